Source: an optimization exercise on an open RTL-to-GDS flow (aim: small area). Production flows keep margins and buffers that such runs may drop.
Where RTL was checked, it was by simulation tests only, not by an equivalence proof against the original.
Runs are listed by start time; runs that overlapped did not see each other's results, and the first one shown may already differ from the original design.
Some runs may be left out. An edit can pass the tests and still lose a function that they never use.
Function not checked in runs 1 to 7, 9 to 11 and 22: the RTL went through the layout flow alone.
Power and IR drop assume default switching activity.

==> design.v <==
`timescale 1 ns / 1 ps
module Shift_filter
				(
				i_clk,
				i_arst_n,
				i_filter,
				i_fop_fin,
				o_filter
				);
input	i_clk;
input	i_arst_n;
input 	[6:0]	i_fop_fin;		
input	signed	[17:0]	i_filter;	
output	reg signed	[17:0]	o_filter;	
reg signed	[17:0]	mem_reg [0:10];
reg signed	[21:0]	mux_select_reg;
reg signed	[21:0]	inv_mux_select_reg;
reg signed	[21:0]	accum_add;
reg signed	[21:0]	select_add;
reg signed	[24:0]	r_accum;
reg signed	[19:0]	round_accum;
reg 	mux_select_mode;	
reg 	sync_rst_n;
reg [6:0]	counter;
integer i;
always @(posedge i_clk, negedge i_arst_n)begin:	COUNTER
	if(!i_arst_n) begin
		counter <= 0;
		sync_rst_n <= 1;
	end	else begin
		if(counter == 5'b1111)
			sync_rst_n <= 0;
		if(counter == i_fop_fin) begin
			counter <= 0;
			sync_rst_n <= 1;
		end	else begin
			counter <= counter + 1'b1;
		end
	end
end 	 
always @(posedge i_clk, negedge i_arst_n)begin:	INPUT_REGISTER
	if(!i_arst_n) 
		for(i = 0; i < 11; i = i + 1)
			mem_reg[i] <= 0;
	else 
		if(counter == i_fop_fin) begin
			mem_reg[0] <= i_filter;
			for(i = 1; i < 11; i = i + 1)
				mem_reg[i] <= mem_reg[i - 1];
		end
end 	 
always @*begin:	MUX1_17X15	 
	case(counter[3:0])
	1:	begin	
			mux_select_reg = mem_reg[0];
			mux_select_mode = 1;
		end
	2:	begin
			mux_select_reg = mem_reg[0]<<1;
			mux_select_mode = 1;
		end	
	3:	begin
			mux_select_reg = mem_reg[1]<<3;
			mux_select_mode = 1;
		end
	4:	begin	
			mux_select_reg = mem_reg[2]<<3;
			mux_select_mode = 1;
		end		
	5:	begin
			mux_select_reg = mem_reg[4]<<3;
			mux_select_mode = 0;
		end
	6:	begin
			mux_select_reg = mem_reg[4]<<1;	
			mux_select_mode = 0;
		end
	7:	begin	
			mux_select_reg = mem_reg[4];
			mux_select_mode = 0;
		end	
	8:	begin
			mux_select_reg = mem_reg[5]<<4;
			mux_select_mode = 0;
		end
	9:	begin
			mux_select_reg = mem_reg[6]<<3;
			mux_select_mode = 0;
		end
	10:	begin
			mux_select_reg = mem_reg[6]<<1;
			mux_select_mode = 0;
		end
	11:	begin
			mux_select_reg = mem_reg[6];
			mux_select_mode = 0;
		end
	12:	begin
			mux_select_reg = mem_reg[8]<<3;
			mux_select_mode = 1;
		end
	13:	begin
			mux_select_reg = mem_reg[9]<<3;
			mux_select_mode = 1;
		end
	14:	begin	
			mux_select_reg = mem_reg[10]<<1;
			mux_select_mode = 1;
		end
	15:	begin
			mux_select_reg = mem_reg[10];
			mux_select_mode = 1;
		end
	default:	begin
					mux_select_reg = 0;
					mux_select_mode = 0;
				end
	endcase
end 	 
always @*	begin:	INV
	if(mux_select_reg[21]&&~(|mux_select_reg[20:0]))
		inv_mux_select_reg = 22'h1FFFF;
	else
		inv_mux_select_reg = ~mux_select_reg + 1'b1;
end 	 
always @*
begin:	MUX2_2X22
	case(mux_select_mode)
	0:	select_add = mux_select_reg;
	1:	select_add = inv_mux_select_reg;
	endcase
end 	 
always @(posedge i_clk)	begin:	ACCUM 	 
	accum_add = select_add & {25{sync_rst_n}};
	if(~(|counter)) 
		r_accum <= 0;
	else
		r_accum <= r_accum + accum_add;	
end 	 
always @*	begin:	ROUND	 
	round_accum = r_accum[24:5] + {r_accum[4]&&(|r_accum[3:0]||r_accum[5])};
end 	 
always @(posedge i_clk, negedge i_arst_n)begin: 	O_FILTER 	 
	if(!i_arst_n)
		o_filter <= 0;
	else if(!sync_rst_n)begin
			if((round_accum[19:17] == 3'b000) || (round_accum[19:17] == 3'b111))
				o_filter <= round_accum[17:0];
			else
				case(round_accum[19])
				0:	o_filter <= 18'h1_FFFF;	
				1:	o_filter <= 18'h2_0000;
				endcase
		end
end 	 
endmodule
==> run.sh <==
#!/bin/bash
# synth_recipe.tcl (not shown) runs the flow's synth.tcl, then flattens the netlist and writes it again
# the make line also repeats each setting of config.mk as NAME=value (left out here)
make -C /OpenROAD-flow-scripts/flow DESIGN_CONFIG=/design/flow/config.mk WORK_HOME=/design/flow/orfs CLKGATE_MAP_FILE= SYNTH_SCRIPT=/design/flow/synth_recipe.tcl finish
==> config.mk <==
export PLATFORM = sky130hd
export DESIGN_NAME = Shift_filter
export DESIGN_NICKNAME = Shift_filter
export VERILOG_FILES = /design/flow/design.v
export SDC_FILE = /design/flow/constraint.sdc
export NUM_CORES = 4
export LEC_CHECK = 0
export CAP_MARGIN = 20
export CORE_MARGIN = 2
export CORE_UTILIZATION = 40
export SLEW_MARGIN = 20
==> constraint.sdc <==
create_clock -name core_clock -period 7.0 [get_ports {i_clk}]
set_input_delay 1.4000 -clock core_clock [delete_from_list [all_inputs] [get_ports {i_clk}]]
set_output_delay 1.4000 -clock core_clock [all_outputs]
set_load 0.01 [all_outputs]
==> key figures, run 1 <==
Outcome
  – Status: no timing/DRC/antenna violations

CTS
  – CTS tree: done
  – Clk buf depth: 3
  – H-tree depth: 1
  – Total CTS buffers: 28
  – Cts repair resizes: 0
  – Clock latency at the later pin of the worst-skew pair: 550 ps
  – # Post-CTS Setup Buffers: 0
  – Clock transition at path regs: 60 ps
  – Clock Sinks: 249
  – CTS root buffer: clkbuf_16
  – Hold-fix buffers at CTS: 0

STA
  – RSZ-0062 raised after global routing: false
  – Fin Setup TNS: 0 ps
  – Final-report setup violation count: 0
  – Tcrit/Tclk final: 0.830
  – Setup WS post-layout: 1190 ps
  – Setup Skew: 23.7 ps
  – Hold_ws: 474 ps
  – Slew margin rel.: 0.233
  – Worst-Margin Slew: 1150 ps
  – Final slew viol count: 0
  – Final Critical Period: 5810 ps
  – Final hold violation count: 0
  – F_max: 0.172 GHz

Drt
  – Initial DRC Count: 968
  – DR vias/cell: 5.78
  – Post-route ant nets: 0
  – Via count: 9659
  – Drt total wl: 31600 um
  – Routed wire per std cell: 18.9 um
  – DRC viols: 0
  – First-pass iteration count of the detailed router: 8

Placement
  – Routability cong.: 0.865
  – Final HPWL from detailed placement: 21900 um
  – Dpl ws: 1260 ps
  – Placed cell areas: 0.0142 mm^2
  – Inst Count DP: 1619
  – Port Buffers: 44

Critical path
  – Worst endpoint data arrival time: 6290 ps
  – Setup Crit Path Kind: flip-flop to flip-flop
  – Startpoint class of the critical path: flip-flop
  – Data required, critical path: 7470 ps
  – CP top delay family: compound AO/OA/AOI/OAI gates
  – Slowest CP cell: dfrtp_2
  – Max incr delay on CP: 910 ps
  – CP cell instances: nor2b_1, a22o_1, a222oi_1, nand3_1, nor3_4, and2_1, a21oi_1, xnor2_1, and2_1, ha_1, a21oi_1, nand2_1, or2_2, o221a_2, o41a_1, a21o_1, a311o_1, a21o_1, a21oi_2
  – Endpoint type of the worst setup path: flip-flop
  – CP Buf/Inv Count: 0
  – Crit Path Max Fanout: 51

Logic synthesis
  – Seq/Total Area, Yosys: 0.457
  – Cell taking the most area after synthesis: dfrtp_1
  – Ys Warns: 2
  – Top post-synthesis cells by area: dfrtp_1 42%, mux2_2 18%, dfxtp_1 3.7%, ha_1 2.9%, a22oi_1 2.6%
  – Post-Syn Area: 0.0134 mm^2
  – Synth Register Bits: 249
  – Avg Synthesized Cell Area: 11.2 um^2
  – Number of synthesized flops with an enable pin: 0
  – Unique cell type count in the Yosys netlist: 79
  – Synth top area share: 0.418
  – Syn nets: 1252
  – Post-Syn Instances: 1193
  – Post-synth ARST share: 0.900
  – Post-synth top flop: dfrtp_1

Floorplanning
  – DIE AREA: 0.0349 mm^2
  – Die X: 187 um
  – Initial Util: 0.409
  – Io pins: 45
  – Die Ht: 187 um
  – Rows: 66
  – Core Region: 0.0327 mm^2

Global routing
  – Gr usage total: 0.179
  – Vias in the first global route: 9406
  – First-pass GRT wire length: 51500 um
  – Largest net degree at the start of global routing: 195
  – Initial antenna violation count: 0
  – Grt ovf: 0

Power and ir drop
  – P_leak: 6.68 nW
  – Power Total: 6.30 mW
  – Max VDD drop: 185 uV
  – Cell Pwr Density: 417 mW/mm^2

Final layout
  – Register area: 0.00611 mm^2
  – Area of the multi-input gates: 0.00684 mm^2
  – Final instance area: 0.0151 mm^2
  – Area added between synthesis and finish: 13.2%
  – Final Util: 0.463
  – Fin cells: 1670
  – Filler cells: 3092
  – Max reg flops: 198
  – Count of nets after finishing: 1267
  – Number of diodes: 0
  – Share of layout cells above drive strength 1: 0.239

Min path
  – Hold Path Class: flip-flop to flip-flop

Job
  – MaxCap Viol Count: 0
==> Yosys cell counts, drive strengths merged (8+ instances only) <==
cell and number:
inv 17, nor3 16, xnor2 30, and3 15, o211ai 19, a21oi 39, a222oi 13, ha 31
a31oi 8, nand3 46, mux2i 18, a21o 13, clkbuf 25, a22o 10, dfxtp 25, a211oi 10
o22ai 9, o21a 19, mux2 210, o21ai 28, nor2 65, dfrtp 223, a22oi 46, nor2b 9
nand2 57, a221oi 8, buf 52, xor2 33
==> layout by cell type (no fill, tap or decap), types with 25 or more instances in the layout <==
cell             instances
a21oi_1                 38
xnor2_1                 30
clkbuf_16               29
clkdlybuf4s50_1         43
nor2_1                  65
dfxtp_1                 25
ha_1                    28
xor2_1                  33
a22oi_1                 46
nand3_1                 46
dfrtp_1                221
o21ai_0                 26
nand2_1                 57
mux2_2                 209
==> per-layer routing <==
layer  vias to the layer above  GRT usage  share of wire
li1                       4505          -              -
met3                        57     0.0263          0.055
met4                         0     0.0479          0.022
met2                       275      0.277           0.44
met1                      4822      0.263           0.48
met5                         -          0              0
==> path summary, 6_finish.rpt <==
path	startpoint	to	slack, ps	cells past startpoint
setup / recovery	counter[2]	r_accum[24]	1190	19
hold / removal	o_filter[2]	o_filter[2]	470	1
setup reg to reg	counter[2]	r_accum[24]	1190	19
hold reg to reg	o_filter[2]	o_filter[2]	470	1
max in group asynchronous	i_arst_n	mem_reg[6][4]	4660	3
min in group asynchronous	i_arst_n	mem_reg[5][17]	710	1
==> where the power goes <==
part	switching [mW]	total, mW	internal (mW)
sequential	0.348	2.05	1.70
combinational	1.60	2.81	1.21
clock	0.578	1.45	0.875
total	2.52	6.30	3.78
==> cell type report <==
type                            count  share of cell area
Multi-Input combinational cell    849               0.453
Sequential cell                   249               0.404
Clock buffer                       43              0.0568
Timing Repair Buffer               62              0.0414
Tap cell                          442              0.0366
Inverter                           18             0.00447
Clock inverter                      7             0.00438
==> logic make-up (layout without fill, tap and decap cells) <==
group                      count (synthesis)  after routing  synth area share
AOI/OAI and AO/OA                        268            268             0.146
xor gates and xnor gates                  63             63            0.0413
adders and majority gates                 32             32            0.0305
buffers and inverters                     95            130            0.0323
DFF                                      249            249             0.457
muxes                                    233            233             0.199
and+or+nand+nor                          253            253            0.0937
==> run 2, diff against run 1 <==
==> design.v (replaced) <==
`timescale 1 ns / 1 ps
module Shift_filter
				(
				i_clk,
				i_arst_n,
				i_filter,
				i_fop_fin,
				o_filter
				);
input	i_clk;
input	i_arst_n;
input 	[6:0]	i_fop_fin;
input	signed	[17:0]	i_filter;
output	reg signed	[17:0]	o_filter;
reg	[6:0]	phase;
reg		started;		 
reg	[3:0]	tap_k;
reg signed	[17:0]	hold_reg;
reg signed	[17:0]	ring [0:9];
reg signed	[24:0]	acc;
integer i;
wire	take = (phase == i_fop_fin);
always @(posedge i_clk, negedge i_arst_n) begin
	if (!i_arst_n) begin
		phase <= 0;
		started <= 0;
	end else begin
		phase <= take ? 7'd0 : phase + 1'b1;
		if (take)
			started <= 1;
	end
end
always @(posedge i_clk)
	if (!take)
		tap_k <= (tap_k == 0) ? 4'd9 : tap_k - 1'b1;
always @(posedge i_clk)
	if (take)
		hold_reg <= i_filter;
wire	early = ~|phase[6:4];
wire	w_tap = early & (phase[3:0] <= 4'd9);
wire	w_w0 = early & (phase[3:0] >= 4'd1) & (phase[3:0] <= 4'd10);
wire	w_h = early & (phase[3:0] == 4'd11);
wire	first = early & (phase[3:0] == 4'd0);
wire	k0 = (tap_k == 4'd0);
wire	k8 = (tap_k == 4'd9) | (tap_k == 4'd8) | (tap_k == 4'd2) | (tap_k == 4'd1);
wire	k11 = (tap_k == 4'd6) | (tap_k == 4'd4);
wire	k16 = (tap_k == 4'd5);
wire	kw0 = (tap_k == 4'd5) | (tap_k == 4'd3);
wire	ins = w_tap & k0;
always @(posedge i_clk) begin
	ring[0] <= started ? (ins ? hold_reg : ring[9]) : 18'd0;
	for (i = 1; i < 10; i = i + 1)
		ring[i] <= ring[i - 1];
end
wire signed	[17:0]	tap = ring[9];
wire signed	[17:0]	w0 = ring[0];
wire	p2 = w_tap & k0;
wire	p3 = w_tap & (k8 | k11);
wire	p4 = w_tap & k16;
wire	neg = (w_tap & (k0 | k8)) | w_h;
wire	q_t = w_tap & k0;
wire	q_t1 = w_tap & k11;
wire	q_w0 = w_w0 & kw0;
wire signed	[21:0]	p_mag = ({22{p2}} & {{2{tap[17]}}, tap, 2'b0})
			| ({22{p3}} & {tap[17], tap, 3'b0})
			| ({22{p4}} & {tap, 4'b0})
			| ({22{w_h}} & {{2{hold_reg[17]}}, hold_reg, 2'b0});
wire signed	[18:0]	q = ({19{q_t}} & {tap[17], tap})
			| ({19{q_t1}} & {tap, 1'b0})
			| ({19{q_w0}} & {w0[17], w0})
			| ({19{w_h}} & {hold_reg[17], hold_reg});
wire signed	[24:0]	a = first ? 25'sd16 : acc;
wire signed	[24:0]	b = {{3{p_mag[21] ^ neg}}, p_mag ^ {22{neg}}};
wire signed	[24:0]	c = {{6{q[18]}}, q};
wire	[24:0]	s = a ^ b ^ c;
wire	[24:0]	cy = {(a[23:0] & b[23:0]) | (a[23:0] & c[23:0]) | (b[23:0] & c[23:0]), neg};
always @(posedge i_clk)
	acc <= s + cy;
wire	[17:0]	y = {acc[22:6], acc[5] & (|acc[4:0])};
wire	ovf = (acc[24:22] != 3'b000) && (acc[24:22] != 3'b111);
always @(posedge i_clk, negedge i_arst_n)
	if (!i_arst_n)
		o_filter <= 0;
	else if (started & ~early)
		o_filter <= ovf ? {acc[24], {17{~acc[24]}}} : y;
endmodule
--- a/config.mk
+++ b/config.mk
@@ -5,6 +5,7 @@
 export SDC_FILE = /design/flow/constraint.sdc
 export NUM_CORES = 4
 export LEC_CHECK = 0
+export ABC_AREA = 1
 export CAP_MARGIN = 20
 export CORE_MARGIN = 2
 export CORE_UTILIZATION = 40
==> run 2 against run 1 <==
  * Worst hold slack got worse by 150 ps
  * Wire length fell by 41%
  * Global-route usage fell by 2.4 points
==> key figures, run 2 <==
Placement
  – Placed cell areas: 0.0102 mm^2 (-28%)
  – Final HPWL from detailed placement: 13100 um (-40%)
  – Routability cong.: 0.878 (+1.5%)
  – Port Buffers: 44 (unchanged)

Logic synthesis
  – Avg Synthesized Cell Area: 10.3 um^2 (-8.5%)
  – Synth Register Bits: 253 (+1.6%)
  – Syn nets: 1003 (-20%)
  – Post-synth ARST share: 0.103 (-0.797)
  – Seq/Total Area, Yosys: 0.575 (+0.118)
  – Number of synthesized flops with an enable pin: 22 (+22)
  – Top cells by count, synth: 205 x dfxtp_1, 146 x nand2_1, 102 x inv_1
  – Cell taking the most area after synthesis: dfxtp_1
  – Synth top area share: 0.436 (+0.0184)
  – Post-Syn Instances: 918 (-23%)
  – Post-synth top flop: dfxtp_1
  – Top-count cell post-synth: dfxtp_1
  – Ys Warns: 2 (unchanged)
  – Post-Syn Area: 0.00941 mm^2 (-30%)
  – Top post-synthesis cells by area: dfxtp_1 44%, edfxtp_1 7.0%, dfrtp_1 6.9%, nand2_1 5.8%, fa_1 5.3%
  – Unique cell type count in the Yosys netlist: 45 (-43%)

Drt
  – Drt total wl: 18700 um (-41%)
  – Post-route ant nets: 0 (unchanged)
  – Via count: 6219 (-36%)
  – DRC viols: 0 (unchanged)
  – Routed wire per std cell: 14.3 um (-24%)
  – First-pass iteration count of the detailed router: 5 (-3)
  – DR vias/cell: 4.75 (-18%)
  – Initial DRC Count: 386 (-60%)

CTS
  – CTS tree: done
  – H-tree depth: 1 (unchanged)
  – Hold-fix buffers at CTS: 0 (unchanged)
  – # Post-CTS Setup Buffers: 0 (unchanged)
  – Clock latency at the later pin of the worst-skew pair: 520 ps (-30 ps)
  – Clock transition at path regs: 60 ps (about the same)
  – Clock Sinks: 253 (+1.6%)
  – Total CTS buffers: 25 (-11%)
  – Clk buf depth: 3 (unchanged)
  – Cts repair resizes: 0 (unchanged)
  – CTS root buffer: clkbuf_16

Critical path
  – Worst reg2reg path depth: 21 (+2)
  – Setup Crit Path Kind: flip-flop to flip-flop
  – Data required, critical path: 7420 ps (-50 ps)
  – Crit Path Max Fanout: 54 (+5.9%)
  – Startpoint class of the critical path: flip-flop
  – CP Depth: 21 (+2)
  – Most frequent CP cell: nand2_1
  – Slowest CP cell: nand3_4
  – CP Buf/Inv Count: 5 (+5)
  – CP cell instances: inv_1, ha_1, inv_1, nor3_4, nand3_4, nand3_4, inv_4, xor2_1, fa_1, inv_1, ha_1, a21oi_1, o21ai_0, nand2_1, nand2_1, nand2_1, nand3_1, a21oi_1, inv_1, nand2_1, nand2_1
  – Worst endpoint data arrival time: 4910 ps (-1380 ps)
  – CP top delay family: simple AND/OR/NAND/NOR gates
  – Endpoint type of the worst setup path: flip-flop
  – Max incr delay on CP: 540 ps (-370 ps)

STA
  – Final-report setup violation count: 0 (unchanged)
  – F_max: 0.223 GHz (+29%)
  – Final slew viol count: 0 (unchanged)
  – RSZ-0062 raised after global routing: false
  – Final Critical Period: 4490 ps (-1320 ps)
  – Tcrit/Tclk final: 0.642 (-0.189)
  – Final hold violation count: 0 (unchanged)
  – Setup Skew: 15.0 ps (-8.63 ps)
  – Fin Setup TNS: 0 ps (unchanged)
  – Slew margin rel.: 0.391 (+0.158)
  – Worst-Margin Slew: 911 ps (-240 ps)

Final layout
  – Final instance area: 0.0110 mm^2 (-27%)
  – Most common cell after layout, fill and taps aside: dfxtp_1
  – Most frequent cells in the layout: 205 x dfxtp_1, 146 x nand2_1, 102 x inv_1
  – Max reg flops: 180 (-9.1%)
  – Number of diodes: 0 (unchanged)
  – Share of layout cells above drive strength 1: 0.0797 (-0.159)
  – Count of nets after finishing: 1058 (-16%)
  – Area added between synthesis and finish: 16.7%
  – Filler cells: 2217 (-28%)

Power and ir drop
  – Max VDD drop: 216 uV (+17%)
  – P_leak: 4.96 nW (-26%)
  – Power Total: 4.60 mW (-27%)
  – Cell Pwr Density: 419 mW/mm^2 (+0.50%)

Job
  – MaxCap Viol Count: 0 (unchanged)

Global routing
  – Grt ovf: 0 (unchanged)
  – Largest net degree at the start of global routing: 55 (-72%)
  – Gr usage total: 0.156 (-0.0237)
  – Initial antenna violation count: 0 (unchanged)
  – Vias in the first global route: 6206 (-34%)
  – First-pass GRT wire length: 30800 um (-40%)

Floorplanning
  – DIE AREA: 0.0248 mm^2 (-29%)
  – Initial Util: 0.405 (-0.00398)
  – Die Ht: 157 um (-16%)
  – Io pins: 45 (unchanged)
  – Core Region: 0.0233 mm^2 (-29%)
  – Die X: 157 um (-16%)
  – Rows: 56 (-15%)

Min path
  – Hold Path Class: flip-flop to flip-flop
  – Worst Hold Path Cells: 0 (-1)

Outcome
  – Status: no timing/DRC/antenna violations
==> run 2: changes by cell type after synthesis, moves of 18 or more <==
| cell | previous run | this run |
|---|---|---|
| mux2_2 | 209 | 0 |
| dfrtp_1 | 223 | 26 |
| dfxtp_1 | 25 | 205 |
| nand2_1 | 57 | 146 |
| inv_1 | 17 | 102 |
| a22oi_1 | 46 | 0 |
| o21ai_0 | 26 | 57 |
| buf_2 | 39 | 9 |
| nand3_1 | 46 | 21 |
| fa_1 | 1 | 25 |
| edfxtp_1 | 0 | 22 |
| clkbuf_1 | 25 | 6 |
| mux2i_1 | 18 | 0 |
| o211ai_1 | 19 | 1 |
==> run 2: routing by layer <==
layer  track usage  vias to the layer above  share of wire
li1              -                     3116              -
met3        0.0229                       36          0.042
met2         0.255                      132           0.45
met1         0.209                     2935           0.48
met4        0.0580                        0          0.033
met5             0                        -              0
==> run 2: path summary, 6_finish.rpt <==
kind | slack, ps | endpoint | from
max in group asynchronous | 5490 | o_filter[0] | i_arst_n
max | 2510 | acc[24] | tap_k[0]
min | 320 | ring[9][2] | ring[8][2]
min in group asynchronous | 1250 | o_filter[9] | i_arst_n
min reg2reg | 320 | ring[9][2] | ring[8][2]
max reg2reg | 2510 | acc[24] | tap_k[0]
==> run 2: layout make-up <==
class / count / area [um^2] / area share
Tap cell: 319 / 399 / 0.0363
Inverter: 115 / 434 / 0.0395
Clock buffer: 38 / 746 / 0.0679
Multi-Input combinational cell: 532 / 3480 / 0.317
Sequential cell: 253 / 5420 / 0.493
Timing Repair Buffer: 46 / 455 / 0.0415
Clock inverter: 7 / 58.8 / 0.00535
==> run 2: kinds of logic (layout without fill, tap and decap cells) <==
family,Yosys count,after routing,synth area share
buf+inv,133,206,0.0557
xor+xnor,47,47,0.0437
fa+ha+maj,58,58,0.0970
compound gates,175,175,0.109
simple gates,252,252,0.119
flops,253,253,0.575
==> run 2: power by group <==
group / total, mW / internal, mW / leakage (nW) / switching (mW)
clock network: 1.29 / 0.740 / 0.386 / 0.545
registers: 1.89 / 1.72 / 2.18 / 0.166
logic: 1.43 / 0.568 / 2.40 / 0.859
total: 4.60 / 3.03 / 4.96 / 1.57
==> run 2: per-stage QoR <==
stage               hold WS [ps]  utilization  cells  setup slack [ps]
floorplan                    310            -    918              3370
detailed placement           312        0.438   1265              2480
finish                       320        0.472   1310              2510
CTS                          321        0.472   1310              2460
global route                 327        0.472   1310              2030
global placement             310        0.438   1265              2590
==> run 2: worst register-to-register path: stages (launching register included) <==
cell and delay, ps:
edfxtp_1 430, inv_1 140, ha_1 200, inv_1 90, nor3_4 250, nand3_4 450
nand3_4 550, inv_4 130, xor2_1 200, fa_1 400, inv_1 70, ha_1 300
a21oi_1 260, o21ai_0 160, nand2_1 80, nand2_1 70, nand2_1 60, nand3_1 140
a21oi_1 220, inv_1 60, nand2_1 60, nand2_1 40
==> run 3, diff against run 2 <==
--- a/design.v
+++ b/design.v
@@ -54,28 +54,33 @@
 end
 wire signed	[17:0]	tap = ring[9];
 wire signed	[17:0]	w0 = ring[0];
-wire	p2 = w_tap & k0;
-wire	p3 = w_tap & (k8 | k11);
-wire	p4 = w_tap & k16;
-wire	neg = (w_tap & (k0 | k8)) | w_h;
+wire	p2 = w_tap & (k0 | k11);
+wire	p3 = w_tap & k8;
+wire	p_w0 = w_w0 & kw0;
 wire	q_t = w_tap & k0;
-wire	q_t1 = w_tap & k11;
-wire	q_w0 = w_w0 & kw0;
-wire signed	[21:0]	p_mag = ({22{p2}} & {{2{tap[17]}}, tap, 2'b0})
+wire	q4 = w_tap & (k11 | k16);
+wire	[21:0]	p = ({22{p2}} & {{2{tap[17]}}, tap, 2'b0})
 			| ({22{p3}} & {tap[17], tap, 3'b0})
-			| ({22{p4}} & {tap, 4'b0})
+			| ({22{p_w0}} & {{4{w0[17]}}, w0})
 			| ({22{w_h}} & {{2{hold_reg[17]}}, hold_reg, 2'b0});
-wire signed	[18:0]	q = ({19{q_t}} & {tap[17], tap})
-			| ({19{q_t1}} & {tap, 1'b0})
-			| ({19{q_w0}} & {w0[17], w0})
-			| ({19{w_h}} & {hold_reg[17], hold_reg});
-wire signed	[24:0]	a = first ? 25'sd16 : acc;
-wire signed	[24:0]	b = {{3{p_mag[21] ^ neg}}, p_mag ^ {22{neg}}};
-wire signed	[24:0]	c = {{6{q[18]}}, q};
+wire	[21:0]	q = ({22{q_t}} & {{4{tap[17]}}, tap})
+			| ({22{q4}} & {tap, 4'b0})
+			| ({22{w_h}} & {{4{hold_reg[17]}}, hold_reg});
+wire	active = early & (phase[3:0] <= 4'd11);
+wire	[24:0]	a = first ? 25'd16 : acc;
+wire	[24:0]	b = {25{active}} & ~{{3{p[21]}}, p};
+wire	[24:0]	c = {{3{q[21]}}, q};
 wire	[24:0]	s = a ^ b ^ c;
-wire	[24:0]	cy = {(a[23:0] & b[23:0]) | (a[23:0] & c[23:0]) | (b[23:0] & c[23:0]), neg};
-always @(posedge i_clk)
-	acc <= s + cy;
+wire	[24:0]	cy = {(a[23:0] & b[23:0]) | (a[23:0] & c[23:0]) | (b[23:0] & c[23:0]), active};
+reg	[1:0]	cpend;
+wire	[25:0]	ci;
+wire	[24:0]	sum = s ^ cy ^ ci[24:0];
+wire	[24:0]	co = (s & cy) | (s & ci[24:0]) | (cy & ci[24:0]);
+assign	ci = {co[24:17], cpend[1], co[15:9], cpend[0], co[7:0], 1'b0};
+always @(posedge i_clk) begin
+	acc <= sum;
+	cpend <= {co[16], co[8]};
+end
 wire	[17:0]	y = {acc[22:6], acc[5] & (|acc[4:0])};
 wire	ovf = (acc[24:22] != 3'b000) && (acc[24:22] != 3'b111);
 always @(posedge i_clk, negedge i_arst_n)
==> run 3 against run 2 <==
  * Still clean on timing, DRC and antenna
  * Clock skew down 1.1 ps
  * First-iteration DRC count down 5.2%
  * Combinational power down 32%
  * Sequential power down 4%
  * Utilization up 1.1 points
  * Flip-flop and latch count up 2
  * Synthesized cell count down 17%
  * Wire length down 15%
  * Critical endpoint unchanged
  * Largest power group unchanged
  * Highest routed layer unchanged
==> key figures, run 3 <==
Logic synthesis
  – Post-synth top flop: dfxtp_1
  – Avg Synthesized Cell Area: 11.4 um^2 (+12%)
  – Unique cell type count in the Yosys netlist: 40 (-11%)
  – Syn nets: 844 (-16%)
  – Post-Syn Area: 0.00869 mm^2 (-7.7%)
  – Number of synthesized flops with an enable pin: 22 (unchanged)
  – Ys Warns: 2 (unchanged)
  – Synth Register Bits: 255 (+0.79%)
  – Top-count cell post-synth: dfxtp_1
  – Cell taking the most area after synthesis: dfxtp_1
  – Seq/Total Area, Yosys: 0.628 (+0.0526)
  – Top cells by count, synth: 207 x dfxtp_1, 103 x inv_1, 95 x nand2_1
  – Top post-synthesis cells by area: dfxtp_1 48%, fa_1 11%, edfxtp_1 7.6%, dfrtp_1 7.5%, a21oi_1 4.5%
  – Synth top area share: 0.477 (+0.0410)
  – Post-Syn Instances: 759 (-17%)
  – Post-synth ARST share: 0.102 (-0.000806)

STA
  – Fin Setup TNS: 0 ps (unchanged)
  – Setup Skew: 14.0 ps (-1.06 ps)
  – RSZ-0062 raised after global routing: false
  – Final-report setup violation count: 0 (unchanged)
  – F_max: 0.163 GHz (-27%)
  – Final Critical Period: 6150 ps (+1660 ps)
  – Final hold violation count: 0 (unchanged)
  – Slew margin rel.: 0.608 (+0.217)
  – Final slew viol count: 0 (unchanged)
  – Tcrit/Tclk final: 0.879 (+0.237)
  – Worst-Margin Slew: 587 ps (-324 ps)

Floorplanning
  – DIE AREA: 0.0229 mm^2 (-7.5%)
  – Core Region: 0.0212 mm^2 (-9.1%)
  – Die X: 151 um (-3.8%)
  – Rows: 53 (-5.4%)
  – Io pins: 45 (unchanged)
  – Initial Util: 0.411 (+0.00609)
  – Die Ht: 151 um (-3.8%)

CTS
  – Clock latency at the later pin of the worst-skew pair: 510 ps (about the same)
  – Hold-fix buffers at CTS: 0 (unchanged)
  – Clock transition at path regs: 60 ps (about the same)
  – CTS tree: done
  – Clk buf depth: 3 (unchanged)
  – Cts repair resizes: 0 (unchanged)
  – H-tree depth: 1 (unchanged)
  – Clock Sinks: 255 (+0.79%)
  – Total CTS buffers: 25 (unchanged)
  – CTS root buffer: clkbuf_16
  – # Post-CTS Setup Buffers: 0 (unchanged)

Drt
  – DRC viols: 0 (unchanged)
  – Initial DRC Count: 366 (-5.2%)
  – Via count: 5180 (-17%)
  – DR vias/cell: 4.67 (-1.6%)
  – First-pass iteration count of the detailed router: 5 (unchanged)
  – Routed wire per std cell: 14.4 um (+0.62%)
  – Drt total wl: 16000 um (-15%)
  – Post-route ant nets: 0 (unchanged)

Power and ir drop
  – Max VDD drop: 168 uV (-22%)
  – Cell internal pwr: 2.84 mW (-6.3%)
  – Sw frac: 0.302 (-0.0388)
  – Cell Pwr Density: 399 mW/mm^2 (-4.9%)
  – Comb pwr share: 0.240 (-0.070)
  – Clock Power Share: 0.315 (+0.036)
  – P_leak: 4.25 nW (-14%)
  – Reg power frac: 0.444 (+0.033)
  – Switch Pwr: 1.23 mW (-22%)

Job
  – MaxCap Viol Count: 0 (unchanged)

Final layout
  – Share of layout cells above drive strength 1: 0.0767 (-0.00298)
  – Count of nets after finishing: 902 (-15%)
  – Final instance area: 0.0102 mm^2 (-7.0%)
  – Max reg flops: 180 (unchanged)
  – Number of diodes: 0 (unchanged)
  – Most frequent cells in the layout: 207 x dfxtp_1, 103 x inv_1, 95 x nand2_1
  – Most common cell after layout, fill and taps aside: dfxtp_1
  – Area added between synthesis and finish: 17.6%

Min path
  – Hold Path Class: flip-flop to flip-flop

Placement
  – Port Buffers: 44 (unchanged)
  – Routability cong.: 0.925 (+5.4%)
  – Placed cell areas: 0.00941 mm^2 (-7.5%)
  – Final HPWL from detailed placement: 11500 um (-12%)

Critical path
  – Endpoint type of the worst setup path: flip-flop
  – Startpoint class of the critical path: flip-flop
  – Crit Path Max Fanout: 21 (-61%)
  – Data required, critical path: 7410 ps (about the same)
  – Worst endpoint data arrival time: 6560 ps (+1650 ps)
  – Setup Crit Path Kind: flip-flop to flip-flop

Global routing
  – Grt ovf: 0 (unchanged)
  – First-pass GRT wire length: 25900 um (-16%)
  – Gr usage total: 0.145 (-0.0108)
  – Initial antenna violation count: 0 (unchanged)
  – Largest net degree at the start of global routing: 37 (-33%)
  – Vias in the first global route: 5119 (-18%)

Outcome
  – Status: no timing/DRC/antenna violations
run 3: cell count changes after synthesis, moves of 9 or more:
cell | before | now
a221oi_1 | 14 | 0
a21oi_1 | 54 | 78
inv_2 | 12 | 3
ha_1 | 33 | 11
nand2_1 | 146 | 95
o21ai_1 | 16 | 0
fa_1 | 25 | 47
xnor2_1 | 16 | 6
nor2_1 | 49 | 23
o21ai_0 | 57 | 34
xor2_1 | 31 | 3
run 3: metal layers:
layer / up-vias / GRT usage / wire [um]
li1: 2556 / - / -
met1: 2402 / 0.213 / 7840
met2: 193 / 0.213 / 6580
met3: 29 / 0.0322 / 1190
met4: 0 / 0.0453 / 343
met5: - / 0 / 0
run 3: critical path, stage by stage, from the launching register on:
cell and delay, ps:
dfrtp_1 430, nor2_4 140, nand2_2 300, nor2_2 430, buf_4 240, inv_1 110
o21ai_0 180, a211oi_1 90, fa_1 430, inv_1 100, fa_1 180, inv_1 60
fa_1 450, fa_1 470, fa_1 460, fa_1 460, fa_1 460, fa_1 440
xor2_1 180, inv_1 60, nand4_1 90, nand2_1 100, nand3_1 80, nand2_1 70
inv_1 30
run 3: cell type report:
class                   instances  area (um^2)
well taps                     275          344
fillers                      1917        10900
flip-flops and latches        255         5460
inverters                     107          402
multi-input cells             377         2720
repair buffers                 51          493
clock buffers                  33          717
clock inverters                11         86.3
run 3: power groups by stage:
| stage | Sequential, mW | Combinational [mW] | Clock, mW |
|---|---|---|---|
| 3_3_place_gp | 1.84 | 0.954 | 0 |
| 2_1_floorplan | 1.83 | 0.675 | 0 |
| 5_1_grt | 1.84 | 1.15 | 1.38 |
| 3_5_place_dp | 1.84 | 0.988 | 0 |
| 4_1_cts | 1.81 | 0.991 | 1.31 |
| 6_report | 1.81 | 0.979 | 1.28 |
run 3: worst paths after layout:
| kind | startpoint | endpoint | slack [ps] | cells past startpoint |
|---|---|---|---|---|
| setup / recovery | phase[4] | acc[24] | 850 | 24 |
| hold / removal | ring[5][10] | ring[6][10] | 320 | 0 |
| setup reg to reg | phase[4] | acc[24] | 850 | 24 |
| hold reg to reg | ring[5][10] | ring[6][10] | 320 | 0 |
| max in group asynchronous | i_arst_n | phase[2] | 5430 | 2 |
| min in group asynchronous | i_arst_n | o_filter[13] | 1270 | 2 |
run 3: kinds of logic after synthesis:
kind of cell,count (synthesis),share of synthesized area
flip-flops,255,0.628
AND/OR/NAND/NOR,164,0.0860
AO/OA/AOI/OAI,146,0.0937
buffers and inverters,127,0.0593
adder cells (fa/ha/maj),58,0.124
XOR/XNOR,9,0.00907
run 3: per-stage QoR:
step | util | hold slack, ps | total power, mW | std cells | worst slack (ps)
4_1_cts | 0.483 | 324 | 4.11 | 1109 | 848
3_5_place_dp | 0.445 | 312 | 2.83 | 1065 | 882
5_1_grt | 0.483 | 326 | 4.36 | 1109 | 450
3_3_place_gp | 0.445 | 310 | 2.79 | 1065 | 983
2_1_floorplan | - | 310 | 2.51 | 759 | 1370
6_report | 0.483 | 322 | 4.07 | 1109 | 849
==> run 4, diff against run 3 <==
--- a/config.mk
+++ b/config.mk
@@ -9,4 +9,5 @@
 export CAP_MARGIN = 20
 export CORE_MARGIN = 2
 export CORE_UTILIZATION = 40
+export CTS_BUF_LIST = sky130_fd_sc_hd__clkbuf_4
 export SLEW_MARGIN = 20
==> run 4 against run 3 <==
  * Critical endpoint unchanged
  * Global-route usage rose by 0.41 points
  * Clock skew rose by 21 ps
  * Flip-flop and latch count did not move
  * Final area did not move
  * Still clean on timing, DRC and antenna
  * Synthesized cell count did not move
  * Critical path depth did not move
  * Combinational power fell by 0.4%
==> key figures, run 4 <==
Global routing
  – First-pass GRT wire length: 26300 um (+1.6%)
  – Largest net degree at the start of global routing: 37 (unchanged)
  – Initial antenna violation count: 1 (+1)
  – Vias in the first global route: 5417 (+5.8%)
  – Grt ovf: 0 (unchanged)
  – Gr usage total: 0.149 (+0.00411)

Outcome
  – Status: no timing/DRC/antenna violations

CTS
  – Clk buf depth: 3 (unchanged)
  – Clock latency at the later pin of the worst-skew pair: 680 ps (+170 ps)
  – CTS tree: done
  – Clock Sinks: 255 (unchanged)
  – Total CTS buffers: 60 (+140%)
  – Clock transition at path regs: 70 ps (about the same)
  – H-tree depth: 2 (+1)
  – # Post-CTS Setup Buffers: 0 (unchanged)
  – CTS root buffer: clkbuf_4
  – Hold-fix buffers at CTS: 0 (unchanged)
  – Cts repair resizes: 0 (unchanged)

STA
  – Worst-Margin Slew: 584 ps (-2.87 ps)
  – Final slew viol count: 0 (unchanged)
  – Final-report setup violation count: 0 (unchanged)
  – Tcrit/Tclk final: 0.873 (-0.00568)
  – F_max: 0.164 GHz (+0.65%)
  – RSZ-0062 raised after global routing: false
  – Final hold violation count: 0 (unchanged)
  – Setup Skew: 34.8 ps (+20.8 ps)
  – Setup WS post-layout: 889 ps (+39.7 ps)
  – Final Critical Period: 6110 ps (-39.7 ps)
  – Slew margin rel.: 0.610 (+0.00192)
  – Fin Setup TNS: 0 ps (unchanged)

Logic synthesis
  – Top cells by count, synth: 207 x dfxtp_1, 103 x inv_1, 95 x nand2_1
  – Ys Warns: 2 (unchanged)
  – Synth top area share: 0.477 (unchanged)
  – Post-synth top flop: dfxtp_1
  – Syn nets: 844 (unchanged)
  – Synth Register Bits: 255 (unchanged)
  – Post-Syn Instances: 759 (unchanged)
  – Post-synth ARST share: 0.102 (unchanged)
  – Top post-synthesis cells by area: dfxtp_1 48%, fa_1 11%, edfxtp_1 7.6%, dfrtp_1 7.5%, a21oi_1 4.5%
  – Top-count cell post-synth: dfxtp_1
  – Post-Syn Area: 0.00869 mm^2 (unchanged)
  – Avg Synthesized Cell Area: 11.4 um^2 (unchanged)
  – Unique cell type count in the Yosys netlist: 40 (unchanged)
  – Number of synthesized flops with an enable pin: 22 (unchanged)
  – Seq/Total Area, Yosys: 0.628 (unchanged)
  – Cell taking the most area after synthesis: dfxtp_1

Placement
  – Inst Count DP: 1065 (unchanged)
  – Routability cong.: 0.925 (unchanged)
  – Final HPWL from detailed placement: 11500 um (unchanged)
  – Port Buffers: 44 (unchanged)
  – Placed cell areas: 0.00941 mm^2 (unchanged)
  – Dpl ws: 882 ps (unchanged)

Final layout
  – Fin cells: 1177 (+6.1%)
  – Most common cell after layout, fill and taps aside: dfxtp_1
  – Max reg flops: 180 (unchanged)
  – Area added between synthesis and finish: 17.6% (unchanged)
  – Filler cells: 1954 (+1.9%)
  – Area of the multi-input gates: 0.00272 mm^2 (unchanged)
  – Register area: 0.00546 mm^2 (unchanged)
  – Share of layout cells above drive strength 1: 0.130 (+0.0531)
  – Count of nets after finishing: 937 (+3.9%)
  – Most frequent cells in the layout: 207 x dfxtp_1, 103 x inv_1, 95 x nand2_1
  – Final instance area: 0.0102 mm^2 (unchanged)

Power and ir drop
  – Cell Pwr Density: 389 mW/mm^2 (-2.5%)
  – Max VDD drop: 139 uV (-17%)
  – P_leak: 4.32 nW (+1.8%)

Floorplanning
  – Die X: 151 um (unchanged)
  – Die Ht: 151 um (unchanged)
  – Initial Util: 0.411 (unchanged)
  – DIE AREA: 0.0229 mm^2 (unchanged)
  – Io pins: 45 (unchanged)
  – Rows: 53 (unchanged)
  – Core Region: 0.0212 mm^2 (unchanged)

Drt
  – DRC viols: 0 (unchanged)
  – Drt total wl: 16200 um (+1.2%)
  – First-pass iteration count of the detailed router: 7 (+2)
  – Initial DRC Count: 312 (-15%)
  – DR vias/cell: 4.59 (-1.7%)
  – Post-route ant nets: 0 (unchanged)
  – Via count: 5406 (+4.4%)
  – Routed wire per std cell: 13.7 um (-4.6%)

Min path
  – Hold Path Class: flip-flop to flip-flop

Critical path
  – Worst endpoint data arrival time: 6690 ps (+130 ps)
  – Endpoint type of the worst setup path: flip-flop
  – Reg-to-reg slack, setup: 890 ps (+40 ps)
  – Startpoint class of the critical path: flip-flop
  – Crit Path Max Fanout: 21 (unchanged)
  – Data required, critical path: 7580 ps (+170 ps)
  – Setup Crit Path Kind: flip-flop to flip-flop

Job
  – MaxCap Viol Count: 0 (unchanged)
==> run 4: cell counts after synthesis <==
Identical to the previous run, type by type.
==> run 4: cells by family (layout without fill, tap and decap cells) <==
group / count (synthesis) / count (layout) / share of synthesized area
other cells: 0 / 1 / 0
buf+inv: 127 / 269 / 0.0593
fa+ha+maj: 58 / 58 / 0.124
simple gates: 164 / 164 / 0.0860
flops: 255 / 255 / 0.628
compound gates: 146 / 146 / 0.0937
xor+xnor: 9 / 9 / 0.00907
==> run 4: final cells by class <==
type | count | area share
well taps | 275 | 0.0337
repair buffers | 51 | 0.0483
clock buffers | 86 | 0.0632
inverters | 107 | 0.0393
multi-input cells | 377 | 0.266
clock inverters | 25 | 0.0152
flip-flops and latches | 255 | 0.534
diodes | 1 | 0.000245
==> run 4: worst max-delay path, cell delays in order (launching register included) <==
cell and delay (ps):
dfrtp_1 440, nor2_4 140, nand2_2 290, nor2_2 420, buf_4 240, inv_1 110
o21ai_0 180, a211oi_1 90, fa_1 430, inv_1 100, fa_1 180, inv_1 60
fa_1 450, fa_1 470, fa_1 460, fa_1 460, fa_1 460, fa_1 440
xor2_1 180, inv_1 60, nand4_1 90, nand2_1 110, nand3_1 80, nand2_1 80
inv_1 30
==> run 4: final timing paths <==
kind / start / endpoint / cells after the start
max: phase[4] / acc[24] / 24
min: ring[1][14] / ring[2][14] / 0
max reg2reg: phase[4] / acc[24] / 24
min reg2reg: ring[1][14] / ring[2][14] / 0
max in group asynchronous: i_arst_n / phase[1] / 2
min in group asynchronous: i_arst_n / o_filter[12] / 2
==> run 4: power by group <==
part	switching, mW	internal (mW)	leakage [nW]
clock network	0.544	0.643	0.470
registers	0.130	1.68	2.18
logic	0.570	0.406	1.68
==> run 4: metal layers <==
metal | share of wire | track usage | vias to the layer above
li1 | - | - | 2670
met1 | 0.49 | 0.208 | 2505
met2 | 0.42 | 0.215 | 196
met3 | 0.069 | 0.0401 | 35
met4 | 0.023 | 0.0710 | 0
met5 | 0 | 0 | -
==> run 4: per-stage QoR <==
stage / power, mW / hold slack (ps) / utilization
2_1_floorplan: 2.51 / 310 / -
3_3_place_gp: 2.79 / 310 / 0.445
5_1_grt: 4.29 / 325 / 0.483
4_1_cts: 4.03 / 309 / 0.483
3_5_place_dp: 2.83 / 312 / 0.445
6_report: 3.97 / 307 / 0.483
==> run 5, diff against run 4 <==
--- a/config.mk
+++ b/config.mk
@@ -9,5 +9,7 @@
 export CAP_MARGIN = 20
 export CORE_MARGIN = 2
 export CORE_UTILIZATION = 40
-export CTS_BUF_LIST = sky130_fd_sc_hd__clkbuf_4
+export CTS_BUF_LIST = sky130_fd_sc_hd__clkbuf_16
+export CTS_CLUSTER_DIAMETER = 80
+export CTS_CLUSTER_SIZE = 30
 export SLEW_MARGIN = 20
==> run 5 against run 4 <==
  * Flip-flop and latch count did not move
  * Area after synthesis did not move
  * First-iteration DRC count increased by 4.8%
  * Die area stayed put
  * Largest power group unchanged
  * Wire length down 4.0%
  * Synthesized cell count is the same
  * Final area down 4.0%
==> key figures, run 5 <==
Outcome
  – Status: no timing/DRC/antenna violations

CTS
  – Total CTS buffers: 13 (-78%)
  – Hold-fix buffers at CTS: 0 (unchanged)
  – # Post-CTS Setup Buffers: 0 (unchanged)
  – H-tree depth: 1 (-1)
  – Clk buf depth: 3 (unchanged)
  – Clock Sinks: 255 (unchanged)
  – CTS root buffer: clkbuf_16
  – Clock latency at the later pin of the worst-skew pair: 500 ps (-180 ps)
  – Cts repair resizes: 0 (unchanged)
  – Clock transition at path regs: 110 ps (+40 ps)
  – CTS tree: done

Power and ir drop
  – Max VDD drop: 176 uV (+26%)
  – Cell internal pwr: 2.44 mW (-10%)
  – Clock Power Share: 0.228 (-0.071)
  – Switch Pwr: 1.16 mW (-6.8%)
  – P_leak: 4.06 nW (-6.1%)
  – Cell Pwr Density: 367 mW/mm^2 (-5.5%)
  – Comb pwr share: 0.271 (+0.025)
  – Reg power frac: 0.502 (+0.046)
  – Sw frac: 0.322 (+0.00882)

Global routing
  – Grt ovf: 0 (unchanged)
  – Gr usage total: 0.141 (-0.00829)
  – First-pass GRT wire length: 25200 um (-4.2%)
  – Largest net degree at the start of global routing: 37 (unchanged)
  – Vias in the first global route: 4968 (-8.3%)
  – Initial antenna violation count: 0 (-1)

Logic synthesis
  – Ys Warns: 2 (unchanged)
  – Post-synth ARST share: 0.102 (unchanged)
  – Top post-synthesis cells by area: dfxtp_1 48%, fa_1 11%, edfxtp_1 7.6%, dfrtp_1 7.5%, a21oi_1 4.5%
  – Syn nets: 844 (unchanged)
  – Unique cell type count in the Yosys netlist: 40 (unchanged)
  – Seq/Total Area, Yosys: 0.628 (unchanged)
  – Cell taking the most area after synthesis: dfxtp_1
  – Avg Synthesized Cell Area: 11.4 um^2 (unchanged)
  – Top cells by count, synth: 207 x dfxtp_1, 103 x inv_1, 95 x nand2_1
  – Post-synth top flop: dfxtp_1
  – Number of synthesized flops with an enable pin: 22 (unchanged)
  – Post-Syn Area: 0.00869 mm^2 (unchanged)
  – Top-count cell post-synth: dfxtp_1
  – Synth top area share: 0.477 (unchanged)
  – Post-Syn Instances: 759 (unchanged)
  – Synth Register Bits: 255 (unchanged)

Critical path
  – Endpoint type of the worst setup path: flip-flop
  – Reg-to-reg slack, setup: 860 ps (-30 ps)
  – Setup Crit Path Kind: flip-flop to flip-flop
  – Critical path endpoint: acc[24]
  – Crit path from: phase[4]
  – Most frequent CP cell: fa_1
  – Max incr delay on CP: 470 ps (about the same)
  – Worst reg2reg path depth: 24 (unchanged)
  – Crit Path Max Fanout: 21 (unchanged)
  – Startpoint class of the critical path: flip-flop
  – Data required, critical path: 7390 ps (-190 ps)
  – Slowest CP cell: fa_1
  – Worst endpoint data arrival time: 6530 ps (-160 ps)
  – CP cell instances: nor2_4, nand2_2, nor2_2, buf_4, inv_1, o21ai_0, a211oi_1, fa_1, inv_1, fa_1, inv_1, fa_1, fa_1, fa_1, fa_1, fa_1, fa_1, xor2_1, inv_1, nand4_1, nand2_1, nand3_1, nand2_1, inv_1
  – Worst r2r src: phase[4]
  – FF-to-FF End: acc[24]

Floorplanning
  – Die Ht: 151 um (unchanged)
  – Rows: 53 (unchanged)
  – Die X: 151 um (unchanged)
  – Initial Util: 0.411 (unchanged)
  – Io pins: 45 (unchanged)
  – Core Region: 0.0212 mm^2 (unchanged)
  – DIE AREA: 0.0229 mm^2 (unchanged)

Drt
  – Via count: 5060 (-6.4%)
  – Initial DRC Count: 327 (+4.8%)
  – Routed wire per std cell: 14.3 um (+3.9%)
  – DRC viols: 0 (unchanged)
  – Post-route ant nets: 0 (unchanged)
  – First-pass iteration count of the detailed router: 5 (-2)
  – Drt total wl: 15500 um (-4.0%)
  – DR vias/cell: 4.66 (+1.3%)

Min path
  – Hold Path Class: flip-flop to flip-flop

STA
  – Final slew viol count: 0 (unchanged)
  – Hold_ws: 297 ps (-10.8 ps)
  – Worst-Margin Slew: 564 ps (-19.7 ps)
  – Tcrit/Tclk final: 0.877 (+0.00367)
  – Setup Skew: 32.8 ps (-2.01 ps)
  – Final-report setup violation count: 0 (unchanged)
  – Final hold violation count: 0 (unchanged)
  – F_max: 0.163 GHz (-0.42%)
  – Fin Setup TNS: 0 ps (unchanged)
  – Final Critical Period: 6140 ps (+25.7 ps)
  – RSZ-0062 raised after global routing: false
  – Slew margin rel.: 0.622 (+0.0121)

Placement
  – Routability cong.: 0.925 (unchanged)
  – Port Buffers: 44 (unchanged)
  – Final HPWL from detailed placement: 11500 um (unchanged)

Final layout
  – Register area: 0.00546 mm^2 (unchanged)
  – Most common cell after layout, fill and taps aside: dfxtp_1
  – Area added between synthesis and finish: 12.9%
  – Most frequent cells in the layout: 207 x dfxtp_1, 106 x inv_1, 95 x nand2_1
  – Count of nets after finishing: 890 (-5.0%)
  – Number of diodes: 0 (-1)
  – Area of the multi-input gates: 0.00272 mm^2 (unchanged)
  – Share of layout cells above drive strength 1: 0.0530 (-0.0769)
  – Filler cells: 1941 (-0.67%)
  – Max reg flops: 180 (unchanged)

Job
  – MaxCap Viol Count: 0 (unchanged)
-- run 5: cell count changes in the layout (fill, tap and decap cells not counted) --
| cell | before | now |
|---|---|---|
| clkinv_1 | 20 | 2 |
| clkbuf_4 | 86 | 0 |
| clkbuf_16 | 0 | 13 |
| diode_2 | 1 | 0 |
| inv_12 | 0 | 2 |
| inv_1 | 103 | 106 |
| clkinv_2 | 3 | 1 |
| inv_6 | 0 | 2 |
| clkinv_4 | 1 | 0 |
| bufinv_16 | 2 | 0 |
-- run 5: per-stage QoR --
step | power (mW) | std cells | setup WS [ps] | utilization | instance area (um^2)
final | 3.60 | 1087 | 863 | 0.464 | 9810
after global routing | 3.88 | 1087 | 465 | 0.464 | 9810
after CTS | 3.64 | 1087 | 855 | 0.464 | 9810
after detailed placement | 2.83 | 1065 | 882 | 0.445 | 9410
after global placement | 2.79 | 1065 | 983 | 0.445 | 9410
after floorplan | 2.51 | 759 | 1370 | - | 8690
-- run 5: kinds of logic (layout without fill, tap and decap cells) --
logic type,Yosys count,after routing,share of synthesized area
AOI/OAI and AO/OA,146,146,0.0937
xor gates and xnor gates,9,9,0.00907
adders and majority gates,58,58,0.124
buffers and inverters,127,180,0.0593
DFF,255,255,0.628
and+or+nand+nor,164,164,0.0860
-- run 5: final cells by class --
type                    count  area share
clock inverters             9     0.00714
flip-flops and latches    255       0.556
clock buffers              13      0.0332
inverters                 107      0.0409
multi-input cells         377       0.277
well taps                 275      0.0351
repair buffers             51      0.0503
-- run 5: critical path, delay by kind of cell (launching register included) --
kind            cells  cell delay (ps)
simple gates        7             1220
flops               1              440
compound gates      2              260
buf+inv             6              590
xor+xnor            1              180
fa+ha+maj           8             3350
-- run 5: layer usage --
metal / vias up / part of all wire / GRT usage / routed length [um]
li1: 2521 / - / - / -
met1: 2370 / 0.50 / 0.212 / 7820
met2: 147 / 0.41 / 0.208 / 6430
met3: 22 / 0.063 / 0.0262 / 984
met4: 0 / 0.017 / 0.0360 / 269
met5: - / 0 / 0 / 0
-- run 5: power groups by stage --
| stage | clock (mW) | sequential [mW] | combinational [mW] |
|---|---|---|---|
| global route | 0.903 | 1.83 | 1.14 |
| floorplan | 0 | 1.83 | 0.675 |
| CTS | 0.848 | 1.81 | 0.987 |
| finish | 0.820 | 1.81 | 0.975 |
| global placement | 0 | 1.84 | 0.954 |
| detailed placement | 0 | 1.84 | 0.988 |
-- run 5: worst min-delay path by stage --
stage               cells after the start     endpoint   startpoint
detailed placement                      0   ring[5][1]   ring[4][1]
CTS                                     0   ring[6][6]   ring[5][6]
finish                                  0   ring[6][6]   ring[5][6]
global placement                        0  ring[2][14]  ring[1][14]
global route                            0   ring[6][6]   ring[5][6]
floorplan                               0   ring[2][0]   ring[1][0]
==> run 6, diff against run 5 <==
--- a/config.mk
+++ b/config.mk
@@ -10,6 +10,6 @@
 export CORE_MARGIN = 2
 export CORE_UTILIZATION = 40
 export CTS_BUF_LIST = sky130_fd_sc_hd__clkbuf_16
-export CTS_CLUSTER_DIAMETER = 80
-export CTS_CLUSTER_SIZE = 30
+export CTS_CLUSTER_DIAMETER = 60
+export CTS_CLUSTER_SIZE = 24
 export SLEW_MARGIN = 20
==> run 6 against run 5 <==
  * Final area is 2.1% higher
  * Area after synthesis is the same
  * Combinational power grew 0.4%
  * Largest cell class unchanged
  * First-iteration DRC count fell by 3.4%
  * Largest power group unchanged
==> key figures, run 6 <==
Outcome
  – Status: no timing/DRC/antenna violations

Logic synthesis
  – Post-Syn Instances: 759 (unchanged)
  – Cell taking the most area after synthesis: dfxtp_1
  – Number of synthesized flops with an enable pin: 22 (unchanged)
  – Unique cell type count in the Yosys netlist: 40 (unchanged)
  – Avg Synthesized Cell Area: 11.4 um^2 (unchanged)
  – Top-count cell post-synth: dfxtp_1
  – Top cells by count, synth: 207 x dfxtp_1, 103 x inv_1, 95 x nand2_1
  – Post-synth top flop: dfxtp_1
  – Post-Syn Area: 0.00869 mm^2 (unchanged)
  – Ys Warns: 2 (unchanged)
  – Synth Register Bits: 255 (unchanged)
  – Top post-synthesis cells by area: dfxtp_1 48%, fa_1 11%, edfxtp_1 7.6%, dfrtp_1 7.5%, a21oi_1 4.5%
  – Synth top area share: 0.477 (unchanged)
  – Post-synth ARST share: 0.102 (unchanged)
  – Seq/Total Area, Yosys: 0.628 (unchanged)
  – Syn nets: 844 (unchanged)

STA
  – Final Critical Period: 6170 ps (+29.1 ps)
  – Final hold violation count: 0 (unchanged)
  – Setup Skew: 14.3 ps (-18.4 ps)
  – Slew margin rel.: 0.618 (-0.00361)
  – Final-report setup violation count: 0 (unchanged)
  – RSZ-0062 raised after global routing: false
  – F_max: 0.162 GHz (-0.47%)
  – Tcrit/Tclk final: 0.881 (+0.00416)
  – Worst-Margin Slew: 570 ps (+5.39 ps)
  – Final slew viol count: 0 (unchanged)
  – Fin Setup TNS: 0 ps (unchanged)

Drt
  – DRC viols: 0 (unchanged)
  – Post-route ant nets: 0 (unchanged)
  – Initial DRC Count: 316 (-3.4%)
  – Routed wire per std cell: 14.3 um (+0.36%)
  – First-pass iteration count of the detailed router: 5 (unchanged)
  – Via count: 5142 (+1.6%)
  – Drt total wl: 15700 um (+1.2%)
  – DR vias/cell: 4.69 (+0.79%)

CTS
  – CTS root buffer: clkbuf_16
  – Clock Sinks: 255 (unchanged)
  – CTS tree: done
  – Clock latency at the later pin of the worst-skew pair: 500 ps (about the same)
  – Clock transition at path regs: 80 ps (-30 ps)
  – # Post-CTS Setup Buffers: 0 (unchanged)
  – Clk buf depth: 3 (unchanged)
  – H-tree depth: 1 (unchanged)
  – Cts repair resizes: 0 (unchanged)
  – Hold-fix buffers at CTS: 0 (unchanged)
  – Total CTS buffers: 18 (+5)

Critical path
  – Crit Path Max Fanout: 21 (unchanged)
  – Worst r2r src: phase[4]
  – Startpoint class of the critical path: flip-flop
  – Worst reg2reg path depth: 24 (unchanged)
  – Worst endpoint data arrival time: 6570 ps (+40 ps)
  – Crit path from: phase[4]
  – CP Buf/Inv Count: 6 (unchanged)
  – CP cell instances: nor2_4, nand2_2, nor2_2, buf_4, inv_1, o21ai_0, a211oi_1, fa_1, inv_1, fa_1, inv_1, fa_1, fa_1, fa_1, fa_1, fa_1, fa_1, xor2_1, inv_1, nand4_1, nand2_1, nand3_1, nand2_1, inv_1
  – CP top delay family: adder cells
  – Endpoint type of the worst setup path: flip-flop
  – CP Depth: 24 (unchanged)
  – Setup Crit Path Kind: flip-flop to flip-flop
  – Reg-to-reg slack, setup: 830 ps (-30 ps)
  – Max incr delay on CP: 470 ps (about the same)
  – Slowest CP cell: fa_1
  – FF-to-FF End: acc[24]
  – Most frequent CP cell: fa_1
  – Data required, critical path: 7400 ps (about the same)
  – Critical path endpoint: acc[24]

Floorplanning
  – Core Region: 0.0212 mm^2 (unchanged)
  – Io pins: 45 (unchanged)
  – Rows: 53 (unchanged)
  – Initial Util: 0.411 (unchanged)
  – Die X: 151 um (unchanged)
  – Die Ht: 151 um (unchanged)
  – DIE AREA: 0.0229 mm^2 (unchanged)

Final layout
  – Final instance area: 0.0100 mm^2 (+2.1%)
  – Most common cell after layout, fill and taps aside: dfxtp_1
  – Register area: 0.00546 mm^2 (unchanged)
  – Most frequent cells in the layout: 207 x dfxtp_1, 105 x inv_1, 95 x nand2_1
  – Area of the multi-input gates: 0.00272 mm^2 (unchanged)
  – Filler cells: 1934 (-0.36%)
  – Number of diodes: 0 (unchanged)
  – Share of layout cells above drive strength 1: 0.0646 (+0.0116)
  – Area added between synthesis and finish: 15.3%
  – Max reg flops: 180 (unchanged)
  – Count of nets after finishing: 895 (+0.56%)

Global routing
  – Largest net degree at the start of global routing: 37 (unchanged)
  – GRT busiest layer: met2
  – Met1 GRT Util: 0.208 (-0.00413)
  – First-pass GRT wire length: 25300 um (+0.16%)
  – Initial antenna violation count: 0 (unchanged)
  – Vias in the first global route: 5002 (+0.68%)
  – Grt ovf: 0 (unchanged)
  – Met2 Use GR: 0.208 (-0.000452)
  – GR Util met3: 0.0295 (+0.00331)
  – Gr usage total: 0.142 (+0.00116)

Min path
  – Hold Path Class: flip-flop to flip-flop

Power and ir drop
  – Cell Pwr Density: 384 mW/mm^2 (+4.7%)
  – Max VDD drop: 249 uV (+42%)
  – P_leak: 4.16 nW (+2.4%)
  – Power Total: 3.85 mW (+6.9%)

Placement
  – Final HPWL from detailed placement: 11500 um (unchanged)
  – Routability cong.: 0.925 (unchanged)
  – Port Buffers: 44 (unchanged)
  – Placed cell areas: 0.00941 mm^2 (unchanged)

Job
  – MaxCap Viol Count: 0 (unchanged)
## run 6: cell counts after synthesis
No cell type changed its count.
## run 6: cells by family after synthesis
logic type      share of synthesized area
flops                               0.628
fa+ha+maj                           0.124
simple gates                       0.0860
xor+xnor                          0.00907
buf+inv                            0.0593
compound gates                     0.0937
## run 6: how the worst min path moves through the flow
stage           startpoint          end  cells past startpoint
2_1_floorplan   ring[1][0]   ring[2][0]                      0
4_1_cts         ring[1][3]   ring[2][3]                      0
6_report        ring[1][3]   ring[2][3]                      0
3_3_place_gp   ring[1][14]  ring[2][14]                      0
3_5_place_dp    ring[4][1]   ring[5][1]                      0
5_1_grt         ring[5][9]   ring[6][9]                      0
## run 6: stage by stage
step	std cells	setup slack, ps	hold slack (ps)	util
2_1_floorplan	759	1370	310	-
3_3_place_gp	1065	983	310	0.445
3_5_place_dp	1065	882	312	0.445
4_1_cts	1096	841	317	0.474
5_1_grt	1096	478	321	0.474
6_report	1096	834	317	0.474
## run 6: worst register-to-register path: stages, from the launching register on
cell	delay, ps
dfrtp_1	440
nor2_4	140
nand2_2	300
nor2_2	430
buf_4	240
inv_1	110
o21ai_0	170
a211oi_1	90
fa_1	430
inv_1	100
fa_1	180
inv_1	60
fa_1	450
fa_1	470
fa_1	460
fa_1	460
fa_1	460
fa_1	440
xor2_1	180
inv_1	60
nand4_1	90
nand2_1	110
nand3_1	80
nand2_1	80
inv_1	30
## run 6: power by group
| group | leakage [nW] | switching (mW) | internal [mW] | total (mW) |
|---|---|---|---|---|
| Clock | 0.304 | 0.537 | 0.529 | 1.07 |
| Sequential | 2.18 | 0.130 | 1.68 | 1.81 |
| Combinational | 1.68 | 0.573 | 0.405 | 0.979 |
## run 6: layer usage
metal	wire length, um	vias to the layer above
met5	0	-
met4	431	0
met3	966	31
met2	6410	165
met1	7880	2409
li1	-	2537
## run 6: cell type report
class,count,share of cell area
multi-input cells,377,0.271
flip-flops and latches,255,0.545
repair buffers,51,0.0492
well taps,275,0.0343
clock buffers,19,0.0475
inverters,107,0.0401
clock inverters,12,0.0130
==> run 7, diff against run 6 <==
==> flow/run.sh (new file) <==
#!/bin/bash
# The standard layout (standard.sh), with two changes to how it is made:
#  - Yosys's ABC step maps with an area-oriented script (flow/abc_area.script)
#    in place of ORFS's abc_area.script, in a copy of ORFS's scripts folder;
#  - the port buffers are plain buf_1 cells.
set -euo pipefail
rm -rf scripts_local
cp -r "$FLOW_HOME/scripts" scripts_local
cp flow/abc_area.script scripts_local/abc_area.script
bash standard.sh "SCRIPTS_DIR=$PWD/scripts_local" \
	"BUFFER_PORTS_ARGS=-buffer_cell sky130_fd_sc_hd__buf_1" finish > standard_flow.log 2>&1
==> flow/abc_area.script (new file) <==
&get -n
&st
&dch
&nf -R 1000
&put
==> standard.sh (new file) <==
#!/bin/bash
# synth_recipe.tcl (not shown) runs the flow's synth.tcl, then flattens the netlist and writes it again
# the make line also repeats each setting of config.mk as NAME=value (left out here)
make -C /OpenROAD-flow-scripts/flow DESIGN_CONFIG=/design/flow/config.mk WORK_HOME=/design/flow/orfs CLKGATE_MAP_FILE= SYNTH_SCRIPT=/design/flow/synth_recipe.tcl "${@:-finish}"
--- a/config.mk
+++ b/config.mk
@@ -10,6 +10,6 @@
 export CORE_MARGIN = 2
 export CORE_UTILIZATION = 40
 export CTS_BUF_LIST = sky130_fd_sc_hd__clkbuf_16
-export CTS_CLUSTER_DIAMETER = 60
-export CTS_CLUSTER_SIZE = 24
+export CTS_CLUSTER_DIAMETER = 80
+export CTS_CLUSTER_SIZE = 30
 export SLEW_MARGIN = 20
removed: run.sh
==> run 7 against run 6 <==
  * Sequential power about the same
  * Still clean
  * Flip-flop and latch count unchanged
  * Wire length grew 5.0%
  * Critical endpoint is now acc[16]
  * Die area is 4.5% lower
  * Worst setup slack got worse by 240 ps
==> key figures, run 7 <==
Power and ir drop
  – Reg power frac: 0.514 (+0.045)
  – P_leak: 3.60 nW (-13%)
  – Switch Pwr: 1.16 mW (-6.7%)
  – Cell internal pwr: 2.42 mW (-7.2%)
  – Comb pwr share: 0.256 (+0.002)
  – Sw frac: 0.323 (+0.00124)
  – Cell Pwr Density: 383 mW/mm^2 (-0.28%)
  – Max VDD drop: 247 uV (-0.89%)
  – Clock Power Share: 0.231 (-0.046)

Logic synthesis
  – Top-count cell post-synth: dfxtp_1
  – Post-Syn Area: 0.00828 mm^2 (-4.7%)
  – Largest family of logic cells by synthesized area: adder cells
  – Post-synth top flop: dfxtp_1
  – Number of synthesized flops with an enable pin: 22 (unchanged)
  – Post-synth ARST share: 0.102 (unchanged)
  – Post-Syn Instances: 653 (-14%)
  – Synth Area in Simple Gates: 0.0908 (+0.00481)
  – Compound-Gate Fraction of Synth Area: 0.0808 (-0.0129)
  – Top post-synthesis cells by area: dfxtp_1 50%, fa_1 11%, edfxtp_1 8.0%, dfrtp_1 7.9%, nand2_1 3.0%
  – Ys Warns: 2 (unchanged)
  – Seq/Total Area, Yosys: 0.659 (+0.0307)
  – Cell taking the most area after synthesis: dfxtp_1
  – Post-synthesis xor/xnor area fraction: 0.0148 (+0.00573)
  – Mux share of post-synthesis cell area: 0.00136 (+0.00136)
  – Synth Register Bits: 255 (unchanged)
  – Synth top area share: 0.500 (+0.0233)
  – Top cells by count, synth: 207 x dfxtp_1, 67 x nand2_1, 54 x nor2_1
  – Syn nets: 738 (-13%)
  – Avg Synthesized Cell Area: 12.7 um^2 (+11%)
  – Unique cell type count in the Yosys netlist: 38 (-5.0%)
  – Post-Synth Adder-Cell Area: 0.130 (+0.00607)

Drt
  – Post-route ant nets: 0 (unchanged)
  – Initial DRC Count: 539 (+71%)
  – Via count: 4850 (-5.7%)
  – DR vias/cell: 4.83 (+3.0%)
  – Drt total wl: 16500 um (+5.0%)
  – Routed wire per std cell: 16.4 um (+15%)
  – DRC viols: 0 (unchanged)
  – First-pass iteration count of the detailed router: 8 (+3)

Critical path
  – Worst endpoint data arrival time: 6760 ps (+190 ps)
  – CP Buf/Inv Count: 3 (-3)
  – CP cell instances: nor3_1, nand2_1, clkinv_1, o21ai_0, a21oi_1, a222oi_1, and3_1, fa_1, clkinv_1, fa_1, clkinv_1, fa_1, fa_1, fa_1, fa_1, fa_1, fa_1, fa_1
  – Endpoint type of the worst setup path: flip-flop
  – Startpoint class of the critical path: flip-flop
  – Data required, critical path: 7350 ps (-50 ps)
  – CP top delay family: adder cells
  – Crit Path Max Fanout: 7 (-67%)
  – Max incr delay on CP: 490 ps (+20 ps)
  – Slowest CP cell: a21oi_1
  – Setup Crit Path Kind: flip-flop to flip-flop
  – Most frequent CP cell: fa_1

CTS
  – Clock latency at the later pin of the worst-skew pair: 480 ps (-20 ps)
  – # Post-CTS Setup Buffers: 0 (unchanged)
  – H-tree depth: 1 (unchanged)
  – CTS tree: done
  – Cts repair resizes: 0 (unchanged)
  – Clk buf depth: 3 (unchanged)
  – Clock transition at path regs: 100 ps (+20 ps)
  – Total CTS buffers: 13 (-5)
  – CTS root buffer: clkbuf_16
  – Hold-fix buffers at CTS: 0 (unchanged)
  – Clock Sinks: 255 (unchanged)

STA
  – Setup Skew: 32.6 ps (+18.2 ps)
  – Hold_ws: 312 ps (-5.38 ps)
  – F_max: 0.156 GHz (-3.7%)
  – Fin Setup TNS: 0 ps (unchanged)
  – Worst-Margin Slew: 786 ps (+217 ps)
  – Slew margin rel.: 0.475 (-0.143)
  – Final hold violation count: 0 (unchanged)
  – Final slew viol count: 0 (unchanged)
  – Final Critical Period: 6410 ps (+239 ps)
  – RSZ-0062 raised after global routing: false
  – Tcrit/Tclk final: 0.915 (+0.0342)
  – Setup WS post-layout: 595 ps (-239 ps)
  – Final-report setup violation count: 0 (unchanged)

Floorplanning
  – Initial Util: 0.408 (-0.00268)
  – DIE AREA: 0.0219 mm^2 (-4.5%)
  – Die Ht: 148 um (-2.3%)
  – Die X: 148 um (-2.3%)
  – Rows: 52 (-1.9%)
  – Io pins: 45 (unchanged)
  – Core Region: 0.0203 mm^2 (-4.0%)

Job
  – MaxCap Viol Count: 0 (unchanged)

Final layout
  – Most frequent cells in the layout: 207 x dfxtp_1, 67 x nand2_1, 54 x nor2_1
  – Number of diodes: 0 (unchanged)
  – Count of nets after finishing: 813 (-9.2%)
  – Most common cell after layout, fill and taps aside: dfxtp_1
  – Filler cells: 1867 (-3.5%)
  – Area added between synthesis and finish: 12.8%
  – Share of layout cells above drive strength 1: 0.0490 (-0.0155)
  – Max reg flops: 180 (unchanged)

Global routing
  – Largest net degree at the start of global routing: 32 (-14%)
  – Vias in the first global route: 5003 (+0.020%)
  – Initial antenna violation count: 0 (unchanged)
  – Gr usage total: 0.156 (+0.0143)
  – First-pass GRT wire length: 27000 um (+6.8%)
  – Grt ovf: 0 (unchanged)

Placement
  – Final HPWL from detailed placement: 11900 um (+2.9%)
  – Dpl ws: 614 ps (-267 ps)
  – Port Buffers: 44 (unchanged)
  – Routability cong.: 0.844 (-8.8%)

Min path
  – Hold Path Class: flip-flop to flip-flop

Outcome
  – Status: no timing/DRC/antenna violations
==> run 7: worst paths after layout <==
kind	cells after the start	to	slack, ps	start
worst max-delay path	18	acc[16]	590	phase[4]
worst min-delay path	0	ring[8][5]	310	ring[7][5]
worst max register to register	18	acc[16]	590	phase[4]
worst min register to register	0	ring[8][5]	310	ring[7][5]
max in group asynchronous	2	phase[1]	5760	i_arst_n
min in group asynchronous	2	o_filter[15]	920	i_arst_n
==> run 7: final cells by class <==
type,count,area [um^2],area share
tap,270,338,0.0362
inverter,52,195,0.0209
sequential,255,5460,0.584
clock inverter,7,58.8,0.00630
timing repair buffer,60,285,0.0305
multi-input combinational,346,2660,0.285
clock buffer,14,350,0.0375
==> run 7: stage by stage <==
step           std cells  utilization  power [mW]  instance area, um^2
5_1_grt             1004        0.460        3.85                 9340
2_1_floorplan        653            -        2.48                 8290
6_report            1004        0.460        3.58                 9340
4_1_cts             1004        0.460        3.64                 9340
3_5_place_dp         983        0.440        2.81                 8930
3_3_place_gp         983        0.440        2.75                 8930
==> run 7: cell families (layout without fill, tap and decap cells) <==
family,after synthesis,count (layout)
flip-flops,255,255
adder cells (fa/ha/maj),58,58
buffers and inverters,52,133
AO/OA/AOI/OAI,102,102
XOR/XNOR,14,14
multiplexers,1,1
AND/OR/NAND/NOR,171,171
==> run 7: power groups by stage <==
stage,sequential (mW),clock [mW],combinational [mW]
floorplan,1.85,0,0.634
global placement,1.86,0,0.886
detailed placement,1.87,0,0.937
CTS,1.84,0.862,0.939
global route,1.87,0.914,1.07
finish,1.84,0.826,0.915
==> run 7: metal layers <==
metal  vias to the layer above  GRT usage  wire, um
li1                       2336          -         -
met1                      2356      0.214      7480
met2                       138      0.259      7740
met3                        20     0.0318       964
met4                         0     0.0319       291
met5                         -          0         0
==> run 8, diff against run 7 <==
--- a/design.v
+++ b/design.v
@@ -66,26 +66,32 @@
 wire	[21:0]	q = ({22{q_t}} & {{4{tap[17]}}, tap})
 			| ({22{q4}} & {tap, 4'b0})
 			| ({22{w_h}} & {{4{hold_reg[17]}}, hold_reg});
-wire	active = early & (phase[3:0] <= 4'd11);
 wire	[24:0]	a = first ? 25'd16 : acc;
-wire	[24:0]	b = {25{active}} & ~{{3{p[21]}}, p};
+wire	[24:0]	b = ~{{3{p[21]}}, p};
 wire	[24:0]	c = {{3{q[21]}}, q};
 wire	[24:0]	s = a ^ b ^ c;
-wire	[24:0]	cy = {(a[23:0] & b[23:0]) | (a[23:0] & c[23:0]) | (b[23:0] & c[23:0]), active};
-reg	[1:0]	cpend;
-wire	[25:0]	ci;
-wire	[24:0]	sum = s ^ cy ^ ci[24:0];
-wire	[24:0]	co = (s & cy) | (s & ci[24:0]) | (cy & ci[24:0]);
-assign	ci = {co[24:17], cpend[1], co[15:9], cpend[0], co[7:0], 1'b0};
+wire	[24:0]	m = (a & b) | (a & c) | (b & c);
+reg	[1:0]	cs_pend;		 
+reg	[1:0]	rc_pend;		 
+wire	[24:0]	cy = {m[23:17], cs_pend[1], m[15:9], cs_pend[0], m[7:0], 1'b1};
+wire	[24:0]	ci;
+wire	[24:0]	sum = s ^ cy ^ ci;
+wire	[24:0]	co = (s & cy) | (s & ci) | (cy & ci);
+assign	ci = {co[23:17], rc_pend[1], co[15:9], rc_pend[0], co[7:0], 1'b0};
 always @(posedge i_clk) begin
 	acc <= sum;
-	cpend <= {co[16], co[8]};
+	cs_pend <= {m[16], m[8]};
+	rc_pend <= {co[16], co[8]};
 end
+wire	ovf = (acc[24:22] != 3'b000) && (acc[24:22] != 3'b111);
+wire	load = started & ~early;
+wire	keep_y = load & ~ovf;
+wire	set_lo = load & ovf & ~acc[24];		 
+wire	set_hi = load & ovf & acc[24];		 
 wire	[17:0]	y = {acc[22:6], acc[5] & (|acc[4:0])};
-wire	ovf = (acc[24:22] != 3'b000) && (acc[24:22] != 3'b111);
 always @(posedge i_clk, negedge i_arst_n)
 	if (!i_arst_n)
 		o_filter <= 0;
-	else if (started & ~early)
-		o_filter <= ovf ? {acc[24], {17{~acc[24]}}} : y;
+	else
+		o_filter <= ({18{keep_y}} & y) | ({18{~load}} & o_filter) | {set_hi, {17{set_lo}}};
 endmodule
==> run 8 against run 7 <==
  * Worst hold slack gained 16 ps
  * Largest cell class unchanged
  * Worst setup slack lost 140 ps
  * Still clean on timing, DRC and antenna
  * Die area shrank 1.1%
  * First-iteration DRC count shrank 18%
  * Register-to-register slack lost 140 ps
  * Utilization shrank 0.41 points
  * Combinational power grew about 10%
  * Power grew 2.6%
  * Critical path type unchanged
  * Final cell count shrank 4.9%
  * Sequential share of layout area grew 1.3 points
  * Wire length shrank 5.2%
==> key figures, run 8 <==
Logic synthesis
  – Number of synthesized flops with an enable pin: 22 (unchanged)
  – Post-Syn Area: 0.00819 mm^2 (-1.2%)
  – Synth Register Bits: 257 (+0.78%)
  – Avg Synthesized Cell Area: 13.5 um^2 (+6.5%)
  – Top-count cell post-synth: dfxtp_1
  – Post-Syn Instances: 606 (-7.2%)
  – Unique cell type count in the Yosys netlist: 38 (unchanged)
  – Top cells by count, synth: 209 x dfxtp_1, 58 x nand2_1, 49 x clkinv_1
  – Post-synth ARST share: 0.101 (-0.000793)
  – Cell taking the most area after synthesis: dfxtp_1
  – Ys Warns: 2 (unchanged)
  – Synth top area share: 0.511 (+0.0108)
  – Seq/Total Area, Yosys: 0.671 (+0.0126)
  – Syn nets: 689 (-6.6%)
  – Top post-synthesis cells by area: dfxtp_1 51%, fa_1 11%, edfxtp_1 8.1%, dfrtp_1 7.9%, a222oi_1 2.9%
  – Post-synth top flop: dfxtp_1

Global routing
  – Gr usage total: 0.146 (-0.00968)
  – Largest net degree at the start of global routing: 32 (unchanged)
  – First-pass GRT wire length: 25200 um (-6.5%)
  – Initial antenna violation count: 0 (unchanged)
  – Grt ovf: 0 (unchanged)
  – Vias in the first global route: 4917 (-1.7%)

Floorplanning
  – Core Region: 0.0202 mm^2 (-0.64%)
  – DIE AREA: 0.0216 mm^2 (-1.1%)
  – Rows: 52 (unchanged)
  – Io pins: 45 (unchanged)
  – Initial Util: 0.406 (-0.00214)
  – Die Ht: 147 um (-0.57%)
  – Die X: 147 um (-0.57%)

Critical path
  – Endpoint type of the worst setup path: flip-flop
  – Reg-to-reg slack, setup: 460 ps (-140 ps)
  – Setup Crit Path Kind: flip-flop to flip-flop
  – Most frequent CP cell: fa_1
  – Data required, critical path: 7430 ps (+80 ps)
  – Worst reg2reg path depth: 15 (-3)
  – CP Buf/Inv Count: 1 (-2)
  – Worst r2r src: phase[0]
  – CP top delay family: adder cells
  – Max incr delay on CP: 540 ps (+50 ps)
  – Worst endpoint data arrival time: 6980 ps (+220 ps)
  – Slowest CP cell: fa_1
  – FF-to-FF End: acc[16]
  – CP cell instances: clkinv_1, ha_1, o311ai_1, a21oi_1, a222oi_1, a21boi_0, fa_1, fa_1, fa_1, fa_1, fa_1, fa_1, fa_1, fa_1, fa_1
  – Startpoint class of the critical path: flip-flop
  – Crit Path Max Fanout: 7 (unchanged)

STA
  – Fin Setup TNS: 0 ps (unchanged)
  – Setup Skew: 27.6 ps (-4.99 ps)
  – Tcrit/Tclk final: 0.935 (+0.0195)
  – Final hold violation count: 0 (unchanged)
  – F_max: 0.153 GHz (-2.1%)
  – Final slew viol count: 0 (unchanged)
  – Worst-Margin Slew: 828 ps (+41.7 ps)
  – Slew margin rel.: 0.447 (-0.0280)
  – Final Critical Period: 6540 ps (+137 ps)
  – Setup WS post-layout: 458 ps (-137 ps)
  – Final-report setup violation count: 0 (unchanged)
  – RSZ-0062 raised after global routing: false

Outcome
  – Status: no timing/DRC/antenna violations

Placement
  – Port Buffers: 44 (unchanged)
  – Final HPWL from detailed placement: 11100 um (-6.5%)
  – Dpl ws: 256 ps (-358 ps)
  – Routability cong.: 0.813 (-3.7%)

Min path
  – Hold endpoint: ring[5][10]
  – Hold Path Class: flip-flop to flip-flop
  – HP Start: ring[4][10]
  – Worst Hold Path Cells: 0 (unchanged)

Power and ir drop
  – P_leak: 3.61 nW (+0.25%)
  – Switch Pwr: 1.16 mW (-0.11%)
  – Max VDD drop: 210 uV (-15%)
  – Comb pwr share: 0.274 (+0.018)
  – Cell Pwr Density: 399 mW/mm^2 (+4.1%)
  – Reg power frac: 0.514 (about the same)
  – Cell internal pwr: 2.52 mW (+3.8%)
  – Clock Power Share: 0.212 (-0.019)
  – Sw frac: 0.315 (-0.00838)

Drt
  – First-pass iteration count of the detailed router: 7 (-1)
  – DRC viols: 0 (unchanged)
  – DR vias/cell: 4.97 (+2.8%)
  – Drt total wl: 15600 um (-5.2%)
  – Post-route ant nets: 0 (unchanged)
  – Routed wire per std cell: 16.3 um (-0.33%)
  – Via count: 4743 (-2.2%)
  – Initial DRC Count: 443 (-18%)

CTS
  – Clock Sinks: 257 (+0.78%)
  – Hold-fix buffers at CTS: 0 (unchanged)
  – Clock latency at the later pin of the worst-skew pair: 490 ps (about the same)
  – Clock transition at path regs: 110 ps (about the same)
  – # Post-CTS Setup Buffers: 0 (unchanged)
  – Total CTS buffers: 12 (-1)
  – H-tree depth: 1 (unchanged)
  – CTS tree: done
  – CTS root buffer: clkbuf_16
  – Clk buf depth: 3 (unchanged)
  – Cts repair resizes: 0 (unchanged)

Job
  – MaxCap Viol Count: 0 (unchanged)

Final layout
  – Max reg flops: 180 (unchanged)
  – Count of nets after finishing: 762 (-6.3%)
  – Number of diodes: 0 (unchanged)
  – Most common cell after layout, fill and taps aside: dfxtp_1
  – Final Util: 0.456 (-0.00410)
  – Area added between synthesis and finish: 12.3%
  – Share of layout cells above drive strength 1: 0.0496 (+0.000589)
  – Most frequent cells in the layout: 209 x dfxtp_1, 58 x nand2_1, 49 x clkinv_1
[run 8: cell count changes in the layout (fill, tap and decap cells not counted), moves of 3 or more]
cell and delta:
nand2_1 -9, inv_1 +3, clkinv_1 -3, a21boi_0 +4, a221o_1 +15, nand3_1 -5
and3_1 -8, nor2_1 -15, a21oi_1 -21, a222oi_1 +4, and2_0 -4
[run 8: power by group through the flow]
| stage | combinational, mW | clock [mW] | sequential (mW) |
|---|---|---|---|
| finish | 1.01 | 0.778 | 1.89 |
| global route | 1.18 | 0.856 | 1.92 |
| CTS | 1.03 | 0.804 | 1.89 |
| detailed placement | 1.03 | 0 | 1.92 |
| global placement | 0.947 | 0 | 1.91 |
| floorplan | 0.718 | 0 | 1.89 |
[run 8: routing by layer]
layer	GRT usage	share of wire	up-vias
met5	0	0	-
met4	0.0510	0.021	0
met3	0.0283	0.063	24
met2	0.245	0.48	152
met1	0.192	0.44	2352
li1	-	-	2215
[run 8: kinds of logic (layout without fill, tap and decap cells)]
| family | Yosys count | after routing | synth area share |
|---|---|---|---|
| DFF | 257 | 257 | 0.671 |
| and+or+nand+nor | 128 | 128 | 0.0672 |
| AOI/OAI and AO/OA | 101 | 101 | 0.0938 |
| adders and majority gates | 56 | 56 | 0.129 |
| buffers and inverters | 49 | 128 | 0.0225 |
| xor gates and xnor gates | 13 | 13 | 0.0139 |
| muxes | 2 | 2 | 0.00275 |
[run 8: final cells by class]
cell class | instances | area (um^2)
clock buffers | 13 | 325
clock inverters | 7 | 38.8
fillers | 1843 | 11000
inverters | 49 | 184
multi-input cells | 300 | 2540
flip-flops and latches | 257 | 5500
well taps | 270 | 338
repair buffers | 59 | 279
[run 8: how the worst max path moves through the flow]
stage | from | to | slack [ps] | cells after the start
2_1_floorplan | phase[5] | acc[24] | 370 | 18
3_3_place_gp | phase[1] | acc[16] | 460 | 15
3_5_place_dp | phase[0] | acc[16] | 260 | 15
4_1_cts | phase[0] | acc[16] | 190 | 15
5_1_grt | phase[1] | acc[24] | 200 | 19
6_report | phase[0] | acc[16] | 460 | 15
[run 8: through the flow]
| step | instance area (um^2) | hold slack, ps | instances | power (mW) |
|---|---|---|---|---|
| 2_1_floorplan | 8190 | 310 | 606 | 2.61 |
| 3_3_place_gp | 8820 | 310 | 935 | 2.86 |
| 3_5_place_dp | 8830 | 312 | 935 | 2.95 |
| 4_1_cts | 9190 | 327 | 955 | 3.72 |
| 5_1_grt | 9200 | 335 | 955 | 3.95 |
| 6_report | 9200 | 328 | 955 | 3.67 |
==> run 9, diff against run 8 <==
--- a/design.v
+++ b/design.v
@@ -47,8 +47,10 @@
 wire	k16 = (tap_k == 4'd5);
 wire	kw0 = (tap_k == 4'd5) | (tap_k == 4'd3);
 wire	ins = w_tap & k0;
+wire	sel_h = started & ins;
+wire	sel_r = started & ~ins;
 always @(posedge i_clk) begin
-	ring[0] <= started ? (ins ? hold_reg : ring[9]) : 18'd0;
+	ring[0] <= ({18{sel_h}} & hold_reg) | ({18{sel_r}} & ring[9]);
 	for (i = 1; i < 10; i = i + 1)
 		ring[i] <= ring[i - 1];
 end
--- a/config.mk
+++ b/config.mk
@@ -6,10 +6,11 @@
 export NUM_CORES = 4
 export LEC_CHECK = 0
 export ABC_AREA = 1
-export CAP_MARGIN = 20
+export CAP_MARGIN = 0
 export CORE_MARGIN = 2
-export CORE_UTILIZATION = 40
+export CORE_UTILIZATION = 65
 export CTS_BUF_LIST = sky130_fd_sc_hd__clkbuf_16
 export CTS_CLUSTER_DIAMETER = 80
 export CTS_CLUSTER_SIZE = 30
-export SLEW_MARGIN = 20
+export PLACE_DENSITY = 0.8
+export SLEW_MARGIN = 0
==> run 9 against run 8 <==
  * Still clean
  * Area after synthesis fell by 0.73%
  * Sequential power is essentially flat
  * Clock skew grew 7.1 ps
  * Power down 0.26%
  * Critical path type unchanged
  * Highest routed layer unchanged
==> key figures, run 9 <==
Outcome
  – Status: no timing/DRC/antenna violations

Critical path
  – Crit Path Max Fanout: 6 (-1)
  – Worst r2r src: phase[1]
  – Startpoint class of the critical path: flip-flop
  – Endpoint type of the worst setup path: flip-flop
  – FF-to-FF End: acc[16]
  – CP Buf/Inv Count: 1 (unchanged)
  – Most frequent CP cell: fa_1
  – Reg-to-reg slack, setup: 660 ps (+200 ps)
  – CP cell instances: clkinv_1, ha_1, o41ai_1, a211oi_2, a222oi_1, a21boi_0, fa_1, fa_1, fa_1, fa_1, fa_1, fa_1, fa_1, fa_1, fa_1
  – CP top delay family: adder cells
  – Worst endpoint data arrival time: 6770 ps (-210 ps)
  – Slowest CP cell: fa_1
  – Data required, critical path: 7420 ps (about the same)
  – Max incr delay on CP: 540 ps (about the same)
  – CP Depth: 15 (unchanged)
  – Setup Crit Path Kind: flip-flop to flip-flop
  – Worst reg2reg path depth: 15 (unchanged)

Final layout
  – Final Util: 0.741 (+0.285)
  – Share of layout cells above drive strength 1: 0.0448 (-0.00488)
  – Count of nets after finishing: 725 (-4.9%)
  – Area added between synthesis and finish: 10.4%
  – Most frequent cells in the layout: 209 x dfxtp_1, 61 x nand2_1, 47 x clkinv_1, 47 x fa_1, 44 x buf_1
  – Most common cell after layout, fill and taps aside: dfxtp_1
  – Number of diodes: 0 (unchanged)
  – Max reg flops: 180 (unchanged)

CTS
  – Total CTS buffers: 12 (unchanged)
  – Clock latency at the later pin of the worst-skew pair: 480 ps (about the same)
  – CTS root buffer: clkbuf_16
  – Clock Sinks: 257 (unchanged)
  – H-tree depth: 1 (unchanged)
  – # Post-CTS Setup Buffers: 0 (unchanged)
  – Clk buf depth: 3 (unchanged)
  – CTS tree: done
  – Cts repair resizes: 0 (unchanged)
  – Hold-fix buffers at CTS: 0 (unchanged)
  – Clock transition at path regs: 120 ps (about the same)

Drt
  – DRC viols: 0 (unchanged)
  – Drt total wl: 14900 um (-4.8%)
  – DR vias/cell: 5.67 (+14%)
  – Initial DRC Count: 421 (-5.0%)
  – Routed wire per std cell: 18.2 um (+11%)
  – First-pass iteration count of the detailed router: 10 (+3)
  – Post-route ant nets: 0 (unchanged)
  – Via count: 4629 (-2.4%)

Logic synthesis
  – Top cells by count, synth: 209 x dfxtp_1, 61 x nand2_1, 47 x clkinv_1, 47 x fa_1, 26 x dfrtp_1
  – Ys Warns: 2 (unchanged)
  – Top-count cell post-synth: dfxtp_1
  – Compound-Gate Fraction of Synth Area: 0.0988 (+0.00500)
  – Post-Syn Instances: 572 (-5.6%)
  – Synth Area in Simple Gates: 0.0559 (-0.0114)
  – Mux share of post-synthesis cell area: 0.00277 (+0.0000203)
  – Synth Register Bits: 257 (unchanged)
  – Unique cell type count in the Yosys netlist: 38 (unchanged)
  – Post-synth ARST share: 0.101 (unchanged)
  – Number of synthesized flops with an enable pin: 22 (unchanged)
  – Largest family of logic cells by synthesized area: adder cells
  – Syn nets: 655 (-4.9%)
  – Synth top area share: 0.515 (+0.00378)
  – Cell taking the most area after synthesis: dfxtp_1
  – Post-Synth Adder-Cell Area: 0.130 (+0.000951)
  – Avg Synthesized Cell Area: 14.2 um^2 (+5.2%)
  – Post-synth top flop: dfxtp_1
  – Top post-synthesis cells by area: dfxtp_1 51%, fa_1 12%, edfxtp_1 8.1%, dfrtp_1 8.0%, a222oi_1 3.0%
  – Seq/Total Area, Yosys: 0.676 (+0.00496)
  – Post-synthesis xor/xnor area fraction: 0.0151 (+0.00118)
  – Post-Syn Area: 0.00813 mm^2 (-0.73%)

STA
  – Final slew viol count: 0 (unchanged)
  – Final-report setup violation count: 0 (unchanged)
  – Worst-Margin Slew: 1280 ps (+447 ps)
  – Setup Skew: 34.7 ps (+7.08 ps)
  – Fin Setup TNS: 0 ps (unchanged)
  – RSZ-0062 raised after global routing: false
  – Slew margin rel.: 0.146 (-0.301)
  – Final hold violation count: 0 (unchanged)
  – F_max: 0.158 GHz (+3.1%)
  – Final Critical Period: 6340 ps (-199 ps)
  – Tcrit/Tclk final: 0.906 (-0.0284)

Global routing
  – Vias in the first global route: 4757 (-3.3%)
  – Initial antenna violation count: 0 (unchanged)
  – Largest net degree at the start of global routing: 32 (unchanged)
  – First-pass GRT wire length: 23700 um (-5.9%)
  – Grt ovf: 0 (unchanged)
  – Gr usage total: 0.230 (+0.0833)

Placement
  – Port Buffers: 44 (unchanged)
  – Routability cong.: 0.867 (+6.7%)
  – Final HPWL from detailed placement: 10300 um (-7.4%)

Floorplanning
  – Die Ht: 116 um (-21%)
  – DIE AREA: 0.0134 mm^2 (-38%)
  – Die X: 116 um (-21%)
  – Io pins: 45 (unchanged)
  – Rows: 40 (-23%)
  – Initial Util: 0.671 (+0.265)
  – Core Region: 0.0121 mm^2 (-40%)

Min path
  – HP Start: ring[2][6]
  – Hold endpoint: ring[3][6]
  – Worst Hold Path Cells: 0 (unchanged)
  – Hold Path Class: flip-flop to flip-flop

Power and ir drop
  – P_leak: 3.54 nW (-1.9%)
  – Cell Pwr Density: 408 mW/mm^2 (+2.2%)
  – Max VDD drop: 269 uV (+28%)

Job
  – MaxCap Viol Count: 0 (unchanged)
-- run 9: cell types whose count changed after synthesis, moves of 2 or more --
cell	change
a22o_1	+18
nor2_1	-33
nand2_1	+3
a21oi_1	-3
o21ai_0	-18
clkinv_1	-2
-- run 9: kinds of logic after synthesis --
group,after synthesis
compound gates,96
xor+xnor,14
fa+ha+maj,56
buf+inv,47
flops,257
mux,2
simple gates,100
-- run 9: final cells by class --
class | count | area [um^2]
flip-flops and latches | 257 | 5500
multi-input cells | 268 | 2470
inverters | 47 | 176
clock buffers | 13 | 325
clock inverters | 7 | 38.8
well taps | 168 | 210
fillers | 826 | 3140
repair buffers | 56 | 255
-- run 9: through the flow --
step | worst slack [ps] | hold WS, ps | cells | power (mW) | cell area [um^2]
2_1_floorplan | 492 | 310 | 572 | 2.60 | 8130
3_3_place_gp | 864 | 310 | 796 | 2.84 | 8610
3_5_place_dp | 766 | 312 | 796 | 2.93 | 8610
4_1_cts | 600 | 318 | 816 | 3.69 | 8970
5_1_grt | 335 | 328 | 816 | 3.90 | 8970
6_report | 657 | 316 | 816 | 3.66 | 8970
-- run 9: power breakdown --
group          internal (mW)  total [mW]  leakage [nW]  switching, mW
Sequential              1.71        1.86          2.21          0.147
Combinational          0.459        1.03          1.13          0.576
Clock                  0.343       0.772         0.199          0.429
Total                   2.51        3.66          3.54           1.15
-- run 9: worst max-delay path by stage --
stage	startpoint	end	slack, ps
floorplan	phase[4]	acc[16]	490
global placement	phase[1]	acc[16]	860
detailed placement	phase[4]	acc[24]	770
CTS	phase[1]	acc[16]	600
global route	phase[4]	acc[24]	330
finish	phase[1]	acc[16]	660
-- run 9: per-layer routing --
| layer | up-vias | GRT usage | wire, um |
|---|---|---|---|
| met1 | 2277 | 0.304 | 6090 |
| li1 | 2121 | - | - |
| met4 | 0 | 0.0730 | 421 |
| met3 | 35 | 0.0345 | 964 |
| met5 | - | 0 | 0 |
| met2 | 196 | 0.396 | 7390 |
==> run 10, diff against run 9 <==
--- a/config.mk
+++ b/config.mk
@@ -10,7 +10,7 @@
 export CORE_MARGIN = 2
 export CORE_UTILIZATION = 65
 export CTS_BUF_LIST = sky130_fd_sc_hd__clkbuf_16
-export CTS_CLUSTER_DIAMETER = 80
-export CTS_CLUSTER_SIZE = 30
+export CTS_CLUSTER_DIAMETER = 60
+export CTS_CLUSTER_SIZE = 36
 export PLACE_DENSITY = 0.8
 export SLEW_MARGIN = 0
==> run 10 against run 9 <==
  * Still clean
  * Flip-flop and latch count did not move
  * First-iteration DRC count rose by 8.8%
  * Non-clock buffer count did not move
  * Power rose by 5.7%
  * Highest routed layer unchanged
==> key figures, run 10 <==
STA
  – Fin Setup TNS: 0 ps (unchanged)
  – Final-report setup violation count: 0 (unchanged)
  – Tcrit/Tclk final: 0.893 (-0.0134)
  – RSZ-0062 raised after global routing: false
  – F_max: 0.160 GHz (+1.5%)
  – Setup Skew: 18.1 ps (-16.5 ps)
  – Slew margin rel.: 0.185 (+0.0388)
  – Setup WS post-layout: 751 ps (+93.6 ps)
  – Worst-Margin Slew: 1220 ps (-58.0 ps)
  – Final Critical Period: 6250 ps (-93.6 ps)
  – Hold_ws: 326 ps (+10.4 ps)
  – Final slew viol count: 0 (unchanged)
  – Final hold violation count: 0 (unchanged)

Placement
  – Dpl ws: 766 ps (unchanged)
  – Final HPWL from detailed placement: 10300 um (unchanged)
  – Placed cell areas: 0.00861 mm^2 (unchanged)
  – Port Buffers: 44 (unchanged)
  – Routability cong.: 0.867 (unchanged)

Drt
  – Via count: 4678 (+1.1%)
  – DR vias/cell: 5.70 (+0.57%)
  – Post-route ant nets: 0 (unchanged)
  – First-pass iteration count of the detailed router: 8 (-2)
  – Drt total wl: 15200 um (+2.5%)
  – Initial DRC Count: 458 (+8.8%)
  – Routed wire per std cell: 18.6 um (+2.0%)
  – DRC viols: 0 (unchanged)

Logic synthesis
  – Post-synth ARST share: 0.101 (unchanged)
  – Synth Register Bits: 257 (unchanged)
  – Post-synth top flop: dfxtp_1
  – Number of synthesized flops with an enable pin: 22 (unchanged)
  – Post-Syn Instances: 572 (unchanged)
  – Top post-synthesis cells by area: dfxtp_1 51%, fa_1 12%, edfxtp_1 8.1%, dfrtp_1 8.0%, a222oi_1 3.0%
  – Top-count cell post-synth: dfxtp_1
  – Unique cell type count in the Yosys netlist: 38 (unchanged)
  – Syn nets: 655 (unchanged)
  – Avg Synthesized Cell Area: 14.2 um^2 (unchanged)
  – Seq/Total Area, Yosys: 0.676 (unchanged)
  – Post-Syn Area: 0.00813 mm^2 (unchanged)
  – Ys Warns: 2 (unchanged)
  – Synth top area share: 0.515 (unchanged)
  – Cell taking the most area after synthesis: dfxtp_1
  – Top cells by count, synth: 209 x dfxtp_1, 61 x nand2_1, 47 x clkinv_1, 47 x fa_1, 26 x dfrtp_1

Global routing
  – Vias in the first global route: 4880 (+2.6%)
  – Grt ovf: 0 (unchanged)
  – Initial antenna violation count: 0 (unchanged)
  – Largest net degree at the start of global routing: 36 (+13%)
  – First-pass GRT wire length: 24300 um (+2.5%)
  – Gr usage total: 0.236 (+0.00577)

CTS
  – H-tree depth: 1 (unchanged)
  – Clk buf depth: 3 (unchanged)
  – Clock latency at the later pin of the worst-skew pair: 480 ps (about the same)
  – CTS tree: done
  – # Post-CTS Setup Buffers: 0 (unchanged)
  – Clock transition at path regs: 110 ps (about the same)
  – Clock Sinks: 257 (unchanged)
  – CTS root buffer: clkbuf_16
  – Hold-fix buffers at CTS: 0 (unchanged)
  – Total CTS buffers: 14 (+2)
  – Cts repair resizes: 0 (unchanged)

Final layout
  – Max reg flops: 180 (unchanged)
  – Final instance area: 0.00914 mm^2 (+1.8%)
  – Count of nets after finishing: 727 (+0.28%)
  – Share of layout cells above drive strength 1: 0.0583 (+0.0135)
  – Most common cell after layout, fill and taps aside: dfxtp_1
  – Area added between synthesis and finish: 12.4%
  – Number of diodes: 0 (unchanged)
  – Most frequent cells in the layout: 209 x dfxtp_1, 61 x nand2_1, 48 x clkinv_1

Floorplanning
  – Io pins: 45 (unchanged)
  – Core Region: 0.0121 mm^2 (unchanged)
  – DIE AREA: 0.0134 mm^2 (unchanged)
  – Rows: 40 (unchanged)
  – Die Ht: 116 um (unchanged)
  – Initial Util: 0.671 (unchanged)
  – Die X: 116 um (unchanged)

Critical path
  – Reg-to-reg slack, setup: 750 ps (+90 ps)
  – Worst endpoint data arrival time: 6670 ps (-100 ps)
  – Worst r2r src: phase[4]
  – Crit path from: phase[4]
  – Data required, critical path: 7420 ps (about the same)
  – Crit Path Max Fanout: 20 (+14)
  – Setup Crit Path Kind: flip-flop to flip-flop
  – Startpoint class of the critical path: flip-flop
  – Endpoint type of the worst setup path: flip-flop

Job
  – MaxCap Viol Count: 0 (unchanged)

Min path
  – Hold Path Class: flip-flop to flip-flop
  – HP Start: ring[7][0]

Outcome
  – Status: no timing/DRC/antenna violations

Power and ir drop
  – P_leak: 3.59 nW (+1.5%)
  – Power Total: 3.87 mW (+5.7%)
  – Max VDD drop: 281 uV (+4.3%)
  – Cell Pwr Density: 424 mW/mm^2 (+3.9%)
[run 10: cell counts after synthesis]
No cell type changed its count.
[run 10: worst paths after layout]
path | endpoint | depth (start not counted)
setup / recovery | acc[24] | 19
hold reg to reg | ring[8][0] | 0
setup reg to reg | acc[24] | 19
min in group asynchronous | o_filter[13] | 2
hold / removal | ring[8][0] | 0
max in group asynchronous | phase[5] | 2
[run 10: worst max-delay path, cell delays in order (launching register included)]
cell and delay, ps:
dfrtp_1 450, nor3_1 510, nand2_1 200, nor2_1 140
buf_4 280, nand2_1 80, nand2_1 160, a21oi_1 90
fa_1 560, clkinv_1 70, fa_1 390, fa_1 470
fa_1 460, fa_1 470, fa_1 470, fa_1 460
fa_1 440, xnor2_1 190, xnor2_1 160, xnor2_1 140
[run 10: cells by family after synthesis]
kind of cell    synth area share
flops                      0.676
simple gates              0.0559
compound gates            0.0988
fa+ha+maj                  0.130
buf+inv                   0.0217
xor+xnor                  0.0151
mux                      0.00277
[run 10: per-layer routing]
metal | track usage | vias up | share of wire
li1 | - | 2133 | -
met1 | 0.302 | 2314 | 0.41
met2 | 0.406 | 184 | 0.50
met3 | 0.0387 | 47 | 0.056
met4 | 0.0897 | 0 | 0.035
met5 | 0 | - | 0
[run 10: power by group]
part           total, mW  internal [mW]  switching (mW)
sequential          1.86           1.71           0.150
combinational       1.05          0.463           0.587
clock              0.964          0.438           0.526
[run 10: layout make-up]
type	count	area (um^2)
fillers	784	2980
multi-input cells	268	2470
well taps	168	210
flip-flops and latches	257	5500
repair buffers	56	255
clock inverters	9	150
inverters	47	176
clock buffers	15	375
[run 10: metrics by stage]
stage,instances,util
after floorplan,572,-
after global placement,796,0.711
after detailed placement,796,0.711
after CTS,820,0.754
after global routing,820,0.754
final,820,0.754
==> run 11, diff against run 10 <==
--- a/config.mk
+++ b/config.mk
@@ -9,8 +9,8 @@
 export CAP_MARGIN = 0
 export CORE_MARGIN = 2
 export CORE_UTILIZATION = 65
-export CTS_BUF_LIST = sky130_fd_sc_hd__clkbuf_16
-export CTS_CLUSTER_DIAMETER = 60
-export CTS_CLUSTER_SIZE = 36
+export CTS_BUF_LIST = sky130_fd_sc_hd__clkbuf_8
+export CTS_CLUSTER_DIAMETER = 50
+export CTS_CLUSTER_SIZE = 20
 export PLACE_DENSITY = 0.8
 export SLEW_MARGIN = 0
==> run 11 against run 10 <==
  * Largest cell class unchanged
  * Worst hold slack better by 5.2 ps
  * Worst setup slack got worse by 38 ps
  * Final area decreased by 1.9%
  * Via count is 1.0% lower
  * Synthesized cell count unchanged
  * Combinational power barely moved
  * Clock power decreased by 24%
  * Clock-buffer cell count increased by 5
  * Register-to-register slack worse by 40 ps
  * Final cell count increased by 0.98%
  * First-iteration DRC count is 1.5% higher
  * Critical endpoint unchanged
  * Still clean on timing, DRC and antenna
==> key figures, run 11 <==
Power and ir drop
  – Max VDD drop: 278 uV (-0.92%)
  – Clock Power Share: 0.203 (-0.046)
  – Reg power frac: 0.513 (+0.033)
  – Cell internal pwr: 2.44 mW (-6.4%)
  – P_leak: 3.55 nW (-1.3%)
  – Comb pwr share: 0.284 (+0.013)
  – Sw frac: 0.325 (-0.00139)
  – Power Total: 3.62 mW (-6.6%)
  – Cell Pwr Density: 404 mW/mm^2 (-4.8%)
  – Switch Pwr: 1.17 mW (-7.0%)

Global routing
  – Grt ovf: 0 (unchanged)
  – Gr usage total: 0.230 (-0.00538)
  – Met2 Use GR: 0.396 (-0.0101)
  – GRT busiest layer: met2
  – Largest net degree at the start of global routing: 27 (-25%)
  – First-pass GRT wire length: 23800 um (-2.0%)
  – GR Util met3: 0.0350 (-0.00366)
  – Vias in the first global route: 4843 (-0.76%)
  – Initial antenna violation count: 0 (unchanged)
  – Met1 GRT Util: 0.299 (-0.00363)

Logic synthesis
  – Number of synthesized flops with an enable pin: 22 (unchanged)
  – Post-Syn Area: 0.00813 mm^2 (unchanged)
  – Top cells by count, synth: 209 x dfxtp_1, 61 x nand2_1, 47 x clkinv_1, 47 x fa_1, 26 x dfrtp_1
  – Ys Warns: 2 (unchanged)
  – Synth Register Bits: 257 (unchanged)
  – Post-synth top flop: dfxtp_1
  – Top-count cell post-synth: dfxtp_1
  – Post-Syn Instances: 572 (unchanged)
  – Top post-synthesis cells by area: dfxtp_1 51%, fa_1 12%, edfxtp_1 8.1%, dfrtp_1 8.0%, a222oi_1 3.0%
  – Cell taking the most area after synthesis: dfxtp_1
  – Synth top area share: 0.515 (unchanged)
  – Post-synth ARST share: 0.101 (unchanged)
  – Unique cell type count in the Yosys netlist: 38 (unchanged)
  – Seq/Total Area, Yosys: 0.676 (unchanged)
  – Avg Synthesized Cell Area: 14.2 um^2 (unchanged)
  – Syn nets: 655 (unchanged)

CTS
  – # Post-CTS Setup Buffers: 0 (unchanged)
  – Clock latency at the later pin of the worst-skew pair: 520 ps (+40 ps)
  – Total CTS buffers: 18 (+4)
  – Clock transition at path regs: 110 ps (about the same)
  – CTS root buffer: clkbuf_8
  – Hold-fix buffers at CTS: 0 (unchanged)
  – Clk buf depth: 3 (unchanged)
  – H-tree depth: 1 (unchanged)
  – Clock Sinks: 257 (unchanged)
  – Cts repair resizes: 0 (unchanged)
  – CTS tree: done

Final layout
  – Register area: 0.00550 mm^2 (unchanged)
  – Max reg flops: 180 (unchanged)
  – Fin cells: 828 (+0.98%)
  – Final instance area: 0.00896 mm^2 (-1.9%)
  – Area of the multi-input gates: 0.00247 mm^2 (unchanged)
  – Area added between synthesis and finish: 10.3%
  – Share of layout cells above drive strength 1: 0.0621 (+0.00384)
  – Filler cells: 815 (+4.0%)
  – Most common cell after layout, fill and taps aside: dfxtp_1
  – Most frequent cells in the layout: 209 x dfxtp_1, 61 x nand2_1, 47 x clkinv_1, 47 x fa_1, 44 x buf_1
  – Count of nets after finishing: 731 (+0.55%)
  – Number of diodes: 0 (unchanged)
  – Final Util: 0.740 (-0.0142)

Floorplanning
  – Io pins: 45 (unchanged)
  – Die X: 116 um (unchanged)
  – Rows: 40 (unchanged)
  – Die Ht: 116 um (unchanged)
  – Core Region: 0.0121 mm^2 (unchanged)
  – DIE AREA: 0.0134 mm^2 (unchanged)
  – Initial Util: 0.671 (unchanged)

Critical path
  – Endpoint type of the worst setup path: flip-flop
  – Data required, critical path: 7440 ps (+20 ps)
  – Worst reg2reg path depth: 19 (unchanged)
  – Worst r2r src: phase[4]
  – Worst endpoint data arrival time: 6720 ps (+50 ps)
  – Reg-to-reg slack, setup: 710 ps (-40 ps)
  – FF-to-FF End: acc[24]
  – Startpoint class of the critical path: flip-flop
  – Setup Crit Path Kind: flip-flop to flip-flop
  – Crit Path Max Fanout: 20 (unchanged)

Drt
  – First-pass iteration count of the detailed router: 6 (-2)
  – Drt total wl: 14800 um (-2.9%)
  – Routed wire per std cell: 17.9 um (-3.8%)
  – DR vias/cell: 5.59 (-2.0%)
  – Post-route ant nets: 0 (unchanged)
  – Initial DRC Count: 465 (+1.5%)
  – DRC viols: 0 (unchanged)
  – Via count: 4631 (-1.0%)

STA
  – Slew margin rel.: 0.166 (-0.0191)
  – F_max: 0.159 GHz (-0.60%)
  – Setup Skew: 22.3 ps (+4.16 ps)
  – Final-report setup violation count: 0 (unchanged)
  – Hold_ws: 331 ps (+5.16 ps)
  – Tcrit/Tclk final: 0.898 (+0.00541)
  – Final hold violation count: 0 (unchanged)
  – Final Critical Period: 6290 ps (+37.8 ps)
  – Fin Setup TNS: 0 ps (unchanged)
  – Final slew viol count: 0 (unchanged)
  – Setup WS post-layout: 713 ps (-37.8 ps)
  – Worst-Margin Slew: 1250 ps (+28.6 ps)
  – RSZ-0062 raised after global routing: false

Min path
  – Worst Hold Path Cells: 0 (unchanged)
  – Hold endpoint: ring[2][9]
  – Hold Path Class: flip-flop to flip-flop
  – HP Start: ring[1][9]

Placement
  – Inst Count DP: 796 (unchanged)
  – Port Buffers: 44 (unchanged)
  – Placed cell areas: 0.00861 mm^2 (unchanged)
  – Final HPWL from detailed placement: 10300 um (unchanged)
  – Routability cong.: 0.867 (unchanged)
  – Dpl ws: 766 ps (unchanged)

Outcome
  – Status: no timing/DRC/antenna violations

Job
  – MaxCap Viol Count: 0 (unchanged)
-- run 11: cell type report --
class	instances	area share
multi-input cells	268	0.276
well taps	168	0.0235
clock buffers	20	0.0307
clock inverters	12	0.00879
inverters	47	0.0197
flip-flops and latches	257	0.613
repair buffers	56	0.0285
-- run 11: critical path, stage by stage, from the launching register on --
cell and delay [ps]:
dfrtp_1 450, nor3_1 520, nand2_1 200, nor2_1 150, buf_4 280, nand2_1 80, nand2_1 160, a21oi_1 90
fa_1 560, clkinv_1 70, fa_1 390, fa_1 470, fa_1 460, fa_1 470, fa_1 470, fa_1 460
fa_1 440, xnor2_1 190, xnor2_1 160, xnor2_1 140
-- run 11: worst max-delay path by stage --
stage	startpoint	endpoint
after global placement	phase[1]	acc[16]
after CTS	phase[4]	acc[24]
after detailed placement	phase[4]	acc[24]
after global routing	phase[4]	acc[24]
final	phase[4]	acc[24]
after floorplan	phase[4]	acc[16]
-- run 11: cell families after synthesis --
group / Yosys count / share of synthesized area
AO/OA/AOI/OAI: 96 / 0.0988
XOR/XNOR: 14 / 0.0151
adder cells (fa/ha/maj): 56 / 0.130
buffers and inverters: 47 / 0.0217
flip-flops: 257 / 0.676
multiplexers: 2 / 0.00277
AND/OR/NAND/NOR: 100 / 0.0559
-- run 11: power by group through the flow --
stage | clock network, mW | registers [mW] | logic, mW
2_1_floorplan | 0 | 1.87 | 0.730
3_3_place_gp | 0 | 1.88 | 0.961
3_5_place_dp | 0 | 1.89 | 1.04
4_1_cts | 0.747 | 1.86 | 1.04
5_1_grt | 0.806 | 1.88 | 1.19
6_report | 0.735 | 1.86 | 1.03
-- run 11: layer usage --
| layer | vias up | wire length, um |
|---|---|---|
| met1 | 2284 | 5970 |
| met3 | 34 | 1010 |
| met4 | 0 | 455 |
| li1 | 2140 | - |
| met2 | 173 | 7360 |
| met5 | - | 0 |
==> run 12, diff against run 11 <==
--- a/design.v
+++ b/design.v
@@ -37,10 +37,10 @@
 	if (take)
 		hold_reg <= i_filter;
 wire	early = ~|phase[6:4];
-wire	w_tap = early & (phase[3:0] <= 4'd9);
-wire	w_w0 = early & (phase[3:0] >= 4'd1) & (phase[3:0] <= 4'd10);
-wire	w_h = early & (phase[3:0] == 4'd11);
 wire	first = early & (phase[3:0] == 4'd0);
+wire	w_tap = early & (phase[3:0] >= 4'd1) & (phase[3:0] <= 4'd10);
+wire	w_w0 = early & (phase[3:0] >= 4'd2) & (phase[3:0] <= 4'd11);
+wire	w_h = first;
 wire	k0 = (tap_k == 4'd0);
 wire	k8 = (tap_k == 4'd9) | (tap_k == 4'd8) | (tap_k == 4'd2) | (tap_k == 4'd1);
 wire	k11 = (tap_k == 4'd6) | (tap_k == 4'd4);
==> flow/run.sh (replaced) <==
#!/bin/bash
# The standard layout (standard.sh), with three changes to how it is made:
#  - Yosys's ABC step maps with an area-oriented script (flow/abc_area.script)
#    in place of ORFS's abc_area.script, in a copy of ORFS's scripts folder;
#  - the port buffers are plain buf_1 cells;
#  - clock tree synthesis runs with the options in flow/cts_args (no dummy loads).
set -euo pipefail
rm -rf scripts_local
cp -r "$FLOW_HOME/scripts" scripts_local
cp flow/abc_area.script scripts_local/abc_area.script
bash standard.sh "SCRIPTS_DIR=$PWD/scripts_local" \
	"BUFFER_PORTS_ARGS=-buffer_cell sky130_fd_sc_hd__buf_1" \
	"CTS_ARGS=$(cat flow/cts_args)" finish > standard_flow.log 2>&1
==> flow/cts_args (new file) <==
-sink_clustering_enable -repair_clock_nets -sink_clustering_size 30 -sink_clustering_max_diameter 80 -buf_list sky130_fd_sc_hd__clkbuf_16 -dont_use_dummy_load
--- a/config.mk
+++ b/config.mk
@@ -9,8 +9,5 @@
 export CAP_MARGIN = 0
 export CORE_MARGIN = 2
 export CORE_UTILIZATION = 65
-export CTS_BUF_LIST = sky130_fd_sc_hd__clkbuf_8
-export CTS_CLUSTER_DIAMETER = 50
-export CTS_CLUSTER_SIZE = 20
 export PLACE_DENSITY = 0.8
 export SLEW_MARGIN = 0
==> run 12 against run 11 <==
  * Critical path type unchanged
  * Die area decreased by 0.21%
  * Synthesized cell count decreased by 0.17%
  * Power increased by 1.8%
  * Clock-buffer cell count decreased by 8
  * Wire length increased by 0.78%
  * Highest routed layer unchanged
  * Sequential power about the same
  * Critical endpoint is now acc[16]
  * Global-route usage increased by 0.19 points
  * Area after synthesis decreased by 0.22%
  * Still clean on timing, DRC and antenna
  * Flip-flop and latch count unchanged
  * Utilization decreased by 0.61 points
==> key figures, run 12 <==
Drt
  – Post-route ant nets: 0 (unchanged)
  – DR vias/cell: 5.69 (+1.8%)
  – Initial DRC Count: 479 (+3.0%)
  – Drt total wl: 14900 um (+0.78%)
  – First-pass iteration count of the detailed router: 8 (+2)
  – Routed wire per std cell: 18.5 um (+3.5%)
  – DRC viols: 0 (unchanged)
  – Via count: 4587 (-0.95%)

Final layout
  – Filler cells: 834 (+2.3%)
  – Share of layout cells above drive strength 1: 0.0423 (-0.0198)
  – Number of diodes: 0 (unchanged)
  – Most common cell after layout, fill and taps aside: dfxtp_1
  – Max reg flops: 180 (unchanged)
  – Count of nets after finishing: 722 (-1.2%)
  – Most frequent cells in the layout: 209 x dfxtp_1, 63 x nand2_1, 49 x clkinv_1
  – Area added between synthesis and finish: 9.61%

Logic synthesis
  – Top-count cell post-synth: dfxtp_1
  – Cell taking the most area after synthesis: dfxtp_1
  – Number of synthesized flops with an enable pin: 22 (unchanged)
  – Post-Syn Instances: 571 (-0.17%)
  – Synth top area share: 0.516 (+0.00111)
  – Avg Synthesized Cell Area: 14.2 um^2 (about the same)
  – Syn nets: 653 (-0.31%)
  – Post-synth ARST share: 0.101 (unchanged)
  – Ys Warns: 2 (unchanged)
  – Post-Syn Area: 0.00811 mm^2 (-0.22%)
  – Seq/Total Area, Yosys: 0.678 (+0.00146)
  – Synth Register Bits: 257 (unchanged)
  – Top cells by count, synth: 209 x dfxtp_1, 63 x nand2_1, 49 x clkinv_1
  – Post-synth top flop: dfxtp_1
  – Unique cell type count in the Yosys netlist: 33 (-13%)
  – Top post-synthesis cells by area: dfxtp_1 52%, fa_1 12%, edfxtp_1 8.1%, dfrtp_1 8.0%, a222oi_1 3.0%

Global routing
  – Vias in the first global route: 4716 (-2.6%)
  – Largest net degree at the start of global routing: 31 (+15%)
  – First-pass GRT wire length: 23800 um (-0.17%)
  – Gr usage total: 0.232 (+0.00185)
  – Grt ovf: 0 (unchanged)
  – Initial antenna violation count: 0 (unchanged)

Critical path
  – CP cell instances: clkinv_1, ha_1, o21ai_0, nor2_1, buf_4, a222oi_1, clkinv_1, fa_1, fa_1, fa_1, fa_1, fa_1, fa_1, fa_1, fa_1, fa_1
  – CP Buf/Inv Count: 3 (+1)
  – Worst endpoint data arrival time: 6890 ps (+170 ps)
  – Data required, critical path: 7350 ps (-90 ps)
  – Slowest CP cell: fa_1
  – Endpoint type of the worst setup path: flip-flop
  – Most frequent CP cell: fa_1
  – Setup Crit Path Kind: flip-flop to flip-flop
  – Max incr delay on CP: 520 ps (-40 ps)
  – Startpoint class of the critical path: flip-flop
  – Crit Path Max Fanout: 20 (unchanged)
  – CP top delay family: adder cells

STA
  – F_max: 0.153 GHz (-3.8%)
  – Tcrit/Tclk final: 0.934 (+0.0356)
  – Fin Setup TNS: 0 ps (unchanged)
  – Final slew viol count: 0 (unchanged)
  – RSZ-0062 raised after global routing: false
  – Final Critical Period: 6540 ps (+249 ps)
  – Worst-Margin Slew: 1130 ps (-117 ps)
  – Final hold violation count: 0 (unchanged)
  – Final-report setup violation count: 0 (unchanged)
  – Setup WS post-layout: 464 ps (-249 ps)
  – Setup Skew: 59.8 ps (+37.5 ps)
  – Slew margin rel.: 0.244 (+0.0777)

CTS
  – Clk buf depth: 3 (unchanged)
  – H-tree depth: 1 (unchanged)
  – Clock latency at the later pin of the worst-skew pair: 480 ps (-40 ps)
  – Total CTS buffers: 12 (-6)
  – CTS tree: done
  – Clock transition at path regs: 100 ps (about the same)
  – Cts repair resizes: 0 (unchanged)
  – Hold-fix buffers at CTS: 0 (unchanged)
  – Clock Sinks: 257 (unchanged)
  – # Post-CTS Setup Buffers: 0 (unchanged)
  – CTS root buffer: clkbuf_16

Min path
  – Hold Path Class: flip-flop to flip-flop

Floorplanning
  – Core Region: 0.0121 mm^2 (unchanged)
  – Io pins: 45 (unchanged)
  – Initial Util: 0.670 (-0.00145)
  – DIE AREA: 0.0134 mm^2 (-0.21%)
  – Rows: 40 (unchanged)
  – Die X: 116 um (-0.10%)
  – Die Ht: 116 um (-0.10%)

Power and ir drop
  – Max VDD drop: 280 uV (+0.48%)
  – P_leak: 3.46 nW (-2.4%)
  – Power Total: 3.68 mW (+1.8%)
  – Cell Pwr Density: 414 mW/mm^2 (+2.7%)

Placement
  – Routability cong.: 0.883 (+1.9%)
  – Dpl ws: 453 ps (-313 ps)
  – Final HPWL from detailed placement: 10500 um (+1.9%)
  – Port Buffers: 44 (unchanged)

Job
  – MaxCap Viol Count: 0 (unchanged)

Outcome
  – Status: no timing/DRC/antenna violations
## run 12: cell types whose count changed in the layout (fill, tap and decap cells not counted), sizes merged, moves of 2 or more
cell / delta
a221oi: +3
a22o: +4
clkbuf: -8
clkinv: -2
nand3: -3
a21boi: -5
inv: -8
nand2: +2
## run 12: final timing paths
check / startpoint / to / slack, ps / depth (start not counted)
max: phase[1] / acc[16] / 460 / 16
min: ring[6][6] / ring[7][6] / 300 / 0
max reg2reg: phase[1] / acc[16] / 460 / 16
min reg2reg: ring[6][6] / ring[7][6] / 300 / 0
max in group asynchronous: i_arst_n / phase[0] / 5780 / 2
min in group asynchronous: i_arst_n / o_filter[17] / 910 / 2
## run 12: where the power goes
part	switching [mW]	internal, mW	total, mW	leakage (nW)
combinational	0.625	0.490	1.11	1.10
sequential	0.147	1.71	1.86	2.21
clock	0.401	0.310	0.711	0.148
total	1.17	2.51	3.68	3.46
## run 12: area by class of cell
cell class | instances | area [um^2] | area share
well taps | 168 | 210 | 0.0236
flip-flops and latches | 257 | 5500 | 0.618
inverters | 49 | 184 | 0.0207
clock buffers | 12 | 300 | 0.0338
repair buffers | 55 | 248 | 0.0279
multi-input cells | 265 | 2450 | 0.276
## run 12: stage by stage
stage	hold slack [ps]	instance area, um^2	std cells	util
floorplan	310	8110	571	-
global placement	310	8590	794	0.709
detailed placement	312	8590	794	0.709
CTS	295	8890	806	0.734
global route	298	8890	806	0.734
finish	298	8890	806	0.734
## run 12: worst reg2reg max path, stage by stage, from the launching register on
cell and delay (ps):
dfrtp_1 490, clkinv_1 180, ha_1 210, o21ai_0 470, nor2_1 80, buf_4 220
a222oi_1 380, clkinv_1 150, fa_1 520, fa_1 420, fa_1 460, fa_1 480
fa_1 470, fa_1 480, fa_1 460, fa_1 460, fa_1 490
## run 12: routing by layer
metal  part of all wire  track usage
met5                  0            0
met1               0.41        0.309
met3              0.060       0.0303
met2               0.50        0.404
met4              0.028       0.0683
## run 12: cell families after synthesis
logic type      Yosys count  synth area share
flops                   257             0.678
simple gates             99            0.0540
compound gates           95            0.0995
fa+ha+maj                55             0.128
buf+inv                  49            0.0227
xor+xnor                 14            0.0151
mux                       2           0.00278
==> run 13, diff against run 12 <==
==> flow/cts_args (replaced) <==
-sink_clustering_enable -repair_clock_nets -sink_clustering_size 16 -sink_clustering_max_diameter 45 -buf_list sky130_fd_sc_hd__clkbuf_8 -dont_use_dummy_load
==> run 13 against run 12 <==
  * Global-route usage up 0.19 points
  * Clock-buffer cell count up 12
  * Worst setup slack worse by 110 ps
  * Worst hold slack worse by 10 ps
  * Utilization up 0.25 points
  * Still clean on timing, DRC and antenna
  * Combinational power about the same
  * First-iteration DRC count up 1.0%
  * Area after synthesis unchanged
  * Flip-flop and latch count unchanged
  * Critical path type unchanged
  * Fmax down 1.6%
  * Wire length up 1.6%
  * Power up 0.82%
==> key figures, run 13 <==
STA
  – Worst-Margin Slew: 1120 ps (-5.13 ps)
  – Final slew viol count: 0 (unchanged)
  – Final hold violation count: 0 (unchanged)
  – F_max: 0.151 GHz (-1.6%)
  – Tcrit/Tclk final: 0.949 (+0.0150)
  – RSZ-0062 raised after global routing: false
  – Setup WS post-layout: 359 ps (-105 ps)
  – Fin Setup TNS: 0 ps (unchanged)
  – Final Critical Period: 6640 ps (+105 ps)
  – Final-report setup violation count: 0 (unchanged)
  – Slew margin rel.: 0.247 (+0.00344)
  – Hold_ws: 287 ps (-10.2 ps)
  – Setup Skew: 54.4 ps (-5.35 ps)

CTS
  – H-tree depth: 1 (unchanged)
  – Clock latency at the later pin of the worst-skew pair: 520 ps (+40 ps)
  – Clock transition at path regs: 90 ps (about the same)
  – Clock Sinks: 257 (unchanged)
  – CTS root buffer: clkbuf_8
  – CTS tree: done
  – Hold-fix buffers at CTS: 0 (unchanged)
  – Total CTS buffers: 24 (+12)
  – Cts repair resizes: 0 (unchanged)
  – # Post-CTS Setup Buffers: 0 (unchanged)
  – Clk buf depth: 3 (unchanged)

Floorplanning
  – Die X: 116 um (unchanged)
  – Die Ht: 116 um (unchanged)
  – Core Region: 0.0121 mm^2 (unchanged)
  – Io pins: 45 (unchanged)
  – DIE AREA: 0.0134 mm^2 (unchanged)
  – Rows: 40 (unchanged)
  – Initial Util: 0.670 (unchanged)

Logic synthesis
  – Post-Syn Instances: 571 (unchanged)
  – Cell taking the most area after synthesis: dfxtp_1
  – Top-count cell post-synth: dfxtp_1
  – Post-synth top flop: dfxtp_1
  – Post-Syn Area: 0.00811 mm^2 (unchanged)
  – Unique cell type count in the Yosys netlist: 33 (unchanged)
  – Avg Synthesized Cell Area: 14.2 um^2 (unchanged)
  – Top cells by count, synth: 209 x dfxtp_1, 63 x nand2_1, 49 x clkinv_1
  – Number of synthesized flops with an enable pin: 22 (unchanged)
  – Post-synth ARST share: 0.101 (unchanged)
  – Syn nets: 653 (unchanged)
  – Synth Register Bits: 257 (unchanged)
  – Synth top area share: 0.516 (unchanged)
  – Ys Warns: 2 (unchanged)
  – Seq/Total Area, Yosys: 0.678 (unchanged)
  – Top post-synthesis cells by area: dfxtp_1 52%, fa_1 12%, edfxtp_1 8.1%, dfrtp_1 8.0%, a222oi_1 3.0%

Drt
  – Initial DRC Count: 484 (+1.0%)
  – DRC viols: 0 (unchanged)
  – Drt total wl: 15200 um (+1.6%)
  – Routed wire per std cell: 18.5 um (+0.14%)
  – DR vias/cell: 5.66 (-0.48%)
  – Post-route ant nets: 0 (unchanged)
  – Via count: 4633 (+1.0%)
  – First-pass iteration count of the detailed router: 7 (-1)

Power and ir drop
  – P_leak: 3.49 nW (+0.71%)
  – Cell Pwr Density: 416 mW/mm^2 (+0.48%)
  – Power Total: 3.71 mW (+0.82%)
  – Max VDD drop: 239 uV (-15%)

Placement
  – Routability cong.: 0.883 (unchanged)
  – Port Buffers: 44 (unchanged)
  – Final HPWL from detailed placement: 10500 um (unchanged)
  – Dpl ws: 453 ps (unchanged)

Global routing
  – Vias in the first global route: 4846 (+2.8%)
  – Largest net degree at the start of global routing: 28 (-9.7%)
  – Initial antenna violation count: 0 (unchanged)
  – Grt ovf: 0 (unchanged)
  – First-pass GRT wire length: 24000 um (+1.1%)
  – Gr usage total: 0.234 (+0.00193)

Final layout
  – Max reg flops: 180 (unchanged)
  – Filler cells: 832 (-0.24%)
  – Most frequent cells in the layout: 209 x dfxtp_1, 63 x nand2_1, 49 x clkinv_1
  – Area added between synthesis and finish: 9.98%
  – Count of nets after finishing: 734 (+1.7%)
  – Share of layout cells above drive strength 1: 0.0600 (+0.0177)
  – Final Util: 0.736 (+0.00248)
  – Most common cell after layout, fill and taps aside: dfxtp_1
  – Number of diodes: 0 (unchanged)

Min path
  – Hold Path Class: flip-flop to flip-flop

Critical path
  – CP top delay family: adder cells
  – Data required, critical path: 7340 ps (about the same)
  – Endpoint type of the worst setup path: flip-flop
  – Worst endpoint data arrival time: 6990 ps (+100 ps)
  – CP cell instances: clkinv_1, ha_1, o21ai_0, nor2_1, buf_4, a222oi_1, clkinv_1, fa_1, fa_1, fa_1, fa_1, fa_1, fa_1, fa_1, fa_1, fa_1
  – Slowest CP cell: fa_1
  – Max incr delay on CP: 520 ps (about the same)
  – Startpoint class of the critical path: flip-flop
  – Crit Path Max Fanout: 20 (unchanged)
  – CP Buf/Inv Count: 3 (unchanged)
  – Setup Crit Path Kind: flip-flop to flip-flop
  – Most frequent CP cell: fa_1

Outcome
  – Status: no timing/DRC/antenna violations

Job
  – MaxCap Viol Count: 0 (unchanged)
## run 13: cell types whose count changed in the layout (fill, tap and decap cells not counted)
cell and change:
clkbuf_16 -12, clkbuf_8 +24
## run 13: per-layer routing
layer	track usage	wire length, um	up-vias
li1	-	-	2131
met1	0.308	6320	2267
met2	0.407	7430	198
met3	0.0361	1030	37
met4	0.0675	369	0
met5	0	0	-
## run 13: where the power goes
part | switching, mW | leakage (nW) | internal (mW)
registers | 0.147 | 2.21 | 1.71
clock network | 0.416 | 0.173 | 0.305
logic | 0.638 | 1.10 | 0.495
## run 13: cell type report
type	count	area, um^2	area share
Tap cell	168	210	0.0236
Inverter	49	184	0.0206
Sequential cell	257	5500	0.616
Multi-Input combinational cell	265	2450	0.275
Timing Repair Buffer	55	248	0.0278
Clock buffer	24	330	0.0370
## run 13: kinds of logic after synthesis
logic type | share of synthesized area
flip-flops | 0.678
AND/OR/NAND/NOR | 0.0540
AO/OA/AOI/OAI | 0.0995
adder cells (fa/ha/maj) | 0.128
buffers and inverters | 0.0227
XOR/XNOR | 0.0151
multiplexers | 0.00278
## run 13: worst paths after layout
path / from / endpoint / slack (ps) / cells after the start
max in group asynchronous: i_arst_n / o_filter[10] / 5830 / 2
min reg2reg: ring[1][16] / ring[2][16] / 290 / 0
max reg2reg: phase[1] / acc[16] / 360 / 16
min in group asynchronous: i_arst_n / o_filter[15] / 870 / 2
min: ring[1][16] / ring[2][16] / 290 / 0
max: phase[1] / acc[16] / 360 / 16
## run 13: metrics by stage
step | std cells | instance area [um^2]
after floorplan | 571 | 8110
after global placement | 794 | 8590
after detailed placement | 794 | 8590
after CTS | 818 | 8920
after global routing | 818 | 8920
final | 818 | 8920
==> run 14, diff against run 13 <==
==> flow/run.sh (replaced) <==
#!/bin/bash
# The standard layout (standard.sh), with these changes to how it is made:
#  - Yosys's ABC step maps with an area-oriented script (flow/abc_area.script)
#    in place of ORFS's abc_area.script, in a copy of ORFS's scripts folder;
#  - in that copy, right after the full adders are mapped, flow/fa_polarity.py
#    picks for each full adder the polarity (a full adder is self-dual) that
#    leaves the fewest inverters between adders and flip-flops;
#  - the port buffers are plain buf_1 cells;
#  - clock tree synthesis runs with the options in flow/cts_args.
set -euo pipefail
rm -rf scripts_local
cp -r "$FLOW_HOME/scripts" scripts_local
cp flow/abc_area.script scripts_local/abc_area.script
python3 - scripts_local/synth.tcl <<'PY'
import sys
p = sys.argv[1]
s = open(p).read()
anchor = "# Technology mapping of latches"
hook = """# Full adders in the cheaper of their two polarities (flow/fa_polarity.py)
write_json $::env(RESULTS_DIR)/fa_polarity_in.json
puts [exec python3 $::env(FA_POLARITY_PY) $::env(RESULTS_DIR)/fa_polarity_in.json $::env(RESULTS_DIR)/fa_polarity_out.json]
design -reset
read_json $::env(RESULTS_DIR)/fa_polarity_out.json
hierarchy -top $::env(DESIGN_NAME)
opt_clean

"""
assert s.count(anchor) == 1
open(p, "w").write(s.replace(anchor, hook + anchor))
PY
export FA_POLARITY_PY="$PWD/flow/fa_polarity.py"
bash standard.sh "SCRIPTS_DIR=$PWD/scripts_local" \
	"BUFFER_PORTS_ARGS=-buffer_cell sky130_fd_sc_hd__buf_1" \
	"CTS_ARGS=$(cat flow/cts_args)" finish > standard_flow.log 2>&1
==> flow/cts_args (replaced) <==
-sink_clustering_enable -repair_clock_nets -sink_clustering_size 40 -sink_clustering_max_diameter 60 -buf_list sky130_fd_sc_hd__clkbuf_16 -dont_use_dummy_load
==> flow/fa_polarity.py (new file) <==
#!/usr/bin/env python3
"""Choose, for every sky130 full-adder cell in a Yosys JSON netlist, whether to
use it in its dual form (all three inputs and both outputs inverted; a full
adder is self-dual), so that as few inverters as possible are left where no
logic can absorb them: between two adder cells, or between an adder cell and a
flip-flop or half adder. The function of the netlist does not change. Inverters
are added as generic $_NOT_ cells, which the later ABC run merges or cancels."""
import json, sys

FA = "sky130_fd_sc_hd__fa_1"
NOT = "$_NOT_"
FA_IN = ("A", "B", "CIN")
FA_OUT = ("COUT", "SUM")

def main(src, dst):
    d = json.load(open(src))
    tops = [n for n, m in d["modules"].items() if m.get("attributes", {}).get("top")]
    mod = d["modules"][tops[0]] if tops else None
    if mod is None:
        mod = max(d["modules"].values(), key=lambda m: len(m.get("cells", {})))
    cells = mod["cells"]
    drv = {}
    loads = {}
    for cn, c in cells.items():
        for p, bits in c["connections"].items():
            direc = c.get("port_directions", {}).get(p, "input")
            for i, b in enumerate(bits):
                if isinstance(b, str):
                    continue
                if direc == "output":
                    drv[b] = (cn, p, i)
                else:
                    loads.setdefault(b, []).append((cn, p, i))
    ports_bits = set()
    for pn, pv in mod.get("ports", {}).items():
        for b in pv["bits"]:
            if not isinstance(b, str):
                ports_bits.add(b)

    def trace_back(b):
        """(root bit, number of NOTs) following NOT cells back from b."""
        k = 0
        while not isinstance(b, str) and b in drv and cells[drv[b][0]]["type"] == NOT:
            b = cells[drv[b][0]]["connections"]["A"][0]
            k += 1
        return b, k

    def hard_kind(cn):
        t = cells[cn]["type"]
        return t != NOT and (t == FA or "__ha_" in t or "df" in t or "edf" in t)

    fas = [cn for cn, c in cells.items() if c["type"] == FA]
    idx = {cn: i for i, cn in enumerate(fas)}
    edges = []
    for cn in fas:
        for p in FA_IN:
            b = cells[cn]["connections"][p][0]
            if isinstance(b, str):
                continue
            root, k = trace_back(b)
            if isinstance(root, str):
                continue
            if root in drv:
                rc = drv[root][0]
                if cells[rc]["type"] == FA:
                    edges.append((idx[rc], idx[cn], k))
                elif hard_kind(rc):
                    edges.append((None, idx[cn], k))
                else:
                    if k % 2:
                        pass  # inverter after logic: absorbable either way
            elif root in ports_bits:
                edges.append((None, idx[cn], k))
    # adder outputs into hard sinks other than adders (flip-flops, half adders)
    def forward(b, k, out):
        for (lc, lp, li) in loads.get(b, []):
            t = cells[lc]["type"]
            if t == NOT:
                forward(cells[lc]["connections"]["Y"][0], k + 1, out)
            elif t != FA and hard_kind(lc):
                out.append(k)
    for cn in fas:
        for p in FA_OUT:
            b = cells[cn]["connections"][p][0]
            ks = []
            forward(b, 0, ks)
            for k in ks:
                edges.append((idx[cn], None, k))
    f = [int(__import__("os").environ.get("FA_POLARITY_INIT", "0"))] * len(fas)
    def cost_of(i):
        c = 0
        for (a, bb, k) in adj[i]:
            fa = f[a] if a is not None else 0
            fb = f[bb] if bb is not None else 0
            c += (k + fa + fb) % 2
        return c
    adj = [[] for _ in fas]
    for e in edges:
        if e[0] is not None:
            adj[e[0]].append(e)
        if e[1] is not None and e[1] != e[0]:
            adj[e[1]].append(e)
    def total():
        s = 0
        for (a, bb, k) in edges:
            s += (k + (f[a] if a is not None else 0) + (f[bb] if bb is not None else 0)) % 2
        return s
    before = total()
    improved = True
    while improved:
        improved = False
        for i in range(len(fas)):
            c0 = cost_of(i)
            f[i] ^= 1
            if cost_of(i) < c0:
                improved = True
            else:
                f[i] ^= 1
    after = total()
    # rewrite flipped adders
    nxt = [max([b for c in cells.values() for bits in c["connections"].values() for b in bits if not isinstance(b, str)] + [1]) + 1]
    def newbit():
        nxt[0] += 1
        return nxt[0] - 1
    nnot = [0]
    def add_not(a, y):
        nnot[0] += 1
        cells[f"$fa_polarity_not${nnot[0]}"] = {
            "hide_name": 1, "type": NOT, "parameters": {}, "attributes": {},
            "port_directions": {"A": "input", "Y": "output"},
            "connections": {"A": [a], "Y": [y]}}
    flipped = 0
    for cn in fas:
        if not f[idx[cn]]:
            continue
        flipped += 1
        c = cells[cn]
        for p in FA_IN:
            b = c["connections"][p][0]
            if isinstance(b, str):
                nb = "1" if b == "0" else ("0" if b == "1" else b)
            elif b in drv and cells[drv[b][0]]["type"] == NOT:
                nb = cells[drv[b][0]]["connections"]["A"][0]
            else:
                nb = newbit()
                add_not(b, nb)
            c["connections"][p] = [nb]
        for p in FA_OUT:
            b = c["connections"][p][0]
            nb = newbit()
            c["connections"][p] = [nb]
            add_not(nb, b)
    sys.stdout.write(f"fa_polarity: {len(fas)} adders, {flipped} flipped, hard inversions {before} -> {after}\n")
    json.dump(d, open(dst, "w"))

if __name__ == "__main__":
    main(sys.argv[1], sys.argv[2])
==> run 14 against run 13 <==
  * Via count fell by 3.6%
  * Die area decreased by 0.70%
  * Utilization about the same
  * Area after synthesis fell by 0.73%
  * First-iteration DRC count down 19%
  * Largest power group unchanged
==> key figures, run 14 <==
Outcome
  – Status: no timing/DRC/antenna violations

Critical path
  – Worst r2r src: phase[1]
  – Slowest CP cell: fa_1
  – Crit Path Max Fanout: 23 (+15%)
  – Max incr delay on CP: 510 ps (about the same)
  – Setup Crit Path Kind: flip-flop to flip-flop
  – Worst reg2reg path depth: 17 (+1)
  – Worst endpoint data arrival time: 6740 ps (-250 ps)
  – CP top delay family: adder cells
  – Startpoint class of the critical path: flip-flop
  – Most frequent CP cell: fa_1
  – CP cell instances: clkinv_1, ha_1, and3_1, nand2_1, a21boi_0, nand2_1, fa_1, fa_1, fa_1, fa_1, fa_1, fa_1, fa_1, fa_1, xor2_1, xnor2_1, xnor2_1
  – Endpoint type of the worst setup path: flip-flop
  – Reg-to-reg slack, setup: 610 ps (+250 ps)
  – FF-to-FF End: acc[24]
  – Data required, critical path: 7350 ps (about the same)
  – CP Buf/Inv Count: 1 (-2)

Drt
  – First-pass iteration count of the detailed router: 5 (-2)
  – DR vias/cell: 5.72 (+0.92%)
  – Via count: 4464 (-3.6%)
  – Post-route ant nets: 0 (unchanged)
  – Initial DRC Count: 394 (-19%)
  – Drt total wl: 15000 um (-0.87%)
  – DRC viols: 0 (unchanged)
  – Routed wire per std cell: 19.2 um (+3.8%)

Logic synthesis
  – Number of synthesized flops with an enable pin: 22 (unchanged)
  – Seq/Total Area, Yosys: 0.683 (+0.00495)
  – Top post-synthesis cells by area: dfxtp_1 52%, fa_1 12%, edfxtp_1 8.2%, dfrtp_1 8.1%, and2_0 2.6%
  – Post-Syn Area: 0.00805 mm^2 (-0.73%)
  – Cell taking the most area after synthesis: dfxtp_1
  – Syn nets: 626 (-4.1%)
  – Post-Syn Instances: 544 (-4.7%)
  – Unique cell type count in the Yosys netlist: 35 (+6.1%)
  – Avg Synthesized Cell Area: 14.8 um^2 (+4.2%)
  – Synth Register Bits: 257 (unchanged)
  – Top cells by count, synth: 209 x dfxtp_1, 52 x nand2_1, 47 x fa_1
  – Post-synth ARST share: 0.101 (unchanged)
  – Synth top area share: 0.520 (+0.00377)
  – Post-synth top flop: dfxtp_1
  – Ys Warns: 2 (unchanged)
  – Top-count cell post-synth: dfxtp_1

Min path
  – HP Start: ring[4][7]
  – Worst Hold Path Cells: 0 (unchanged)
  – Hold endpoint: ring[5][7]
  – Hold Path Class: flip-flop to flip-flop

CTS
  – Cts repair resizes: 0 (unchanged)
  – Total CTS buffers: 14 (-42%)
  – CTS root buffer: clkbuf_16
  – CTS tree: done
  – Clock transition at path regs: 120 ps (+30 ps)
  – H-tree depth: 1 (unchanged)
  – Hold-fix buffers at CTS: 0 (unchanged)
  – # Post-CTS Setup Buffers: 0 (unchanged)
  – Clock Sinks: 257 (unchanged)
  – Clock latency at the later pin of the worst-skew pair: 490 ps (-30 ps)
  – Clk buf depth: 3 (unchanged)

Global routing
  – Gr usage total: 0.234 (about the same)
  – Grt ovf: 0 (unchanged)
  – First-pass GRT wire length: 23600 um (-1.9%)
  – Vias in the first global route: 4655 (-3.9%)
  – Largest net degree at the start of global routing: 38 (+36%)
  – Initial antenna violation count: 0 (unchanged)

Final layout
  – Max reg flops: 180 (unchanged)
  – Share of layout cells above drive strength 1: 0.0473 (-0.0127)
  – Most frequent cells in the layout: 209 x dfxtp_1, 52 x nand2_1, 47 x fa_1
  – Area added between synthesis and finish: 10.3%
  – Fin cells: 781 (-4.5%)
  – Number of diodes: 0 (unchanged)
  – Most common cell after layout, fill and taps aside: dfxtp_1
  – Count of nets after finishing: 697 (-5.0%)

Power and ir drop
  – Cell Pwr Density: 416 mW/mm^2 (-0.13%)
  – Comb pwr share: 0.288 (-0.017)
  – Cell internal pwr: 2.56 mW (+1.8%)
  – Switch Pwr: 1.13 mW (-5.6%)
  – Sw frac: 0.307 (-0.0163)
  – Max VDD drop: 251 uV (+5.1%)
  – P_leak: 3.43 nW (-1.7%)
  – Power Total: 3.69 mW (-0.56%)
  – Reg power frac: 0.502 (about the same)
  – Clock Power Share: 0.211 (+0.017)

STA
  – Setup Skew: 58.4 ps (+3.98 ps)
  – RSZ-0062 raised after global routing: false
  – Tcrit/Tclk final: 0.913 (-0.0357)
  – F_max: 0.156 GHz (+3.9%)
  – Slew margin rel.: 0.151 (-0.0959)
  – Hold_ws: 291 ps (+3.66 ps)
  – Worst-Margin Slew: 1270 ps (+143 ps)
  – Final Critical Period: 6390 ps (-250 ps)
  – Fin Setup TNS: 0 ps (unchanged)
  – Final hold violation count: 0 (unchanged)
  – Final-report setup violation count: 0 (unchanged)
  – Final slew viol count: 0 (unchanged)

Floorplanning
  – Initial Util: 0.668 (-0.00210)
  – Die Ht: 115 um (-0.35%)
  – DIE AREA: 0.0133 mm^2 (-0.70%)
  – Die X: 115 um (-0.35%)
  – Rows: 40 (unchanged)
  – Io pins: 45 (unchanged)
  – Core Region: 0.0121 mm^2 (-0.41%)

Placement
  – Inst Count DP: 767 (-3.4%)
  – Port Buffers: 44 (unchanged)
  – Routability cong.: 0.866 (-1.9%)
  – Final HPWL from detailed placement: 10300 um (-2.0%)

Job
  – MaxCap Viol Count: 0 (unchanged)
## run 14: cell count changes after synthesis, moves of 5 or more
cell,before,now
a222oi_1,24,16
a22oi_1,6,13
a21boi_0,0,5
clkinv_1,49,8
and2_0,6,34
nand2_1,63,52
## run 14: layout make-up
class	instances	area [um^2]
clock buffers	14	350
fillers	802	3180
inverters	8	30.0
multi-input cells	279	2550
flip-flops and latches	257	5500
well taps	168	210
repair buffers	55	248
## run 14: metrics by stage
stage	util	cell area [um^2]	setup WS, ps
2_1_floorplan	-	8050	542
3_3_place_gp	0.707	8530	767
3_5_place_dp	0.707	8530	625
4_1_cts	0.736	8880	622
5_1_grt	0.736	8880	290
6_report	0.736	8880	609
## run 14: layer usage
layer	part of all wire	vias to the layer above	GRT usage
met5	0	-	0
met4	0.039	0	0.0843
met3	0.055	37	0.0269
met2	0.50	164	0.407
met1	0.41	2207	0.306
li1	-	2056	-
## run 14: kinds of logic after synthesis
kind of cell | count (synthesis) | share of synthesized area
buf+inv | 8 | 0.00373
flops | 257 | 0.683
simple gates | 116 | 0.0707
xor+xnor | 14 | 0.0152
mux | 2 | 0.00280
compound gates | 92 | 0.0957
fa+ha+maj | 55 | 0.129
## run 14: how the worst max path moves through the flow
| stage | start | to | slack, ps | cells after the start |
|---|---|---|---|---|
| after CTS | phase[5] | acc[16] | 620 | 16 |
| after global routing | phase[1] | acc[24] | 290 | 17 |
| after global placement | phase[5] | acc[16] | 770 | 16 |
| final | phase[1] | acc[24] | 610 | 17 |
| after floorplan | phase[5] | acc[16] | 540 | 15 |
| after detailed placement | phase[1] | acc[24] | 630 | 17 |
## run 14: worst reg2reg max path, cell delays in order, from the launching register on
cell	delay [ps]
dfrtp_1	460
clkinv_1	180
ha_1	250
and3_1	440
nand2_1	210
a21boi_0	470
nand2_1	160
fa_1	510
fa_1	400
fa_1	460
fa_1	470
fa_1	460
fa_1	460
fa_1	460
fa_1	440
xor2_1	180
xnor2_1	140
xnor2_1	160
## run 14: power groups by stage
stage	clock network [mW]	logic, mW	registers, mW
final	0.779	1.06	1.85
after global routing	0.835	1.22	1.88
after CTS	0.792	1.08	1.85
after detailed placement	0	1.06	1.89
after global placement	0	0.989	1.87
after floorplan	0	0.736	1.87
==> run 15, diff against run 14 <==
==> flow/cts_args (replaced) <==
-sink_clustering_enable -repair_clock_nets -sink_clustering_size 30 -sink_clustering_max_diameter 80 -buf_list sky130_fd_sc_hd__clkbuf_16 -dont_use_dummy_load
==> run 15 against run 14 <==
  * Still clean on timing, DRC and antenna
  * Area after synthesis stayed put
  * Worst setup slack better by 3.1 ps
  * Flip-flop and latch count is the same
  * Register-to-register slack is essentially flat
  * Critical path depth stayed put
  * Critical path type unchanged
  * Largest cell class unchanged
==> key figures, run 15 <==
Outcome
  – Status: no timing/DRC/antenna violations

Floorplanning
  – Rows: 40 (unchanged)
  – Initial Util: 0.668 (unchanged)
  – Die X: 115 um (unchanged)
  – Io pins: 45 (unchanged)
  – Die Ht: 115 um (unchanged)
  – Core Region: 0.0121 mm^2 (unchanged)
  – DIE AREA: 0.0133 mm^2 (unchanged)

Global routing
  – Vias in the first global route: 4659 (+0.086%)
  – Largest net degree at the start of global routing: 31 (-18%)
  – First-pass GRT wire length: 23500 um (-0.38%)
  – Grt ovf: 0 (unchanged)
  – Gr usage total: 0.232 (-0.00138)
  – Initial antenna violation count: 0 (unchanged)

STA
  – F_max: 0.157 GHz (about the same)
  – Hold_ws: 302 ps (+10.9 ps)
  – Final hold violation count: 0 (unchanged)
  – Setup Skew: 61.4 ps (+2.96 ps)
  – Fin Setup TNS: 0 ps (unchanged)
  – Worst-Margin Slew: 1210 ps (-55.6 ps)
  – Final-report setup violation count: 0 (unchanged)
  – Slew margin rel.: 0.189 (+0.0373)
  – Final slew viol count: 0 (unchanged)
  – Final Critical Period: 6390 ps (-3.13 ps)
  – RSZ-0062 raised after global routing: false
  – Tcrit/Tclk final: 0.913 (about the same)

Drt
  – DR vias/cell: 5.75 (+0.64%)
  – Initial DRC Count: 443 (+12%)
  – First-pass iteration count of the detailed router: 8 (+3)
  – Drt total wl: 14800 um (-1.3%)
  – Via count: 4481 (+0.38%)
  – DRC viols: 0 (unchanged)
  – Routed wire per std cell: 19.0 um (-1.1%)
  – Post-route ant nets: 0 (unchanged)

Critical path
  – CP top delay family: adder cells
  – CP Buf/Inv Count: 1 (unchanged)
  – Startpoint class of the critical path: flip-flop
  – Max incr delay on CP: 510 ps (about the same)
  – Worst endpoint data arrival time: 6770 ps (+30 ps)
  – Most frequent CP cell: fa_1
  – Endpoint type of the worst setup path: flip-flop
  – Data required, critical path: 7380 ps (+30 ps)
  – Crit Path Max Fanout: 23 (unchanged)
  – Setup Crit Path Kind: flip-flop to flip-flop
  – Slowest CP cell: fa_1
  – CP cell instances: clkinv_1, ha_1, and3_1, nand2_1, a21boi_0, nand2_1, fa_1, fa_1, fa_1, fa_1, fa_1, fa_1, fa_1, fa_1, xor2_1, xnor2_1, xnor2_1

Logic synthesis
  – Post-Syn Area: 0.00805 mm^2 (unchanged)
  – Syn nets: 626 (unchanged)
  – Post-Syn Instances: 544 (unchanged)
  – Synth Register Bits: 257 (unchanged)
  – Top cells by count, synth: 209 x dfxtp_1, 52 x nand2_1, 47 x fa_1
  – Seq/Total Area, Yosys: 0.683 (unchanged)
  – Number of synthesized flops with an enable pin: 22 (unchanged)
  – Top post-synthesis cells by area: dfxtp_1 52%, fa_1 12%, edfxtp_1 8.2%, dfrtp_1 8.1%, and2_0 2.6%
  – Unique cell type count in the Yosys netlist: 35 (unchanged)
  – Post-synth top flop: dfxtp_1
  – Avg Synthesized Cell Area: 14.8 um^2 (unchanged)
  – Cell taking the most area after synthesis: dfxtp_1
  – Ys Warns: 2 (unchanged)
  – Top-count cell post-synth: dfxtp_1
  – Synth top area share: 0.520 (unchanged)
  – Post-synth ARST share: 0.101 (unchanged)

CTS
  – Clock transition at path regs: 110 ps (about the same)
  – Clk buf depth: 3 (unchanged)
  – Hold-fix buffers at CTS: 0 (unchanged)
  – CTS tree: done
  – CTS root buffer: clkbuf_16
  – Total CTS buffers: 12 (-2)
  – H-tree depth: 1 (unchanged)
  – Clock Sinks: 257 (unchanged)
  – # Post-CTS Setup Buffers: 0 (unchanged)
  – Cts repair resizes: 0 (unchanged)
  – Clock latency at the later pin of the worst-skew pair: 480 ps (about the same)

Power and ir drop
  – Max VDD drop: 245 uV (-2.4%)
  – P_leak: 3.40 nW (-0.72%)
  – Cell Pwr Density: 411 mW/mm^2 (-1.1%)

Final layout
  – Filler cells: 805 (+0.37%)
  – Register area: 0.00550 mm^2 (unchanged)
  – Most common cell after layout, fill and taps aside: dfxtp_1
  – Number of diodes: 0 (unchanged)
  – Share of layout cells above drive strength 1: 0.0442 (-0.00312)
  – Count of nets after finishing: 695 (-0.29%)
  – Most frequent cells in the layout: 209 x dfxtp_1, 52 x nand2_1, 47 x fa_1
  – Max reg flops: 180 (unchanged)
  – Area added between synthesis and finish: 9.68%
  – Area of the multi-input gates: 0.00255 mm^2 (unchanged)
  – Fin cells: 779 (-0.26%)

Placement
  – Routability cong.: 0.866 (unchanged)
  – Port Buffers: 44 (unchanged)
  – Inst Count DP: 767 (unchanged)
  – Final HPWL from detailed placement: 10300 um (unchanged)

Min path
  – Hold Path Class: flip-flop to flip-flop

Job
  – MaxCap Viol Count: 0 (unchanged)
run 15: cell counts after synthesis:
Identical to the previous run, type by type.
run 15: layout make-up:
cell class	instances	area share
inverter	8	0.00340
timing repair buffer	55	0.0281
sequential	257	0.622
tap	168	0.0238
clock buffer	12	0.0340
multi-input combinational	279	0.288
run 15: metal layers:
metal | wire [um] | vias up | global-route usage
met1 | 6120 | 2223 | 0.302
met3 | 701 | 42 | 0.0327
met4 | 562 | 0 | 0.0803
li1 | - | 2043 | -
met2 | 7440 | 173 | 0.404
met5 | 0 | - | 0
run 15: final timing paths:
check | start | end | slack, ps | cells past startpoint
min in group asynchronous | i_arst_n | phase[6] | 900 | 2
hold / removal | ring[7][0] | ring[8][0] | 300 | 0
max in group asynchronous | i_arst_n | phase[5] | 5750 | 2
setup reg to reg | phase[1] | acc[24] | 610 | 17
setup / recovery | phase[1] | acc[24] | 610 | 17
hold reg to reg | ring[7][0] | ring[8][0] | 300 | 0
run 15: report_power, final:
| group | total [mW] | leakage (nW) | internal, mW | switching (mW) |
|---|---|---|---|---|
| sequential | 1.85 | 2.21 | 1.71 | 0.139 |
| clock | 0.713 | 0.148 | 0.310 | 0.403 |
| combinational | 1.07 | 1.04 | 0.490 | 0.576 |
| total | 3.63 | 3.40 | 2.51 | 1.12 |
run 15: per-stage QoR:
stage / area [um^2] / power (mW) / utilization / setup WS [ps]
5_1_grt: 8830 / 3.87 / 0.732 / 292
3_3_place_gp: 8530 / 2.86 / 0.707 / 767
4_1_cts: 8830 / 3.65 / 0.732 / 640
2_1_floorplan: 8050 / 2.61 / - / 542
3_5_place_dp: 8530 / 2.95 / 0.707 / 625
6_report: 8830 / 3.63 / 0.732 / 612
run 15: kinds of logic after synthesis:
logic type / share of synthesized area
flip-flops: 0.683
AND/OR/NAND/NOR: 0.0707
buffers and inverters: 0.00373
XOR/XNOR: 0.0152
multiplexers: 0.00280
adder cells (fa/ha/maj): 0.129
AO/OA/AOI/OAI: 0.0957
run 15: worst reg2reg max path: cells and delay by family, from the launching register on:
kind / cells / cell delay (ps)
AOI/OAI and AO/OA: 1 / 500
adders and majority gates: 9 / 3930
xor gates and xnor gates: 3 / 470
buffers and inverters: 1 / 180
and+or+nand+nor: 3 / 820
DFF: 1 / 460
==> run 16, diff against run 15 <==
==> flow/cts_args (replaced) <==
-sink_clustering_enable -repair_clock_nets -sink_clustering_size 34 -sink_clustering_max_diameter 90 -buf_list sky130_fd_sc_hd__clkbuf_16 -root_buf sky130_fd_sc_hd__clkbuf_4 -tree_buf sky130_fd_sc_hd__clkbuf_4 -dont_use_dummy_load
==> run 16 against run 15 <==
  * Utilization decreased by 0.64 points
  * Power shrank 2.7%
  * Global-route usage is 0.26 points lower
  * Sequential power about the same
  * Final area is 0.88% lower
  * Worst setup slack better by 6.4 ps
  * Clock skew shrank 4.1 ps
  * Clock-buffer cell count fell by 1
  * Clock power decreased by 13%
  * First-iteration DRC count down 12%
  * Sequential share of layout area is 0.55 points higher
  * Critical path type unchanged
  * Largest power group unchanged
==> key figures, run 16 <==
STA
  – Slew margin rel.: 0.184 (-0.00459)
  – Tcrit/Tclk final: 0.912 (about the same)
  – Final slew viol count: 0 (unchanged)
  – Final Critical Period: 6380 ps (-6.36 ps)
  – Setup WS post-layout: 618 ps (+6.36 ps)
  – RSZ-0062 raised after global routing: false
  – Fin Setup TNS: 0 ps (unchanged)
  – Final hold violation count: 0 (unchanged)
  – Setup Skew: 57.3 ps (-4.09 ps)
  – Worst-Margin Slew: 1220 ps (+6.84 ps)
  – Final-report setup violation count: 0 (unchanged)
  – F_max: 0.157 GHz (about the same)

Logic synthesis
  – Post-synthesis xor/xnor area fraction: 0.0152 (unchanged)
  – Post-synth ARST share: 0.101 (unchanged)
  – Post-synth top flop: dfxtp_1
  – Synth top area share: 0.520 (unchanged)
  – Avg Synthesized Cell Area: 14.8 um^2 (unchanged)
  – Mux share of post-synthesis cell area: 0.00280 (unchanged)
  – Ys Warns: 2 (unchanged)
  – Synth Area in Simple Gates: 0.0707 (unchanged)
  – Number of synthesized flops with an enable pin: 22 (unchanged)
  – Compound-Gate Fraction of Synth Area: 0.0957 (unchanged)
  – Synth Register Bits: 257 (unchanged)
  – Unique cell type count in the Yosys netlist: 35 (unchanged)
  – Top post-synthesis cells by area: dfxtp_1 52%, fa_1 12%, edfxtp_1 8.2%, dfrtp_1 8.1%, and2_0 2.6%
  – Syn nets: 626 (unchanged)
  – Seq/Total Area, Yosys: 0.683 (unchanged)
  – Post-Syn Instances: 544 (unchanged)
  – Post-Syn Area: 0.00805 mm^2 (unchanged)
  – Largest family of logic cells by synthesized area: adder cells
  – Cell taking the most area after synthesis: dfxtp_1
  – Top cells by count, synth: 209 x dfxtp_1, 52 x nand2_1, 47 x fa_1
  – Post-Synth Adder-Cell Area: 0.129 (unchanged)
  – Top-count cell post-synth: dfxtp_1

Critical path
  – Crit Path Max Fanout: 11 (-52%)
  – Reg-to-reg slack, setup: 620 ps (about the same)
  – Endpoint type of the worst setup path: flip-flop
  – Worst reg2reg path depth: 16 (-1)
  – CP top delay family: adder cells
  – Slowest CP cell: fa_1
  – Worst r2r src: phase[5]
  – Setup Crit Path Kind: flip-flop to flip-flop
  – Most frequent CP cell: fa_1
  – CP Buf/Inv Count: 1 (unchanged)
  – Worst endpoint data arrival time: 6860 ps (+90 ps)
  – Max incr delay on CP: 500 ps (about the same)
  – CP cell instances: nor3_1, nand2_1, a311o_1, nor2_1, buf_4, a22oi_1, nand2_1, fa_1, fa_1, fa_1, fa_1, fa_1, fa_1, fa_1, fa_1, fa_1
  – Startpoint class of the critical path: flip-flop
  – FF-to-FF End: acc[16]
  – Data required, critical path: 7470 ps (+90 ps)

Min path
  – Worst Hold Path Cells: 0 (unchanged)
  – HP Start: ring[4][1]
  – Hold Path Class: flip-flop to flip-flop
  – Hold endpoint: ring[5][1]

Global routing
  – First-pass GRT wire length: 23400 um (-0.62%)
  – Largest net degree at the start of global routing: 35 (+13%)
  – Gr usage total: 0.230 (-0.00261)
  – Initial antenna violation count: 0 (unchanged)
  – Grt ovf: 0 (unchanged)
  – Vias in the first global route: 4633 (-0.56%)

Power and ir drop
  – Cell Pwr Density: 404 mW/mm^2 (-1.9%)
  – Power Total: 3.53 mW (-2.7%)
  – P_leak: 3.37 nW (-1.0%)
  – Max VDD drop: 250 uV (+2.2%)

Drt
  – DRC viols: 0 (unchanged)
  – DR vias/cell: 5.71 (-0.79%)
  – Drt total wl: 14700 um (-0.55%)
  – Routed wire per std cell: 18.9 um (-0.43%)
  – First-pass iteration count of the detailed router: 9 (+1)
  – Initial DRC Count: 390 (-12%)
  – Via count: 4440 (-0.91%)
  – Post-route ant nets: 0 (unchanged)

Floorplanning
  – Initial Util: 0.668 (unchanged)
  – Rows: 40 (unchanged)
  – Core Region: 0.0121 mm^2 (unchanged)
  – Io pins: 45 (unchanged)
  – Die Ht: 115 um (unchanged)
  – DIE AREA: 0.0133 mm^2 (unchanged)
  – Die X: 115 um (unchanged)

Final layout
  – Number of diodes: 0 (unchanged)
  – Count of nets after finishing: 694 (-0.14%)
  – Most frequent cells in the layout: 209 x dfxtp_1, 52 x nand2_1, 47 x fa_1
  – Most common cell after layout, fill and taps aside: dfxtp_1
  – Area added between synthesis and finish: 8.72%
  – Share of layout cells above drive strength 1: 0.0426 (-0.00157)
  – Max reg flops: 180 (unchanged)

CTS
  – Clock latency at the later pin of the worst-skew pair: 590 ps (+110 ps)
  – Cts repair resizes: 0 (unchanged)
  – Hold-fix buffers at CTS: 0 (unchanged)
  – CTS tree: done
  – Total CTS buffers: 11 (-1)
  – H-tree depth: 1 (unchanged)
  – # Post-CTS Setup Buffers: 0 (unchanged)
  – Clock Sinks: 257 (unchanged)
  – Clock transition at path regs: 120 ps (about the same)
  – Clk buf depth: 3 (unchanged)
  – CTS root buffer: clkbuf_4

Placement
  – Dpl ws: 625 ps (unchanged)
  – Port Buffers: 44 (unchanged)
  – Final HPWL from detailed placement: 10300 um (unchanged)
  – Routability cong.: 0.866 (unchanged)

Outcome
  – Status: no timing/DRC/antenna violations

Job
  – MaxCap Viol Count: 0 (unchanged)
==> run 16: cell counts after synthesis <==
Identical to the previous run, type by type.
==> run 16: area by class of cell <==
type	count	area, um^2
fill	819	3310
tap	168	210
clock buffer	11	223
sequential	257	5500
multi-input combinational	279	2550
timing repair buffer	55	248
inverter	8	30.0
==> run 16: worst register-to-register path, delay by kind of cell, from the launching register on <==
family	cells	cell delay, ps
AO/OA/AOI/OAI	2	480
adder cells (fa/ha/maj)	9	4090
buffers and inverters	1	260
flip-flops	1	460
AND/OR/NAND/NOR	4	970
==> run 16: cell families (layout without fill, tap and decap cells) <==
group,after synthesis,in the layout
mux,2,2
buf+inv,8,74
compound gates,92,92
flops,257,257
xor+xnor,14,14
simple gates,116,116
fa+ha+maj,55,55
==> run 16: worst max-delay path by stage <==
stage,startpoint,cells past startpoint,end,slack [ps]
4_1_cts,phase[5],16,acc[16],600
3_3_place_gp,phase[5],16,acc[16],770
6_report,phase[5],16,acc[16],620
5_1_grt,phase[1],17,acc[24],280
3_5_place_dp,phase[1],17,acc[24],630
2_1_floorplan,phase[5],15,acc[16],540
==> run 16: report_power, final <==
group | leakage (nW) | switching [mW] | total, mW | internal (mW)
combinational | 1.04 | 0.572 | 1.06 | 0.488
clock | 0.112 | 0.394 | 0.620 | 0.227
sequential | 2.21 | 0.139 | 1.85 | 1.71
==> run 16: metal layers <==
metal | wire (um) | up-vias | track usage | share of wire
met5 | 0 | - | 0 | 0
met4 | 501 | 0 | 0.0811 | 0.034
met3 | 730 | 41 | 0.0369 | 0.050
met2 | 7450 | 150 | 0.394 | 0.51
met1 | 6060 | 2206 | 0.300 | 0.41
li1 | - | 2043 | - | -
==> run 16: stage by stage <==
stage	instances	area (um^2)	util	hold WS [ps]
3_3_place_gp	767	8530	0.707	310
5_1_grt	778	8750	0.726	297
6_report	778	8750	0.726	303
2_1_floorplan	544	8050	-	310
3_5_place_dp	767	8530	0.707	312
4_1_cts	778	8750	0.726	301
==> run 17, diff against run 16 <==
--- a/design.v
+++ b/design.v
@@ -69,8 +69,8 @@
 			| ({22{q4}} & {tap, 4'b0})
 			| ({22{w_h}} & {{4{hold_reg[17]}}, hold_reg});
 wire	[24:0]	a = first ? 25'd16 : acc;
-wire	[24:0]	b = ~{{3{p[21]}}, p};
-wire	[24:0]	c = {{3{q[21]}}, q};
+wire	[24:0]	b = {3'b111, p[21], ~p[20:0]};
+wire	[24:0]	c = {3'b000, ~q[21], q[20:0]};
 wire	[24:0]	s = a ^ b ^ c;
 wire	[24:0]	m = (a & b) | (a & c) | (b & c);
 reg	[1:0]	cs_pend;		 
==> flow/cts_args (replaced) <==
-sink_clustering_enable -repair_clock_nets -sink_clustering_size 30 -sink_clustering_max_diameter 80 -buf_list sky130_fd_sc_hd__clkbuf_16 -root_buf sky130_fd_sc_hd__clkbuf_4 -tree_buf sky130_fd_sc_hd__clkbuf_4 -dont_use_dummy_load
==> run 17 against run 16 <==
  * Power grew 0.36%
  * Still clean
  * Register-to-register slack got worse by 50 ps
  * Worst hold slack worse by 63 ps
  * Wire length fell by 0.85%
==> key figures, run 17 <==
Final layout
  – Most frequent cells in the layout: 209 x dfxtp_1, 45 x nand2_1, 45 x fa_1
  – Area of the multi-input gates: 0.00248 mm^2 (-2.7%)
  – Register area: 0.00550 mm^2 (unchanged)
  – Most common cell after layout, fill and taps aside: dfxtp_1
  – Final instance area: 0.00869 mm^2 (-0.67%)
  – Area added between synthesis and finish: 8.71% (about the same)
  – Fin cells: 753 (-3.2%)
  – Max reg flops: 180 (unchanged)
  – Final Util: 0.724 (-0.00187)
  – Filler cells: 800 (-2.3%)
  – Share of layout cells above drive strength 1: 0.0446 (+0.00201)
  – Count of nets after finishing: 687 (-1.0%)

STA
  – RSZ-0062 raised after global routing: false
  – Fin Setup TNS: 0 ps (unchanged)
  – Final Critical Period: 6430 ps (+47.8 ps)
  – F_max: 0.156 GHz (-0.74%)
  – Hold_ws: 240 ps (-62.8 ps)
  – Setup Skew: 85.5 ps (+28.3 ps)
  – Worst-Margin Slew: 1300 ps (+86.0 ps)
  – Final slew viol count: 0 (unchanged)
  – Final-report setup violation count: 0 (unchanged)
  – Setup WS post-layout: 570 ps (-47.8 ps)
  – Tcrit/Tclk final: 0.919 (+0.00683)
  – Final hold violation count: 0 (unchanged)
  – Slew margin rel.: 0.126 (-0.0576)

Drt
  – DR vias/cell: 5.84 (+2.2%)
  – Drt total wl: 14600 um (-0.85%)
  – DRC viols: 0 (unchanged)
  – Routed wire per std cell: 19.4 um (+2.4%)
  – Via count: 4394 (-1.0%)
  – Post-route ant nets: 0 (unchanged)
  – First-pass iteration count of the detailed router: 5 (-4)
  – Initial DRC Count: 354 (-9.2%)

Logic synthesis
  – Top-count cell post-synth: dfxtp_1
  – Unique cell type count in the Yosys netlist: 35 (unchanged)
  – Top post-synthesis cells by area: dfxtp_1 52%, fa_1 11%, edfxtp_1 8.3%, dfrtp_1 8.1%, a22o_1 2.5%
  – Ys Warns: 2 (unchanged)
  – Post-Syn Instances: 539 (-0.92%)
  – Avg Synthesized Cell Area: 14.8 um^2 (+0.25%)
  – Synth top area share: 0.523 (+0.00350)
  – Top cells by count, synth: 209 x dfxtp_1, 45 x fa_1, 45 x nand2_1
  – Cell taking the most area after synthesis: dfxtp_1
  – Syn nets: 619 (-1.1%)
  – Synth Register Bits: 257 (unchanged)
  – Seq/Total Area, Yosys: 0.687 (+0.00459)
  – Post-Syn Area: 0.00800 mm^2 (-0.67%)
  – Post-synth ARST share: 0.101 (unchanged)
  – Number of synthesized flops with an enable pin: 22 (unchanged)
  – Post-synth top flop: dfxtp_1

Global routing
  – Gr usage total: 0.228 (-0.00149)
  – First-pass GRT wire length: 23200 um (-0.83%)
  – Grt ovf: 0 (unchanged)
  – Initial antenna violation count: 1 (+1)
  – Largest net degree at the start of global routing: 31 (-11%)
  – Vias in the first global route: 4542 (-2.0%)

Critical path
  – Worst endpoint data arrival time: 6980 ps (+120 ps)
  – Crit Path Max Fanout: 12 (+1)
  – Endpoint type of the worst setup path: flip-flop
  – Slowest CP cell: fa_1
  – CP cell instances: clkinv_1, ha_1, o21ai_0, nor2_1, buf_4, a21boi_0, nand2_1, fa_1, fa_1, fa_1, fa_1, fa_1, fa_1, fa_1, fa_1, xnor2_1
  – Startpoint class of the critical path: flip-flop
  – Max incr delay on CP: 520 ps (+20 ps)
  – Setup Crit Path Kind: flip-flop to flip-flop
  – CP top delay family: adder cells
  – Most frequent CP cell: fa_1
  – CP Buf/Inv Count: 2 (+1)
  – Data required, critical path: 7550 ps (+80 ps)

Floorplanning
  – Io pins: 45 (unchanged)
  – Core Region: 0.0120 mm^2 (-0.42%)
  – Die X: 115 um (-0.32%)
  – Initial Util: 0.666 (-0.00170)
  – DIE AREA: 0.0132 mm^2 (-0.64%)
  – Rows: 40 (unchanged)
  – Die Ht: 115 um (-0.32%)

Power and ir drop
  – Cell Pwr Density: 408 mW/mm^2 (+1.0%)
  – Power Total: 3.55 mW (+0.36%)
  – Max VDD drop: 223 uV (-11%)
  – P_leak: 3.37 nW (+0.20%)

Min path
  – Hold Path Class: flip-flop to flip-flop

CTS
  – CTS tree: done
  – Clock Sinks: 257 (unchanged)
  – Clk buf depth: 3 (unchanged)
  – Hold-fix buffers at CTS: 0 (unchanged)
  – Clock latency at the later pin of the worst-skew pair: 610 ps (+20 ps)
  – H-tree depth: 1 (unchanged)
  – CTS root buffer: clkbuf_4
  – Total CTS buffers: 12 (+1)
  – Clock transition at path regs: 120 ps (about the same)
  – Cts repair resizes: 0 (unchanged)
  – # Post-CTS Setup Buffers: 0 (unchanged)

Outcome
  – Status: no timing/DRC/antenna violations

Placement
  – Final HPWL from detailed placement: 10100 um (-1.9%)
  – Routability cong.: 0.878 (+1.3%)
  – Dpl ws: 573 ps (-52.5 ps)
  – Inst Count DP: 740 (-3.5%)
  – Placed cell areas: 0.00844 mm^2 (-1.0%)
  – Port Buffers: 44 (unchanged)

Job
  – MaxCap Viol Count: 0 (unchanged)
-- run 17: logic make-up after synthesis --
| family | after synthesis | synth area share |
|---|---|---|
| buffers and inverters | 12 | 0.00563 |
| and+or+nand+nor | 107 | 0.0663 |
| DFF | 257 | 0.687 |
| adders and majority gates | 53 | 0.125 |
| AOI/OAI and AO/OA | 96 | 0.0998 |
| xor gates and xnor gates | 12 | 0.0131 |
| muxes | 2 | 0.00282 |
-- run 17: cell type report --
cell class / instances / share of cell area
Antenna cell: 1 / 0.000288
Timing Repair Buffer: 54 / 0.0278
Multi-Input combinational cell: 270 / 0.285
Tap cell: 147 / 0.0212
Clock buffer: 12 / 0.0285
Inverter: 12 / 0.00518
Sequential cell: 257 / 0.632
-- run 17: where the power goes --
part / total (mW) / leakage (nW) / internal (mW) / switching, mW
combinational: 1.04 / 1.04 / 0.477 / 0.558
clock: 0.651 / 0.125 / 0.250 / 0.400
sequential: 1.86 / 2.21 / 1.71 / 0.147
-- run 17: worst paths after layout --
check,slack (ps),depth (start not counted),startpoint,end
worst max-delay path,570,16,phase[0],acc[24]
worst min-delay path,240,0,ring[7][17],ring[8][17]
worst max register to register,570,16,phase[0],acc[24]
worst min register to register,240,0,ring[7][17],ring[8][17]
max in group asynchronous,5560,1,i_arst_n,o_filter[0]
min in group asynchronous,850,1,i_arst_n,started
-- run 17: per-layer routing --
layer | GRT usage | routed length, um
met5 | 0 | 0
met4 | 0.0859 | 416
met3 | 0.0327 | 837
met2 | 0.380 | 7000
met1 | 0.309 | 6360
==> run 18, diff against run 17 <==
--- a/design.v
+++ b/design.v
@@ -41,6 +41,7 @@
 wire	w_tap = early & (phase[3:0] >= 4'd1) & (phase[3:0] <= 4'd10);
 wire	w_w0 = early & (phase[3:0] >= 4'd2) & (phase[3:0] <= 4'd11);
 wire	w_h = first;
+wire	bias = early & (phase[3:0] == 4'd12);
 wire	k0 = (tap_k == 4'd0);
 wire	k8 = (tap_k == 4'd9) | (tap_k == 4'd8) | (tap_k == 4'd2) | (tap_k == 4'd1);
 wire	k11 = (tap_k == 4'd6) | (tap_k == 4'd4);
@@ -63,12 +64,12 @@
 wire	q4 = w_tap & (k11 | k16);
 wire	[21:0]	p = ({22{p2}} & {{2{tap[17]}}, tap, 2'b0})
 			| ({22{p3}} & {tap[17], tap, 3'b0})
-			| ({22{p_w0}} & {{4{w0[17]}}, w0})
-			| ({22{w_h}} & {{2{hold_reg[17]}}, hold_reg, 2'b0});
+			| ({22{p_w0}} & {{4{w0[17]}}, w0});
 wire	[21:0]	q = ({22{q_t}} & {{4{tap[17]}}, tap})
 			| ({22{q4}} & {tap, 4'b0})
-			| ({22{w_h}} & {{4{hold_reg[17]}}, hold_reg});
-wire	[24:0]	a = first ? 25'd16 : acc;
+			| ({22{w_h}} & {{4{hold_reg[17]}}, hold_reg})
+			| {17'd0, bias, 4'd0};
+wire	[24:0]	a = first ? ~{{5{hold_reg[17]}}, hold_reg, 2'b00} : acc;
 wire	[24:0]	b = {3'b111, p[21], ~p[20:0]};
 wire	[24:0]	c = {3'b000, ~q[21], q[20:0]};
 wire	[24:0]	s = a ^ b ^ c;
@@ -79,7 +80,7 @@
 wire	[24:0]	ci;
 wire	[24:0]	sum = s ^ cy ^ ci;
 wire	[24:0]	co = (s & cy) | (s & ci) | (cy & ci);
-assign	ci = {co[23:17], rc_pend[1], co[15:9], rc_pend[0], co[7:0], 1'b0};
+assign	ci = {co[23:17], rc_pend[1], co[15:9], rc_pend[0], co[7:0], first};
 always @(posedge i_clk) begin
 	acc <= sum;
 	cs_pend <= {m[16], m[8]};
==> run 18 against run 17 <==
  * Synthesized cell count is 1.5% lower
  * Die area shrank 0.59%
  * Critical path depth unchanged
  * Non-clock buffer count did not move
  * Register-to-register slack better by 60 ps
  * Utilization is 0.095 points lower
  * Sequential share of layout area up 0.35 points
  * Clock skew shrank 21 ps
  * Largest cell class unchanged
==> key figures, run 18 <==
Outcome
  – Status: no timing/DRC/antenna violations

Drt
  – Post-route ant nets: 0 (unchanged)
  – Routed wire per std cell: 19.7 um (+1.4%)
  – Drt total wl: 14600 um (+0.19%)
  – Initial DRC Count: 433 (+22%)
  – DR vias/cell: 6.00 (+2.8%)
  – DRC viols: 0 (unchanged)
  – Via count: 4463 (+1.6%)
  – First-pass iteration count of the detailed router: 6 (+1)

Final layout
  – Count of nets after finishing: 680 (-1.0%)
  – Most common cell after layout, fill and taps aside: dfxtp_1
  – Fin cells: 744 (-1.2%)
  – Area added between synthesis and finish: 8.78% (about the same)
  – Most frequent cells in the layout: 209 x dfxtp_1, 45 x fa_1, 43 x buf_1
  – Filler cells: 821 (+2.6%)
  – Max reg flops: 180 (unchanged)
  – Share of layout cells above drive strength 1: 0.0486 (+0.00395)
  – Number of diodes: 0 (-1)

Critical path
  – Data required, critical path: 7520 ps (-30 ps)
  – Reg-to-reg slack, setup: 630 ps (+60 ps)
  – Crit Path Max Fanout: 19 (+7)
  – Worst r2r src: phase[1]
  – Critical path endpoint: acc[16]
  – Setup Crit Path Kind: flip-flop to flip-flop
  – FF-to-FF End: acc[16]
  – Worst reg2reg path depth: 16 (unchanged)
  – Endpoint type of the worst setup path: flip-flop
  – Crit path from: phase[1]
  – Startpoint class of the critical path: flip-flop
  – Worst endpoint data arrival time: 6900 ps (-80 ps)

CTS
  – CTS root buffer: clkbuf_4
  – Clock Sinks: 257 (unchanged)
  – CTS tree: done
  – Clk buf depth: 3 (unchanged)
  – Clock transition at path regs: 110 ps (about the same)
  – Clock latency at the later pin of the worst-skew pair: 610 ps (about the same)
  – Cts repair resizes: 0 (unchanged)
  – # Post-CTS Setup Buffers: 0 (unchanged)
  – Total CTS buffers: 12 (unchanged)
  – Hold-fix buffers at CTS: 0 (unchanged)
  – H-tree depth: 1 (unchanged)

Floorplanning
  – Io pins: 45 (unchanged)
  – Die Ht: 115 um (-0.30%)
  – Rows: 40 (unchanged)
  – Core Region: 0.0120 mm^2 (-0.42%)
  – Die X: 115 um (-0.30%)
  – DIE AREA: 0.0131 mm^2 (-0.59%)
  – Initial Util: 0.665 (-0.00129)

STA
  – Final Critical Period: 6370 ps (-57.8 ps)
  – Worst-Margin Slew: 1280 ps (-26.1 ps)
  – Fin Setup TNS: 0 ps (unchanged)
  – Slew margin rel.: 0.148 (+0.0217)
  – Setup Skew: 64.9 ps (-20.7 ps)
  – Final-report setup violation count: 0 (unchanged)
  – Setup WS post-layout: 628 ps (+57.8 ps)
  – Final slew viol count: 0 (unchanged)
  – Tcrit/Tclk final: 0.910 (-0.00825)
  – Hold_ws: 296 ps (+55.7 ps)
  – Final hold violation count: 0 (unchanged)
  – RSZ-0062 raised after global routing: false
  – F_max: 0.157 GHz (+0.91%)

Power and ir drop
  – Max VDD drop: 265 uV (+19%)
  – P_leak: 3.29 nW (-2.5%)
  – Cell Pwr Density: 410 mW/mm^2 (+0.62%)
  – Power Total: 3.55 mW (about the same)

Logic synthesis
  – Syn nets: 612 (-1.1%)
  – Number of synthesized flops with an enable pin: 22 (unchanged)
  – Unique cell type count in the Yosys netlist: 34 (-2.9%)
  – Top cells by count, synth: 209 x dfxtp_1, 45 x fa_1, 29 x a222oi_1
  – Post-synth ARST share: 0.101 (unchanged)
  – Top post-synthesis cells by area: dfxtp_1 53%, fa_1 11%, edfxtp_1 8.3%, dfrtp_1 8.2%, a222oi_1 3.7%
  – Avg Synthesized Cell Area: 15.0 um^2 (+0.89%)
  – Post-Syn Instances: 531 (-1.5%)
  – Ys Warns: 2 (unchanged)
  – Synth Register Bits: 257 (unchanged)
  – Post-synth top flop: dfxtp_1
  – Synth top area share: 0.526 (+0.00321)
  – Cell taking the most area after synthesis: dfxtp_1
  – Post-Syn Area: 0.00795 mm^2 (-0.61%)
  – Seq/Total Area, Yosys: 0.691 (+0.00422)
  – Top-count cell post-synth: dfxtp_1

Job
  – MaxCap Viol Count: 0 (unchanged)

Placement
  – Dpl ws: 593 ps (+20.9 ps)
  – Inst Count DP: 732 (-1.1%)
  – Port Buffers: 44 (unchanged)
  – Routability cong.: 0.857 (-2.3%)
  – Final HPWL from detailed placement: 9920 um (-1.4%)

Global routing
  – Vias in the first global route: 4632 (+2.0%)
  – Initial antenna violation count: 0 (-1)
  – Largest net degree at the start of global routing: 31 (unchanged)
  – Gr usage total: 0.236 (+0.00751)
  – First-pass GRT wire length: 24000 um (+3.6%)
  – Grt ovf: 0 (unchanged)

Min path
  – Hold Path Class: flip-flop to flip-flop
==> run 18: cell count changes after synthesis, sizes merged, moves of 2 or more <==
cell and change:
clkinv +12, a21boi -5, nor2b -21, nor2 +18, o21ai +2, nand2 -24
nand3 -3, and2 -7, o21a +3, a22oi -8, a222oi +12, a21oi +15
nand2b -2
==> run 18: cells by family (layout without fill, tap and decap cells) <==
kind of cell | after synthesis | after routing | synth area share
flops | 257 | 257 | 0.691
compound gates | 113 | 113 | 0.115
fa+ha+maj | 54 | 54 | 0.127
buf+inv | 24 | 90 | 0.0113
xor+xnor | 12 | 12 | 0.0132
simple gates | 69 | 69 | 0.0392
mux | 2 | 2 | 0.00283
==> run 18: worst min-delay path by stage <==
stage | start | slack (ps) | end | cells past startpoint
6_report | ring[5][17] | 300 | ring[6][17] | 0
5_1_grt | ring[5][17] | 310 | ring[6][17] | 0
4_1_cts | ring[5][17] | 300 | ring[6][17] | 0
3_5_place_dp | ring[8][9] | 310 | ring[9][9] | 0
3_3_place_gp | ring[1][12] | 310 | ring[2][12] | 0
2_1_floorplan | ring[1][0] | 310 | ring[2][0] | 0
==> run 18: power by group <==
group	internal (mW)	switching (mW)	leakage, nW
combinational	0.470	0.566	0.954
sequential	1.71	0.157	2.21
clock	0.250	0.394	0.125
==> run 18: through the flow <==
step / util / area [um^2]
after floorplan: - / 7950
after global placement: 0.702 / 8400
after detailed placement: 0.702 / 8400
after CTS: 0.723 / 8650
after global routing: 0.723 / 8650
final: 0.723 / 8650
==> run 18: area by class of cell <==
class | instances | area (um^2) | area share
repair buffers | 54 | 241 | 0.0279
multi-input cells | 250 | 2390 | 0.276
inverters | 24 | 90.1 | 0.0104
well taps | 147 | 184 | 0.0213
flip-flops and latches | 257 | 5500 | 0.636
clock buffers | 12 | 248 | 0.0287
==> run 18: critical path, stage by stage, from the launching register on <==
cell,delay (ps)
dfrtp_1,480
clkinv_1,170
ha_1,210
o21ai_0,440
nor2_1,140
buf_4,240
a222oi_1,260
clkinv_1,150
fa_1,510
fa_1,410
fa_1,470
fa_1,460
fa_1,460
fa_1,460
fa_1,470
fa_1,460
fa_1,530
==> run 18: per-layer routing <==
layer / track usage / routed length, um
met1: 0.335 / 6170
met2: 0.377 / 7000
met3: 0.0360 / 1080
met4: 0.0797 / 381
met5: 0 / 0
==> run 19, diff against run 18 <==
--- a/config.mk
+++ b/config.mk
@@ -8,6 +8,6 @@
 export ABC_AREA = 1
 export CAP_MARGIN = 0
 export CORE_MARGIN = 2
-export CORE_UTILIZATION = 65
-export PLACE_DENSITY = 0.8
+export CORE_UTILIZATION = 75
+export PLACE_DENSITY = 0.9
 export SLEW_MARGIN = 0
==> run 19 against run 18 <==
  * Critical path depth grew 1
  * Sequential share of layout area barely moved
  * Synthesized cell count stayed put
  * Clock power grew 2%
  * Flip-flop and latch count unchanged
  * Final area about the same
  * Register-to-register slack got worse by 130 ps
  * Via count is 8.4% higher
  * Non-clock buffer count increased by 3
  * Wire length up 17%
  * Combinational power is 13% higher
  * Clock-buffer cell count unchanged
  * Critical path type unchanged
==> key figures, run 19 <==
Outcome
  – Status: no timing/DRC/antenna violations

Min path
  – Hold Path Class: flip-flop to flip-flop
  – HP Start: ring[8][17]

Logic synthesis
  – Post-synth top flop: dfxtp_1
  – Synth Register Bits: 257 (unchanged)
  – Top-count cell post-synth: dfxtp_1
  – Number of synthesized flops with an enable pin: 22 (unchanged)
  – Post-synth ARST share: 0.101 (unchanged)
  – Post-Synth Adder-Cell Area: 0.127 (unchanged)
  – Post-Syn Area: 0.00795 mm^2 (unchanged)
  – Unique cell type count in the Yosys netlist: 34 (unchanged)
  – Top post-synthesis cells by area: dfxtp_1 53%, fa_1 11%, edfxtp_1 8.3%, dfrtp_1 8.2%, a222oi_1 3.7%
  – Mux share of post-synthesis cell area: 0.00283 (unchanged)
  – Synth top area share: 0.526 (unchanged)
  – Cell taking the most area after synthesis: dfxtp_1
  – Largest family of logic cells by synthesized area: adder cells
  – Seq/Total Area, Yosys: 0.691 (unchanged)
  – Synth Area in Simple Gates: 0.0392 (unchanged)
  – Post-synthesis xor/xnor area fraction: 0.0132 (unchanged)
  – Ys Warns: 2 (unchanged)
  – Avg Synthesized Cell Area: 15.0 um^2 (unchanged)
  – Compound-Gate Fraction of Synth Area: 0.115 (unchanged)
  – Top cells by count, synth: 209 x dfxtp_1, 45 x fa_1, 29 x a222oi_1
  – Syn nets: 612 (unchanged)
  – Post-Syn Instances: 531 (unchanged)

STA
  – Fin Setup TNS: 0 ps (unchanged)
  – F_max: 0.154 GHz (-2.0%)
  – Setup Skew: 83.5 ps (+18.6 ps)
  – Worst-Margin Slew: 1340 ps (+58.1 ps)
  – Tcrit/Tclk final: 0.929 (+0.0186)
  – Final slew viol count: 0 (unchanged)
  – Final Critical Period: 6500 ps (+130 ps)
  – Final hold violation count: 0 (unchanged)
  – Hold_ws: 239 ps (-56.7 ps)
  – Final-report setup violation count: 0 (unchanged)
  – Setup WS post-layout: 498 ps (-130 ps)
  – RSZ-0062 raised after global routing: false
  – Slew margin rel.: 0.109 (-0.0388)

Global routing
  – Gr usage total: 0.318 (+0.0819)
  – Initial antenna violation count: 0 (unchanged)
  – First-pass GRT wire length: 27500 um (+15%)
  – Grt ovf: 0 (unchanged)
  – Vias in the first global route: 5151 (+11%)
  – Largest net degree at the start of global routing: 37 (+19%)

Drt
  – First-pass iteration count of the detailed router: 7 (+1)
  – Drt total wl: 17200 um (+17%)
  – Met1 WL: 6300 um (+2.0%)
  – Met3 WL: 1600 um (+49%)
  – DR vias/cell: 6.57 (+9.6%)
  – Routed wire per std cell: 23.3 um (+18%)
  – Post-route ant nets: 0 (unchanged)
  – Initial DRC Count: 711 (+64%)
  – Met2 wire len: 8060 um (+15%)
  – Via count: 4839 (+8.4%)
  – Top Metal Used: met4
  – DRC viols: 0 (unchanged)

Critical path
  – Worst endpoint data arrival time: 6970 ps (+70 ps)
  – Startpoint class of the critical path: flip-flop
  – Max incr delay on CP: 560 ps (+30 ps)
  – Worst r2r src: phase[4]
  – Endpoint type of the worst setup path: flip-flop
  – Slowest CP cell: fa_1
  – Crit path from: phase[4]
  – Data required, critical path: 7470 ps (-50 ps)
  – Setup Crit Path Kind: flip-flop to flip-flop
  – CP cell instances: nor3_1, nand2_1, a31oi_1, o21ai_0, nor2_1, a22oi_1, fa_1, ha_1, clkinv_1, fa_1, fa_1, fa_1, fa_1, fa_1, fa_1, fa_1, fa_1
  – Most frequent CP cell: fa_1
  – Crit Path Max Fanout: 6 (-13)

Power and ir drop
  – Clock Power Share: 0.177 (-0.004)
  – Comb pwr share: 0.315 (+0.023)
  – Max VDD drop: 344 uV (+30%)
  – Power Total: 3.71 mW (+4.5%)
  – P_leak: 3.30 nW (+0.36%)
  – Cell internal pwr: 2.47 mW (+1.7%)
  – Switch Pwr: 1.23 mW (+11%)
  – Sw frac: 0.333 (+0.0183)
  – Reg power frac: 0.507 (-0.020)
  – Cell Pwr Density: 428 mW/mm^2 (+4.4%)

Final layout
  – Filler cells: 502 (-39%)
  – Share of layout cells above drive strength 1: 0.0500 (+0.00142)
  – Most frequent cells in the layout: 209 x dfxtp_1, 45 x fa_1, 44 x buf_1
  – Area added between synthesis and finish: 8.85% (about the same)
  – Max reg flops: 180 (unchanged)
  – Most common cell after layout, fill and taps aside: dfxtp_1
  – Count of nets after finishing: 683 (+0.44%)
  – Number of diodes: 0 (unchanged)

Placement
  – Port Buffers: 44 (unchanged)
  – Final HPWL from detailed placement: 11000 um (+11%)
  – Dpl ws: 588 ps (-5.23 ps)
  – Routability cong.: 0.825 (-3.7%)

Floorplanning
  – Die Ht: 107 um (-6.7%)
  – Rows: 37 (-7.5%)
  – Core Region: 0.0103 mm^2 (-14%)
  – Die X: 107 um (-6.7%)
  – Initial Util: 0.770 (+0.105)
  – DIE AREA: 0.0114 mm^2 (-13%)
  – Io pins: 45 (unchanged)

CTS
  – CTS tree: done
  – Clk buf depth: 3 (unchanged)
  – Hold-fix buffers at CTS: 0 (unchanged)
  – Clock transition at path regs: 120 ps (about the same)
  – H-tree depth: 1 (unchanged)
  – Total CTS buffers: 12 (unchanged)
  – Clock Sinks: 257 (unchanged)
  – Cts repair resizes: 0 (unchanged)
  – Clock latency at the later pin of the worst-skew pair: 620 ps (about the same)
  – CTS root buffer: clkbuf_4
  – # Post-CTS Setup Buffers: 0 (unchanged)

Job
  – MaxCap Viol Count: 0 (unchanged)
## run 19: cell types whose count changed in the layout (fill, tap and decap cells not counted)
cell	change
buf_1	+1
nor2b_2	-1
clkbuf_2	-1
buf_4	+3
nor2b_1	+1
## run 19: layout make-up
type	instances	area, um^2	share of cell area
Multi-Input combinational cell	250	2390	0.276
Sequential cell	257	5500	0.635
Clock buffer	12	248	0.0286
Timing Repair Buffer	57	263	0.0304
Tap cell	136	170	0.0197
Inverter	24	90.1	0.0104
## run 19: per-layer routing
layer	track usage	vias up
met2	0.487	352
li1	-	2034
met4	0.189	0
met3	0.0608	108
met1	0.429	2345
met5	0	-
## run 19: final timing paths
check | endpoint | slack [ps] | cells past startpoint
max in group asynchronous | phase[0] | 5820 | 2
max reg2reg | acc[8] | 500 | 17
min in group asynchronous | started | 800 | 2
min | ring[9][17] | 240 | 0
max | acc[8] | 500 | 17
min reg2reg | ring[9][17] | 240 | 0
## run 19: cells by family (layout without fill, tap and decap cells)
family	Yosys count	count (layout)
DFF	257	257
AOI/OAI and AO/OA	113	113
adders and majority gates	54	54
and+or+nand+nor	69	69
muxes	2	2
buffers and inverters	24	93
xor gates and xnor gates	12	12
## run 19: critical path: cells and delay by family, from the launching register on
| family | cells | cell delay, ps |
|---|---|---|
| adders and majority gates | 10 | 4510 |
| and+or+nand+nor | 3 | 830 |
| AOI/OAI and AO/OA | 3 | 510 |
| DFF | 1 | 450 |
| buffers and inverters | 1 | 80 |
## run 19: power by group through the flow
stage / Combinational [mW] / Clock, mW / Sequential (mW)
finish: 1.17 / 0.658 / 1.88
global route: 1.27 / 0.717 / 1.90
CTS: 1.14 / 0.664 / 1.88
detailed placement: 1.09 / 0 / 1.90
global placement: 0.958 / 0 / 1.88
floorplan: 0.717 / 0 / 1.88
## run 19: through the flow
| stage | area [um^2] | instances | utilization |
|---|---|---|---|
| global placement | 8400 | 724 | 0.814 |
| detailed placement | 8400 | 724 | 0.814 |
| CTS | 8650 | 736 | 0.838 |
| global route | 8650 | 736 | 0.838 |
| finish | 8650 | 736 | 0.838 |
| floorplan | 7950 | 531 | - |
==> run 20, diff against run 19 <==
--- a/config.mk
+++ b/config.mk
@@ -8,6 +8,6 @@
 export ABC_AREA = 1
 export CAP_MARGIN = 0
 export CORE_MARGIN = 2
-export CORE_UTILIZATION = 75
-export PLACE_DENSITY = 0.9
+export CORE_UTILIZATION = 55
+export PLACE_DENSITY = 0.7
 export SLEW_MARGIN = 0
==> run 20 against run 19 <==
  * Largest power group unchanged
  * Flip-flop and latch count unchanged
  * Area after synthesis unchanged
  * Non-clock buffer count down 2
  * Register-to-register slack worse by 30 ps
  * Power down 3.8%
  * Critical path depth unchanged
  * Worst hold slack better by 63 ps
  * Final area up 0.51%
  * Clock-buffer cell count unchanged
==> key figures, run 20 <==
Outcome
  – Status: no timing/DRC/antenna violations

Floorplanning
  – DIE AREA: 0.0154 mm^2 (+35%)
  – Io pins: 45 (unchanged)
  – Rows: 43 (+16%)
  – Die Ht: 124 um (+16%)
  – Die X: 124 um (+16%)
  – Initial Util: 0.568 (-0.202)
  – Core Region: 0.0140 mm^2 (+35%)

Critical path
  – Reg-to-reg slack, setup: 470 ps (-30 ps)
  – Worst endpoint data arrival time: 7020 ps (+50 ps)
  – Startpoint class of the critical path: flip-flop
  – Endpoint type of the worst setup path: flip-flop
  – Crit Path Max Fanout: 6 (unchanged)
  – Data required, critical path: 7490 ps (+20 ps)
  – Setup Crit Path Kind: flip-flop to flip-flop

Final layout
  – Area added between synthesis and finish: 9.40%
  – Most common cell after layout, fill and taps aside: dfxtp_1
  – Area of the multi-input gates: 0.00239 mm^2 (+0.10%)
  – Register area: 0.00550 mm^2 (unchanged)
  – Count of nets after finishing: 681 (-0.29%)
  – Most frequent cells in the layout: 209 x dfxtp_1, 45 x fa_1, 43 x buf_1
  – Max reg flops: 180 (unchanged)
  – Number of diodes: 0 (unchanged)
  – Fin cells: 778 (+5.7%)
  – Filler cells: 1056 (+110%)
  – Share of layout cells above drive strength 1: 0.0502 (+0.000167)

Drt
  – Routed wire per std cell: 18.8 um (-19%)
  – Drt total wl: 14700 um (-15%)
  – Initial DRC Count: 439 (-38%)
  – Via count: 4416 (-8.7%)
  – DRC viols: 0 (unchanged)
  – DR vias/cell: 5.68 (-14%)
  – Post-route ant nets: 0 (unchanged)
  – First-pass iteration count of the detailed router: 6 (-1)

CTS
  – Hold-fix buffers at CTS: 0 (unchanged)
  – CTS tree: done
  – H-tree depth: 1 (unchanged)
  – Clk buf depth: 3 (unchanged)
  – Cts repair resizes: 0 (unchanged)
  – Clock Sinks: 257 (unchanged)
  – # Post-CTS Setup Buffers: 0 (unchanged)
  – Total CTS buffers: 12 (unchanged)
  – Clock transition at path regs: 100 ps (-20 ps)
  – Clock latency at the later pin of the worst-skew pair: 610 ps (about the same)
  – CTS root buffer: clkbuf_4

STA
  – Hold_ws: 302 ps (+63.0 ps)
  – Slew margin rel.: 0.160 (+0.0508)
  – Final-report setup violation count: 0 (unchanged)
  – Setup WS post-layout: 469 ps (-29.4 ps)
  – Final slew viol count: 0 (unchanged)
  – Fin Setup TNS: 0 ps (unchanged)
  – RSZ-0062 raised after global routing: false
  – Setup Skew: 57.8 ps (-25.7 ps)
  – Tcrit/Tclk final: 0.933 (+0.00419)
  – Final Critical Period: 6530 ps (+29.4 ps)
  – F_max: 0.153 GHz (-0.45%)
  – Final hold violation count: 0 (unchanged)
  – Worst-Margin Slew: 1260 ps (-76.2 ps)

Job
  – MaxCap Viol Count: 0 (unchanged)

Logic synthesis
  – Post-synth ARST share: 0.101 (unchanged)
  – Post-Syn Instances: 531 (unchanged)
  – Top post-synthesis cells by area: dfxtp_1 53%, fa_1 11%, edfxtp_1 8.3%, dfrtp_1 8.2%, a222oi_1 3.7%
  – Synth top area share: 0.526 (unchanged)
  – Top cells by count, synth: 209 x dfxtp_1, 45 x fa_1, 29 x a222oi_1
  – Post-synth top flop: dfxtp_1
  – Cell taking the most area after synthesis: dfxtp_1
  – Unique cell type count in the Yosys netlist: 34 (unchanged)
  – Seq/Total Area, Yosys: 0.691 (unchanged)
  – Ys Warns: 2 (unchanged)
  – Number of synthesized flops with an enable pin: 22 (unchanged)
  – Synth Register Bits: 257 (unchanged)
  – Top-count cell post-synth: dfxtp_1
  – Post-Syn Area: 0.00795 mm^2 (unchanged)
  – Syn nets: 612 (unchanged)
  – Avg Synthesized Cell Area: 15.0 um^2 (unchanged)

Global routing
  – Initial antenna violation count: 0 (unchanged)
  – Gr usage total: 0.190 (-0.128)
  – Vias in the first global route: 4533 (-12%)
  – First-pass GRT wire length: 23600 um (-14%)
  – Grt ovf: 0 (unchanged)
  – Largest net degree at the start of global routing: 31 (-16%)

Power and ir drop
  – Sw frac: 0.315 (-0.0176)
  – Power Total: 3.57 mW (-3.8%)
  – Cell internal pwr: 2.44 mW (-1.3%)
  – Max VDD drop: 253 uV (-27%)
  – Comb pwr share: 0.296 (-0.019)
  – Clock Power Share: 0.181 (+0.004)
  – Switch Pwr: 1.12 mW (-8.9%)
  – Reg power frac: 0.523 (+0.016)
  – P_leak: 3.30 nW (-0.19%)
  – Cell Pwr Density: 410 mW/mm^2 (-4.3%)

Placement
  – Inst Count DP: 766 (+5.8%)
  – Dpl ws: 407 ps (-182 ps)
  – Port Buffers: 44 (unchanged)
  – Final HPWL from detailed placement: 9860 um (-11%)
  – Routability cong.: 0.855 (+3.6%)

Min path
  – Hold Path Class: flip-flop to flip-flop
[run 20: critical path, cell delays in order, from the launching register on]
cell	delay, ps
dfrtp_1	450
nor3_1	420
nand2_1	160
a31oi_1	180
o21ai_0	220
nor2_1	370
a22oi_1	160
fa_1	560
ha_1	140
clkinv_1	80
fa_1	450
fa_1	460
fa_1	480
fa_1	460
fa_1	480
fa_1	470
fa_1	460
fa_1	480
[run 20: power groups by stage]
stage / sequential, mW / combinational, mW / clock, mW
2_1_floorplan: 1.88 / 0.717 / 0
3_3_place_gp: 1.88 / 0.975 / 0
3_5_place_dp: 1.90 / 1.06 / 0
4_1_cts: 1.86 / 1.07 / 0.670
5_1_grt: 1.88 / 1.19 / 0.719
6_report: 1.86 / 1.05 / 0.647
[run 20: through the flow]
stage | utilization | instance area (um^2)
2_1_floorplan | - | 7950
3_3_place_gp | 0.604 | 8450
3_5_place_dp | 0.604 | 8450
4_1_cts | 0.622 | 8700
5_1_grt | 0.622 | 8700
6_report | 0.622 | 8700
[run 20: cell type report]
type,count,area share
flip-flops and latches,257,0.632
multi-input cells,250,0.275
repair buffers,55,0.0286
clock buffers,12,0.0285
well taps,180,0.0259
inverters,24,0.0104
[run 20: cell families after synthesis]
| kind of cell | count (synthesis) | share of synthesized area |
|---|---|---|
| adders and majority gates | 54 | 0.127 |
| and+or+nand+nor | 69 | 0.0392 |
| DFF | 257 | 0.691 |
| muxes | 2 | 0.00283 |
| buffers and inverters | 24 | 0.0113 |
| AOI/OAI and AO/OA | 113 | 0.115 |
| xor gates and xnor gates | 12 | 0.0132 |
[run 20: routing by layer]
| metal | part of all wire | global-route usage | vias to the layer above | routed length [um] |
|---|---|---|---|---|
| li1 | - | - | 2037 | - |
| met1 | 0.45 | 0.273 | 2192 | 6620 |
| met2 | 0.46 | 0.301 | 161 | 6790 |
| met3 | 0.062 | 0.0323 | 26 | 905 |
| met4 | 0.024 | 0.0542 | 0 | 349 |
| met5 | 0 | 0 | - | 0 |
[run 20: final timing paths]
| kind | startpoint | end | depth (start not counted) |
|---|---|---|---|
| min | ring[7][17] | ring[8][17] | 0 |
| max in group asynchronous | i_arst_n | o_filter[16] | 1 |
| max | phase[4] | acc[8] | 17 |
| min in group asynchronous | i_arst_n | o_filter[12] | 1 |
| max reg2reg | phase[4] | acc[8] | 17 |
| min reg2reg | ring[7][17] | ring[8][17] | 0 |
==> run 21, diff against run 20 <==
--- a/config.mk
+++ b/config.mk
@@ -8,6 +8,7 @@
 export ABC_AREA = 1
 export CAP_MARGIN = 0
 export CORE_MARGIN = 2
-export CORE_UTILIZATION = 55
-export PLACE_DENSITY = 0.7
+export CORE_UTILIZATION = 65
+export GPL_TIMING_DRIVEN = 0
+export PLACE_DENSITY = 0.8
 export SLEW_MARGIN = 0
==> run 21 against run 20 <==
  * Sequential share of layout area about the same
  * First-iteration DRC count grew 31%
  * Final area barely moved
  * Synthesized cell count unchanged
  * Worst setup slack lost 200 ps
  * Global-route usage grew 4.1 points
  * Area after synthesis stayed put
  * Fmax is 2.9% lower
==> key figures, run 21 <==
STA
  – Hold_ws: 292 ps (-10.3 ps)
  – Worst-Margin Slew: 1230 ps (-32.9 ps)
  – Tcrit/Tclk final: 0.961 (+0.0282)
  – Final Critical Period: 6730 ps (+197 ps)
  – Final hold violation count: 0 (unchanged)
  – Slew margin rel.: 0.182 (+0.0219)
  – Final-report setup violation count: 0 (unchanged)
  – Setup Skew: 73.1 ps (+15.3 ps)
  – Fin Setup TNS: 0 ps (unchanged)
  – RSZ-0062 raised after global routing: false
  – Final slew viol count: 0 (unchanged)
  – F_max: 0.149 GHz (-2.9%)

Critical path
  – Worst r2r src: phase[0]
  – Data required, critical path: 7500 ps (about the same)
  – Crit Path Max Fanout: 13 (+7)
  – Worst reg2reg path depth: 18 (+1)
  – Startpoint class of the critical path: flip-flop
  – FF-to-FF End: acc[16]
  – Endpoint type of the worst setup path: flip-flop
  – Reg-to-reg slack, setup: 270 ps (-200 ps)
  – Worst endpoint data arrival time: 7230 ps (+210 ps)
  – Setup Crit Path Kind: flip-flop to flip-flop

Logic synthesis
  – Unique cell type count in the Yosys netlist: 34 (unchanged)
  – Post-synth ARST share: 0.101 (unchanged)
  – Synth Register Bits: 257 (unchanged)
  – Ys Warns: 2 (unchanged)
  – Post-synth top flop: dfxtp_1
  – Number of synthesized flops with an enable pin: 22 (unchanged)
  – Synth top area share: 0.526 (unchanged)
  – Top post-synthesis cells by area: dfxtp_1 53%, fa_1 11%, edfxtp_1 8.3%, dfrtp_1 8.2%, a222oi_1 3.7%
  – Syn nets: 612 (unchanged)
  – Top-count cell post-synth: dfxtp_1
  – Avg Synthesized Cell Area: 15.0 um^2 (unchanged)
  – Cell taking the most area after synthesis: dfxtp_1
  – Post-Syn Instances: 531 (unchanged)
  – Top cells by count, synth: 209 x dfxtp_1, 45 x fa_1, 29 x a222oi_1
  – Post-Syn Area: 0.00795 mm^2 (unchanged)
  – Seq/Total Area, Yosys: 0.691 (unchanged)

Global routing
  – Largest net degree at the start of global routing: 34 (+9.7%)
  – Grt ovf: 0 (unchanged)
  – Gr usage total: 0.231 (+0.0413)
  – First-pass GRT wire length: 23500 um (-0.38%)
  – Vias in the first global route: 4725 (+4.2%)
  – Initial antenna violation count: 0 (unchanged)

Drt
  – DRC viols: 0 (unchanged)
  – DR vias/cell: 6.11 (+7.6%)
  – Initial DRC Count: 574 (+31%)
  – Drt total wl: 14700 um (+0.11%)
  – Routed wire per std cell: 19.8 um (+5.0%)
  – First-pass iteration count of the detailed router: 9 (+3)
  – Post-route ant nets: 0 (unchanged)
  – Via count: 4531 (+2.6%)

Final layout
  – Count of nets after finishing: 678 (-0.44%)
  – Share of layout cells above drive strength 1: 0.0521 (+0.00193)
  – Filler cells: 795 (-25%)
  – Final instance area: 0.00869 mm^2 (about the same)
  – Most frequent cells in the layout: 209 x dfxtp_1, 45 x fa_1, 43 x buf_1
  – Most common cell after layout, fill and taps aside: dfxtp_1
  – Number of diodes: 0 (unchanged)
  – Area added between synthesis and finish: 9.33% (about the same)
  – Area of the multi-input gates: 0.00242 mm^2 (+1.2%)
  – Max reg flops: 180 (unchanged)
  – Register area: 0.00550 mm^2 (unchanged)

CTS
  – Clock transition at path regs: 110 ps (about the same)
  – Clock Sinks: 257 (unchanged)
  – Clk buf depth: 3 (unchanged)
  – CTS tree: done
  – H-tree depth: 1 (unchanged)
  – Total CTS buffers: 12 (unchanged)
  – Hold-fix buffers at CTS: 0 (unchanged)
  – Clock latency at the later pin of the worst-skew pair: 610 ps (about the same)
  – CTS root buffer: clkbuf_4
  – # Post-CTS Setup Buffers: 0 (unchanged)

Floorplanning
  – Die Ht: 115 um (-7.8%)
  – Die X: 115 um (-7.8%)
  – DIE AREA: 0.0131 mm^2 (-15%)
  – Initial Util: 0.665 (+0.0963)
  – Core Region: 0.0120 mm^2 (-14%)
  – Io pins: 45 (unchanged)
  – Rows: 40 (-7.0%)

Power and ir drop
  – P_leak: 3.29 nW (-0.23%)
  – Max VDD drop: 267 uV (+5.6%)
  – Cell Pwr Density: 412 mW/mm^2 (+0.43%)

Placement
  – Port Buffers: 44 (unchanged)
  – Routability cong.: 0.917 (+7.3%)
  – Placed cell areas: 0.00842 mm^2 (-0.30%)
  – Final HPWL from detailed placement: 10100 um (+2.5%)

Min path
  – HP Start: ring[1][6]
  – Hold endpoint: ring[2][6]
  – Worst Hold Path Cells: 0 (unchanged)
  – Hold Path Class: flip-flop to flip-flop

Job
  – MaxCap Viol Count: 0 (unchanged)

Outcome
  – Status: no timing/DRC/antenna violations
-- run 21: cell counts after synthesis --
No cell type changed its count.
-- run 21: how the worst max path moves through the flow --
stage             start      end  slack, ps  depth (start not counted)
2_1_floorplan  phase[4]   acc[8]        280                         14
3_3_place_gp   phase[4]  acc[16]       -640                         13
3_5_place_dp   phase[4]   acc[8]       -580                         17
4_1_cts        phase[1]  acc[16]        130                         16
5_1_grt        phase[0]  acc[16]         10                         18
6_report       phase[0]  acc[16]        270                         18
-- run 21: power breakdown --
| part | internal, mW | switching (mW) |
|---|---|---|
| combinational | 0.481 | 0.579 |
| clock | 0.250 | 0.397 |
| sequential | 1.71 | 0.161 |
| total | 2.44 | 1.14 |
-- run 21: cell type report --
type,count,area share
clock buffer,12,0.0285
inverter,24,0.0104
multi-input combinational,250,0.278
sequential,257,0.632
tap,147,0.0212
timing repair buffer,52,0.0297
-- run 21: cells by family after synthesis --
| group | Yosys count | share of synthesized area |
|---|---|---|
| AO/OA/AOI/OAI | 113 | 0.115 |
| XOR/XNOR | 12 | 0.0132 |
| adder cells (fa/ha/maj) | 54 | 0.127 |
| buffers and inverters | 24 | 0.0113 |
| flip-flops | 257 | 0.691 |
| multiplexers | 2 | 0.00283 |
| AND/OR/NAND/NOR | 69 | 0.0392 |
-- run 21: per-stage QoR --
step | setup WS [ps] | total power [mW] | util | std cells
final | 271 | 3.58 | 0.727 | 742
after global routing | 13.6 | 3.82 | 0.727 | 742
after floorplan | 281 | 2.59 | - | 531
after CTS | 135 | 3.59 | 0.726 | 742
after global placement | -636 | 2.82 | 0.694 | 722
after detailed placement | -576 | 2.95 | 0.704 | 730
-- run 21: layer usage --
layer / vias to the layer above / track usage / wire [um]
li1: 2032 / - / -
met1: 2248 / 0.298 / 5760
met2: 211 / 0.390 / 7190
met3: 40 / 0.0487 / 1230
met4: 0 / 0.0837 / 501
met5: - / 0 / 0
-- run 21: worst max-delay path: stages (launching register included) --
cell,delay (ps)
dfrtp_1,520
clkinv_1,160
ha_1,230
clkinv_1,40
a31oi_1,70
o21ai_1,330
a21oi_1,290
buf_4,280
a222oi_1,340
clkinv_1,160
fa_1,500
fa_1,400
fa_1,460
fa_1,470
fa_1,460
fa_1,470
fa_1,480
fa_1,480
fa_1,500
-- run 21: what timing repair did --
| item | CTS | global route |
|---|---|---|
| pin swaps | 0 | 1 |
| gates cloned | 0 | 0 |
| endpoints found under the setup margin | 7 | 4 |
| gates resized for setup | 2 | 4 |
==> run 22, diff against run 21 <==
--- a/design.v
+++ b/design.v
@@ -32,7 +32,19 @@
 end
 always @(posedge i_clk)
 	if (!take)
-		tap_k <= (tap_k == 0) ? 4'd9 : tap_k - 1'b1;
+		case (tap_k)
+		4'd6: tap_k <= 4'd5;
+		4'd4: tap_k <= 4'd6;
+		4'd15: tap_k <= 4'd4;
+		4'd0: tap_k <= 4'd15;
+		4'd3: tap_k <= 4'd0;
+		4'd11: tap_k <= 4'd3;
+		4'd13: tap_k <= 4'd11;
+		4'd12: tap_k <= 4'd13;
+		4'd14: tap_k <= 4'd12;
+		4'd5: tap_k <= 4'd14;
+		default: tap_k <= 4'd5;
+		endcase
 always @(posedge i_clk)
 	if (take)
 		hold_reg <= i_filter;
@@ -42,11 +54,11 @@
 wire	w_w0 = early & (phase[3:0] >= 4'd2) & (phase[3:0] <= 4'd11);
 wire	w_h = first;
 wire	bias = early & (phase[3:0] == 4'd12);
-wire	k0 = (tap_k == 4'd0);
-wire	k8 = (tap_k == 4'd9) | (tap_k == 4'd8) | (tap_k == 4'd2) | (tap_k == 4'd1);
-wire	k11 = (tap_k == 4'd6) | (tap_k == 4'd4);
-wire	k16 = (tap_k == 4'd5);
-wire	kw0 = (tap_k == 4'd5) | (tap_k == 4'd3);
+wire	k0 = (tap_k == 4'd6);
+wire	k8 = (tap_k == 4'd5) | (tap_k == 4'd14) | (tap_k == 4'd15) | (tap_k == 4'd4);
+wire	k11 = (tap_k == 4'd13) | (tap_k == 4'd3);
+wire	k16 = (tap_k == 4'd11);
+wire	kw0 = (tap_k == 4'd11) | (tap_k == 4'd0);
 wire	ins = w_tap & k0;
 wire	sel_h = started & ins;
 wire	sel_r = started & ~ins;
--- a/config.mk
+++ b/config.mk
@@ -9,6 +9,5 @@
 export CAP_MARGIN = 0
 export CORE_MARGIN = 2
 export CORE_UTILIZATION = 65
-export GPL_TIMING_DRIVEN = 0
 export PLACE_DENSITY = 0.8
 export SLEW_MARGIN = 0
==> run 22 against run 21 <==
  * Non-clock buffer count grew 3
  * Worst setup slack improved by 440 ps
  * Combinational power about the same
  * First-iteration DRC count decreased by 17%
  * Fmax grew 6.9%
  * Clock-buffer cell count is the same
  * Register-to-register slack gained 440 ps
  * Die area fell by 0.53%
  * Power is 0.17% lower
  * Wire length down 2.4%
  * Synthesized cell count is 0.56% lower
  * Final cell count did not move
==> key figures, run 22 <==
Floorplanning
  – Io pins: 45 (unchanged)
  – Die Ht: 114 um (-0.27%)
  – Rows: 40 (unchanged)
  – Core Region: 0.0120 mm^2 (unchanged)
  – Initial Util: 0.661 (-0.00366)
  – Die X: 114 um (-0.27%)
  – DIE AREA: 0.0131 mm^2 (-0.53%)

CTS
  – H-tree depth: 1 (unchanged)
  – Clock Sinks: 257 (unchanged)
  – Hold-fix buffers at CTS: 0 (unchanged)
  – Clk buf depth: 3 (unchanged)
  – # Post-CTS Setup Buffers: 0 (unchanged)
  – Total CTS buffers: 12 (unchanged)
  – Clock transition at path regs: 110 ps (about the same)
  – Cts repair resizes: 0 (-2)
  – Clock latency at the later pin of the worst-skew pair: 600 ps (about the same)
  – CTS root buffer: clkbuf_4
  – CTS tree: done

Critical path
  – Data required, critical path: 7450 ps (-50 ps)
  – Startpoint class of the critical path: flip-flop
  – Worst r2r src: phase[2]
  – Reg-to-reg slack, setup: 710 ps (+440 ps)
  – FF-to-FF End: acc[16]
  – Setup Crit Path Kind: flip-flop to flip-flop
  – CP top delay family: adder cells
  – Endpoint type of the worst setup path: flip-flop
  – Max incr delay on CP: 510 ps (about the same)
  – Slowest CP cell: fa_1
  – Crit Path Max Fanout: 19 (+6)
  – Worst endpoint data arrival time: 6740 ps (-490 ps)
  – Worst reg2reg path depth: 16 (-2)
  – CP Buf/Inv Count: 2 (-2)
  – CP cell instances: nor2_1, nand2_1, o21ai_0, nor2_1, buf_4, a222oi_1, clkinv_1, fa_1, fa_1, fa_1, fa_1, fa_1, fa_1, fa_1, fa_1, fa_1
  – Most frequent CP cell: fa_1

Power and ir drop
  – P_leak: 3.27 nW (-0.63%)
  – Cell Pwr Density: 415 mW/mm^2 (+0.78%)
  – Max VDD drop: 266 uV (-0.44%)

Final layout
  – Filler cells: 790 (-0.63%)
  – Number of diodes: 0 (unchanged)
  – Share of layout cells above drive strength 1: 0.0487 (-0.00336)
  – Count of nets after finishing: 674 (-0.59%)
  – Max reg flops: 180 (unchanged)
  – Most common cell after layout, fill and taps aside: dfxtp_1
  – Most frequent cells in the layout: 209 x dfxtp_1, 45 x fa_1, 44 x buf_1
  – Area added between synthesis and finish: 8.91%
  – Fin cells: 742 (unchanged)
  – Area of the multi-input gates: 0.00235 mm^2 (-2.6%)
  – Register area: 0.00550 mm^2 (unchanged)

Drt
  – Via count: 4400 (-2.9%)
  – DRC viols: 0 (unchanged)
  – Routed wire per std cell: 19.3 um (-2.4%)
  – Initial DRC Count: 477 (-17%)
  – Drt total wl: 14300 um (-2.4%)
  – First-pass iteration count of the detailed router: 9 (unchanged)
  – Post-route ant nets: 0 (unchanged)
  – DR vias/cell: 5.93 (-2.9%)

Logic synthesis
  – Syn nets: 605 (-1.1%)
  – Unique cell type count in the Yosys netlist: 38 (+12%)
  – Ys Warns: 2 (unchanged)
  – Cell taking the most area after synthesis: dfxtp_1
  – Synth Register Bits: 257 (unchanged)
  – Avg Synthesized Cell Area: 15.0 um^2 (about the same)
  – Post-Syn Area: 0.00791 mm^2 (-0.55%)
  – Number of synthesized flops with an enable pin: 22 (unchanged)
  – Seq/Total Area, Yosys: 0.695 (+0.00383)
  – Post-Syn Instances: 528 (-0.56%)
  – Top post-synthesis cells by area: dfxtp_1 53%, fa_1 11%, edfxtp_1 8.4%, dfrtp_1 8.2%, a222oi_1 3.7%
  – Post-synth ARST share: 0.101 (unchanged)
  – Post-synth top flop: dfxtp_1
  – Synth top area share: 0.529 (+0.00292)
  – Top cells by count, synth: 209 x dfxtp_1, 45 x fa_1, 31 x nor2_1
  – Top-count cell post-synth: dfxtp_1

STA
  – Final Critical Period: 6290 ps (-436 ps)
  – Setup Skew: 67.3 ps (-5.81 ps)
  – Fin Setup TNS: 0 ps (unchanged)
  – Final hold violation count: 0 (unchanged)
  – F_max: 0.159 GHz (+6.9%)
  – Worst-Margin Slew: 1220 ps (-3.50 ps)
  – Final slew viol count: 0 (unchanged)
  – Slew margin rel.: 0.184 (+0.00233)
  – Final-report setup violation count: 0 (unchanged)
  – RSZ-0062 raised after global routing: false
  – Tcrit/Tclk final: 0.899 (-0.0622)

Global routing
  – Largest net degree at the start of global routing: 31 (-8.8%)
  – First-pass GRT wire length: 23100 um (-1.9%)
  – Grt ovf: 0 (unchanged)
  – Initial antenna violation count: 0 (unchanged)
  – Vias in the first global route: 4521 (-4.3%)
  – Gr usage total: 0.229 (-0.00279)

Placement
  – Port Buffers: 44 (unchanged)
  – Inst Count DP: 730 (unchanged)
  – Routability cong.: 0.858 (-6.4%)
  – Final HPWL from detailed placement: 9800 um (-3.0%)

Min path
  – Worst Hold Path Cells: 0 (unchanged)
  – HP Start: ring[7][17]
  – Hold endpoint: ring[8][17]
  – Hold Path Class: flip-flop to flip-flop

Job
  – MaxCap Viol Count: 0 (unchanged)

Outcome
  – Status: no timing/DRC/antenna violations
## run 22: cell count changes after synthesis, sizes merged, moves of 2 or more
cell	before	now
clkinv	24	22
nor2	27	31
ha	9	5
nand2b	1	3
o21ai	6	3
a21oi	24	22
nand3	0	2
## run 22: layout make-up
| cell class | count | area share |
|---|---|---|
| Clock buffer | 12 | 0.0288 |
| Inverter | 22 | 0.00959 |
| Multi-Input combinational cell | 249 | 0.273 |
| Sequential cell | 257 | 0.638 |
| Tap cell | 147 | 0.0214 |
| Timing Repair Buffer | 55 | 0.0288 |
## run 22: worst max-delay path by stage
stage,startpoint,to,slack (ps),depth (start not counted)
2_1_floorplan,phase[4],acc[8],280,14
3_3_place_gp,phase[1],acc[16],840,16
3_5_place_dp,phase[1],acc[16],660,16
4_1_cts,phase[2],acc[16],670,16
5_1_grt,phase[2],acc[24],260,16
6_report,phase[2],acc[16],710,16
## run 22: cell families (layout without fill, tap and decap cells)
logic type / count (synthesis) / count (layout) / share of synthesized area
DFF: 257 / 257 / 0.695
AOI/OAI and AO/OA: 112 / 112 / 0.116
and+or+nand+nor: 75 / 75 / 0.0431
adders and majority gates: 50 / 50 / 0.122
buffers and inverters: 22 / 89 / 0.0104
xor gates and xnor gates: 11 / 11 / 0.0122
muxes: 1 / 1 / 0.00142
## run 22: per-stage QoR
| step | total power, mW | utilization | setup slack (ps) | cell area [um^2] | hold WS [ps] |
|---|---|---|---|---|---|
| 3_3_place_gp | 2.87 | 0.699 | 836 | 8360 | 310 |
| 2_1_floorplan | 2.60 | - | 281 | 7910 | 310 |
| 5_1_grt | 3.80 | 0.720 | 257 | 8610 | 293 |
| 6_report | 3.57 | 0.720 | 707 | 8610 | 287 |
| 4_1_cts | 3.59 | 0.720 | 667 | 8610 | 296 |
| 3_5_place_dp | 2.95 | 0.699 | 661 | 8360 | 312 |
## run 22: power breakdown
| group | internal (mW) | switching (mW) |
|---|---|---|
| Clock | 0.250 | 0.396 |
| Combinational | 0.481 | 0.577 |
| Sequential | 1.71 | 0.157 |
| Total | 2.44 | 1.13 |
## run 22: routing by layer
metal	up-vias	wire (um)	track usage
met2	182	6680	0.369
li1	2040	-	-
met3	35	1100	0.0466
met1	2143	6150	0.311
met5	-	0	0
met4	0	408	0.0837
==> run 23, diff against run 22 <==
--- a/design.v
+++ b/design.v
@@ -30,20 +30,22 @@
 			started <= 1;
 	end
 end
+localparam [3:0] K0 = 4'd6, K1 = 4'd4, K2 = 4'd15, K3 = 4'd0, K4 = 4'd3,
+		K5 = 4'd11, K6 = 4'd13, K7 = 4'd12, K8 = 4'd14, K9 = 4'd5;
 always @(posedge i_clk)
 	if (!take)
 		case (tap_k)
-		4'd6: tap_k <= 4'd5;
-		4'd4: tap_k <= 4'd6;
-		4'd15: tap_k <= 4'd4;
-		4'd0: tap_k <= 4'd15;
-		4'd3: tap_k <= 4'd0;
-		4'd11: tap_k <= 4'd3;
-		4'd13: tap_k <= 4'd11;
-		4'd12: tap_k <= 4'd13;
-		4'd14: tap_k <= 4'd12;
-		4'd5: tap_k <= 4'd14;
-		default: tap_k <= 4'd5;
+		K0: tap_k <= K9;
+		K1: tap_k <= K0;
+		K2: tap_k <= K1;
+		K3: tap_k <= K2;
+		K4: tap_k <= K3;
+		K5: tap_k <= K4;
+		K6: tap_k <= K5;
+		K7: tap_k <= K6;
+		K8: tap_k <= K7;
+		K9: tap_k <= K8;
+		default: tap_k <= K9;
 		endcase
 always @(posedge i_clk)
 	if (take)
@@ -54,11 +56,11 @@
 wire	w_w0 = early & (phase[3:0] >= 4'd2) & (phase[3:0] <= 4'd11);
 wire	w_h = first;
 wire	bias = early & (phase[3:0] == 4'd12);
-wire	k0 = (tap_k == 4'd6);
-wire	k8 = (tap_k == 4'd5) | (tap_k == 4'd14) | (tap_k == 4'd15) | (tap_k == 4'd4);
-wire	k11 = (tap_k == 4'd13) | (tap_k == 4'd3);
-wire	k16 = (tap_k == 4'd11);
-wire	kw0 = (tap_k == 4'd11) | (tap_k == 4'd0);
+wire	k0 = (tap_k == K0);
+wire	k8 = (tap_k == K9) | (tap_k == K8) | (tap_k == K2) | (tap_k == K1);
+wire	k11 = (tap_k == K6) | (tap_k == K4);
+wire	k16 = (tap_k == K5);
+wire	kw0 = (tap_k == K5) | (tap_k == K3);
 wire	ins = w_tap & k0;
 wire	sel_h = started & ins;
 wire	sel_r = started & ~ins;
==> run 23 against run 22 <==
  * Critical endpoint unchanged
  * Area after synthesis unchanged
  * Largest power group unchanged
  * Combinational power about the same
  * Critical path depth is the same
  * Sequential power about the same
  * Still clean
  * Clock power about the same
  * Via count is the same
  * First-iteration DRC count stayed put
  * Fmax is the same
==> key figures, run 23 <==
Outcome
  – Status: no timing/DRC/antenna violations

Floorplanning
  – Rows: 40 (unchanged)
  – Die X: 114 um (unchanged)
  – Initial Util: 0.661 (unchanged)
  – Die Ht: 114 um (unchanged)
  – Io pins: 45 (unchanged)
  – Core Region: 0.0120 mm^2 (unchanged)
  – DIE AREA: 0.0131 mm^2 (unchanged)

CTS
  – H-tree depth: 1 (unchanged)
  – Clock transition at path regs: 110 ps (about the same)
  – Clock Sinks: 257 (unchanged)
  – Total CTS buffers: 12 (unchanged)
  – CTS tree: done
  – Clk buf depth: 3 (unchanged)
  – CTS root buffer: clkbuf_4
  – # Post-CTS Setup Buffers: 0 (unchanged)
  – Clock latency at the later pin of the worst-skew pair: 600 ps (about the same)
  – Hold-fix buffers at CTS: 0 (unchanged)
  – Cts repair resizes: 0 (unchanged)

Drt
  – DR vias/cell: 5.93 (unchanged)
  – DRC viols: 0 (unchanged)
  – First-pass iteration count of the detailed router: 9 (unchanged)
  – Via count: 4400 (unchanged)
  – Post-route ant nets: 0 (unchanged)
  – Routed wire per std cell: 19.3 um (unchanged)
  – Drt total wl: 14300 um (unchanged)
  – Initial DRC Count: 477 (unchanged)

Critical path
  – Endpoint type of the worst setup path: flip-flop
  – Worst r2r src: phase[2]
  – Worst endpoint data arrival time: 6740 ps (about the same)
  – CP top delay family: adder cells
  – Most frequent CP cell: fa_1
  – Crit Path Max Fanout: 19 (unchanged)
  – Startpoint class of the critical path: flip-flop
  – Worst reg2reg path depth: 16 (unchanged)
  – Data required, critical path: 7450 ps (about the same)
  – CP cell instances: nor2_1, nand2_1, o21ai_0, nor2_1, buf_4, a222oi_1, clkinv_1, fa_1, fa_1, fa_1, fa_1, fa_1, fa_1, fa_1, fa_1, fa_1
  – Slowest CP cell: fa_1
  – CP Buf/Inv Count: 2 (unchanged)
  – Reg-to-reg slack, setup: 710 ps (about the same)
  – Setup Crit Path Kind: flip-flop to flip-flop
  – Max incr delay on CP: 510 ps (about the same)
  – FF-to-FF End: acc[16]

Final layout
  – Share of layout cells above drive strength 1: 0.0487 (unchanged)
  – Filler cells: 790 (unchanged)
  – Area of the multi-input gates: 0.00235 mm^2 (unchanged)
  – Count of nets after finishing: 674 (unchanged)
  – Most common cell after layout, fill and taps aside: dfxtp_1
  – Register area: 0.00550 mm^2 (unchanged)
  – Area added between synthesis and finish: 8.91% (unchanged)
  – Final instance area: 0.00861 mm^2 (unchanged)
  – Number of diodes: 0 (unchanged)
  – Max reg flops: 180 (unchanged)
  – Final Util: 0.720 (unchanged)
  – Most frequent cells in the layout: 209 x dfxtp_1, 45 x fa_1, 44 x buf_1

Logic synthesis
  – Avg Synthesized Cell Area: 15.0 um^2 (unchanged)
  – Seq/Total Area, Yosys: 0.695 (unchanged)
  – Synth Register Bits: 257 (unchanged)
  – Synth top area share: 0.529 (unchanged)
  – Syn nets: 605 (unchanged)
  – Top cells by count, synth: 209 x dfxtp_1, 45 x fa_1, 31 x nor2_1
  – Top-count cell post-synth: dfxtp_1
  – Post-synth top flop: dfxtp_1
  – Unique cell type count in the Yosys netlist: 38 (unchanged)
  – Post-Syn Area: 0.00791 mm^2 (unchanged)
  – Post-Syn Instances: 528 (unchanged)
  – Cell taking the most area after synthesis: dfxtp_1
  – Ys Warns: 2 (unchanged)
  – Post-synth ARST share: 0.101 (unchanged)
  – Number of synthesized flops with an enable pin: 22 (unchanged)
  – Top post-synthesis cells by area: dfxtp_1 53%, fa_1 11%, edfxtp_1 8.4%, dfrtp_1 8.2%, a222oi_1 3.7%

Placement
  – Port Buffers: 44 (unchanged)
  – Placed cell areas: 0.00836 mm^2 (unchanged)
  – Routability cong.: 0.858 (unchanged)
  – Final HPWL from detailed placement: 9800 um (unchanged)

Global routing
  – First-pass GRT wire length: 23100 um (unchanged)
  – Grt ovf: 0 (unchanged)
  – Met1 GRT Util: 0.311 (unchanged)
  – GRT busiest layer: met2
  – Gr usage total: 0.229 (unchanged)
  – GR Util met3: 0.0466 (unchanged)
  – Initial antenna violation count: 0 (unchanged)
  – Met2 Use GR: 0.369 (unchanged)
  – Largest net degree at the start of global routing: 31 (unchanged)
  – Vias in the first global route: 4521 (unchanged)

STA
  – Final-report setup violation count: 0 (unchanged)
  – Hold_ws: 287 ps (unchanged)
  – Final slew viol count: 0 (unchanged)
  – F_max: 0.159 GHz (unchanged)
  – RSZ-0062 raised after global routing: false
  – Worst-Margin Slew: 1220 ps (unchanged)
  – Tcrit/Tclk final: 0.899 (unchanged)
  – Fin Setup TNS: 0 ps (unchanged)
  – Final hold violation count: 0 (unchanged)
  – Slew margin rel.: 0.184 (unchanged)
  – Setup Skew: 67.3 ps (unchanged)
  – Final Critical Period: 6290 ps (unchanged)

Min path
  – Worst Hold Path Cells: 0 (unchanged)
  – Hold endpoint: ring[8][17]
  – HP Start: ring[7][17]
  – Hold Path Class: flip-flop to flip-flop

Power and ir drop
  – P_leak: 3.27 nW (unchanged)
  – Cell Pwr Density: 415 mW/mm^2 (unchanged)
  – Max VDD drop: 266 uV (unchanged)

Job
  – MaxCap Viol Count: 0 (unchanged)
run 23: kinds of logic (layout without fill, tap and decap cells):
kind of cell               count (synthesis)  after routing  synth area share
DFF                                      257            257             0.695
xor gates and xnor gates                  11             11            0.0122
muxes                                      1              1           0.00142
buffers and inverters                     22             89            0.0104
AOI/OAI and AO/OA                        112            112             0.116
and+or+nand+nor                           75             75            0.0431
adders and majority gates                 50             50             0.122
run 23: power breakdown:
group	internal [mW]	switching, mW	total [mW]
sequential	1.71	0.157	1.87
clock	0.250	0.396	0.646
combinational	0.481	0.577	1.06
total	2.44	1.13	3.57
run 23: worst max-delay path by stage:
stage / endpoint / startpoint / cells after the start
floorplan: acc[8] / phase[4] / 14
global placement: acc[16] / phase[1] / 16
detailed placement: acc[16] / phase[1] / 16
CTS: acc[16] / phase[2] / 16
global route: acc[24] / phase[2] / 16
finish: acc[16] / phase[2] / 16
run 23: per-stage QoR:
stage | instances | power (mW) | setup WS, ps
finish | 742 | 3.57 | 707
global route | 742 | 3.80 | 257
CTS | 742 | 3.59 | 667
detailed placement | 730 | 2.95 | 661
global placement | 730 | 2.87 | 836
floorplan | 528 | 2.60 | 281
run 23: area by class of cell:
| type | instances | share of cell area |
|---|---|---|
| multi-input cells | 249 | 0.273 |
| inverters | 22 | 0.00959 |
| repair buffers | 55 | 0.0288 |
| flip-flops and latches | 257 | 0.638 |
| well taps | 147 | 0.0214 |
| clock buffers | 12 | 0.0288 |
run 23: per-layer routing:
layer / wire length (um) / vias up
li1: - / 2040
met1: 6150 / 2143
met2: 6680 / 182
met3: 1100 / 35
met4: 408 / 0
met5: 0 / -

what the ideal ports hide:
The results above use ideal ports. As a check the final layouts listed here were re-extracted and re-timed, cells and wires unchanged. Step 1: set_driving_cell puts a clkbuf_16 on i_clk and a buf_2 on each other input, an assumption about the parent block. Step 2, shift: input delay + t, output delay - t, t = (earliest + latest rising clock arrival at the registers) / 2. This alone moves slack from input paths to output paths. a / b / c = ideal ports / drivers / drivers and shift; a / b = the first two.
run	t (ns)	setup slack, ns	hold WS [ns]
run 1	0.586	1.187 / 1.187 / 1.187	0.474 / 0.474 / 0.474
run 2	0.562	2.509 / 2.509 / 2.509	0.320 / 0.320 / 0.320
run 3	0.546	0.849 / 0.849 / 0.849	0.322 / 0.322 / 0.322
run 4	0.701	0.889 / 0.889 / 0.889	0.307 / 0.307 / 0.307
run 5	0.524	0.863 / 0.863 / 0.863	0.297 / 0.297 / 0.297
run 6	0.538	0.834 / 0.834 / 0.834	0.317 / 0.317 / 0.317
run 7	0.506	0.595 / 0.595 / 0.595	0.312 / 0.312 / 0.312
run 8	0.519	0.458 / 0.458 / 0.458	0.328 / 0.328 / 0.328
run 9	0.506	0.657 / 0.657 / 0.657	0.316 / 0.316 / 0.316
run 10	0.517	0.751 / 0.751 / 0.751	0.326 / 0.326 / 0.326
run 11	0.549	0.713 / 0.713 / 0.713	0.331 / 0.331 / 0.331
run 12	0.494	0.464 / 0.464 / 0.464	0.298 / 0.298 / 0.298
run 13	0.532	0.359 / 0.359 / 0.359	0.287 / 0.287 / 0.287
run 14	0.500	0.609 / 0.609 / 0.609	0.291 / 0.291 / 0.291
run 15	0.494	0.612 / 0.612 / 0.612	0.302 / 0.302 / 0.302
run 16	0.599	0.618 / 0.618 / 0.618	0.303 / 0.303 / 0.303
run 17	0.605	0.570 / 0.570 / 0.570	0.240 / 0.240 / 0.240
run 18	0.609	0.628 / 0.628 / 0.628	0.296 / 0.296 / 0.296
run 19	0.614	0.498 / 0.498 / 0.498	0.239 / 0.239 / 0.239
run 20	0.613	0.469 / 0.469 / 0.469	0.302 / 0.302 / 0.302
run 21	0.613	0.271 / 0.271 / 0.271	0.292 / 0.292 / 0.292
run 22	0.594	0.707 / 0.707 / 0.707	0.287 / 0.287 / 0.287
run 23	0.594	0.707 / 0.707 / 0.707	0.287 / 0.287 / 0.287
After both steps setup and hold are still met in every run listed.
